This design comes from an exercise in tuning for small area, a short achievable clock period and few clock cycles on the open sky130 flow, not from production work. In this exercise RTL edits were held to simulation tests only and were not proved equivalent to the original. Runs are listed by start time; runs that overlapped did not see each other's results, and the first one shown may already differ from the original design. Some runs may be left out. An edit can pass the tests and still lose a function that they never use.

<file path="design.v">
module Registrador(
    input  wire        Clk,
    input  wire        Reset,
    input  wire        Load,
    input  wire [31:0] Entrada,
    output reg  [31:0] Saida
);
    always @(posedge Clk or posedge Reset) begin
        if (Reset)
            Saida <= 32'd0;
        else if (Load)
            Saida <= Entrada;
    end
endmodule
module Instr_Reg(
    input  wire        Clk,
    input  wire        Reset,
    input  wire        Load_ir,
    input  wire [31:0] Entrada,
    output reg  [5:0]  Instr31_26,
    output reg  [4:0]  Instr25_21,
    output reg  [4:0]  Instr20_16,
    output reg  [15:0] Instr15_0
);
    always @(posedge Clk or posedge Reset) begin
        if (Reset) begin
            Instr31_26 <= 6'd0;
            Instr25_21 <= 5'd0;
            Instr20_16 <= 5'd0;
            Instr15_0  <= 16'd0;
        end else if (Load_ir) begin
            Instr31_26 <= Entrada[31:26];
            Instr25_21 <= Entrada[25:21];
            Instr20_16 <= Entrada[20:16];
            Instr15_0  <= Entrada[15:0];
        end
    end
endmodule
module Banco_reg(
    input  wire        Clk,
    input  wire        Reset,
    input  wire        RegWrite,
    input  wire [4:0]  ReadReg1,
    input  wire [4:0]  ReadReg2,
    input  wire [4:0]  WriteReg,
    input  wire [31:0] WriteData,
    output wire [31:0] ReadData1,
    output wire [31:0] ReadData2
);
    reg [31:0] Reg [0:31];
    integer k;
    assign ReadData1 = Reg[ReadReg1];
    assign ReadData2 = Reg[ReadReg2];
    always @(posedge Clk or posedge Reset) begin
        if (Reset) begin
            for (k = 0; k < 32; k = k + 1)
                Reg[k] <= (k == 2 || k == 3) ? 32'd1 : 32'd0;
        end else if (RegWrite) begin
            Reg[WriteReg] <= WriteData;
        end
    end
endmodule
module RegDesloc(
    input  wire        Clk,
    input  wire        Reset,
    input  wire [2:0]  Shift,
    input  wire [4:0]  N,
    input  wire [31:0] Entrada,
    output wire [31:0] Saida
);
    reg [31:0] temp;
    wire [63:0] rr = {temp, temp} >> N;
    wire [63:0] rl = {temp, temp} << N;
    always @(posedge Clk or posedge Reset) begin
        if (Reset)
            temp <= 32'd0;
        else begin
            case (Shift)
                3'b001: temp <= Entrada;
                3'b010: temp <= temp << N;
                3'b011: temp <= temp >> N;
                3'b100: temp <= $signed(temp) >>> N;
                3'b101: temp <= rr[31:0];
                3'b110: temp <= rl[63:32];
                default: temp <= temp;
            endcase
        end
    end
    assign Saida = temp;
endmodule
module Ula32(
    input  wire [31:0] A,
    input  wire [31:0] B,
    input  wire [2:0]  Seletor,
    output wire [31:0] S,
    output wire        Overflow,
    output wire        Negativo,
    output wire        z,
    output wire        Igual,
    output wire        Maior,
    output wire        Menor
);
    reg  [31:0] s_temp;
    reg  [31:0] novo_B;
    wire [31:0] soma_temp;
    wire [31:0] carry_temp;
    always @* begin
        case (Seletor)
            3'b001:  novo_B = B;
            3'b100:  novo_B = 32'd1;
            default: novo_B = ~B;
        endcase
    end
    assign soma_temp[0]  = A[0] ^ novo_B[0] ^ Seletor[1];
    assign carry_temp[0] = (Seletor[1] & (A[0] | novo_B[0])) | (A[0] & novo_B[0]);
    genvar g;
    generate
        for (g = 1; g < 32; g = g + 1) begin : rc
            assign soma_temp[g]  = A[g] ^ novo_B[g] ^ carry_temp[g-1];
            assign carry_temp[g] = (carry_temp[g-1] & (A[g] | novo_B[g])) | (A[g] & novo_B[g]);
        end
    endgenerate
    always @* begin
        case (Seletor)
            3'b000:  s_temp = A;
            3'b001:  s_temp = soma_temp;
            3'b010:  s_temp = soma_temp;
            3'b011:  s_temp = A & B;
            3'b110:  s_temp = A ^ B;
            3'b101:  s_temp = ~A;
            3'b100:  s_temp = soma_temp;
            default: s_temp = 32'd0;
        endcase
    end
    wire overflow_temp = carry_temp[31] ^ carry_temp[30];
    wire igual_temp    = (soma_temp == 32'd0) ? ~overflow_temp : 1'b0;
    assign S        = s_temp;
    assign Negativo = s_temp[31];
    assign z        = (s_temp == 32'd0);
    assign Overflow = overflow_temp;
    assign Igual    = igual_temp;
    assign Maior    = ((~soma_temp[31] & ~overflow_temp) | (overflow_temp & ~A[31])) & ~igual_temp;
    assign Menor    = (soma_temp[31] & ~overflow_temp) | (overflow_temp & A[31]);
endmodule
module Controle(input wire [5:0] Opcode,
input wire [5:0] func,
input wire [0:0] clk,
input wire reset,
output reg [0:0] PCWrite,
output reg [0:0] PCWriteCond,
output reg [1:0] PCWriteCondMux,
output reg [2:0] MuxBranch,
output reg [2:0] MuxMemoriaEnd,
output reg [0:0] IRWrite,
output reg [0:0] RegWrite,
output reg [1:0] RegDst,
output reg [2:0] MuxULA1,
output reg [2:0] ALUControl,
output reg [0:0] ALUOutControl,
output reg [0:0] DivControl,
output reg [2:0] MuxULA2,
output reg [1:0] MuxMemoriaDado,
output reg [0:0] AControl,
output reg [0:0] BControl,
output reg [0:0] EPCCont,
output reg [0:0] MultControl,
output reg [2:0] RDControl,
output reg [0:0] MuxRD,
output reg [0:0] MuxSaidaLO,
output reg [0:0] MuxSaidaHI,
output reg [1:0] ContShifts,
output reg [3:0] MuxWriteData,
output reg [0:0] MuxHILO,
output reg [0:0] LuiControl,
output reg [0:0] MuxMDR,
output reg [2:0] ControleBits,
output reg [0:0] CHi,
output reg [0:0] CLo,
output reg [0:0] MemRead,
output reg [0:0] MDRControl);
parameter TipoR = 6'd0;
parameter Addi = 6'd8;
parameter Beq = 6'd4;
parameter Bne = 6'd5;
parameter Bgt = 6'd7;
parameter Ble = 6'd6;
parameter Lui = 6'd15;
parameter Lw = 6'd35;
parameter Sw = 6'd43;
parameter J = 6'd2;
parameter Jal = 6'd3;
parameter Add = 6'd32;
parameter Sub = 6'd34;
parameter Srl = 6'd0;
parameter Sra = 6'd3;
parameter Sll = 6'd2;
parameter Slt = 6'd42;
parameter And = 6'd36;
parameter Jr = 6'd8;
parameter Sllv = 6'd4;
parameter Srav = 6'd7;
parameter S_RESET  = 5'd0;
parameter S_INIT   = 5'd1;
parameter S_FETCH  = 5'd2;
parameter S_FWAIT  = 5'd3;
parameter S_IR     = 5'd4;
parameter S_DEC    = 5'd5;
parameter S_ALU    = 5'd6;
parameter S_ALUWB  = 5'd7;
parameter S_SLT    = 5'd8;
parameter S_ADDI   = 5'd9;
parameter S_ADDIWB = 5'd10;
parameter S_SHLD   = 5'd11;
parameter S_SH     = 5'd12;
parameter S_SHWB   = 5'd13;
parameter S_LUI    = 5'd14;
parameter S_MADDR  = 5'd15;
parameter S_LWA    = 5'd16;
parameter S_LWWAIT = 5'd17;
parameter S_LWMDR  = 5'd18;
parameter S_LWWB   = 5'd19;
parameter S_SW     = 5'd20;
parameter S_BR     = 5'd21;
parameter S_J      = 5'd22;
parameter S_JAL    = 5'd23;
parameter S_JR     = 5'd24;
reg [4:0] state;
reg [4:0] next;
wire rtype    = (Opcode == TipoR);
wire shamt_op = rtype && (func == Sll || func == Srl || func == Sra);
wire var_op   = rtype && (func == Sllv || func == Srav);
always @(*) begin
	case (state)
		S_RESET:  next = S_INIT;
		S_INIT:   next = S_FETCH;
		S_FETCH:  next = S_FWAIT;
		S_FWAIT:  next = S_IR;
		S_IR:     next = S_DEC;
		S_DEC:
			case (Opcode)
				TipoR:
					case (func)
						Add, Sub, And:  next = S_ALU;
						Slt:            next = S_SLT;
						Sll, Srl, Sra,
						Sllv, Srav:     next = S_SHLD;
						Jr:             next = S_JR;
						default:        next = S_FETCH;
					endcase
				Addi:               next = S_ADDI;
				Beq, Bne, Bgt, Ble: next = S_BR;
				Lui:                next = S_LUI;
				Lw, Sw:             next = S_MADDR;
				J:                  next = S_J;
				Jal:                next = S_JAL;
				default:            next = S_FETCH;
			endcase
		S_ALU:    next = S_ALUWB;
		S_ADDI:   next = S_ADDIWB;
		S_SHLD:   next = S_SH;
		S_SH:     next = S_SHWB;
		S_MADDR:  next = (Opcode == Sw) ? S_SW : S_LWA;
		S_LWA:    next = S_LWWAIT;
		S_LWWAIT: next = S_LWMDR;
		S_LWMDR:  next = S_LWWB;
		default:  next = S_FETCH;
	endcase
end
always @(posedge clk) begin
	if (reset)
		state <= S_RESET;
	else
		state <= next;
end
always @(*) begin
	PCWrite = 1'd0;
	PCWriteCond = 1'd0;
	PCWriteCondMux = 2'd0;
	MuxBranch = 3'd0;
	MuxMemoriaEnd = 3'd0;
	IRWrite = 1'd0;
	RegWrite = 1'd0;
	RegDst = 2'd0;
	MuxULA1 = 3'd0;
	ALUControl = 3'd0;
	ALUOutControl = 1'd0;
	DivControl = 1'd0;
	MuxULA2 = 3'd0;
	MuxMemoriaDado = 2'd0;
	AControl = 1'd0;
	BControl = 1'd0;
	EPCCont = 1'd0;
	MultControl = 1'd0;
	RDControl = 3'd0;
	MuxRD = 1'd0;
	MuxSaidaLO = 1'd0;
	MuxSaidaHI = 1'd0;
	ContShifts = 2'd0;
	MuxWriteData = 4'd0;
	MuxHILO = 1'd0;
	LuiControl = 1'd0;
	MuxMDR = 1'd0;
	ControleBits = 3'd0;
	CHi = 1'd0;
	CLo = 1'd0;
	MemRead = 1'd0;
	MDRControl = 1'd0;
	case (state)
		S_INIT: begin
			RegWrite = 1'd1;
			RegDst = 2'd3;
			MuxWriteData = 4'b1000;
		end
		S_FETCH: begin
			MuxMemoriaEnd = 3'd0;
			MuxULA1 = 3'd0;
			MuxULA2 = 3'd1;
			ALUControl = 3'd1;
			PCWrite = 1'd1;
			MuxBranch = 3'd0;
		end
		S_IR: begin
			IRWrite = 1'd1;
		end
		S_DEC: begin
			AControl = 1'd1;
			BControl = 1'd1;
			MuxULA1 = 3'd0;
			MuxULA2 = 3'd4;
			ALUControl = 3'd1;
			ALUOutControl = 1'd1;
		end
		S_ALU: begin
			MuxULA1 = 3'b100;
			MuxULA2 = 3'b000;
			ALUControl = (func == Sub) ? 3'b010 : (func == And) ? 3'b011 : 3'b001;
			ALUOutControl = 1'd1;
		end
		S_ALUWB: begin
			RegWrite = 1'd1;
			RegDst = 2'd1;
			MuxWriteData = 4'd0;
		end
		S_SLT: begin
			MuxULA1 = 3'b100;
			MuxULA2 = 3'b000;
			ALUControl = 3'b010;
			RegWrite = 1'd1;
			RegDst = 2'd1;
			MuxWriteData = 4'd3;
		end
		S_ADDI: begin
			MuxULA1 = 3'b100;
			MuxULA2 = 3'b010;
			ALUControl = 3'b001;
			ALUOutControl = 1'd1;
		end
		S_ADDIWB: begin
			RegWrite = 1'd1;
			RegDst = 2'd0;
			MuxWriteData = 4'd0;
		end
		S_SHLD: begin
			MuxULA1 = 3'b100;
			MuxULA2 = 3'b000;
			MuxRD = shamt_op;
			RDControl = 3'b001;
		end
		S_SH: begin
			ContShifts = var_op ? 2'b01 : 2'b10;
			RDControl = (func == Sll || func == Sllv) ? 3'b010 :
			            (func == Srl) ? 3'b011 : 3'b100;
		end
		S_SHWB: begin
			RegWrite = 1'd1;
			RegDst = 2'd1;
			MuxWriteData = 4'd4;
		end
		S_LUI: begin
			LuiControl = 1'd1;
			RegWrite = 1'd1;
			RegDst = 2'd0;
			MuxWriteData = 4'd7;
		end
		S_MADDR: begin
			MuxULA1 = 3'b100;
			MuxULA2 = 3'b010;
			ALUControl = 3'b001;
			ALUOutControl = 1'd1;
		end
		S_LWA: begin
			MuxMemoriaEnd = 3'd1;
		end
		S_LWMDR: begin
			MuxMDR = 1'd0;
			ControleBits = 3'd0;
			MDRControl = 1'd1;
		end
		S_LWWB: begin
			RegWrite = 1'd1;
			RegDst = 2'd0;
			MuxWriteData = 4'd2;
		end
		S_SW: begin
			MuxMemoriaEnd = 3'd1;
			MuxMemoriaDado = 2'd0;
			MemRead = 1'd1;
		end
		S_BR: begin
			MuxULA1 = 3'b100;
			MuxULA2 = 3'b000;
			ALUControl = 3'b010;
			PCWriteCond = 1'd1;
			MuxBranch = 3'd2;
			PCWriteCondMux = (Opcode == Beq) ? 2'b01 : (Opcode == Bne) ? 2'b00 :
			                 (Opcode == Bgt) ? 2'b10 : 2'b11;
		end
		S_J: begin
			PCWrite = 1'd1;
			MuxBranch = 3'd3;
		end
		S_JAL: begin
			PCWrite = 1'd1;
			MuxBranch = 3'd3;
			RegWrite = 1'd1;
			RegDst = 2'd2;
			MuxWriteData = 4'd5;
		end
		S_JR: begin
			MuxULA1 = 3'b100;
			ALUControl = 3'b000;
			PCWrite = 1'd1;
			MuxBranch = 3'd0;
		end
		default: ;
	endcase
end
endmodule
module CaixaLui(input wire [0:0] LuiControl, input wire [0:0] clk, input wire [15:0] OffsetFio, output wire [31:0] LuiFio);
assign LuiFio = {OffsetFio,16'd0};
endmodule 
module ExtensorBits1(input wire [0:0] MenorFio, output wire [31:0] Ext1bitFio);
assign Ext1bitFio = {31'd0, MenorFio[0:0]};
endmodule
module ExtensorSinal16(input wire [15:0] OffsetFio, output wire [31:0] Ext16Fio);
assign Ext16Fio = {{16{OffsetFio[15]}}, OffsetFio[15:0]};
endmodule
module ExtensorSinal26(input wire [25:0] JFio, output wire [31:0] Ext26Fio);
assign Ext26Fio = {6'd0, JFio[25:0]};
endmodule
module J20B( input wire [15:0] OffsetFio, input wire [4:0] Fio2016, output wire [20:0] J20F);
assign J20F = {Fio2016,OffsetFio};
endmodule 
module J26B( input wire [20:0] J20F, input wire [4:0] RSFio, output wire [25:0] JFio);
assign JFio = {RSFio,J20F};
endmodule 
module J5B( input wire [15:0] J20F, output wire [5:0] JFio);
assign JFio = J20F[5:0];
endmodule 
module Juncao( input wire [31:0] PCULAFio, input wire [27:0] ShiftLCimaFio, output wire [31:0] JumpFio);
assign JumpFio = {PCULAFio[31:28],ShiftLCimaFio};
endmodule 
module MUXWriteData (input wire [3:0] MuxWriteData, input wire [31:0] AluOutFio , input wire [31:0] EPCFio , input wire [31:0] MDRFio,
						input wire [31:0] Menor , input wire [31:0] RegDeslFio , input wire [31:0] SaidaPCFio, 
		    				input wire [31:0] MuxHiLoFio, input wire [31:0] LuiFio,
						output reg [31:0] WriteDataFio);	
	always @* begin
		case(MuxWriteData)
			4'b0000:
			begin
			WriteDataFio <= AluOutFio;
			end
			4'b0001:
			begin
			WriteDataFio <= EPCFio;
			end
			4'b0010:
			begin
			WriteDataFio <= MDRFio;
			end
			4'b0011:
			begin
			WriteDataFio <= Menor;
			end
			4'b0100:
			begin
			WriteDataFio <= RegDeslFio;
			end
			4'b0101:
			begin
			WriteDataFio <= SaidaPCFio;
			end
			4'b0110:
			begin
			WriteDataFio <= MuxHiLoFio;
			end
			4'b0111:
			begin
			WriteDataFio <= LuiFio;
			end
			4'b1000:
			begin
			WriteDataFio <= {24'b0,8'b11100011};
			end
			default: WriteDataFio <= 0;
		endcase
	end				
endmodule
module MuxHi( input wire [31:0] MultHiFio, input wire [31:0] DivHiFio, input wire [0:0] MuxHi, output reg [31:0] MuxHiFio);
always @* begin
		case(MuxHi)
			1'b0: 
			begin
			MuxHiFio <= MultHiFio;
			end
			1'b1:
			begin
			MuxHiFio <= DivHiFio;
			end
			default: MuxHiFio <= 0;
		endcase
	end
endmodule
module MuxMDR (input wire[0:0] MuxMDR, input wire [31:0] ExtBitsFio, input wire [31:0] QtdBitsDadoFio,
			 output reg [31:0] MuxMDRFio); 	
	always @* begin
		case(MuxMDR)
			1'b0: 
			begin
			MuxMDRFio <= QtdBitsDadoFio;
			end
			1'b1:
			begin
			MuxMDRFio <= ExtBitsFio;
			end
			default: MuxMDRFio <= 0;
		endcase
	end
endmodule
module MuxMemoriaEndereco( input wire [2:0] MuxMemoriaEnd, input wire [31:0] SaidaPCFio, input wire [31:0] ALUOutFio, input wire[31:0] RDFio, output reg [31:0] MuxMemFio);
	always @* begin 
		case(MuxMemoriaEnd)
			3'b000:
			begin
				MuxMemFio <= SaidaPCFio;
			end
			3'b001:
			begin
				MuxMemFio <= ALUOutFio;
			end
			3'b010:
			begin
				MuxMemFio <= {24'd0,8'b11111111};
			end
			3'b011:
			begin
				MuxMemFio <= {24'd0,8'b11111110};
			end
			3'b100:
			begin
				MuxMemFio <= {24'd0,8'b11111101};
			end
			3'b101:
			begin
				MuxMemFio <= RDFio;
			end
			default: MuxMemFio <= 0;
		endcase
	end
endmodule 
module MuxPC( input wire [2:0] RegDst, input wire [31:0] SaidaAritDadoFio , input wire [31:0] EPCFio, input wire [31:0] ALUOutFio, input wire [31:0] JumpFio, input wire [31:0] MDRFio, output reg [31:0] PCFio);
	always @* begin 
		case(RegDst)
			3'b000:
			begin
				PCFio <= SaidaAritDadoFio;
			end	
			3'b001:
			begin
				PCFio <= EPCFio;
			end
			3'b010:
			begin
				PCFio <= ALUOutFio;
			end
			3'b011:
			begin
				PCFio <= JumpFio;
			end
			3'b100:
			begin
				PCFio <= MDRFio;
			end
			default: PCFio <= 0;
		endcase
	end
endmodule 
module MuxPCWriteCond( input wire [1:0]PCWriteCondMux, input wire [0:0] ZeroFio, input wire [0:0] MaiorFio,input wire [0:0] MenorFio, input wire [0:0] IgualFio, output reg [0:0] MuxPCWriteCondFio);
	wire [0:0] NotZero;
	wire [0:0] OuFio;
	assign NotZero = ~ ZeroFio;
	always @* begin 
		case(PCWriteCondMux)
			2'b00:
			begin
				MuxPCWriteCondFio <= NotZero;
			end	
			2'b01:
			begin
				MuxPCWriteCondFio <= ZeroFio;
			end
			2'b10:
			begin
				MuxPCWriteCondFio <= MaiorFio;
			end
			2'b11:
			begin
				MuxPCWriteCondFio <= MenorFio | IgualFio;
			end
			default: MuxPCWriteCondFio <= 0;
		endcase
	end
endmodule 
module MuxRegDesl( input wire [1:0] ContShifts, input wire [4:0] Shamt, input wire [31:0] BFio, output reg [4:0] RegWriteFio);
	always @* begin 
		case(ContShifts)
			2'b00:
			begin
				RegWriteFio <= 5'b10000;
			end	
			2'b01:
			begin
				RegWriteFio <= BFio[4:0];
			end
			2'b10:
			begin
				RegWriteFio <= Shamt;
			end
			default: RegWriteFio <= 0;
		endcase
	end
endmodule 
module MuxULA1( input wire [31:0] Ext26Fio, input wire [31:0] PCULAFio, input wire [31:0] AFio, input wire [31:0] MemoriaFio,
input wire [2:0] MuxULA1, output reg [31:0] MuxULA1Fio);
always @* begin
		case(MuxULA1)
			3'b000: 
			begin
			MuxULA1Fio <= PCULAFio;
			end
			3'b010:
			begin
			MuxULA1Fio <= Ext26Fio;
			end
			3'b011: 
			begin
			MuxULA1Fio <= 32'd0;
			end
			3'b100:
			begin
			MuxULA1Fio <= AFio;
			end
			3'b101:
			begin
			MuxULA1Fio <= MemoriaFio;
			end
			default: MuxULA1Fio <= 0;
		endcase
	end
endmodule
module MuxULA2 (input wire [2:0]CRTMuxULA2 ,input wire [31:0] BFio, 
				input wire [31:0] Ext16Fio,  input wire [31:0] ShiftLFio,
				 output reg [31:0] MuxULA2Fio);
	always @* begin
		case(CRTMuxULA2)
			3'b000:
			begin
				MuxULA2Fio <= BFio;
			end
			3'b001:
			begin
				MuxULA2Fio <= {29'd0, 3'd100};
			end
			3'b010:
			begin
				MuxULA2Fio <= Ext16Fio;
			end
			3'b011:
			begin
				MuxULA2Fio <= {31'd0, 1'd1};
			end
			3'b100:
			begin
				MuxULA2Fio <= ShiftLFio;
			end
			3'b101:
			begin
				MuxULA2Fio <= {32'd0};
			end
			default: MuxULA2Fio <= 0;
		endcase
	end
endmodule
module MuxWriteR( input wire [1:0] RegDst, input wire [4:0] FioVinte, input wire [15:0] FioQuinze, output reg [4:0] RegWriteFio);
	always @* begin 
		case(RegDst)
			2'b00:
			begin
				RegWriteFio <= FioVinte;
			end	
			2'b01:
			begin
				RegWriteFio <= FioQuinze[15:11];
			end
			2'b10:
			begin
				RegWriteFio <= 5'b11111;
			end
			2'b11:
			begin
				RegWriteFio <= 5'b11101;
			end
			default: RegWriteFio <= 0;
		endcase
	end
endmodule 
module MuxxMemoriaDado (input wire[1:0] MuxMemoriaDado, input wire [31:0] BFio, input wire [31:0] SaidaAritDadoFio,
						 input wire [31:0] QtdBitsDadoFio , output reg [31:0] MuxDadoFio); 	
	always @* begin
		case(MuxMemoriaDado)
			2'b00: 
			begin
			MuxDadoFio <= BFio;
			end
			2'b01:
			begin
			MuxDadoFio <= SaidaAritDadoFio;
			end
			2'b10:
			begin
			MuxDadoFio <= QtdBitsDadoFio;
			end
			default: MuxDadoFio <= 0;
		endcase
	end
endmodule
module PCCond(input wire [0:0] PCWriteCond, input wire [0:0] PCWrite, input wire [0:0] MuxPCWriteCondFio, output wire [0:0] PCWriteFio);
wire [0:0] PCWriteCondAND;
assign PCWriteCondAND = PCWriteCond[0:0] & MuxPCWriteCondFio[0:0];
assign PCWriteFio = PCWriteCondAND[0:0] | PCWrite[0:0];
endmodule
module QuantidadeDeBits(input wire [31:0] BFio, input wire [31:0] MemFio, input wire [2:0] ControleBits,
 output reg[31:0] QtdBitsDadoFio);
	always @* begin
		case(ControleBits)
			3'b000:  
			begin
			QtdBitsDadoFio <= MemFio;
			end
			3'b001:  
			begin
			QtdBitsDadoFio <= {MemFio[7:0], 24'd0};
			end
			3'b010:  
			begin
			QtdBitsDadoFio <= {MemFio[15:0], 15'd0};
			end
			3'b011:  
			begin
			QtdBitsDadoFio <= {MemFio[31:16], BFio[15:0]};
			end
			3'b100:  
			begin
			QtdBitsDadoFio <= {MemFio[31:8], BFio[7:0]};
			end
			default: QtdBitsDadoFio <= 0;
		endcase
	end	
 endmodule
module ShiftLeft28(input wire [25:0] JFio, output wire [27:0] ShiftCimaFio);
assign ShiftCimaFio = JFio[25:0] << 2'b10;
endmodule
module ShiftLeft32(input wire [31:0] Ext16Fio, output wire [31:0] ShiftLFio);
assign ShiftLFio = Ext16Fio[31:0] << 2'b10;
endmodule
module CPU(
    input  wire        clk,
    input  wire        reset,
    output wire [31:0] mem_addr,
    output wire [31:0] mem_wdata,
    output wire        mem_wr,
    input  wire [31:0] mem_rdata
);
    wire [31:0] inst10_MuxULA1Fio;
    wire [31:0] inst11_MuxULA2Fio;
    wire inst12_Igual;
    wire inst12_Maior;
    wire inst12_Menor;
    wire inst12_Negativo;
    wire inst12_Overflow;
    wire [31:0] inst12_S;
    wire inst12_z;
    wire [31:0] inst13_Saida;
    wire inst14_AControl;
    wire [2:0] inst14_ALUControl;
    wire inst14_ALUOutControl;
    wire inst14_BControl;
    wire inst14_CHi;
    wire inst14_CLo;
    wire [1:0] inst14_ContShifts;
    wire [2:0] inst14_ControleBits;
    wire inst14_DivControl;
    wire inst14_EPCCont;
    wire inst14_IRWrite;
    wire inst14_LuiControl;
    wire inst14_MDRControl;
    wire inst14_MultControl;
    wire [2:0] inst14_MuxBranch;
    wire inst14_MuxHILO;
    wire inst14_MuxMDR;
    wire [1:0] inst14_MuxMemoriaDado;
    wire [2:0] inst14_MuxMemoriaEnd;
    wire inst14_MuxRD;
    wire inst14_MuxSaidaHI;
    wire inst14_MuxSaidaLO;
    wire [2:0] inst14_MuxULA1;
    wire [2:0] inst14_MuxULA2;
    wire [3:0] inst14_MuxWriteData;
    wire inst14_PCWrite;
    wire inst14_PCWriteCond;
    wire [1:0] inst14_PCWriteCondMux;
    wire [2:0] inst14_RDControl;
    wire [1:0] inst14_RegDst;
    wire inst14_RegWrite;
    wire [4:0] inst16_RegWriteFio;
    wire [31:0] inst18_MuxHiLoFio;
    wire inst22_PCWriteFio;
    wire [31:0] inst24_QtdBitsDadoFio;
    wire [31:0] inst26_Saida;
    wire [31:0] inst27_MuxMDRFio;
    wire [31:0] inst28_Saida;
    wire [4:0] inst29_RegWriteFio;
    wire [31:0] inst30_MuxHiFio;
    wire [5:0] inst31_JFio;
    wire [31:0] inst32_WriteDataFio;
    wire [31:0] inst34_Ext1bitFio;
    wire [31:0] inst35_EPCFio;
    wire [31:0] inst36_Ext16Fio;
    wire inst37_MuxPCWriteCondFio;
    wire [31:0] inst38_ShiftLFio;
    wire [20:0] inst39_J20F;
    wire [15:0] inst3_Instr15_0;
    wire [4:0] inst3_Instr20_16;
    wire [4:0] inst3_Instr25_21;
    wire [5:0] inst3_Instr31_26;
    wire [25:0] inst40_JFio;
    wire [27:0] inst42_ShiftCimaFio;
    wire [31:0] inst43_JumpFio;
    wire [31:0] inst44_Ext26Fio;
    wire [31:0] inst4_PCFio;
    wire [31:0] inst6_LuiFio;
    wire [31:0] inst7_ReadData1;
    wire [31:0] inst7_ReadData2;
    wire [31:0] inst8_Saida;
    wire [31:0] inst9_Saida;
    wire [31:0] inst_Saida;
    assign inst35_EPCFio = 32'd0;
    assign inst18_MuxHiLoFio = 32'd0;
    Instr_Reg u_inst3 (.Clk(clk), .Reset(reset), .Load_ir(inst14_IRWrite), .Entrada(mem_rdata), .Instr31_26(inst3_Instr31_26), .Instr25_21(inst3_Instr25_21), .Instr20_16(inst3_Instr20_16), .Instr15_0(inst3_Instr15_0));
    Registrador u_inst8 (.Clk(clk), .Reset(reset), .Load(inst14_BControl), .Entrada(inst7_ReadData2), .Saida(inst8_Saida));
    Registrador u_inst9 (.Clk(clk), .Reset(reset), .Load(inst14_AControl), .Entrada(inst7_ReadData1), .Saida(inst9_Saida));
    Ula32 u_inst12 (.A(inst10_MuxULA1Fio), .B(inst11_MuxULA2Fio), .Seletor(inst14_ALUControl), .S(inst12_S), .Overflow(inst12_Overflow), .Negativo(inst12_Negativo), .z(inst12_z), .Igual(inst12_Igual), .Maior(inst12_Maior), .Menor(inst12_Menor));
    MuxPC u_inst4 (.RegDst(inst14_MuxBranch), .SaidaAritDadoFio(inst12_S), .EPCFio(inst35_EPCFio), .ALUOutFio(inst13_Saida), .JumpFio(inst43_JumpFio), .MDRFio(inst26_Saida), .PCFio(inst4_PCFio));
    MuxULA2 u_inst11 (.CRTMuxULA2(inst14_MuxULA2), .BFio(inst8_Saida), .Ext16Fio(inst36_Ext16Fio), .ShiftLFio(inst38_ShiftLFio), .MuxULA2Fio(inst11_MuxULA2Fio));
    PCCond u_inst22 (.PCWriteCond(inst14_PCWriteCond), .PCWrite(inst14_PCWrite), .MuxPCWriteCondFio(inst37_MuxPCWriteCondFio), .PCWriteFio(inst22_PCWriteFio));
    QuantidadeDeBits u_inst24 (.BFio(inst8_Saida), .MemFio(mem_rdata), .ControleBits(inst14_ControleBits), .QtdBitsDadoFio(inst24_QtdBitsDadoFio));
    MuxxMemoriaDado u_inst25 (.MuxMemoriaDado(inst14_MuxMemoriaDado), .BFio(inst8_Saida), .SaidaAritDadoFio(inst12_S), .QtdBitsDadoFio(inst24_QtdBitsDadoFio), .MuxDadoFio(mem_wdata));
    Registrador u_inst26 (.Clk(clk), .Reset(reset), .Load(inst14_MDRControl), .Entrada(inst27_MuxMDRFio), .Saida(inst26_Saida));
    MuxMDR u_inst27 (.MuxMDR(inst14_MuxMDR), .ExtBitsFio(inst36_Ext16Fio), .QtdBitsDadoFio(inst24_QtdBitsDadoFio), .MuxMDRFio(inst27_MuxMDRFio));
    RegDesloc u_inst28 (.Clk(clk), .Reset(reset), .Shift(inst14_RDControl), .N(inst29_RegWriteFio), .Entrada(inst30_MuxHiFio), .Saida(inst28_Saida));
    MuxHi u_inst30 (.MultHiFio(inst10_MuxULA1Fio), .DivHiFio(inst11_MuxULA2Fio), .MuxHi(inst14_MuxRD), .MuxHiFio(inst30_MuxHiFio));
    MUXWriteData u_inst32 (.MuxWriteData(inst14_MuxWriteData), .AluOutFio(inst13_Saida), .EPCFio(inst35_EPCFio), .MDRFio(inst26_Saida), .Menor(inst34_Ext1bitFio), .RegDeslFio(inst28_Saida), .SaidaPCFio(inst_Saida), .MuxHiLoFio(inst18_MuxHiLoFio), .LuiFio(inst6_LuiFio), .WriteDataFio(inst32_WriteDataFio));
    ExtensorBits1 u_inst34 (.MenorFio(inst12_Menor), .Ext1bitFio(inst34_Ext1bitFio));
    ExtensorSinal16 u_inst36 (.OffsetFio(inst3_Instr15_0), .Ext16Fio(inst36_Ext16Fio));
    ShiftLeft32 u_inst38 (.Ext16Fio(inst36_Ext16Fio), .ShiftLFio(inst38_ShiftLFio));
    J20B u_inst39 (.OffsetFio(inst3_Instr15_0), .Fio2016(inst3_Instr20_16), .J20F(inst39_J20F));
    J26B u_inst40 (.J20F(inst39_J20F), .RSFio(inst3_Instr25_21), .JFio(inst40_JFio));
    ShiftLeft28 u_inst42 (.JFio(inst40_JFio), .ShiftCimaFio(inst42_ShiftCimaFio));
    Juncao u_inst43 (.PCULAFio(inst_Saida), .ShiftLCimaFio(inst42_ShiftCimaFio), .JumpFio(inst43_JumpFio));
    ExtensorSinal26 u_inst44 (.JFio(inst40_JFio), .Ext26Fio(inst44_Ext26Fio));
    Registrador u_inst13 (.Clk(clk), .Reset(reset), .Load(inst14_ALUOutControl), .Entrada(inst12_S), .Saida(inst13_Saida));
    Registrador u_inst (.Clk(clk), .Load(inst22_PCWriteFio), .Entrada(inst4_PCFio), .Saida(inst_Saida), .Reset(reset));
    MuxRegDesl u_inst29 (.ContShifts(inst14_ContShifts), .Shamt(inst3_Instr15_0[10:6]), .BFio(inst8_Saida), .RegWriteFio(inst29_RegWriteFio));
    MuxPCWriteCond u_inst37 (.PCWriteCondMux(inst14_PCWriteCondMux), .ZeroFio(inst12_z), .MaiorFio(inst12_Maior), .MenorFio(inst12_Menor), .IgualFio(inst12_Igual), .MuxPCWriteCondFio(inst37_MuxPCWriteCondFio));
    MuxMemoriaEndereco u_inst1 (.MuxMemoriaEnd(inst14_MuxMemoriaEnd), .SaidaPCFio(inst_Saida), .ALUOutFio(inst13_Saida), .RDFio(inst28_Saida), .MuxMemFio(mem_addr));
    CaixaLui u_inst6 (.LuiControl(inst14_LuiControl), .clk(clk), .OffsetFio(inst3_Instr15_0), .LuiFio(inst6_LuiFio));
    MuxULA1 u_inst10 (.Ext26Fio(inst44_Ext26Fio), .PCULAFio(inst_Saida), .AFio(inst9_Saida), .MemoriaFio(mem_rdata), .MuxULA1(inst14_MuxULA1), .MuxULA1Fio(inst10_MuxULA1Fio));
    MuxWriteR u_inst16 (.RegDst(inst14_RegDst), .FioVinte(inst3_Instr20_16), .FioQuinze(inst3_Instr15_0), .RegWriteFio(inst16_RegWriteFio));
    J5B u_inst31 (.J20F(inst3_Instr15_0), .JFio(inst31_JFio));
    Banco_reg u_inst7 (.Clk(clk), .Reset(reset), .RegWrite(inst14_RegWrite), .ReadReg1(inst3_Instr25_21), .ReadReg2(inst3_Instr20_16), .WriteReg(inst16_RegWriteFio), .WriteData(inst32_WriteDataFio), .ReadData1(inst7_ReadData1), .ReadData2(inst7_ReadData2));
    Controle u_inst14 (.Opcode(inst3_Instr31_26), .func(inst31_JFio), .clk(clk), .PCWrite(inst14_PCWrite), .PCWriteCond(inst14_PCWriteCond), .PCWriteCondMux(inst14_PCWriteCondMux), .MuxBranch(inst14_MuxBranch), .MuxMemoriaEnd(inst14_MuxMemoriaEnd), .IRWrite(inst14_IRWrite), .RegWrite(inst14_RegWrite), .RegDst(inst14_RegDst), .MuxULA1(inst14_MuxULA1), .ALUControl(inst14_ALUControl), .ALUOutControl(inst14_ALUOutControl), .DivControl(inst14_DivControl), .MuxULA2(inst14_MuxULA2), .MuxMemoriaDado(inst14_MuxMemoriaDado), .AControl(inst14_AControl), .BControl(inst14_BControl), .EPCCont(inst14_EPCCont), .MultControl(inst14_MultControl), .RDControl(inst14_RDControl), .MuxRD(inst14_MuxRD), .MuxSaidaLO(inst14_MuxSaidaLO), .MuxSaidaHI(inst14_MuxSaidaHI), .ContShifts(inst14_ContShifts), .MuxWriteData(inst14_MuxWriteData), .MuxHILO(inst14_MuxHILO), .LuiControl(inst14_LuiControl), .MuxMDR(inst14_MuxMDR), .ControleBits(inst14_ControleBits), .CHi(inst14_CHi), .CLo(inst14_CLo), .MemRead(mem_wr), .MDRControl(inst14_MDRControl), .reset(reset));
endmodule
</file>
<file path="run.sh">
#!/bin/bash
# synth_recipe.tcl (not shown) runs the flow's synth.tcl, then flattens the netlist and writes it again
# the make line also repeats each setting of config.mk as NAME=value (left out here)
make -C /OpenROAD-flow-scripts/flow DESIGN_CONFIG=/design/flow/config.mk WORK_HOME=/design/flow/orfs CLKGATE_MAP_FILE= SYNTH_SCRIPT=/design/flow/synth_recipe.tcl finish
</file>
<file path="config.mk">
export PLATFORM = sky130hd
export DESIGN_NAME = CPU
export DESIGN_NICKNAME = CPU
export VERILOG_FILES = /design/flow/design.v
export SDC_FILE = /design/flow/constraint.sdc
export NUM_CORES = 4
export LEC_CHECK = 0
export CAP_MARGIN = 20
export CORE_MARGIN = 2
export CORE_UTILIZATION = 30
export PLACE_DENSITY = 0.35
export SLEW_MARGIN = 20
</file>
<file path="constraint.sdc">
create_clock -name core_clock -period 18.0 [get_ports {clk}]
set_input_delay 3.6000 -clock core_clock [delete_from_list [all_inputs] [get_ports {clk}]]
set_output_delay 3.6000 -clock core_clock [all_outputs]
set_load 0.01 [all_outputs]
</file>
==> metrics.md, run 1 <==
| Metric | Value |
|---|---|
| Crit-path leading delay family | adder cells |
| CTS clk-pin slew, worst paths | 0.06 ns |
| Status | finished clean |
| Clock Latency Late Sink | ~0.83 ns |
| Routed length per instance | 44.6 µm |
| EDFF count, synth | 0 |
| Via Count | 64900 |
| Yosys reg bits | 1253 |
| Die H | 471 µm |
| Most frequent cells in the layout | 1246 x dfrtp_1, 773 x nand2_1, 720 x o21ai_0 |
| Synth Area in XOR/XNOR | 0.00522 |
| Bufs and invs on worst path | 6 |
| CP dominant cell by count | fa_1 |
| CP endpoint kind | flop |
| Ys flop type | dfrtp_1 |
| Period utilization | 0.965 |
| Setup violators final | 0 |
| Hold WC Path Type | flop to flop |
| Total CTS buffers | approximately 160 |
| Worst-Margin Slew | ~1.3 ns |
| Multiplexer share of the synthesized area | 0.0547 |
| Vias in the first global route | ~62000 |
| Gr ovfl total | 0 |
| First-pass GRT wire length | around 600 mm |
| Max incr delay on CP | ~0.51 ns |
| DR pass1 iterations | 8 |
| Post-Synth Adder-Cell Area | 0.0107 |
| R2R depth | between 50 and 60 |
| Startpoint Class | flop |
| Full die area | between 200000 and 250000 µm² |
| Gates resized, CTS repair | 0 |
| Longest Clk Path Bufs | 3 |
| Most common cell after layout, fill and taps aside | dfrtp_1 |
| Main combinational cell family by area after synthesis | compound AO/OA/AOI/OAI gates |
| Number of core rows | about 170 |
| Initial antenna violation count | 48 |
| Vias per cell | ~6.5 |
| Slowest stage cell on the critical path | fa_1 |
| Crit path max fanout | 8 |
| Mapped Cells | between 7000 and 8000 |
| Seq. cell area | ~31000 µm² |
| Fin util | 0.351 |
| # hold bufs at CTS | 0 |
| Worst relative slew slack | 0.127 |
| Area growth from synthesis to layout | 16.3% |
| Post-synthesis sequential area ratio | 0.479 |
| WP data required | between 15 and 20 ns |
| Placer Congestion | roughly 0.96 |
| H-tree levels | 4 |
| Avg Synthesized Cell Area | approximately 9.2 µm² |
| CTS sink count | 1253 |
| DRT antenna net count | 0 |
| Fillers | 22400 |
| Post-synthesis compound-gate area fraction | 0.280 |
| Worst EP arrival | 18.05 ns |
| Post-CTS setup repair buffer count | 0 |
| Initial Util | 0.302 |
| Count of unique library cells instantiated by Yosys | around 90 |
| Final Hold Fails | 0 |
| Fin nets | between 7000 and 8000 |
| Max-slew violations | 0 |
| Post-Synth Simple-Gate Area | 0.128 |
| Fmax | between 50 and 60 MHz |
| Count of input and output buffers | 98 |
| Levels on crit path | between 50 and 60 |
| WL final | roughly 450 mm |
| Maxcap violations | 0 |
| Die extent in x | 471 µm |
| Cells on Worst Hold Path | 2 |
| Area of the multi-input gates | approximately 32000 µm² |
| Minimum clock period | between 15 and 20 ns |
| YS warnings | 20 |
| Async SR Flop Fraction | 0.996 |
| Core Region | approximately 220000 µm² |
| CTS tree | done |
| RSZ-0062 raised after global routing | false |
| Clock root buffer | clkbuf_16 |
| Largest net degree at the start of global routing | around 160 |
| Detailed-route DRC error count | 0 |
| Drt initial violations | between 9000 and 10000 |
| Critical path class | flop to flop |
| Total Routing Usage GR | 0.392 |
| Post-DP HPWL | about 280 mm |
| Final Skew | ~0.034 ns |
| Layout cells sized above 1 | 0.128 |
| Synth Cell Area | ~65000 µm² |
| # IOs | a little under 100 |
sequential cells by signal, indices dropped and copies added (netlist names), 6 cells and up:
register            cells
u_inst3.Instr31_26      6
u_inst.Saida           32
u_inst9.Saida          32
u_inst3.Instr15_0      16
u_inst7.Reg          1024
u_inst28.temp          32
u_inst8.Saida          32
u_inst13.Saida         32
u_inst26.Saida         32
synth_stat cells, types with 19 or more instances:
library cell | count | area [µm²]
fa_1 | 33 | 661
nand4_1 | 131 | 820
dfrtp_1 | 1246 | 31200
o22ai_1 | 27 | 169
o32ai_1 | 51 | 447
inv_1 | 32 | 120
xor2_1 | 20 | 175
nor2_1 | 737 | 2770
a211oi_1 | 46 | 345
clkbuf_1 | 620 | 2330
nand3_1 | 121 | 606
nor4_1 | 22 | 138
a22o_1 | 344 | 3010
xnor2_1 | 19 | 166
nor3_1 | 61 | 305
a222oi_1 | 37 | 370
a21oi_1 | 694 | 3470
mux2_2 | 156 | 1760
a221oi_1 | 326 | 2860
o21ai_0 | 721 | 3610
a31oi_1 | 23 | 144
buf_1 | 47 | 176
a22oi_1 | 376 | 2820
nand2_1 | 773 | 2900
and2_1 | 27 | 169
mux2i_1 | 162 | 1620
buf_2 | 33 | 165
final timing paths:
| path | from | to | slack [ns] |
|---|---|---|---|
| max in group asynchronous | reset | u_inst7.Reg[14][12]$_DFFE_PP0P_ | 11.06 |
| max reg2reg | u_inst3.Instr15_0[0]$_DFFE_PP0P_ | u_inst.Saida[21]$_DFFE_PP0P_ | 0.63 |
| min | u_inst9.Saida[1]$_DFFE_PP0P_ | u_inst9.Saida[1]$_DFFE_PP0P_ | 0.49 |
| min reg2reg | u_inst9.Saida[1]$_DFFE_PP0P_ | u_inst9.Saida[1]$_DFFE_PP0P_ | 0.49 |
| max | u_inst3.Instr15_0[0]$_DFFE_PP0P_ | u_inst.Saida[21]$_DFFE_PP0P_ | 0.63 |
| min in group asynchronous | reset | u_inst28.temp[20]$_DFFE_PP0P_ | 3.23 |
layout make-up:
type / instances / area share
diodes: 13 / 0.000427
clock buffers: 234 / 0.0604
clock inverters: 41 / 0.00707
inverters: 33 / 0.00168
multi-input cells: 5139 / 0.427
flip-flops and latches: 1253 / 0.412
well taps: 2854 / 0.0469
repair buffers: 414 / 0.0452
worst register-to-register path: cells and delay by family (launching register included):
family,cells,cell delay (ns)
AOI/OAI and AO/OA,5,0.94
and+or+nand+nor,6,1.28
DFF,1,0.37
adders and majority gates,33,13.23
muxes,1,0.31
xor gates and xnor gates,2,0.35
buffers and inverters,6,0.79
cell families after synthesis:
| group | count (synthesis) |
|---|---|
| AO/OA/AOI/OAI | 2772 |
| adder cells (fa/ha/maj) | 36 |
| buffers and inverters | 740 |
| XOR/XNOR | 39 |
| flip-flops | 1253 |
| multiplexers | 330 |
| AND/OR/NAND/NOR | 1962 |
metal layers:
layer / GRT usage / vias to the layer above / share of wire
li1: - / 26300 / -
met1: 0.528 / 33900 / 0.43
met2: 0.598 / 3756 / 0.44
met3: 0.0869 / 1023 / 0.082
met4: 0.182 / 30 / 0.053
met5: 0 / - / 0.00045
stage by stage:
stage	cell area (µm²)	cells	TNS, ns	hold WS [ns]	setup WS (ns)
after global placement	70900	9692	0	0.469	0.500
after global routing	76100	9969	0	0.501	0.0806
final	76100	9981	0	0.487	0.631
after floorplan	65500	7132	-3579.49	0.446	-5.71
after CTS	76000	9967	0	0.489	0.509
after detailed placement	70900	9692	0	0.477	0.616
Testbench counts, summed over its fixed seeds: cycles 89,820.
Power of run 1 is not shown: the default activity estimate is doubtful for this run.
==> run 2, diff against run 1 <==
==> design.v (replaced) <==
module CPU(
    input  wire        clk,
    input  wire        reset,
    output wire [31:0] mem_addr,
    output wire [31:0] mem_wdata,
    output wire        mem_wr,
    input  wire [31:0] mem_rdata
);
    reg  [31:0] rf [0:31];
    reg  [31:0] rf_v;
    reg         e_v;         
    reg         e_we;        
    reg  [4:0]  e_wd;        
    reg  [31:0] e_a, e_b;    
    reg  [15:0] e_imm;       
    reg         e_pc4hi;     
    reg  [15:0] e_tgt;       
    reg         e_sub, e_useimm;
    reg  [2:0]  e_rsel;      
    reg         e_shl, e_sra, e_shvar;
    reg         e_ld, e_st;
    reg         e_br;
    reg  [1:0]  e_bty;       
    reg         e_jmp;       
    reg         e_jr;        
    reg  [31:0] ldr;         
    reg  [15:0] fpc;
    reg         s1_f, s2_f, s1_ld, s2_ld;
    reg  [15:0] s1_pc, s2_pc;
    reg  [4:0]  s1_rt, s2_rt;
    wire [31:0] simm  = {{16{e_imm[15]}}, e_imm};
    wire [31:0] opb   = e_sub ? ~e_b : (e_useimm ? simm : e_b);
    wire [31:0] sum   = e_a + opb + {31'd0, e_sub};
    wire        lt    = (e_a[31] ^ e_b[31]) ? e_a[31] : sum[31];
    wire        eq    = (e_a == e_b);
    wire [31:0] sh_in  = e_shvar ? e_a : e_b;
    wire [4:0]  sh_amt = e_shvar ? e_b[4:0] : e_imm[10:6];
    reg  [31:0] sh_rev;
    integer i;
    always @* for (i = 0; i < 32; i = i + 1) sh_rev[i] = sh_in[31 - i];
    wire [31:0] sh_src = e_shl ? sh_rev : sh_in;
    wire [31:0] sh_r   = $signed({e_sra & sh_in[31], sh_src}) >>> sh_amt;
    reg  [31:0] sh_out;
    always @* for (i = 0; i < 32; i = i + 1) sh_out[i] = e_shl ? sh_r[31 - i] : sh_r[i];
    reg [31:0] e_res;
    always @* begin
        case (e_rsel)
            3'd0: e_res = sum;
            3'd1: e_res = e_a & e_b;
            3'd2: e_res = {31'd0, lt};
            3'd3: e_res = sh_out;
            3'd4: e_res = {e_imm, 16'd0};
            3'd5: e_res = {15'd0, e_pc4hi, e_imm};
            default: e_res = ldr;
        endcase
    end
    reg cond;
    always @* begin
        case (e_bty)
            2'd0: cond = eq;
            2'd1: cond = ~eq;
            2'd2: cond = ~lt & ~eq;
            default: cond = lt | eq;
        endcase
    end
    wire redirect = e_v & (e_jmp | e_jr | (e_br & cond));
    wire dmem     = e_v & (e_ld | e_st);
    wire [15:0] rtgt = e_jr ? e_a[15:0] : e_tgt;
    wire [15:0] addr = redirect ? rtgt : (dmem ? sum[15:0] : fpc);
    wire        fetch = ~dmem;
    assign mem_addr  = {16'd0, addr};
    assign mem_wdata = e_b;
    assign mem_wr    = e_v & e_st;
    wire        wen = e_v & e_we;
    always @(posedge clk) begin
        if (wen) rf[e_wd] <= e_res;
    end
    always @(posedge clk or posedge reset) begin
        if (reset) rf_v <= 32'd0;
        else if (wen) rf_v[e_wd] <= 1'b1;
    end
    always @(posedge clk or posedge reset) begin
        if (reset) begin
            fpc  <= 16'd0;
            s1_f <= 1'b0;
            s2_f <= 1'b0;
            s1_ld <= 1'b0;
            s2_ld <= 1'b0;
        end else begin
            if (fetch) fpc <= addr + 16'd4;
            s1_f  <= fetch;
            s2_f  <= s1_f & ~redirect;
            s1_ld <= e_v & e_ld;
            s2_ld <= s1_ld;
        end
    end
    always @(posedge clk) begin
        s1_pc <= addr;
        s2_pc <= s1_pc;
        s1_rt <= e_wd;
        s2_rt <= s1_rt;
        ldr   <= mem_rdata;
    end
    wire [31:0] ins = mem_rdata;
    wire [5:0]  op  = ins[31:26];
    wire [4:0]  rs  = ins[25:21];
    wire [4:0]  rt  = ins[20:16];
    wire [4:0]  rd  = ins[15:11];
    wire [5:0]  fn  = ins[5:0];
    wire rtype = (op == 6'd0);
    wire f_add = rtype & (fn == 6'd32);
    wire f_sub = rtype & (fn == 6'd34);
    wire f_and = rtype & (fn == 6'd36);
    wire f_slt = rtype & (fn == 6'd42);
    wire f_srl = rtype & (fn == 6'd0);
    wire f_sll = rtype & (fn == 6'd2);
    wire f_sra = rtype & (fn == 6'd3);
    wire f_sllv = rtype & (fn == 6'd4);
    wire f_srav = rtype & (fn == 6'd7);
    wire f_jr  = rtype & (fn == 6'd8);
    wire o_addi = (op == 6'd8);
    wire o_lui  = (op == 6'd15);
    wire o_beq  = (op == 6'd4);
    wire o_bne  = (op == 6'd5);
    wire o_bgt  = (op == 6'd7);
    wire o_ble  = (op == 6'd6);
    wire o_lw   = (op == 6'd35);
    wire o_sw   = (op == 6'd43);
    wire o_j    = (op == 6'd2);
    wire o_jal  = (op == 6'd3);
    wire o_br   = o_beq | o_bne | o_bgt | o_ble;
    wire r_alu  = f_add | f_sub | f_and | f_slt;
    wire r_sh   = f_srl | f_sll | f_sra | f_sllv | f_srav;
    wire use_rs = r_alu | f_sllv | f_srav | f_jr | o_addi | o_br | o_lw | o_sw;
    wire use_rt = r_alu | r_sh | o_br | o_sw;
    wire we_d   = r_alu | r_sh | o_addi | o_lui | o_jal;    
    wire [4:0] wd_d = (r_alu | r_sh) ? rd : (o_jal ? 5'd31 : rt);
    wire has_dst = we_d | o_lw;
    wire p1 = e_v & e_ld;
    wire hz1 = p1 & ((use_rs & (rs == e_wd)) | (use_rt & (rt == e_wd)) | (has_dst & (wd_d == e_wd)));
    wire hz2 = s1_ld & ((use_rs & (rs == s1_rt)) | (use_rt & (rt == s1_rt)) | (has_dst & (wd_d == s1_rt)));
    wire hz  = hz1 | hz2;
    wire d_ins  = s2_f & ~redirect;
    wire d_ldwb = s2_ld;
    function [31:0] rinit(input [4:0] r);
        rinit = (r == 5'd2 || r == 5'd3) ? 32'd1 : (r == 5'd29) ? 32'd227 : 32'd0;
    endfunction
    wire [31:0] rf_a = rf_v[rs] ? rf[rs] : rinit(rs);
    wire [31:0] rf_b = rf_v[rt] ? rf[rt] : rinit(rt);
    wire byp_a = wen & (e_wd == rs);
    wire byp_b = wen & (e_wd == rt);
    wire [31:0] a_d = byp_a ? e_res : rf_a;
    wire [31:0] b_d = byp_b ? e_res : rf_b;
    wire [15:0] pc4  = s2_pc + 16'd4;
    wire        pc4hi = (s2_pc[15:2] == 14'h3fff);
    wire [15:0] btgt = pc4 + {ins[13:0], 2'b00};
    wire [15:0] jtgt = {ins[13:0], 2'b00};
    always @(posedge clk or posedge reset) begin
        if (reset) e_v <= 1'b0;
        else e_v <= d_ins | d_ldwb;
    end
    always @(posedge clk) begin
        e_a <= a_d;
        e_b <= b_d;
        e_imm <= o_jal ? pc4 : ins[15:0];
        e_pc4hi <= pc4hi;
        e_tgt <= hz ? s2_pc : ((o_j | o_jal) ? jtgt : btgt);
        if (d_ldwb) begin
            e_we <= 1'b1;
            e_wd <= s2_rt;
            e_rsel <= 3'd6;
            e_ld <= 1'b0; e_st <= 1'b0; e_br <= 1'b0; e_jmp <= 1'b0; e_jr <= 1'b0;
        end else begin
            e_we  <= we_d & ~hz;
            e_wd  <= wd_d;
            e_rsel <= (f_and) ? 3'd1 : f_slt ? 3'd2 : r_sh ? 3'd3 : o_lui ? 3'd4 : o_jal ? 3'd5 : 3'd0;
            e_ld  <= o_lw & ~hz;
            e_st  <= o_sw & ~hz;
            e_br  <= o_br & ~hz;
            e_jmp <= hz | o_j | o_jal;
            e_jr  <= f_jr & ~hz;
        end
        e_sub   <= f_sub | f_slt | o_br;
        e_useimm <= o_addi | o_lw | o_sw;
        e_shl   <= f_sll | f_sllv;
        e_sra   <= f_sra | f_srav;
        e_shvar <= f_sllv | f_srav;
        e_bty   <= o_beq ? 2'd0 : o_bne ? 2'd1 : o_bgt ? 2'd2 : 2'd3;
    end
endmodule
==> metrics.md, run 2 <==
| Metric | Value |
|---|---|
| Status | finished clean |
| Startpoint Class | flop |
| Crit path max fanout | 47 (+39) |
| Maxcap violations | 0 (unchanged) |
| Initial antenna violation count | 14 (-71%) |
| # IOs | 99 (unchanged) |
| Post-DP HPWL | 164 mm (-42%) |
| DR pass1 iterations | 6 (-2) |
| Die extent in x | 467 µm (-0.79%) |
| Minimum clock period | 9.88 ns (-7.49 ns) |
| Count of input and output buffers | 82 (-16%) |
| Detailed-route DRC error count | 0 (unchanged) |
| Max reg flops | 1024 (unchanged) |
| Crit-path leading delay family | compound AO/OA/AOI/OAI gates |
| RSZ-0062 raised after global routing | false |
| Max incr delay on CP | 0.64 ns (+0.13 ns) |
| Worst EP arrival | 6.28 ns (-11.77 ns) |
| Number of core rows | 170 (-0.58%) |
| Bufs and invs on worst path | 3 (-3) |
| Die H | 467 µm (-0.79%) |
| Critical path class | flop to output pin |
| Via Count | 40100 (-38%) |
| Final Hold Fails | 0 (unchanged) |
| Async SR Flop Fraction | 0.0418 (-0.954) |
| Ys flop type | edfxtp_1 |
| Post-synthesis sequential area ratio | 0.558 (+0.0789) |
| Layout cells sized above 1 | 0.265 (+0.136) |
| Period utilization | 0.549 (-0.416) |
| Initial Util | 0.301 (-0.000676) |
| Vias in the first global route | 41100 (-34%) |
| H-tree levels | 4 (unchanged) |
| CP endpoint kind | output pin |
| Gr ovfl total | 0 (unchanged) |
| WL final | 259 mm (-42%) |
| EDFF count, synth | 1024 (+1024) |
| Core Region | 214000 µm² (-1.4%) |
| Post-synth top cells | 1024 x edfxtp_1, 655 x mux4_2, 222 x nand2_1, 207 x mux2i_1, 199 x nor2_1 |
| Drt initial violations | 3560 (-61%) |
| Most frequent cells in the layout | 1024 x edfxtp_1, 655 x mux4_2, 222 x nand2_1 |
| Fillers | 20600 (-8.0%) |
| Post-CTS setup repair buffer count | 0 (unchanged) |
| CTS clk-pin slew, worst paths | 0.06 ns (about the same) |
| Fin nets | 4301 (-39%) |
| Clock root buffer | clkbuf_16 |
| Mapped Cells | 4107 (-42%) |
| WP data required | 14.40 ns (-4.28 ns) |
| Most common cell after layout, fill and taps aside | edfxtp_1 |
| Fmax | 101 MHz (+76%) |
| Setup violators final | 0 (unchanged) |
| Total CTS buffers | 158 (+1.3%) |
| Synth Cell Area | 64400 µm² (-1.6%) |
| Top cells by area, synth | edfxtp_1 48%, mux4_2 23%, dfxtp_1 6.0% |
| Area leader, netlist | edfxtp_1 |
| # hold bufs at CTS | 0 (unchanged) |
| Count leader, synth | edfxtp_1 |
| Count of unique library cells instantiated by Yosys | 87 (-2.2%) |
| Longest Clk Path Bufs | 3 (unchanged) |
| Routed length per instance | 36.1 µm (-19%) |
| Clock Latency Late Sink | 0.83 ns (about the same) |
| Gates resized, CTS repair | 0 (unchanged) |
| YS warnings | 1 (-95%) |
| Full die area | 218000 µm² (-1.6%) |
| CTS tree | done |
| Largest net degree at the start of global routing | 93 (-41%) |
| Total Routing Usage GR | 0.235 (-0.157) |
| Area growth from synthesis to layout | 14.7% |
| Post-synth top area share | 0.477 (+0.00101) |
| Hold WC Path Type | flop to flop |
| Vias per cell | 5.61 (-14%) |
| Slowest stage cell on the critical path | xor2_1 |
| Largest Register | rf |
| Max-slew violations | 0 (unchanged) |
| CTS sink count | 1269 (+1.3%) |
| DRT antenna net count | 0 (unchanged) |
| Placer Congestion | 0.889 (-7.0%) |
| Worst path cell trace | buf_4, mux2_2, o21ai_0, fa_1, inv_1, fa_1, a211o_1, a211o_1, a211oi_1, o21ai_1, xor2_1, nand2_1, and2_1, mux2i_1, clkdlybuf4s50_1 |
| Avg Synthesized Cell Area | 15.7 µm² (+71%) |
| Setup TNS | 0 ns (unchanged) |
| Worst-Margin Slew | 1.30 ns (-0.0136 ns) |
| Worst relative slew slack | 0.133 (+0.00575) |
| Final Skew | 0.0431 ns (+0.00861 ns) |
| Yosys reg bits | 1269 (+1.3%) |
| First-pass GRT wire length | 354 mm (-41%) |
## run 2: cell count changes after synthesis, sizes merged, moves of 119 or more
cell,delta
dfxtp,+187
nand4,-119
nand2,-551
a221oi,-317
nor2,-539
mux4,+652
edfxtp,+1024
clkbuf,-447
a22oi,-364
dfrtp,-1193
o21ai,-553
a22o,-336
a21oi,-551
## run 2: kinds of logic after synthesis
| group | share of synthesized area |
|---|---|
| muxes | 0.270 |
| DFF | 0.558 |
| other | 0.0000582 |
| and+or+nand+nor | 0.0510 |
| AOI/OAI and AO/OA | 0.0663 |
| adders and majority gates | 0.0167 |
| buffers and inverters | 0.0252 |
| xor gates and xnor gates | 0.0131 |
## run 2: layout make-up
class / instances / area (µm²) / area share
sequential: 1269 / 35900 / 0.486
multi-input combinational: 2473 / 27300 / 0.370
clock buffer: 207 / 4320 / 0.0585
tap: 2838 / 3550 / 0.0480
timing repair buffer: 217 / 1940 / 0.0263
clock inverter: 81 / 612 / 0.00828
inverter: 64 / 240 / 0.00325
antenna: 4 / 10.0 / 0.000135
## run 2: routing by layer
metal	vias to the layer above	track usage	wire length (µm)
li1	16900	-	-
met1	21800	0.319	114000
met2	1178	0.395	127000
met3	287	0.0313	11200
met4	2	0.0651	7040
met5	-	0	7
## run 2: final timing paths
check | start | to | slack (ns) | depth (start not counted)
max in group asynchronous | reset | rf_v[25]$_DFFE_PP0P_ | 14.10 | 3
min | s1_pc[12]$_DFF_P_ | s2_pc[12]$_DFF_P_ | 0.32 | 0
max | e_useimm$_DFF_P_ | mem_addr[14] | 8.12 | 15
max reg2reg | e_useimm$_DFF_P_ | rf[12][28]$_DFFE_PP_ | 10.95 | 17
min in group asynchronous | reset | s1_f$_DFF_PP0_ | 3.33 | 3
min reg2reg | s1_pc[12]$_DFF_P_ | s2_pc[12]$_DFF_P_ | 0.32 | 0
## run 2: worst register-to-register path: cells and delay by family, from the launching register on
family          cells  cell delay [ns]
compound gates     10             3.75
buf+inv             3             1.29
xor+xnor            1             0.14
fa+ha+maj           2             0.68
flops               1             0.31
mux                 1             0.40
## run 2: per-stage QoR
step	utilization	hold WS (ns)	cell area, µm²	std cells	setup WS (ns)
after detailed placement	0.322	0.312	69000	6861	9.04
after global routing	0.345	0.331	73900	7150	7.87
after CTS	0.345	0.325	73900	7149	8.10
final	0.345	0.324	73900	7153	8.12
after global placement	0.322	0.310	68900	6858	9.05
after floorplan	-	0.310	64500	4122	10.22
Testbench counts for the RTL of run 2, summed over its fixed seeds: cycles 24,196.
Power of run 2 is not shown: the default activity estimate is doubtful for this run.
==> run 3, diff against run 2 <==
==> design.v (replaced) <==
module CPU(
    input  wire        clk,
    input  wire        reset,
    output wire [31:0] mem_addr,
    output wire [31:0] mem_wdata,
    output wire        mem_wr,
    input  wire [31:0] mem_rdata
);
    reg  [31:0] rf [0:31];
    reg  [31:0] rf_v;
    reg  [15:0] mar;         
    reg  [15:0] fpc;         
    reg         mwr;
    reg  [31:0] wdata;
    assign mem_addr  = {16'd0, mar};
    assign mem_wdata = wdata;
    assign mem_wr    = mwr;
    reg         s0_f, s1_f, s2_f;      
    reg         s0_ld, s1_ld, s2_ld;   
    reg  [4:0]  s0_rt, s1_rt, s2_rt;   
    reg  [15:0] s1_pc, s2_pc;
    reg  [31:0] ir;          
    reg         e_v;
    reg         e_we;
    reg  [4:0]  e_wd;
    reg  [2:0]  e_rsel;      
    reg         e_sub, e_useimm;
    reg         e_shl, e_sra, e_shvar;
    reg         e_ld, e_st;
    reg         e_br;
    reg  [1:0]  e_bty;       
    reg         e_jmp;       
    reg         e_jr;
    reg  [15:0] e_tgt;
    reg  [16:0] e_pc4;
    function [31:0] rinit(input [4:0] r);
        rinit = (r == 5'd2 || r == 5'd3) ? 32'd1 : (r == 5'd29) ? 32'd227 : 32'd0;
    endfunction
    wire [4:0]  ers = ir[25:21];
    wire [4:0]  ert = ir[20:16];
    wire [31:0] va  = rf_v[ers] ? rf[ers] : rinit(ers);
    wire [31:0] vb  = rf_v[ert] ? rf[ert] : rinit(ert);
    wire [31:0] simm  = {{16{ir[15]}}, ir[15:0]};
    wire [31:0] opb   = e_sub ? ~vb : (e_useimm ? simm : vb);
    wire [31:0] sum   = va + opb + {31'd0, e_sub};
    wire        lt    = $signed(va) < $signed(vb);
    wire        eq    = (va == vb);
    wire [15:0] daddr = va[15:0] + ir[15:0];
    wire [31:0] sh_in  = e_shvar ? va : vb;
    wire [4:0]  sh_amt = e_shvar ? vb[4:0] : ir[10:6];
    reg  [31:0] sh_rev;
    integer i;
    always @* for (i = 0; i < 32; i = i + 1) sh_rev[i] = sh_in[31 - i];
    wire [31:0] sh_src = e_shl ? sh_rev : sh_in;
    wire [31:0] sh_r   = $signed({e_sra & sh_in[31], sh_src}) >>> sh_amt;
    reg  [31:0] sh_out;
    always @* for (i = 0; i < 32; i = i + 1) sh_out[i] = e_shl ? sh_r[31 - i] : sh_r[i];
    reg [31:0] e_res;
    always @* begin
        case (e_rsel)
            3'd0: e_res = sum;
            3'd1: e_res = va & vb;
            3'd2: e_res = {31'd0, lt};
            3'd3: e_res = sh_out;
            3'd4: e_res = {ir[15:0], 16'd0};
            3'd5: e_res = {15'd0, e_pc4};
            default: e_res = ir;
        endcase
    end
    reg cond;
    always @* begin
        case (e_bty)
            2'd0: cond = eq;
            2'd1: cond = ~eq;
            2'd2: cond = ~lt & ~eq;
            default: cond = lt | eq;
        endcase
    end
    wire e_redir = e_v & (e_jmp | e_jr | (e_br & cond));
    wire e_dm    = e_v & (e_ld | e_st);
    wire [15:0] e_rtgt = e_jr ? va[15:0] : e_tgt;
    wire wen = e_v & e_we;
    always @(posedge clk) begin
        if (wen) rf[e_wd] <= e_res;
    end
    always @(posedge clk or posedge reset) begin
        if (reset) rf_v <= 32'd0;
        else if (wen) rf_v[e_wd] <= 1'b1;
    end
    wire [31:0] ins = mem_rdata;
    wire [5:0]  op  = ins[31:26];
    wire [4:0]  rs  = ins[25:21];
    wire [4:0]  rt  = ins[20:16];
    wire [4:0]  rd  = ins[15:11];
    wire [5:0]  fn  = ins[5:0];
    wire rtype = (op == 6'd0);
    wire f_add = rtype & (fn == 6'd32);
    wire f_sub = rtype & (fn == 6'd34);
    wire f_and = rtype & (fn == 6'd36);
    wire f_slt = rtype & (fn == 6'd42);
    wire f_srl = rtype & (fn == 6'd0);
    wire f_sll = rtype & (fn == 6'd2);
    wire f_sra = rtype & (fn == 6'd3);
    wire f_sllv = rtype & (fn == 6'd4);
    wire f_srav = rtype & (fn == 6'd7);
    wire f_jr  = rtype & (fn == 6'd8);
    wire o_addi = (op == 6'd8);
    wire o_lui  = (op == 6'd15);
    wire o_beq  = (op == 6'd4);
    wire o_bne  = (op == 6'd5);
    wire o_bgt  = (op == 6'd7);
    wire o_ble  = (op == 6'd6);
    wire o_lw   = (op == 6'd35);
    wire o_sw   = (op == 6'd43);
    wire o_j    = (op == 6'd2);
    wire o_jal  = (op == 6'd3);
    wire o_br   = o_beq | o_bne | o_bgt | o_ble;
    wire r_alu  = f_add | f_sub | f_and | f_slt;
    wire r_sh   = f_srl | f_sll | f_sra | f_sllv | f_srav;
    wire use_rs = r_alu | f_sllv | f_srav | f_jr | o_addi | o_br | o_lw | o_sw;
    wire use_rt = r_alu | r_sh | o_br | o_sw;
    wire we_d   = r_alu | r_sh | o_addi | o_lui | o_jal;    
    wire [4:0] wd_d = (r_alu | r_sh) ? rd : (o_jal ? 5'd31 : rt);
    wire has_dst = we_d | o_lw;
    function conflict(input [4:0] r);
        conflict = (use_rs & (rs == r)) | (use_rt & (rt == r)) | (has_dst & (wd_d == r));
    endfunction
    wire hz = (e_v & e_ld & conflict(e_wd)) | (s0_ld & conflict(s0_rt)) | (s1_ld & conflict(s1_rt));
    wire d_ins  = s2_f & ~e_redir;
    wire d_ldwb = s2_ld;
    wire d_jump = o_j | o_jal;
    wire d_redir = d_ins & (d_jump | hz) & ~e_dm;
    wire [16:0] pc4  = {1'b0, s2_pc} + 17'd4;
    wire [15:0] btgt = pc4[15:0] + {ins[13:0], 2'b00};
    wire [15:0] jtgt = {ins[13:0], 2'b00};
    wire [15:0] d_rtgt = hz ? s2_pc : jtgt;
    reg  [15:0] mar_n;
    reg         fetch_n;
    always @* begin
        if (e_redir)      begin mar_n = e_rtgt; fetch_n = 1'b1; end
        else if (e_dm)    begin mar_n = daddr;  fetch_n = 1'b0; end
        else if (d_redir) begin mar_n = d_rtgt; fetch_n = 1'b1; end
        else              begin mar_n = fpc;    fetch_n = 1'b1; end
    end
    wire squash = e_redir | d_redir;
    always @(posedge clk or posedge reset) begin
        if (reset) begin
            mar  <= 16'd0;
            fpc  <= 16'd4;
            mwr  <= 1'b0;
            s0_f <= 1'b1;
            s1_f <= 1'b0;
            s2_f <= 1'b0;
            s0_ld <= 1'b0;
            s1_ld <= 1'b0;
            s2_ld <= 1'b0;
            e_v  <= 1'b0;
        end else begin
            mar  <= mar_n;
            if (fetch_n) fpc <= mar_n + 16'd4;
            mwr  <= e_v & e_st;
            s0_f <= fetch_n;
            s1_f <= s0_f & ~squash;
            s2_f <= s1_f & ~squash;
            s0_ld <= e_v & e_ld;
            s1_ld <= s0_ld;
            s2_ld <= s1_ld;
            e_v  <= d_ldwb | (d_ins & ~(hz & ~e_dm));
        end
    end
    always @(posedge clk) begin
        wdata <= vb;
        s0_rt <= e_wd;
        s1_rt <= s0_rt;
        s2_rt <= s1_rt;
        s1_pc <= mar;
        s2_pc <= s1_pc;
        ir    <= mem_rdata;
        e_pc4 <= pc4;
        e_tgt <= hz ? s2_pc : (d_jump ? jtgt : btgt);
        if (d_ldwb) begin
            e_we <= 1'b1;
            e_wd <= s2_rt;
            e_rsel <= 3'd6;
            e_ld <= 1'b0; e_st <= 1'b0; e_br <= 1'b0; e_jmp <= 1'b0; e_jr <= 1'b0;
        end else begin
            e_we  <= we_d & ~hz;
            e_wd  <= wd_d;
            e_rsel <= f_and ? 3'd1 : f_slt ? 3'd2 : r_sh ? 3'd3 : o_lui ? 3'd4 : o_jal ? 3'd5 : 3'd0;
            e_ld  <= o_lw & ~hz;
            e_st  <= o_sw & ~hz;
            e_br  <= o_br & ~hz;
            e_jmp <= (hz | d_jump) & e_dm;
            e_jr  <= f_jr & ~hz;
        end
        e_sub   <= f_sub | f_slt;
        e_useimm <= o_addi | o_lw | o_sw;
        e_shl   <= f_sll | f_sllv;
        e_sra   <= f_sra | f_srav;
        e_shvar <= f_sllv | f_srav;
        e_bty   <= o_beq ? 2'd0 : o_bne ? 2'd1 : o_bgt ? 2'd2 : 2'd3;
    end
endmodule
==> metrics.md, run 3 <==
| Metric | Value |
|---|---|
| Gr ovfl total | 0 (unchanged) |
| Clock Latency Late Sink | 0.86 ns (+0.03 ns) |
| Post-synthesis sequential area ratio | 0.535 (-0.0225) |
| CTS clk-pin slew, worst paths | 0.06 ns (about the same) |
| # hold bufs at CTS | 0 (unchanged) |
| Avg Synthesized Cell Area | 13.7 µm² (-13%) |
| Clock root buffer | clkbuf_16 |
| Most common cell after layout, fill and taps aside | edfxtp_1 |
| Drt initial violations | 5240 (+47%) |
| Count leader, synth | edfxtp_1 |
| Gates resized, CTS repair | 0 (unchanged) |
| Placer Congestion | 0.934 (+5.0%) |
| WP data required | 18.77 ns (+4.37 ns) |
| EDFF count, synth | 1024 (unchanged) |
| Place WS | 8.15 ns (-0.897 ns) |
| Die extent in x | 477 µm (+2.0%) |
| WL final | 321 mm (+24%) |
| Initial antenna violation count | 16 (+2) |
| RSZ-0062 raised after global routing | false |
| Minimum clock period | 9.85 ns (-0.0368 ns) |
| Top cells by area, synth | edfxtp_1 46%, mux4_2 11%, mux2i_1 7.0% |
| Maxcap violations | 0 (unchanged) |
| Hold slack final | 0.324 ns (+0.000225 ns) |
| CTS sink count | 1261 (-0.63%) |
| Fillers | 21600 (+5.1%) |
| Count of unique library cells instantiated by Yosys | 122 (+40%) |
| Ys flop type | edfxtp_1 |
| Setup ws final | 8.15 ns (+0.0368 ns) |
| Area of the multi-input gates | 29300 µm² (+7.2%) |
| Setup violators final | 0 (unchanged) |
| Hold WC Path Type | flop to flop |
| Yosys reg bits | 1261 (-0.63%) |
| Cells on Worst Hold Path | 0 (unchanged) |
| Final Hold Fails | 0 (unchanged) |
| Count of input and output buffers | 82 (unchanged) |
| Area growth from synthesis to layout | 15.2% |
| Mapped Cells | 4907 (+19%) |
| Full die area | 227000 µm² (+4.0%) |
| Worst-Margin Slew | 1.17 ns (-0.130 ns) |
| Synth Cell Area | 67000 µm² (+4.0%) |
| First-pass GRT wire length | 433 mm (+22%) |
| Fin nets | 5206 (+21%) |
| CTS tree | done |
| CP endpoint kind | flop |
| Layout cells sized above 1 | 0.193 (-0.0721) |
| Largest Register | rf |
| Reg2reg setup slack | 8.15 ns (-2.80 ns) |
| Number of core rows | 173 (+1.8%) |
| Max reg flops | 1024 (unchanged) |
| Total CTS buffers | 156 (-1.3%) |
| Post-DP HPWL | 216 mm (+32%) |
| DRT antenna net count | 0 (unchanged) |
| Async SR Flop Fraction | 0.0571 (+0.0153) |
| Vias per cell | 5.90 (+5.2%) |
| Setup TNS | 0 ns (unchanged) |
| # IOs | 99 (unchanged) |
| Final Skew | 0.0522 ns (+0.00909 ns) |
| Max-slew violations | 0 (unchanged) |
| Largest net degree at the start of global routing | 101 (+8.6%) |
| Vias in the first global route | 48100 (+17%) |
| Period utilization | 0.547 (-0.00204) |
| DR pass1 iterations | 8 (+2) |
| Total Routing Usage GR | 0.277 (+0.0416) |
| H-tree levels | 4 (unchanged) |
| Worst EP arrival | 10.62 ns (+4.34 ns) |
| Via Count | 48100 (+20%) |
| Status | finished clean |
| Worst relative slew slack | 0.221 (+0.0884) |
| Critical path class | flop to flop |
| Seq. cell area | 35900 µm² (about the same) |
| Post-CTS setup repair buffer count | 0 (unchanged) |
| Fmax | 102 MHz (+0.37%) |
| Routed length per instance | 39.4 µm (+9.0%) |
| Post-synth top area share | 0.459 (-0.0185) |
| Most frequent cells in the layout | 1024 x edfxtp_1, 469 x mux2i_1, 318 x mux4_2 |
| Die H | 477 µm (+2.0%) |
| Core Region | 222000 µm² (+3.8%) |
| Longest Clk Path Bufs | 3 (unchanged) |
| Detailed-route DRC error count | 0 (unchanged) |
| YS warnings | 1 (unchanged) |
| Area leader, netlist | edfxtp_1 |
| Post-synth top cells | 1024 x edfxtp_1, 472 x mux2i_1, 318 x mux4_2, 239 x nor2_1, 230 x nand2_1 |
| Startpoint Class | flop |
| Initial Util | 0.302 (+0.000702) |
| Crit path max fanout | 62 (+32%) |
| R2R depth | 24 (+7) |
| Fin util | 0.348 (+0.00206) |
run 3: through the flow:
| stage | cell area (µm²) | cells |
|---|---|---|
| 2_1_floorplan | 67100 | 4922 |
| 3_3_place_gp | 71900 | 7851 |
| 3_5_place_dp | 72000 | 7856 |
| 4_1_cts | 77200 | 8142 |
| 5_1_grt | 77200 | 8144 |
| 6_report | 77200 | 8148 |
run 3: path summary, 6_finish.rpt:
| kind | startpoint | endpoint |
|---|---|---|
| max in group asynchronous | reset | rf_v[0]$_DFFE_PP0P_ |
| min reg2reg | s1_pc[6]$_DFF_P_ | s2_pc[6]$_DFF_P_ |
| min | s1_pc[6]$_DFF_P_ | s2_pc[6]$_DFF_P_ |
| min in group asynchronous | reset | fpc[9]$_DFFE_PP0P_ |
| max reg2reg | ir[21]$_DFF_P_ | fpc[14]$_DFFE_PP0P_ |
| max | ir[21]$_DFF_P_ | fpc[14]$_DFFE_PP0P_ |
run 3: logic make-up after synthesis:
group                    share of synthesized area
flip-flops                                   0.535
multiplexers                                 0.200
AND/OR/NAND/NOR                             0.0702
buffers and inverters                       0.0370
AO/OA/AOI/OAI                                0.118
adder cells (fa/ha/maj)                     0.0251
XOR/XNOR                                    0.0145
other                                    0.0000560
run 3: worst max-delay path: stages (launching register included):
cell and delay (ns):
dfxtp_4 0.68, buf_4 0.65, buf_12 0.43, buf_4 0.66, mux4_2 0.59, a22oi_1 0.22
a22oi_1 0.12, nor2_1 0.63, inv_1 0.29, ha_1 0.36, nand4_1 0.15, nor4_1 1.00
o21ai_0 0.24, nor4_1 0.58, nand2_1 0.10, a2111o_1 0.41, o211a_1 0.32, a31oi_1 0.25
or2_2 0.16, ha_1 0.14, inv_1 0.07, nor4_1 0.79, nand4_1 0.22, xor2_1 0.18
o21ai_0 0.15
run 3: per-layer routing:
layer  part of all wire  routed length (µm)  up-vias  GRT usage
li1                   -                   -    20000          -
met1               0.44              141000    25800      0.379
met2               0.47              151000     1837      0.449
met3              0.051               16300      401     0.0353
met4              0.039               12500        8      0.100
met5            0.00015                  49        -          0
run 3: cell type report:
type / count / area share
sequential: 1261 / 0.465
inverter: 100 / 0.00488
tap: 2975 / 0.0482
clock buffer: 203 / 0.0554
timing repair buffer: 314 / 0.0353
clock inverter: 83 / 0.0117
antenna: 5 / 0.000162
multi-input combinational: 3207 / 0.379
Testbench counts for the RTL of run 3, summed over its fixed seeds: cycles 25,609.
Power of run 3 is not shown: the default activity estimate is doubtful for this run.
==> run 4, diff against run 3 <==
--- a/config.mk
+++ b/config.mk
@@ -6,4 +6,5 @@
 export NUM_CORES = 4
 export LEC_CHECK = 0
+export ABC_CLOCK_PERIOD_IN_PS = 4000
 export CAP_MARGIN = 20
 export CORE_MARGIN = 2
==> metrics.md, run 4 <==
| Metric | Value |
|---|---|
| Area leader, netlist | edfxtp_1 |
| Count of unique library cells instantiated by Yosys | 122 (unchanged) |
| Final Skew | 0.0522 ns (unchanged) |
| Max-slew violations | 0 (unchanged) |
| Count of input and output buffers | 82 (unchanged) |
| Startpoint Class | flop |
| Gates resized, CTS repair | 0 (unchanged) |
| Post-CTS setup repair buffer count | 0 (unchanged) |
| Largest net degree at the start of global routing | 101 (unchanged) |
| Core Region | 222000 µm² (unchanged) |
| Post-DP HPWL | 216 mm (unchanged) |
| Count leader, synth | edfxtp_1 |
| Largest Register | rf |
| Hold WC Path Type | flop to flop |
| EDFF count, synth | 1024 (unchanged) |
| CP endpoint kind | flop |
| Initial Util | 0.302 (unchanged) |
| Via Count | 48100 (unchanged) |
| Avg Synthesized Cell Area | 13.7 µm² (unchanged) |
| DR pass1 iterations | 8 (unchanged) |
| Layout cells sized above 1 | 0.193 (unchanged) |
| First-pass GRT wire length | 433 mm (unchanged) |
| Final Hold Fails | 0 (unchanged) |
| Synth Cell Area | 67000 µm² (unchanged) |
| Ys flop type | edfxtp_1 |
| Period utilization | 0.547 (unchanged) |
| R2R depth | 24 (unchanged) |
| Longest Clk Path Bufs | 3 (unchanged) |
| Fillers | 21600 (unchanged) |
| Vias per cell | 5.90 (unchanged) |
| Post-synth top cells | 1024 x edfxtp_1, 472 x mux2i_1, 318 x mux4_2, 239 x nor2_1, 230 x nand2_1 |
| Setup TNS | 0 ns (unchanged) |
| Critical path class | flop to flop |
| # hold bufs at CTS | 0 (unchanged) |
| Mapped Cells | 4907 (unchanged) |
| Clock Latency Late Sink | 0.86 ns (about the same) |
| Die H | 477 µm (unchanged) |
| CTS sink count | 1261 (unchanged) |
| WL final | 321 mm (unchanged) |
| Full die area | 227000 µm² (unchanged) |
| Fmax | 102 MHz (unchanged) |
| Fin nets | 5206 (unchanged) |
| Worst EP arrival | 10.62 ns (about the same) |
| DRT antenna net count | 0 (unchanged) |
| Worst-Margin Slew | 1.17 ns (unchanged) |
| Status | finished clean |
| H-tree levels | 4 (unchanged) |
| Worst relative slew slack | 0.221 (unchanged) |
| Max reg flops | 1024 (unchanged) |
| WP data required | 18.77 ns (about the same) |
| CTS clk-pin slew, worst paths | 0.06 ns (about the same) |
| Post-synthesis sequential area ratio | 0.535 (unchanged) |
| Total CTS buffers | 156 (unchanged) |
| Total Routing Usage GR | 0.277 (unchanged) |
| Post-synth top area share | 0.459 (unchanged) |
| Die extent in x | 477 µm (unchanged) |
| Async SR Flop Fraction | 0.0571 (unchanged) |
| Vias in the first global route | 48100 (unchanged) |
| # IOs | 99 (unchanged) |
| Maxcap violations | 0 (unchanged) |
| Number of core rows | 173 (unchanged) |
| Drt initial violations | 5240 (unchanged) |
| Minimum clock period | 9.85 ns (unchanged) |
| Area growth from synthesis to layout | 15.2% (unchanged) |
| RSZ-0062 raised after global routing | false |
| Placer Congestion | 0.934 (unchanged) |
| Gr ovfl total | 0 (unchanged) |
| CTS tree | done |
| Clock root buffer | clkbuf_16 |
| Yosys reg bits | 1261 (unchanged) |
| Detailed-route DRC error count | 0 (unchanged) |
| Cells on Worst Hold Path | 0 (unchanged) |
| Most common cell after layout, fill and taps aside | edfxtp_1 |
| Top cells by area, synth | edfxtp_1 46%, mux4_2 11%, mux2i_1 7.0% |
| YS warnings | 1 (unchanged) |
| Most frequent cells in the layout | 1024 x edfxtp_1, 469 x mux2i_1, 318 x mux4_2 |
| Routed length per instance | 39.4 µm (unchanged) |
| Crit path max fanout | 62 (unchanged) |
| Setup violators final | 0 (unchanged) |
| Initial antenna violation count | 16 (unchanged) |
[run 4: cells by family (layout without fill, tap and decap cells)]
| group | Yosys count | count (layout) | synth area share |
|---|---|---|---|
| adder cells (fa/ha/maj) | 132 | 132 | 0.0251 |
| buffers and inverters | 454 | 700 | 0.0370 |
| AO/OA/AOI/OAI | 1127 | 1127 | 0.118 |
| flip-flops | 1261 | 1261 | 0.535 |
| XOR/XNOR | 111 | 111 | 0.0145 |
| other | 1 | 21 | 0.0000560 |
| multiplexers | 872 | 872 | 0.200 |
| AND/OR/NAND/NOR | 949 | 949 | 0.0702 |
[run 4: routing by layer]
layer  vias up  track usage  routed length, µm
li1      20000            -                  -
met1     25800        0.379             141000
met2      1837        0.449             151000
met3       401       0.0353              16300
met4         8        0.100              12500
met5         -            0                 49
[run 4: cell type report]
cell class / instances / area (µm²) / area share
antenna: 5 / 12.5 / 0.000162
clock buffer: 203 / 4280 / 0.0554
clock inverter: 83 / 900 / 0.0117
inverter: 100 / 377 / 0.00488
multi-input combinational: 3207 / 29300 / 0.379
sequential: 1261 / 35900 / 0.465
tap: 2975 / 3720 / 0.0482
timing repair buffer: 314 / 2730 / 0.0353
[run 4: worst paths after layout]
check / from / endpoint / slack [ns]
max: ir[21]$_DFF_P_ / fpc[14]$_DFFE_PP0P_ / 8.15
min: s1_pc[6]$_DFF_P_ / s2_pc[6]$_DFF_P_ / 0.32
max reg2reg: ir[21]$_DFF_P_ / fpc[14]$_DFFE_PP0P_ / 8.15
min reg2reg: s1_pc[6]$_DFF_P_ / s2_pc[6]$_DFF_P_ / 0.32
max in group asynchronous: reset / rf_v[0]$_DFFE_PP0P_ / 13.85
min in group asynchronous: reset / fpc[9]$_DFFE_PP0P_ / 3.05
[run 4: stage by stage]
stage / instances / setup WS, ns / util / hold slack (ns) / cell area, µm²
global placement: 7851 / 7.66 / 0.324 / 0.312 / 71900
detailed placement: 7856 / 8.15 / 0.324 / 0.313 / 72000
CTS: 8142 / 8.16 / 0.347 / 0.327 / 77200
global route: 8144 / 7.53 / 0.347 / 0.331 / 77200
floorplan: 4922 / 10.81 / - / 0.310 / 67100
finish: 8148 / 8.15 / 0.348 / 0.324 / 77200
[run 4: worst max-delay path, stage by stage, from the launching register on]
cell and delay, ns:
dfxtp_4 0.68, buf_4 0.65, buf_12 0.43, buf_4 0.66, mux4_2 0.59, a22oi_1 0.22
a22oi_1 0.12, nor2_1 0.63, inv_1 0.29, ha_1 0.36, nand4_1 0.15, nor4_1 1.00
o21ai_0 0.24, nor4_1 0.58, nand2_1 0.10, a2111o_1 0.41, o211a_1 0.32, a31oi_1 0.25
or2_2 0.16, ha_1 0.14, inv_1 0.07, nor4_1 0.79, nand4_1 0.22, xor2_1 0.18
o21ai_0 0.15
Power of run 4 is not shown: the default activity estimate is doubtful for this run.
==> run 5, diff against run 4 <==
==> flow/run.sh (new file) <==
#!/bin/bash
# Standard synthesis unchanged, then the standard ORFS layout with repair_timing
# aiming for a setup margin of 11 ns against the design's clock.
set -e
bash standard.sh synth > synth.log 2>&1
bash standard.sh SETUP_SLACK_MARGIN=11 finish > layout.log 2>&1
==> standard.sh (new file) <==
#!/bin/bash
# synth_recipe.tcl (not shown) runs the flow's synth.tcl, then flattens the netlist and writes it again
# the make line also repeats each setting of config.mk as NAME=value (left out here)
make -C /OpenROAD-flow-scripts/flow DESIGN_CONFIG=/design/flow/config.mk WORK_HOME=/design/flow/orfs CLKGATE_MAP_FILE= SYNTH_SCRIPT=/design/flow/synth_recipe.tcl "${@:-finish}"
--- a/config.mk
+++ b/config.mk
@@ -6,5 +6,4 @@
 export NUM_CORES = 4
 export LEC_CHECK = 0
-export ABC_CLOCK_PERIOD_IN_PS = 4000
 export CAP_MARGIN = 20
 export CORE_MARGIN = 2
removed: run.sh
==> metrics.md, run 5 <==
| Metric | Value |
|---|---|
| Status | finished clean |
| Most common cell after layout, fill and taps aside | edfxtp_1 |
| Largest Register | rf |
| Area leader, netlist | edfxtp_1 |
| Max-slew violations | 0 (unchanged) |
| Largest net degree at the start of global routing | 58 (-43%) |
| Total Routing Usage GR | 0.288 (+0.0111) |
| Longest Clk Path Bufs | 3 (unchanged) |
| DRT antenna net count | 0 (unchanged) |
| Period utilization | 0.386 (-0.161) |
| Fin nets | 5363 (+3.0%) |
| Hold WC Path Type | flop to flop |
| Full die area | 227000 µm² (unchanged) |
| Mapped Cells | 4907 (unchanged) |
| Async SR Flop Fraction | 0.0571 (unchanged) |
| First-pass GRT wire length | 447 mm (+3.2%) |
| Vias in the first global route | 48600 (+0.92%) |
| Avg Synthesized Cell Area | 13.7 µm² (unchanged) |
| Slowest stage cell on the critical path | nor2_1 |
| Placer Congestion | 0.933 (about the same) |
| Detailed-route DRC error count | 0 (unchanged) |
| Worst relative slew slack | 0.194 (-0.0271) |
| Via Count | 49900 (+3.7%) |
| Max reg flops | 1024 (unchanged) |
| Clock root buffer | clkbuf_16 |
| Initial antenna violation count | 23 (+7) |
| Die H | 477 µm (unchanged) |
| EDFF count, synth | 1024 (unchanged) |
| Setup violators final | 0 (unchanged) |
| Count of input and output buffers | 82 (unchanged) |
| Worst Hold End | s2_pc[4]$_DFF_P_ |
| Ys flop type | edfxtp_1 |
| CTS tree | done |
| Initial Util | 0.302 (unchanged) |
| YS warnings | 1 (unchanged) |
| H-tree levels | 4 (unchanged) |
| Worst-Margin Slew | 1.21 ns (+0.0400 ns) |
| Count leader, synth | edfxtp_1 |
| # IOs | 99 (unchanged) |
| Post-synth top area share | 0.459 (unchanged) |
| Max incr delay on CP | 0.82 ns (-0.18 ns) |
| Layout cells sized above 1 | 0.236 (+0.0437) |
| Crit path max fanout | 30 (-52%) |
| Area growth from synthesis to layout | 19.9% |
| Fmax | 144 MHz (+42%) |
| WL final | 339 mm (+5.7%) |
| Gr ovfl total | 0 (unchanged) |
| Hold Startpoint | s1_pc[4]$_DFF_P_ |
| Most frequent cells in the layout | 1024 x edfxtp_1, 467 x mux2i_1, 321 x mux4_2 |
| WP data required | 18.57 ns (-0.20 ns) |
| Maxcap violations | 0 (unchanged) |
| Critical path class | flop to flop |
| RR Startpoint | ir[20]$_DFF_P_ |
| Final Skew | 0.0599 ns (+0.00769 ns) |
| Startpoint Class | flop |
| DR pass1 iterations | 6 (-2) |
| Drt initial violations | 5791 (+11%) |
| Top cells by area, synth | edfxtp_1 46%, mux4_2 11%, mux2i_1 7.0% |
| Reg2reg setup slack | 11.06 ns (+2.91 ns) |
| # hold bufs at CTS | 0 (unchanged) |
| RSZ-0062 raised after global routing | true |
| Post-synthesis sequential area ratio | 0.535 (unchanged) |
| Die extent in x | 477 µm (unchanged) |
| Count of unique library cells instantiated by Yosys | 122 (unchanged) |
| Minimum clock period | 6.94 ns (-2.91 ns) |
| R2R depth | 28 (+17%) |
| Clock Latency Late Sink | 0.84 ns (-0.02 ns) |
| Vias per cell | 6.00 (+1.7%) |
| Cells on Worst Hold Path | 0 (unchanged) |
| CTS sink count | 1261 (unchanged) |
| CP endpoint kind | flop |
| Post-DP HPWL | 213 mm (-1.5%) |
| Setup TNS | 0 ns (unchanged) |
| Routed length per instance | 40.8 µm (+3.6%) |
| Yosys reg bits | 1261 (unchanged) |
| Number of core rows | 173 (unchanged) |
| Worst EP arrival | 7.51 ns (-3.11 ns) |
| Final Hold Fails | 0 (unchanged) |
| CTS clk-pin slew, worst paths | 0.06 ns (about the same) |
| Post-synth top cells | 1024 x edfxtp_1, 472 x mux2i_1, 318 x mux4_2, 239 x nor2_1, 230 x nand2_1 |
| Synth Cell Area | 67000 µm² (unchanged) |
| Core Region | 222000 µm² (unchanged) |
| Total CTS buffers | 157 (+0.64%) |
| RR Endpoint | rf[19][30]$_DFFE_PP_ |
run 5: cell counts after synthesis:
No cell type changed its count.
run 5: cells by family after synthesis:
family / synth area share
DFF: 0.535
AOI/OAI and AO/OA: 0.118
and+or+nand+nor: 0.0702
muxes: 0.200
buffers and inverters: 0.0370
adders and majority gates: 0.0251
xor gates and xnor gates: 0.0145
other: 0.0000560
run 5: final cells by class:
type                    instances  area [µm²]
diodes                          9        22.5
well taps                    2975        3720
flip-flops and latches       1261       35900
inverters                     100         379
repair buffers                464        5140
clock buffers                 202        4260
multi-input cells            3213       30100
fillers                     21500      142000
clock inverters                86         823
run 5: timing repair:
item                       in CTS  in global routing
cloned                         14                 12
setup buffers                  81                 54
pin swaps                      26                 44
hold endpoints to repair        0                  0
resized for setup             201                110
setup endpoints to repair    1063                299
run 5: through the flow:
| step | setup WS (ns) | hold WS (ns) | cell area, µm² | cells | utilization |
|---|---|---|---|---|---|
| global placement | 8.37 | 0.310 | 71900 | 7848 | 0.324 |
| global route | 10.96 | 0.332 | 80400 | 8303 | 0.362 |
| CTS | 10.86 | 0.328 | 79200 | 8233 | 0.357 |
| detailed placement | 8.40 | 0.312 | 72000 | 7850 | 0.324 |
| floorplan | 11.01 | 0.310 | 67200 | 4922 | - |
| finish | 11.06 | 0.325 | 80400 | 8310 | 0.362 |
run 5: worst max-delay path by stage:
stage	start	end	slack (ns)	cells after the start
CTS	mem_rdata[2]	fpc[15]$_DFFE_PP0P_	10.86	15
finish	ir[20]$_DFF_P_	rf[19][30]$_DFFE_PP_	11.06	28
global route	mem_rdata[2]	fpc[15]$_DFFE_PP0P_	10.96	18
floorplan	mem_rdata[31]	fpc[15]$_DFFE_PP0P_	11.01	14
global placement	ir[22]$_DFF_P_	fpc[12]$_DFFE_PP0P_	8.37	24
detailed placement	ir[21]$_DFF_P_	fpc[15]$_DFFE_PP0P_	8.40	22
run 5: routing by layer:
layer | GRT usage | share of wire | vias to the layer above
met1 | 0.392 | 0.43 | 26800
met2 | 0.470 | 0.47 | 2193
met3 | 0.0446 | 0.062 | 500
met5 | 0 | 0.00010 | -
met4 | 0.0913 | 0.038 | 6
li1 | - | - | 20400
run 5: critical path: cells and delay by family (launching register included):
family | cells | cell delay [ns]
and+or+nand+nor | 8 | 2.28
AOI/OAI and AO/OA | 11 | 2.00
buffers and inverters | 7 | 1.48
DFF | 1 | 0.32
adders and majority gates | 1 | 0.27
muxes | 1 | 0.18
Power of run 5 is not shown: the default activity estimate is doubtful for this run.
==> run 6, diff against run 5 <==
==> design.v (replaced) <==
module CPU(
    input  wire        clk,
    input  wire        reset,
    output wire [31:0] mem_addr,
    output wire [31:0] mem_wdata,
    output wire        mem_wr,
    input  wire [31:0] mem_rdata
);
    reg  [31:0] rf [0:31];
    reg         rst_q;
    reg  [15:0] mar;         
    reg  [15:0] lf;          
    reg         mwr;
    reg  [31:0] wdata;
    assign mem_addr  = {16'd0, mar};
    assign mem_wdata = wdata;
    assign mem_wr    = mwr;
    reg         s0_f, s1_f, s2_f;      
    reg         s0_ld, s1_ld, s2_ld;   
    reg  [4:0]  s0_rt, s1_rt, s2_rt;   
    reg  [15:0] s1_pc, s2_pc;
    reg  [31:0] ir;          
    reg  [31:0] sel_a, sel_b;    
    reg         e_v;
    reg         e_hz;        
    reg         e_we;
    reg  [4:0]  e_wd;
    reg  [15:0] e_pc;
    reg  [1:0]  e_imm;       
    reg         e_link;      
    reg  [1:0]  e_rsel;      
    reg         e_add;       
    reg         e_sub;
    reg         e_shl, e_sra, e_shvar;
    reg         e_ld, e_st;
    reg         e_br;
    reg  [1:0]  e_bty;       
    reg         e_jmp;       
    reg         e_jr;
    function [31:0] rinit(input [4:0] r);
        rinit = (r == 5'd2 || r == 5'd3) ? 32'd1 : (r == 5'd29) ? 32'd227 : 32'd0;
    endfunction
    integer i;
    reg  [31:0] ra, rb;
    always @* begin
        ra = 32'd0;
        rb = 32'd0;
        for (i = 0; i < 32; i = i + 1) begin
            ra = ra | (rf[i] & {32{sel_a[i]}});
            rb = rb | (rf[i] & {32{sel_b[i]}});
        end
    end
    wire [16:0] pc4 = {1'b0, e_pc} + 17'd4;
    reg  [31:0] immv;
    always @* begin
        case (e_imm)
            2'd1: immv = {{16{ir[15]}}, ir[15:0]};
            2'd2: immv = {ir[15:0], 16'd0};
            2'd3: immv = ir;
            default: immv = e_link ? {15'd0, pc4} : 32'd0;
        endcase
    end
    wire [31:0] va = ra;
    wire [31:0] vb = rb | immv;
    wire [31:0] opb = e_sub ? ~vb : vb;
    wire [31:0] sum = va + opb + {31'd0, e_sub};
    wire        lt  = (va[31] ^ vb[31]) ? va[31] : sum[31];
    wire        eq  = (va == vb);
    wire [31:0] sh_in  = e_shvar ? va : vb;
    wire [4:0]  sh_amt = e_shvar ? vb[4:0] : ir[10:6];
    reg  [31:0] sh_rev;
    always @* for (i = 0; i < 32; i = i + 1) sh_rev[i] = sh_in[31 - i];
    wire [31:0] sh_src = e_shl ? sh_rev : sh_in;
    wire [31:0] sh_r   = $signed({e_sra & sh_in[31], sh_src}) >>> sh_amt;
    reg  [31:0] sh_out;
    always @* for (i = 0; i < 32; i = i + 1) sh_out[i] = e_shl ? sh_r[31 - i] : sh_r[i];
    reg [31:0] e_oth;
    always @* begin
        case (e_rsel)
            2'd1: e_oth = va & vb;
            2'd2: e_oth = {31'd0, lt};
            2'd3: e_oth = sh_out;
            default: e_oth = 32'd0;
        endcase
    end
    wire [31:0] e_res = e_add ? sum : e_oth;
    reg cond;
    always @* begin
        case (e_bty)
            2'd0: cond = eq;
            2'd1: cond = ~eq;
            2'd2: cond = ~lt & ~eq;
            default: cond = lt | eq;
        endcase
    end
    wire e_ok    = e_v & ~e_hz;
    wire e_redir = e_v & (e_hz | e_jmp | e_jr | (e_br & cond));
    wire e_dm    = e_ok & (e_ld | e_st);
    wire [15:0] btgt   = pc4[15:0] + {ir[13:0], 2'b00};
    wire [15:0] e_rtgt = e_hz ? e_pc : e_jr ? va[15:0] : e_br ? btgt : {ir[13:0], 2'b00};
    wire [15:0] daddr  = va[15:0] + ir[15:0];
    wire        wen    = e_ok & e_we;
    always @(posedge clk) rst_q <= reset;
    genvar g;
    generate
        for (g = 0; g < 32; g = g + 1) begin : rfw
            always @(posedge clk)
                if (rst_q | (wen & (e_wd == g))) rf[g] <= e_res | (rst_q ? rinit(g) : 32'd0);
        end
    endgenerate
    wire [31:0] ins = mem_rdata;
    wire [5:0]  op  = ins[31:26];
    wire [4:0]  rs  = ins[25:21];
    wire [4:0]  rt  = ins[20:16];
    wire [4:0]  rd  = ins[15:11];
    wire [5:0]  fn  = ins[5:0];
    wire rtype = (op == 6'd0);
    wire f_add = rtype & (fn == 6'd32);
    wire f_sub = rtype & (fn == 6'd34);
    wire f_and = rtype & (fn == 6'd36);
    wire f_slt = rtype & (fn == 6'd42);
    wire f_srl = rtype & (fn == 6'd0);
    wire f_sll = rtype & (fn == 6'd2);
    wire f_sra = rtype & (fn == 6'd3);
    wire f_sllv = rtype & (fn == 6'd4);
    wire f_srav = rtype & (fn == 6'd7);
    wire f_jr  = rtype & (fn == 6'd8);
    wire o_addi = (op == 6'd8);
    wire o_lui  = (op == 6'd15);
    wire o_beq  = (op == 6'd4);
    wire o_bne  = (op == 6'd5);
    wire o_bgt  = (op == 6'd7);
    wire o_ble  = (op == 6'd6);
    wire o_lw   = (op == 6'd35);
    wire o_sw   = (op == 6'd43);
    wire o_j    = (op == 6'd2);
    wire o_jal  = (op == 6'd3);
    wire o_br   = o_beq | o_bne | o_bgt | o_ble;
    wire r_alu  = f_add | f_sub | f_and | f_slt;
    wire r_sh   = f_srl | f_sll | f_sra | f_sllv | f_srav;
    wire use_rs = r_alu | f_sllv | f_srav | f_jr | o_addi | o_br | o_lw | o_sw;
    wire use_rt = r_alu | r_sh | o_br | o_sw;
    wire we_d   = r_alu | r_sh | o_addi | o_lui | o_jal;    
    wire [4:0] wd_d = (r_alu | r_sh) ? rd : (o_jal ? 5'd31 : rt);
    wire has_dst = we_d | o_lw;
    function conflict(input [4:0] r);
        conflict = (use_rs & (rs == r)) | (use_rt & (rt == r)) | (has_dst & (wd_d == r));
    endfunction
    wire hz = (e_ok & e_ld & conflict(e_wd)) | (s0_ld & conflict(s0_rt)) | (s1_ld & conflict(s1_rt));
    wire d_ins  = s2_f & ~e_redir;
    wire d_ldwb = s2_ld;
    wire d_jump = o_j | o_jal;
    wire p31 = (e_ok & e_ld & (e_wd == 5'd31)) | (s0_ld & (s0_rt == 5'd31)) | (s1_ld & (s1_rt == 5'd31));
    wire d_redir = d_ins & d_jump & ~e_dm & ~(o_jal & p31);
    wire [15:0] d_rtgt = {ins[13:0], 2'b00};
    reg  [15:0] mar_n;
    reg         fetch_n;
    always @* begin
        if (e_redir)      begin mar_n = e_rtgt; fetch_n = 1'b1; end
        else if (e_dm)    begin mar_n = daddr;  fetch_n = 1'b0; end
        else if (d_redir) begin mar_n = d_rtgt; fetch_n = 1'b1; end
        else              begin mar_n = lf + 16'd4; fetch_n = 1'b1; end
    end
    wire squash = e_redir | d_redir;
    always @(posedge clk or posedge reset) begin
        if (reset) begin
            mar  <= 16'd0;
            lf   <= 16'd0;
            mwr  <= 1'b0;
            s0_f <= 1'b1;
            s1_f <= 1'b0;
            s2_f <= 1'b0;
            s0_ld <= 1'b0;
            s1_ld <= 1'b0;
            s2_ld <= 1'b0;
            e_v  <= 1'b0;
            e_add  <= 1'b0;
            e_rsel <= 2'd0;
        end else begin
            mar  <= mar_n;
            if (fetch_n) lf <= mar_n;
            mwr  <= e_ok & e_st;
            s0_f <= fetch_n;
            s1_f <= s0_f & ~squash;
            s2_f <= s1_f & ~squash;
            s0_ld <= e_ok & e_ld;
            s1_ld <= s0_ld;
            s2_ld <= s1_ld;
            e_v  <= d_ldwb | d_ins;
            e_add  <= d_ldwb | ~(f_and | f_slt | r_sh);
            e_rsel <= d_ldwb ? 2'd0 : f_and ? 2'd1 : f_slt ? 2'd2 : r_sh ? 2'd3 : 2'd0;
        end
    end
    always @(posedge clk) begin
        wdata <= vb;
        s0_rt <= e_wd;
        s1_rt <= s0_rt;
        s2_rt <= s1_rt;
        s1_pc <= mar;
        s2_pc <= s1_pc;
        ir    <= mem_rdata;
        e_pc  <= s2_pc;
        e_hz  <= hz & ~d_ldwb;
        for (i = 0; i < 32; i = i + 1) begin
            sel_a[i] <= (rs == i) & ~d_ldwb & ~o_lui & ~o_jal;
            sel_b[i] <= (rt == i) & ~d_ldwb & ~o_addi & ~o_lui & ~o_jal & ~o_lw;
        end
        if (d_ldwb) begin
            e_we <= 1'b1;
            e_wd <= s2_rt;
            e_imm <= 2'd3;
            e_link <= 1'b0;
            e_ld <= 1'b0; e_st <= 1'b0; e_br <= 1'b0; e_jmp <= 1'b0; e_jr <= 1'b0;
            e_sub <= 1'b0;
        end else begin
            e_we  <= we_d;
            e_wd  <= wd_d;
            e_imm <= o_addi ? 2'd1 : o_lui ? 2'd2 : 2'd0;
            e_link <= o_jal;
            e_ld  <= o_lw;
            e_st  <= o_sw;
            e_br  <= o_br;
            e_jmp <= d_jump & (e_dm | (o_jal & p31));
            e_jr  <= f_jr;
            e_sub <= f_sub | f_slt | o_br;
        end
        e_shl   <= f_sll | f_sllv;
        e_sra   <= f_sra | f_srav;
        e_shvar <= f_sllv | f_srav;
        e_bty   <= o_beq ? 2'd0 : o_bne ? 2'd1 : o_bgt ? 2'd2 : 2'd3;
    end
endmodule
==> flow/run.sh (replaced) <==
#!/bin/bash
# Standard synthesis unchanged, then the standard ORFS layout with repair_timing
# aiming for a setup margin against the design's clock (MARGIN ns).
set -e
MARGIN=12.5
bash standard.sh synth > synth.log 2>&1
bash standard.sh SETUP_SLACK_MARGIN=$MARGIN finish > layout.log 2>&1
--- a/config.mk
+++ b/config.mk
@@ -6,7 +6,10 @@
 export NUM_CORES = 4
 export LEC_CHECK = 0
-export CAP_MARGIN = 20
+export CAP_MARGIN = 35
 export CORE_MARGIN = 2
-export CORE_UTILIZATION = 30
-export PLACE_DENSITY = 0.35
-export SLEW_MARGIN = 20
+export CORE_UTILIZATION = 45
+export CTS_BUF_LIST = sky130_fd_sc_hd__clkbuf_8
+export CTS_CLUSTER_DIAMETER = 50
+export CTS_CLUSTER_SIZE = 12
+export PLACE_DENSITY = 0.55
+export SLEW_MARGIN = 35
==> metrics.md, run 6 <==
| Metric | Value |
|---|---|
| Worst Hold End | e_pc[14]$_DFF_P_ |
| DR pass1 iterations | 17 (+11) |
| Vias in the first global route | 47900 (-1.4%) |
| Reg2reg setup slack | 12.36 ns (+1.30 ns) |
| Clock Latency Late Sink | 0.95 ns (+0.11 ns) |
| Most frequent cells in the layout | 1024 x edfxtp_1, 789 x a22oi_1, 275 x buf_4 |
| Max reg flops | 1024 (unchanged) |
| Max incr delay on CP | 0.87 ns (+0.05 ns) |
| Detailed-route DRC error count | 0 (unchanged) |
| Yosys reg bits | 1280 (+1.5%) |
| WL final | 319 mm (-6.0%) |
| Synth Cell Area | 58600 µm² (-13%) |
| Cells on Worst Hold Path | 0 (unchanged) |
| DRT antenna net count | 0 (unchanged) |
| Async SR Flop Fraction | 0.0336 (-0.0235) |
| Via Count | 52400 (+5.0%) |
| Post-synth top cells | 1024 x edfxtp_1, 806 x a22oi_1, 213 x dfxtp_1, 213 x nand4_1 |
| # hold bufs at CTS | 0 (unchanged) |
| Hold WC Path Type | flop to flop |
| YS warnings | 2 (+1) |
| Post-synth top area share | 0.524 (+0.0657) |
| H-tree levels | 4 (unchanged) |
| Fmax | 177 MHz (+23%) |
| Minimum clock period | 5.64 ns (-1.30 ns) |
| # IOs | 99 (unchanged) |
| Worst relative slew slack | 0.250 (+0.0562) |
| CTS sink count | 1280 (+1.5%) |
| Die extent in x | 365 µm (-23%) |
| Number of core rows | 132 (-24%) |
| Setup violators final | 0 (unchanged) |
| EDFF count, synth | 1024 (unchanged) |
| Longest Clk Path Bufs | 3 (unchanged) |
| Clock root buffer | clkbuf_8 |
| Mapped Cells | 4518 (-7.9%) |
| Slowest stage cell on the critical path | nor4_1 |
| Largest Register | rf |
| First-pass GRT wire length | 419 mm (-6.3%) |
| CP endpoint kind | flop |
| Max-slew violations | 0 (unchanged) |
| Drt initial violations | 12600 (+120%) |
| Layout cells sized above 1 | 0.211 (-0.0255) |
| Total CTS buffers | 150 (-4.5%) |
| Worst path cell trace | buf_6, buf_16, buf_4, a22oi_1, nand4_1, nor4_1, buf_4, inv_1, ha_1, nor4_1, nand4_1, or2_2, nand2_1, o31a_1, nor3_2, a221oi_4, buf_12, bufbuf_16, mux2i_1, o21bai_1 |
| Total Routing Usage GR | 0.467 (+0.179) |
| Final Skew | 0.0770 ns (+0.0171 ns) |
| Final Hold Fails | 0 (unchanged) |
| R2R depth | 20 (-29%) |
| Full die area | 133000 µm² (-41%) |
| Area growth from synthesis to layout | 18.0% |
| Fin nets | 4988 (-7.0%) |
| Count of unique library cells instantiated by Yosys | 94 (-23%) |
| Ys flop type | edfxtp_1 |
| Routed length per instance | 47.5 µm (+16%) |
| Maxcap violations | 0 (unchanged) |
| Top cells by area, synth | edfxtp_1 52%, a22oi_1 10%, dfxtp_1 7.3% |
| Placer Congestion | 1.05 (+12%) |
| Post-synthesis sequential area ratio | 0.616 (+0.0806) |
| Post-DP HPWL | 193 mm (-9.2%) |
| Status | finished clean |
| CTS tree | done |
| WP data required | 18.81 ns (+0.24 ns) |
| Critical path class | flop to flop |
| Worst-Margin Slew | 1.12 ns (-0.0809 ns) |
| Gr ovfl total | 0 (unchanged) |
| Largest net degree at the start of global routing | 44 (-24%) |
| Most common cell after layout, fill and taps aside | edfxtp_1 |
| Avg Synthesized Cell Area | 13.0 µm² (-5.0%) |
| Count of input and output buffers | 82 (unchanged) |
| RR Startpoint | sel_a[14]$_DFF_P_ |
| Vias per cell | 7.80 (+30%) |
| Area leader, netlist | edfxtp_1 |
| CTS clk-pin slew, worst paths | 0.08 ns (+0.02 ns) |
| Worst EP arrival | 6.45 ns (-1.06 ns) |
| Core Region | 129000 µm² (-42%) |
| RSZ-0062 raised after global routing | true |
| Die H | 365 µm (-23%) |
| Setup TNS | 0 ns (unchanged) |
| Crit path max fanout | 21 (-30%) |
| RR Endpoint | lf[14]$_DFFE_PP0P_ |
| Hold Startpoint | s2_pc[14]$_DFF_P_ |
| Initial antenna violation count | 23 (unchanged) |
| Count leader, synth | edfxtp_1 |
| Period utilization | 0.313 (-0.0723) |
| Startpoint Class | flop |
| Initial Util | 0.453 (+0.151) |
run 6: how the worst max path moves through the flow:
stage                      start                    to  slack (ns)  depth (start not counted)
5_1_grt         sel_b[1]$_DFF_P_  rf[25][28]$_DFFE_PP_       12.37                         25
3_3_place_gp   sel_a[21]$_DFF_P_   rf[0][28]$_DFFE_PP_       10.09                         18
6_report       sel_a[14]$_DFF_P_    lf[14]$_DFFE_PP0P_       12.36                         20
3_5_place_dp     e_pc[2]$_DFF_P_  rf[19][25]$_DFFE_PP_       10.84                         19
4_1_cts         sel_a[9]$_DFF_P_  rf[25][28]$_DFFE_PP_       12.49                         21
2_1_floorplan      mem_rdata[31]     mar[10]$_DFF_PP0_       12.51                         10
run 6: final cells by class:
cell class	instances	area [µm²]
antenna	20	50.0
clock buffer	160	2200
clock inverter	89	708
fill	11000	60300
inverter	78	299
multi-input combinational	2857	22300
sequential	1280	36300
tap	1742	2180
timing repair buffer	491	5230
timing repair inverter	1	5.00
run 6: kinds of logic (layout without fill, tap and decap cells):
group / count (synthesis) / in the layout / share of synthesized area
adders and majority gates: 95 / 95 / 0.0207
xor gates and xnor gates: 158 / 158 / 0.0236
DFF: 1280 / 1280 / 0.616
buffers and inverters: 400 / 819 / 0.0358
muxes: 117 / 117 / 0.0217
AOI/OAI and AO/OA: 1564 / 1568 / 0.204
and+or+nand+nor: 903 / 903 / 0.0787
other: 1 / 36 / 0.0000640
run 6: what timing repair did:
item,4_1_cts,5_1_grt
resized for setup,289,183
cloned,5,7
hold endpoints to repair,0,0
endpoints found under the setup margin,977,673
setup buffers,58,122
pin swaps,48,71
run 6: through the flow:
stage               hold WS (ns)  setup slack [ns]  cells  instance area [µm²]   util
finish                     0.315             12.36   6718                69200  0.535
global route               0.322             12.37   6703                69200  0.534
CTS                        0.316             12.49   6565                67000  0.518
detailed placement         0.312             10.84   6253                62300  0.481
global placement           0.312             10.09   6250                62100  0.480
floorplan                  0.310             12.51   4533                58700      -
run 6: worst max-delay path: cells and delay by family, from the launching register on:
| family | cells | cell delay, ns |
|---|---|---|
| AO/OA/AOI/OAI | 4 | 0.78 |
| adder cells (fa/ha/maj) | 1 | 0.29 |
| buffers and inverters | 7 | 1.49 |
| flip-flops | 1 | 0.33 |
| multiplexers | 1 | 0.30 |
| AND/OR/NAND/NOR | 7 | 2.25 |
run 6: metal layers:
metal	vias to the layer above	GRT usage	wire length, µm
met5	-	0.0439	1150
met4	40	0.322	31300
met3	1934	0.256	54800
met2	5957	0.639	125000
met1	25300	0.553	107000
li1	19100	-	-
Testbench counts for the RTL of run 6, summed over its fixed seeds: cycles 25,639.
Power of run 6 is not shown: the default activity estimate is doubtful for this run.
==> run 7, diff against run 6 <==
--- a/config.mk
+++ b/config.mk
@@ -6,10 +6,10 @@
 export NUM_CORES = 4
 export LEC_CHECK = 0
-export CAP_MARGIN = 35
+export CAP_MARGIN = 20
 export CORE_MARGIN = 2
-export CORE_UTILIZATION = 45
+export CORE_UTILIZATION = 30
 export CTS_BUF_LIST = sky130_fd_sc_hd__clkbuf_8
 export CTS_CLUSTER_DIAMETER = 50
 export CTS_CLUSTER_SIZE = 12
-export PLACE_DENSITY = 0.55
-export SLEW_MARGIN = 35
+export PLACE_DENSITY = 0.35
+export SLEW_MARGIN = 20
==> metrics.md, run 7 <==
| Metric | Value |
|---|---|
| Status | finished clean |
| Hold slack final | 0.318 ns (+0.00393 ns) |
| Vias in the first global route | 48400 (+1.1%) |
| Longest Clk Path Bufs | 3 (unchanged) |
| CP endpoint kind | flop |
| Worst EP arrival | 6.33 ns (-0.12 ns) |
| Initial antenna violation count | 27 (+17%) |
| Count leader, synth | edfxtp_1 |
| CTS clk-pin slew, worst paths | 0.08 ns (about the same) |
| Setup TNS | 0 ns (unchanged) |
| Most common cell after layout, fill and taps aside | edfxtp_1 |
| Fillers | 18900 (+71%) |
| WL final | 384 mm (+20%) |
| Multiplexer share of the synthesized area | 0.0217 (unchanged) |
| Layout cells sized above 1 | 0.216 (+0.00556) |
| Crit-path leading delay family | compound AO/OA/AOI/OAI gates |
| Mapped Cells | 4518 (unchanged) |
| RSZ-0062 raised after global routing | true |
| Maxcap violations | 0 (unchanged) |
| Fin util | 0.366 (-0.169) |
| Post-synthesis sequential area ratio | 0.616 (unchanged) |
| Full die area | 199000 µm² (+49%) |
| Post-synth top area share | 0.524 (unchanged) |
| Clock Latency Late Sink | 1.06 ns (+0.11 ns) |
| Max incr delay on CP | 0.97 ns (+0.10 ns) |
| Yosys reg bits | 1280 (unchanged) |
| Hold WC Path Type | flop to flop |
| Critical path class | flop to flop |
| Post-synthesis compound-gate area fraction | 0.204 (unchanged) |
| Minimum clock period | 5.70 ns (+0.0605 ns) |
| Post-synth top cells | 1024 x edfxtp_1, 806 x a22oi_1, 213 x dfxtp_1, 213 x nand4_1 |
| Gr ovfl total | 0 (unchanged) |
| Detailed-route DRC error count | 0 (unchanged) |
| Core Region | 195000 µm² (+50%) |
| Async SR Flop Fraction | 0.0336 (unchanged) |
| DRT antenna net count | 0 (unchanged) |
| Crit path max fanout | 32 (+52%) |
| Bufs and invs on worst path | 3 (-4) |
| Worst-Margin Slew | 1.46 ns (+0.339 ns) |
| Most frequent cells in the layout | 1024 x edfxtp_1, 790 x a22oi_1, 222 x buf_4 |
| WP data required | 18.63 ns (-0.18 ns) |
| RR Startpoint | sel_a[11]$_DFF_P_ |
| Post-Synth Simple-Gate Area | 0.0787 (unchanged) |
| Total Routing Usage GR | 0.373 (-0.0943) |
| Slowest stage cell on the critical path | o21ai_4 |
| Cells on Worst Hold Path | 0 (unchanged) |
| Largest net degree at the start of global routing | 44 (unchanged) |
| Synth Area in XOR/XNOR | 0.0236 (unchanged) |
| Via Count | 51600 (-1.6%) |
| CTS tree | done |
| Post-Synth Adder-Cell Area | 0.0207 (unchanged) |
| EDFF count, synth | 1024 (unchanged) |
| R2R depth | 15 (-25%) |
| RR Endpoint | rf[15][17]$_DFFE_PP_ |
| # IOs | 99 (unchanged) |
| YS warnings | 2 (unchanged) |
| Synth Cell Area | 58600 µm² (unchanged) |
| Ys flop type | edfxtp_1 |
| Die H | 446 µm (+22%) |
| Seq. cell area | 36300 µm² (about the same) |
| Vias per cell | 6.85 (-12%) |
| Max reg flops | 1024 (unchanged) |
| First-pass GRT wire length | 488 mm (+17%) |
| Main combinational cell family by area after synthesis | compound AO/OA/AOI/OAI gates |
| Worst path cell trace | buf_6, a22oi_1, nand4_1, nor4_4, buf_4, buf_4, o22ai_1, a221oi_2, mux2i_1, mux2i_1, a22oi_1, o21ai_0, nand2_1, o21ai_0, o21ai_4 |
| Fin nets | 4970 (-0.36%) |
| Die extent in x | 446 µm (+22%) |
| DR pass1 iterations | 8 (-9) |
| Area of the multi-input gates | 22500 µm² (+1.2%) |
| H-tree levels | 4 (unchanged) |
| Fmax | 175 MHz (-1.1%) |
| Final Hold Fails | 0 (unchanged) |
| Post-DP HPWL | 233 mm (+20%) |
| Total CTS buffers | 173 (+15%) |
| Final Skew | 0.0845 ns (+0.00754 ns) |
| Startpoint Class | flop |
| Avg Synthesized Cell Area | 13.0 µm² (unchanged) |
| Clock root buffer | clkbuf_8 |
| Worst Hold End | s2_pc[4]$_DFF_P_ |
| Area leader, netlist | edfxtp_1 |
| Setup violators final | 0 (unchanged) |
| Period utilization | 0.317 (+0.00336) |
| Hold Startpoint | s1_pc[4]$_DFF_P_ |
| Count of unique library cells instantiated by Yosys | 94 (unchanged) |
| Max-slew violations | 0 (unchanged) |
| Placer Congestion | 0.947 (-9.5%) |
| Drt initial violations | 9070 (-28%) |
| Initial Util | 0.301 (-0.151) |
| Worst relative slew slack | 0.0242 (-0.226) |
| Routed length per instance | 50.9 µm (+7.3%) |
| Count of input and output buffers | 82 (unchanged) |
| Area growth from synthesis to layout | 21.4% |
| CTS sink count | 1280 (unchanged) |
| Largest Register | rf |
| Number of core rows | 162 (+23%) |
| Reg2reg setup slack | 12.30 ns (-0.06 ns) |
| Top cells by area, synth | edfxtp_1 52%, a22oi_1 10%, dfxtp_1 7.3% |
-- run 7: cell count changes in the layout (fill, tap and decap cells not counted), sizes merged, moves of 3 or more --
cell,before,now
bufinv,5,18
clkinvlp,7,13
buf,401,354
o21ai,113,117
inv,131,137
dlygate4sd2,11,45
bufbuf,2,5
diode,20,16
clkdlybuf4s50,66,23
dlymetal6s2s,5,13
clkinv,25,37
clkbuf,166,184
-- run 7: how the worst max path moves through the flow --
stage	cells after the start	endpoint	startpoint	slack [ns]
2_1_floorplan	10	mar[10]$_DFF_PP0_	mem_rdata[31]	12.51
3_5_place_dp	19	rf[23][28]$_DFFE_PP_	e_imm[0]$_SDFF_PP1_	9.98
5_1_grt	6	rf[13][4]$_DFFE_PP_	e_add$_DFF_PP0_	12.43
3_3_place_gp	19	rf[0][28]$_DFFE_PP_	e_imm[0]$_SDFF_PP1_	10.02
6_report	15	rf[15][17]$_DFFE_PP_	sel_a[11]$_DFF_P_	12.30
4_1_cts	21	rf[9][28]$_DFFE_PP_	sel_b[27]$_DFF_P_	12.46
-- run 7: kinds of logic after synthesis --
family,Yosys count
muxes,117
xor gates and xnor gates,158
buffers and inverters,400
adders and majority gates,95
DFF,1280
other,1
and+or+nand+nor,903
AOI/OAI and AO/OA,1564
-- run 7: layout make-up --
type	instances	share of cell area
repair buffers	445	0.0701
well taps	2542	0.0447
flip-flops and latches	1280	0.509
diodes	16	0.000563
multi-input cells	2863	0.317
clock inverters	127	0.0196
inverters	78	0.00418
clock buffers	179	0.0346
-- run 7: routing by layer --
| metal | up-vias | GRT usage | routed length (µm) |
|---|---|---|---|
| met2 | 4604 | 0.560 | 163000 |
| met5 | - | 0 | 102 |
| met4 | 14 | 0.227 | 29000 |
| met3 | 1361 | 0.124 | 46700 |
| met1 | 26400 | 0.462 | 144000 |
| li1 | 19200 | - | - |
-- run 7: stage by stage --
step | cells | worst slack, ns | cell area [µm²]
global placement | 7047 | 10.02 | 63300
finish | 7530 | 12.30 | 71200
floorplan | 4533 | 12.51 | 58700
CTS | 7446 | 12.46 | 69900
detailed placement | 7048 | 9.98 | 63300
global route | 7519 | 12.43 | 71100
-- run 7: repair_timing --
action                                  in CTS  in global routing
endpoints found under the setup margin    1123                556
setup buffers                               77                 60
hold buffers                                 0                  0
gates resized for setup                    423                142
endpoints found under the hold margin        0                  0
pin swaps                                   64                 56
gates cloned                                15                  6
Power of run 7 is not shown: the default activity estimate is doubtful for this run.
==> run 8, diff against run 7 <==
--- a/config.mk
+++ b/config.mk
@@ -6,5 +6,5 @@
 export NUM_CORES = 4
 export LEC_CHECK = 0
-export CAP_MARGIN = 20
+export CAP_MARGIN = 35
 export CORE_MARGIN = 2
 export CORE_UTILIZATION = 30
@@ -13,3 +13,3 @@
 export CTS_CLUSTER_SIZE = 12
 export PLACE_DENSITY = 0.35
-export SLEW_MARGIN = 20
+export SLEW_MARGIN = 35
==> metrics.md, run 8 <==
| Metric | Value |
|---|---|
| Status | finished clean |
| Die H | 446 µm (unchanged) |
| First-pass GRT wire length | 483 mm (-1.1%) |
| Levels on crit path | 21 (+6) |
| Fmax | 181 MHz (+3.5%) |
| WP data required | 18.85 ns (+0.22 ns) |
| CTS clk-pin slew, worst paths | 0.08 ns (about the same) |
| Placer Congestion | 0.947 (unchanged) |
| Reg2reg setup slack | 12.49 ns (+0.19 ns) |
| Clock Latency Late Sink | 1.02 ns (-0.04 ns) |
| Worst path cell trace | buf_6, a22oi_1, nand4_1, nor4_4, buf_6, inv_1, ha_1, a21o_1, a21o_1, a21o_1, a221o_1, a41oi_2, nand3_2, xnor2_2, o31a_1, nor3_2, a221oi_4, buf_12, buf_16, mux2i_4, o21ai_0 |
| Max incr delay on CP | 0.49 ns (-0.48 ns) |
| Area growth from synthesis to layout | 20.8% |
| Core Region | 195000 µm² (unchanged) |
| Total Routing Usage GR | 0.368 (-0.00461) |
| Bufs and invs on worst path | 5 (+2) |
| Async SR Flop Fraction | 0.0336 (unchanged) |
| R2R depth | 21 (+6) |
| Grt met3 use | 0.115 (-0.00940) |
| Most Crowded Layer GR | met2 |
| Initial Util | 0.301 (unchanged) |
| YS warnings | 2 (unchanged) |
| Slowest stage cell on the critical path | dfxtp_2 |
| Met1 GRT Util | 0.459 (-0.00353) |
| EDFF count, synth | 1024 (unchanged) |
| Post-DP HPWL | 234 mm (+0.59%) |
| Vias per cell | 6.81 (-0.51%) |
| Hold WC Path Type | flop to flop |
| Drt initial violations | 9030 (-0.44%) |
| Fin cells | 7520 (-0.13%) |
| Longest Clk Path Bufs | 3 (unchanged) |
| Mapped Cells | 4518 (unchanged) |
| Worst-Margin Slew | 1.01 ns (-0.450 ns) |
| Yosys reg bits | 1280 (unchanged) |
| Full die area | 199000 µm² (unchanged) |
| RSZ-0062 raised after global routing | true |
| Most common cell after layout, fill and taps aside | edfxtp_1 |
| Crit-path leading delay family | compound AO/OA/AOI/OAI gates |
| Cells on Worst Hold Path | 0 (unchanged) |
| Area leader, netlist | edfxtp_1 |
| Via Count | 51200 (-0.65%) |
| Fin util | 0.364 (-0.00168) |
| CP dominant cell by count | a21o_1 |
| Detailed-route DRC error count | 0 (unchanged) |
| Synth Cell Area | 58600 µm² (unchanged) |
| Minimum clock period | 5.51 ns (-0.191 ns) |
| Layout cells sized above 1 | 0.214 (-0.00249) |
| Total CTS buffers | 174 (+0.58%) |
| Avg Synthesized Cell Area | 13.0 µm² (unchanged) |
| Max reg flops | 1024 (unchanged) |
| # IOs | 99 (unchanged) |
| Final Hold Fails | 0 (unchanged) |
| Period utilization | 0.306 (-0.0106) |
| Largest net degree at the start of global routing | 44 (unchanged) |
| CP endpoint kind | flop |
| Placed insts | 7059 (+0.16%) |
| Post-synthesis sequential area ratio | 0.616 (unchanged) |
| Top cells by area, synth | edfxtp_1 52%, a22oi_1 10%, dfxtp_1 7.3% |
| Clock root buffer | clkbuf_8 |
| Worst relative slew slack | 0.324 (+0.300) |
| Fin nets | 4962 (-0.16%) |
| Number of core rows | 162 (unchanged) |
| Most frequent cells in the layout | 1024 x edfxtp_1, 799 x a22oi_1, 213 x nand4_1 |
| Largest Register | rf |
| H-tree levels | 4 (unchanged) |
| CP Launch Point | sel_a[10]$_DFF_P_ |
| RR Endpoint | mar[11]$_DFF_PP0_ |
| Count of input and output buffers | 82 (unchanged) |
| Ys flop type | edfxtp_1 |
| Post-synth top area share | 0.524 (unchanged) |
| CTS sink count | 1280 (unchanged) |
| DR pass1 iterations | 14 (+6) |
| Critical path class | flop to flop |
| Gr ovfl total | 0 (unchanged) |
| Startpoint Class | flop |
| Crit path max fanout | 25 (-22%) |
| Die extent in x | 446 µm (unchanged) |
| Routed length per instance | 50.1 µm (-1.6%) |
| CTS tree | done |
| Worst EP arrival | 6.36 ns (+0.03 ns) |
| Vias in the first global route | 48200 (-0.42%) |
| Setup violators final | 0 (unchanged) |
| DRT antenna net count | 0 (unchanged) |
| Max-slew violations | 0 (unchanged) |
| Initial antenna violation count | 28 (+3.7%) |
| Post-synth top cells | 1024 x edfxtp_1, 806 x a22oi_1, 213 x dfxtp_1, 213 x nand4_1 |
| RR Startpoint | sel_a[10]$_DFF_P_ |
| Fillers | 18900 (-0.016%) |
| Count of unique library cells instantiated by Yosys | 94 (unchanged) |
| Capture point of the worst path | mar[11]$_DFF_PP0_ |
| Final Skew | 0.0646 ns (-0.0198 ns) |
| WL final | 377 mm (-1.8%) |
| Setup TNS | 0 ns (unchanged) |
| Met2 Use GR | 0.557 (-0.00350) |
| Maxcap violations | 0 (unchanged) |
| Count leader, synth | edfxtp_1 |
run 8: through the flow:
step | instance area, µm² | hold slack, ns | setup WS [ns]
finish | 70800 | 0.326 | 12.49
global route | 70800 | 0.326 | 12.41
CTS | 69500 | 0.326 | 12.48
detailed placement | 63600 | 0.312 | 9.98
global placement | 63300 | 0.310 | 10.02
floorplan | 58700 | 0.310 | 12.51
run 8: layer usage:
| layer | routed length [µm] | vias up |
|---|---|---|
| met5 | 92 | - |
| met4 | 29400 | 14 |
| met3 | 42700 | 1349 |
| met2 | 162000 | 4355 |
| met1 | 142000 | 26400 |
| li1 | - | 19200 |
run 8: cell type report:
type                            instances  area, µm²  area share
Antenna cell                            9       22.5    0.000318
Timing Repair Buffer                  443       4930      0.0696
Multi-Input combinational cell       2856      22500       0.317
Tap cell                             2542       3180      0.0449
Inverter                               78        298     0.00420
Clock inverter                        134       1230      0.0173
Clock buffer                          178       2450      0.0346
Sequential cell                      1280      36300       0.512
run 8: worst min path at each step:
| stage | startpoint | endpoint | slack, ns |
|---|---|---|---|
| floorplan | s2_pc[0]$_DFF_P_ | e_pc[0]$_DFF_P_ | 0.31 |
| global placement | s1_pc[0]$_DFF_P_ | s2_pc[0]$_DFF_P_ | 0.31 |
| detailed placement | s2_pc[10]$_DFF_P_ | e_pc[10]$_DFF_P_ | 0.31 |
| CTS | s1_pc[12]$_DFF_P_ | s2_pc[12]$_DFF_P_ | 0.33 |
| global route | s1_pc[12]$_DFF_P_ | s2_pc[12]$_DFF_P_ | 0.33 |
| finish | s1_pc[12]$_DFF_P_ | s2_pc[12]$_DFF_P_ | 0.33 |
run 8: cell families after synthesis:
logic type               Yosys count  share of synthesized area
AO/OA/AOI/OAI                   1564                      0.204
XOR/XNOR                         158                     0.0236
AND/OR/NAND/NOR                  903                     0.0787
multiplexers                     117                     0.0217
flip-flops                      1280                      0.616
adder cells (fa/ha/maj)           95                     0.0207
other                              1                  0.0000640
buffers and inverters            400                     0.0358
run 8: what timing repair did:
item                        CTS  global route
hold buffers                  0             0
setup endpoints to repair  1123           632
gates resized for setup     382           162
cloned                        9             4
pin swaps                    54            69
setup buffers                73            54
Power of run 8 is not shown: the default activity estimate is doubtful for this run.
==> run 9, diff against run 8 <==
==> flow/run.sh (replaced) <==
#!/bin/bash
# Standard synthesis unchanged, then the standard ORFS layout with repair_timing
# aiming for a setup margin against the design's clock (MARGIN ns), and CTS
# without dummy clock loads (same clustering and buffer as config.mk).
set -e
MARGIN=12.5
CTS="-sink_clustering_enable -repair_clock_nets -sink_clustering_size 12 -sink_clustering_max_diameter 50 -buf_list sky130_fd_sc_hd__clkbuf_8 -dont_use_dummy_load"
bash standard.sh synth > synth.log 2>&1
bash standard.sh SETUP_SLACK_MARGIN=$MARGIN "CTS_ARGS=$CTS" finish > layout.log 2>&1
==> metrics.md, run 9 <==
| Metric | Value |
|---|---|
| Total Routing Usage GR | 0.369 (+0.000826) |
| Most common cell after layout, fill and taps aside | edfxtp_1 |
| Max-slew violations | 0 (unchanged) |
| Max reg flops | 1024 (unchanged) |
| Die H | 446 µm (unchanged) |
| Worst path cell trace | buf_8, buf_16, buf_8, a222oi_1, nand4_1, a211o_4, buf_4, a221oi_1, mux2i_1, a211oi_1, and3_1, a2111oi_0, a21o_1, mux2i_1, o21ai_2, buf_4 |
| Final Skew | 0.101 ns (+0.0360 ns) |
| WP data required | 18.62 ns (-0.23 ns) |
| Final Hold Fails | 0 (unchanged) |
| Via Count | 50600 (-1.2%) |
| Crit path max fanout | 32 (+28%) |
| Largest Register | rf |
| Max incr delay on CP | 0.73 ns (+0.24 ns) |
| Worst relative slew slack | 0.304 (-0.0198) |
| Vias per cell | 6.85 (+0.62%) |
| YS warnings | 2 (unchanged) |
| RSZ-0062 raised after global routing | true |
| Number of core rows | 162 (unchanged) |
| Clock root buffer | clkbuf_8 |
| Status | finished clean |
| Setup violators final | 0 (unchanged) |
| Routed length per instance | 51.1 µm (+1.9%) |
| Mapped Cells | 4518 (unchanged) |
| Worst Hold End | s2_pc[12]$_DFF_P_ |
| Initial antenna violation count | 27 (-3.6%) |
| Ys flop type | edfxtp_1 |
| Layout cells sized above 1 | 0.197 (-0.0168) |
| Worst-Margin Slew | 1.04 ns (+0.0296 ns) |
| Seq. cell area | 36300 µm² (about the same) |
| # IOs | 99 (unchanged) |
| Post-synthesis sequential area ratio | 0.616 (unchanged) |
| Count of input and output buffers | 82 (unchanged) |
| Hold Startpoint | s1_pc[12]$_DFF_P_ |
| Post-synth top cells | 1024 x edfxtp_1, 806 x a22oi_1, 213 x dfxtp_1, 213 x nand4_1 |
| R2R depth | 16 (-24%) |
| Reg2reg setup slack | 12.46 ns (-0.03 ns) |
| DRT antenna net count | 0 (unchanged) |
| Post-synth top area share | 0.524 (unchanged) |
| CTS sink count | 1280 (unchanged) |
| Core Region | 195000 µm² (unchanged) |
| H-tree levels | 4 (unchanged) |
| RR Endpoint | rf[2][2]$_DFFE_PP_ |
| Maxcap violations | 0 (unchanged) |
| Full die area | 199000 µm² (unchanged) |
| Startpoint Class | flop |
| Top cells by area, synth | edfxtp_1 52%, a22oi_1 10%, dfxtp_1 7.3% |
| Count of unique library cells instantiated by Yosys | 94 (unchanged) |
| Detailed-route DRC error count | 0 (unchanged) |
| Setup TNS | 0 ns (unchanged) |
| Area leader, netlist | edfxtp_1 |
| CP endpoint kind | flop |
| Minimum clock period | 5.54 ns (+0.0348 ns) |
| RR Startpoint | sel_b[5]$_DFF_P_ |
| Largest net degree at the start of global routing | 44 (unchanged) |
| Die extent in x | 446 µm (unchanged) |
| Synth Cell Area | 58600 µm² (unchanged) |
| EDFF count, synth | 1024 (unchanged) |
| Gr ovfl total | 0 (unchanged) |
| Initial Util | 0.301 (unchanged) |
| Avg Synthesized Cell Area | 13.0 µm² (unchanged) |
| Post-DP HPWL | 234 mm (unchanged) |
| Vias in the first global route | 48100 (-0.32%) |
| Area of the multi-input gates | 22300 µm² (-0.60%) |
| Yosys reg bits | 1280 (unchanged) |
| Async SR Flop Fraction | 0.0336 (unchanged) |
| Slowest stage cell on the critical path | a221oi_1 |
| Clock Latency Late Sink | 1.01 ns (about the same) |
| WL final | 377 mm (about the same) |
| Fillers | 18900 (+0.17%) |
| Drt initial violations | 8181 (-9.4%) |
| Total CTS buffers | 174 (unchanged) |
| Hold WC Path Type | flop to flop |
| Period utilization | 0.308 (+0.00193) |
| Worst EP arrival | 6.16 ns (-0.20 ns) |
| CTS clk-pin slew, worst paths | 0.07 ns (about the same) |
| CTS tree | done |
| Most frequent cells in the layout | 1024 x edfxtp_1, 799 x a22oi_1, 216 x buf_4 |
| Critical path class | flop to flop |
| Longest Clk Path Bufs | 3 (unchanged) |
| # hold bufs at CTS | 0 (unchanged) |
| DR pass1 iterations | 10 (-4) |
| Fin nets | 4966 (+0.081%) |
| Placer Congestion | 0.947 (unchanged) |
| Cells on Worst Hold Path | 0 (unchanged) |
| Area growth from synthesis to layout | 18.5% |
| Fmax | 180 MHz (-0.63%) |
| Count leader, synth | edfxtp_1 |
| First-pass GRT wire length | 483 mm (about the same) |
-- run 9: cell counts after synthesis --
No cell type changed its count.
-- run 9: worst max path at each step --
stage / from / endpoint / slack [ns] / cells after the start
final: sel_b[5]$_DFF_P_ / rf[2][2]$_DFFE_PP_ / 12.46 / 16
after CTS: sel_b[23]$_DFF_P_ / rf[27][28]$_DFFE_PP_ / 12.43 / 21
after detailed placement: e_imm[0]$_SDFF_PP1_ / rf[6][28]$_DFFE_PP_ / 9.98 / 19
after global placement: e_imm[0]$_SDFF_PP1_ / rf[0][28]$_DFFE_PP_ / 10.02 / 19
after floorplan: mem_rdata[31] / mar[10]$_DFF_PP0_ / 12.51 / 10
after global routing: sel_b[20]$_DFF_P_ / lf[14]$_DFFE_PP0P_ / 12.48 / 22
-- run 9: metal layers --
metal  part of all wire  global-route usage
met1               0.38               0.456
met3               0.12               0.122
met5            0.00034                   0
met4              0.080               0.224
met2               0.43               0.558
-- run 9: logic make-up after synthesis --
family,Yosys count,synth area share
AOI/OAI and AO/OA,1564,0.204
xor gates and xnor gates,158,0.0236
adders and majority gates,95,0.0207
buffers and inverters,400,0.0358
DFF,1280,0.616
muxes,117,0.0217
other,1,0.0000640
and+or+nand+nor,903,0.0787
-- run 9: final cells by class --
| class | count | area share |
|---|---|---|
| repair buffers | 448 | 0.0722 |
| diodes | 7 | 0.000252 |
| multi-input cells | 2855 | 0.321 |
| well taps | 2542 | 0.0458 |
| inverters | 78 | 0.00428 |
| flip-flops and latches | 1280 | 0.522 |
| clock buffers | 174 | 0.0345 |
-- run 9: critical path, delay by kind of cell, from the launching register on --
kind                   cells  cell delay (ns)
AOI/OAI and AO/OA          7             2.41
buffers and inverters      5             1.05
muxes                      2             0.86
and+or+nand+nor            2             0.45
DFF                        1             0.32
-- run 9: timing repair --
action	CTS	global route
gates cloned	10	3
endpoints found under the setup margin	1110	544
setup buffers	77	54
resized for setup	387	134
pin swaps	52	62
-- run 9: per-stage QoR --
step	setup slack (ns)	cells	cell area [µm²]	hold WS, ns	util
floorplan	12.51	4533	58700	0.310	-
global placement	10.02	7047	63300	0.310	0.325
detailed placement	9.98	7059	63600	0.312	0.327
CTS	12.43	7320	68400	0.313	0.352
global route	12.48	7380	69500	0.312	0.357
finish	12.46	7384	69500	0.312	0.357
Power of run 9 is not shown: the default activity estimate is doubtful for this run.
==> run 10, diff against run 9 <==
--- a/config.mk
+++ b/config.mk
@@ -14,2 +14,3 @@
 export PLACE_DENSITY = 0.35
 export SLEW_MARGIN = 35
+export TNS_END_PERCENT = 0
==> metrics.md, run 10 <==
| Metric | Value |
|---|---|
| Total CTS buffers | 176 (+1.1%) |
| Final Hold Fails | 0 (unchanged) |
| Die H | 446 µm (unchanged) |
| Count of unique library cells instantiated by Yosys | 94 (unchanged) |
| Gr ovfl total | 0 (unchanged) |
| Initial antenna violation count | 21 (-22%) |
| RSZ-0062 raised after global routing | true |
| Setup violators final | 0 (unchanged) |
| # IOs | 99 (unchanged) |
| Startpoint Class | flop |
| Post-Synth Adder-Cell Area | 0.0207 (unchanged) |
| Fin nets | 4931 (-0.70%) |
| Multiplexer share of the synthesized area | 0.0217 (unchanged) |
| Area growth from synthesis to layout | 17.2% |
| Routed length per instance | 50.4 µm (-1.3%) |
| CP dominant cell by count | mux2i_1 |
| CP endpoint kind | flop |
| Minimum clock period | 5.79 ns (+0.242 ns) |
| CTS clk-pin slew, worst paths | 0.08 ns (about the same) |
| Max reg flops | 1024 (unchanged) |
| R2R depth | 13 (-3) |
| Avg Synthesized Cell Area | 13.0 µm² (unchanged) |
| Full die area | 199000 µm² (unchanged) |
| WP data required | 18.63 ns (about the same) |
| Placer Congestion | 0.941 (-0.60%) |
| CTS sink count | 1280 (unchanged) |
| Worst EP arrival | 6.42 ns (+0.26 ns) |
| WL final | 371 mm (-1.7%) |
| Drt initial violations | 8685 (+6.2%) |
| Status | finished clean |
| Core Region | 195000 µm² (unchanged) |
| Total Routing Usage GR | 0.362 (-0.00666) |
| H-tree levels | 4 (unchanged) |
| Fin util | 0.353 (-0.00406) |
| Setup ws final | 12.21 ns (-0.242 ns) |
| Hold Startpoint | s2_pc[0]$_DFF_P_ |
| Post-Synth Simple-Gate Area | 0.0787 (unchanged) |
| Reg2reg setup slack | 12.21 ns (-0.24 ns) |
| Top cells by area, synth | edfxtp_1 52%, a22oi_1 10%, dfxtp_1 7.3% |
| CTS tree | done |
| Clock root buffer | clkbuf_8 |
| Ys flop type | edfxtp_1 |
| Hold WC Path Type | flop to flop |
| First-pass GRT wire length | 476 mm (-1.6%) |
| Fmax | 173 MHz (-4.2%) |
| Count of input and output buffers | 82 (unchanged) |
| Die extent in x | 446 µm (unchanged) |
| Period utilization | 0.321 (+0.0134) |
| Critical path class | flop to flop |
| YS warnings | 2 (unchanged) |
| Longest Clk Path Bufs | 3 (unchanged) |
| Area leader, netlist | edfxtp_1 |
| Post-synth top cells | 1024 x edfxtp_1, 806 x a22oi_1, 213 x dfxtp_1, 213 x nand4_1 |
| Number of core rows | 162 (unchanged) |
| DRT antenna net count | 0 (unchanged) |
| Synth Cell Area | 58600 µm² (unchanged) |
| Largest Register | rf |
| Async SR Flop Fraction | 0.0336 (unchanged) |
| EDFF count, synth | 1024 (unchanged) |
| Post-synthesis compound-gate area fraction | 0.204 (unchanged) |
| Worst-Margin Slew | 1.03 ns (-0.0140 ns) |
| Most frequent cells in the layout | 1024 x edfxtp_1, 804 x a22oi_1, 213 x nand4_1 |
| Layout cells sized above 1 | 0.185 (-0.0123) |
| Most common cell after layout, fill and taps aside | edfxtp_1 |
| Post-synth top area share | 0.524 (unchanged) |
| Main combinational cell family by area after synthesis | compound AO/OA/AOI/OAI gates |
| Cells on Worst Hold Path | 0 (unchanged) |
| Post-synthesis sequential area ratio | 0.616 (unchanged) |
| Vias per cell | 6.83 (-0.28%) |
| Setup TNS | 0 ns (unchanged) |
| Detailed-route DRC error count | 0 (unchanged) |
| Crit path max fanout | 32 (unchanged) |
| Max incr delay on CP | 0.81 ns (+0.08 ns) |
| Initial Util | 0.301 (unchanged) |
| Clock Latency Late Sink | 1.01 ns (about the same) |
| Synth Area in XOR/XNOR | 0.0236 (unchanged) |
| Worst Hold End | e_pc[0]$_DFF_P_ |
| Final Skew | 0.0998 ns (-0.000863 ns) |
| Yosys reg bits | 1280 (unchanged) |
| Place WS | 10.35 ns (+0.376 ns) |
| DR pass1 iterations | 10 (unchanged) |
| Worst path cell trace | buf_12, a222oi_1, o21ai_1, nor2_2, nand2_2, o21bai_4, buf_4, mux2i_1, mux2i_1, a21oi_1, a221oi_2, a31oi_1, a221o_2 |
| Max-slew violations | 0 (unchanged) |
| Slowest stage cell on the critical path | a221o_2 |
| Largest net degree at the start of global routing | 44 (unchanged) |
| RR Endpoint | rf[6][31]$_DFFE_PP_ |
| RR Startpoint | sel_b[8]$_DFF_P_ |
| Count leader, synth | edfxtp_1 |
| Post-DP HPWL | 233 mm (-0.42%) |
| Vias in the first global route | 47500 (-1.0%) |
| Via Count | 50300 (-0.70%) |
| # hold bufs at CTS | 0 (unchanged) |
| Worst relative slew slack | 0.314 (+0.00931) |
| Maxcap violations | 0 (unchanged) |
| Mapped Cells | 4518 (unchanged) |
-- run 10: stage by stage --
| step | hold WS, ns | area [µm²] | std cells |
|---|---|---|---|
| after floorplan | 0.310 | 58700 | 4533 |
| after global placement | 0.310 | 63300 | 7054 |
| after detailed placement | 0.312 | 63800 | 7071 |
| after CTS | 0.276 | 67700 | 7299 |
| after global routing | 0.283 | 68700 | 7345 |
| final | 0.288 | 68700 | 7353 |
-- run 10: what timing repair did --
action,CTS,global route
pin swaps,37,54
endpoints found under the setup margin,1097,722
gates resized for setup,253,128
gates cloned,4,3
buffers inserted,48,40
-- run 10: worst max path at each step --
| stage | start | end | slack (ns) | depth (start not counted) |
|---|---|---|---|---|
| final | sel_b[8]$_DFF_P_ | rf[6][31]$_DFFE_PP_ | 12.21 | 13 |
| after CTS | sel_b[21]$_DFF_P_ | rf[31][28]$_DFFE_PP_ | 12.33 | 20 |
| after floorplan | mem_rdata[2] | e_hz$_DFF_P_ | 12.25 | 13 |
| after detailed placement | e_imm[0]$_SDFF_PP1_ | rf[0][30]$_DFFE_PP_ | 10.35 | 19 |
| after global placement | sel_a[24]$_DFF_P_ | rf[30][30]$_DFFE_PP_ | 9.90 | 18 |
| after global routing | sel_b[26]$_DFF_P_ | rf[22][31]$_DFFE_PP_ | 12.34 | 15 |
-- run 10: layer usage --
layer  routed length (µm)  share of wire  GRT usage  up-vias
met3                39500           0.11      0.100     1264
li1                     -              -          -    18900
met4                27800          0.075      0.219       12
met1               143000           0.38      0.457    26000
met5                   62        0.00017          0        -
met2               161000           0.43      0.552     4059
-- run 10: critical path, delay by kind of cell, from the launching register on --
| kind | cells | cell delay (ns) |
|---|---|---|
| buffers and inverters | 2 | 0.64 |
| multiplexers | 2 | 0.93 |
| flip-flops | 1 | 0.38 |
| AO/OA/AOI/OAI | 7 | 2.92 |
| AND/OR/NAND/NOR | 2 | 0.44 |
-- run 10: kinds of logic after synthesis --
logic type,count (synthesis)
other,1
adders and majority gates,95
xor gates and xnor gates,158
and+or+nand+nor,903
DFF,1280
AOI/OAI and AO/OA,1564
muxes,117
buffers and inverters,400
-- run 10: final cells by class --
cell class / count / area, µm²
fill: 18900 / 126000
sequential: 1280 / 36200
multi-input combinational: 2854 / 22100
timing repair buffer: 412 / 4420
tap: 2542 / 3180
clock buffer: 176 / 2420
inverter: 78 / 302
antenna: 11 / 27.5
Power of run 10 is not shown: the default activity estimate is doubtful for this run.
==> run 11, diff against run 10 <==
--- a/flow/run.sh
+++ b/flow/run.sh
@@ -5,5 +5,5 @@
 set -e
 MARGIN=12.5
-CTS="-sink_clustering_enable -repair_clock_nets -sink_clustering_size 12 -sink_clustering_max_diameter 50 -buf_list sky130_fd_sc_hd__clkbuf_8 -dont_use_dummy_load"
+CTS="-sink_clustering_enable -repair_clock_nets -sink_clustering_size 16 -sink_clustering_max_diameter 60 -buf_list sky130_fd_sc_hd__clkbuf_8 -dont_use_dummy_load"
 bash standard.sh synth > synth.log 2>&1
 bash standard.sh SETUP_SLACK_MARGIN=$MARGIN "CTS_ARGS=$CTS" finish > layout.log 2>&1
--- a/config.mk
+++ b/config.mk
@@ -10,7 +10,6 @@
 export CORE_UTILIZATION = 30
 export CTS_BUF_LIST = sky130_fd_sc_hd__clkbuf_8
-export CTS_CLUSTER_DIAMETER = 50
-export CTS_CLUSTER_SIZE = 12
+export CTS_CLUSTER_DIAMETER = 60
+export CTS_CLUSTER_SIZE = 16
 export PLACE_DENSITY = 0.35
 export SLEW_MARGIN = 35
-export TNS_END_PERCENT = 0
==> metrics.md, run 11 <==
| Metric | Value |
|---|---|
| Status | finished clean |
| Core Region | 195000 µm² (unchanged) |
| Setup ws final | 12.43 ns (+0.213 ns) |
| Seq. cell area | 36300 µm² (about the same) |
| Async SR Flop Fraction | 0.0336 (unchanged) |
| Crit-path leading delay family | compound AO/OA/AOI/OAI gates |
| Place WS | 9.98 ns (-0.376 ns) |
| # IOs | 99 (unchanged) |
| Post-synthesis compound-gate area fraction | 0.204 (unchanged) |
| Longest Clk Path Bufs | 3 (unchanged) |
| Die extent in x | 446 µm (unchanged) |
| Count of input and output buffers | 82 (unchanged) |
| DR pass1 iterations | 10 (unchanged) |
| Area of the multi-input gates | 22400 µm² (+1.3%) |
| CTS sink count | 1280 (unchanged) |
| Hold Startpoint | s1_pc[15]$_DFF_P_ |
| Critical path class | flop to flop |
| Die H | 446 µm (unchanged) |
| Crit path max fanout | 32 (unchanged) |
| Clock Latency Late Sink | 1.00 ns (about the same) |
| R2R depth | 18 (+5) |
| Total Routing Usage GR | 0.366 (+0.00407) |
| Post-synth top cells | 1024 x edfxtp_1, 806 x a22oi_1, 213 x dfxtp_1, 213 x nand4_1 |
| Full die area | 199000 µm² (unchanged) |
| CTS tree | done |
| CP endpoint kind | flop |
| Area leader, netlist | edfxtp_1 |
| Post-DP HPWL | 234 mm (+0.42%) |
| Final Hold Fails | 0 (unchanged) |
| Top cells by area, synth | edfxtp_1 52%, a22oi_1 10%, dfxtp_1 7.3% |
| # hold bufs at CTS | 0 (unchanged) |
| Final Skew | 0.136 ns (+0.0359 ns) |
| Max-slew violations | 0 (unchanged) |
| DRT antenna net count | 0 (unchanged) |
| Largest Register | rf |
| Fin cells | 7388 (+0.48%) |
| Startpoint Class | flop |
| Worst relative slew slack | 0.296 (-0.0175) |
| Yosys reg bits | 1280 (unchanged) |
| Number of core rows | 162 (unchanged) |
| Initial antenna violation count | 22 (+4.8%) |
| Setup violators final | 0 (unchanged) |
| Detailed-route DRC error count | 0 (unchanged) |
| Count of unique library cells instantiated by Yosys | 94 (unchanged) |
| Layout cells sized above 1 | 0.199 (+0.0147) |
| CTS clk-pin slew, worst paths | 0.10 ns (+0.02 ns) |
| Most frequent cells in the layout | 1024 x edfxtp_1, 798 x a22oi_1, 237 x buf_4 |
| Fillers | 18900 (+0.12%) |
| Synth Cell Area | 58600 µm² (unchanged) |
| WL final | 377 mm (+1.9%) |
| Ys flop type | edfxtp_1 |
| Synth Area in XOR/XNOR | 0.0236 (unchanged) |
| WP data required | 18.57 ns (-0.06 ns) |
| Hold WC Path Type | flop to flop |
| Bufs and invs on worst path | 3 (+1) |
| Max reg flops | 1024 (unchanged) |
| EDFF count, synth | 1024 (unchanged) |
| Max incr delay on CP | 0.55 ns (-0.26 ns) |
| Post-synth top area share | 0.524 (unchanged) |
| Maxcap violations | 0 (unchanged) |
| Placer Congestion | 0.947 (+0.61%) |
| Post-Synth Simple-Gate Area | 0.0787 (unchanged) |
| Area growth from synthesis to layout | 18.7% |
| Fmax | 179 MHz (+3.8%) |
| Most common cell after layout, fill and taps aside | edfxtp_1 |
| Worst-Margin Slew | 1.06 ns (+0.0262 ns) |
| Post-Synth Adder-Cell Area | 0.0207 (unchanged) |
| Main combinational cell family by area after synthesis | compound AO/OA/AOI/OAI gates |
| Total CTS buffers | 140 (-20%) |
| Placed insts | 7059 (-0.17%) |
| Worst path cell trace | buf_12, a22oi_2, nand4_1, nor4_2, buf_4, clkinvlp_4, fa_2, a21oi_4, nor2_1, a2111oi_4, o21ai_4, a21oi_2, o21ai_2, o21ai_0, nand2b_1, a31oi_4, xnor2_1, a221o_4 |
| Reg2reg setup slack | 12.43 ns (+0.21 ns) |
| Post-synthesis sequential area ratio | 0.616 (unchanged) |
| Post-DP Area | 63600 µm² (-0.27%) |
| Routed length per instance | 51.1 µm (+1.4%) |
| Worst EP arrival | 6.14 ns (-0.28 ns) |
| Setup TNS | 0 ns (unchanged) |
| Slowest stage cell on the critical path | a221o_4 |
| Via Count | 50900 (+1.2%) |
| Count leader, synth | edfxtp_1 |
| Minimum clock period | 5.57 ns (-0.213 ns) |
| YS warnings | 2 (unchanged) |
| H-tree levels | 4 (unchanged) |
| Period utilization | 0.310 (-0.0118) |
| Vias in the first global route | 47400 (-0.34%) |
| Fin nets | 4963 (+0.65%) |
| Post-route cell area | 69600 µm² (+1.3%) |
| Initial Util | 0.301 (unchanged) |
| Drt initial violations | 8721 (+0.41%) |
| Multiplexer share of the synthesized area | 0.0217 (unchanged) |
| RR Startpoint | sel_a[29]$_DFF_P_ |
| RSZ-0062 raised after global routing | true |
| Cells on Worst Hold Path | 0 (unchanged) |
| Vias per cell | 6.89 (+0.75%) |
| Clock root buffer | clkbuf_8 |
| Worst Hold End | s2_pc[15]$_DFF_P_ |
| Mapped Cells | 4518 (unchanged) |
| Largest net degree at the start of global routing | 44 (unchanged) |
| RR Endpoint | rf[11][26]$_DFFE_PP_ |
| Avg Synthesized Cell Area | 13.0 µm² (unchanged) |
| Gr ovfl total | 0 (unchanged) |
| First-pass GRT wire length | 481 mm (+1.1%) |
-- run 11: cell counts after synthesis --
Identical to the previous run, type by type.
-- run 11: layout make-up --
cell class / instances / share of cell area
sequential: 1280 / 0.521
multi-input combinational: 2854 / 0.322
timing repair buffer: 480 / 0.0788
tap: 2542 / 0.0457
clock buffer: 140 / 0.0277
inverter: 78 / 0.00428
antenna: 14 / 0.000503
-- run 11: metal layers --
metal  vias up  part of all wire  track usage
met5         -           0.00024            0
met4        16             0.077        0.202
met3      1412              0.12        0.118
met2      4461              0.43        0.560
met1     26000              0.37        0.457
li1      19000                 -            -
-- run 11: cells by family (layout without fill, tap and decap cells) --
kind of cell,count (synthesis),after routing
flops,1280,1280
compound gates,1564,1565
other cells,1,30
fa+ha+maj,95,95
simple gates,903,903
mux,117,117
buf+inv,400,698
xor+xnor,158,158
-- run 11: per-stage QoR --
stage | hold slack [ns] | utilization
6_report | 0.303 | 0.358
3_3_place_gp | 0.310 | 0.325
4_1_cts | 0.306 | 0.347
5_1_grt | 0.308 | 0.357
3_5_place_dp | 0.312 | 0.327
2_1_floorplan | 0.310 | -
-- run 11: timing repair --
item	CTS	global route
gates resized for setup	330	205
setup buffers	60	95
pin swaps	46	65
endpoints found under the setup margin	1100	675
cloned	6	14
-- run 11: worst max path at each step --
| stage | slack [ns] | cells past startpoint | startpoint | to |
|---|---|---|---|---|
| finish | 12.43 | 18 | sel_a[29]$_DFF_P_ | rf[11][26]$_DFFE_PP_ |
| global route | 12.46 | 23 | sel_b[20]$_DFF_P_ | mar[5]$_DFF_PP0_ |
| floorplan | 12.51 | 10 | mem_rdata[31] | mar[10]$_DFF_PP0_ |
| CTS | 12.48 | 22 | e_pc[3]$_DFF_P_ | mar[11]$_DFF_PP0_ |
| detailed placement | 9.98 | 19 | e_imm[0]$_SDFF_PP1_ | rf[6][28]$_DFFE_PP_ |
| global placement | 10.02 | 19 | e_imm[0]$_SDFF_PP1_ | rf[0][28]$_DFFE_PP_ |
-- run 11: worst register-to-register path, cell delays in order (launching register included) --
cell	delay, ns
dfxtp_2	0.50
buf_12	0.30
a22oi_2	0.35
nand4_1	0.17
nor4_2	0.40
buf_4	0.28
clkinvlp_4	0.21
fa_2	0.41
a21oi_4	0.20
nor2_1	0.10
a2111oi_4	0.45
o21ai_4	0.17
a21oi_2	0.20
o21ai_2	0.10
o21ai_0	0.16
nand2b_1	0.14
a31oi_4	0.27
xnor2_1	0.13
a221o_4	0.55
Power of run 11 is not shown: the default activity estimate is doubtful for this run.
==> run 12, diff against run 11 <==
==> flow/run.sh (replaced) <==
#!/bin/bash
# Standard synthesis unchanged, then the standard ORFS layout with repair_timing
# aiming for a setup margin against the design's clock (MARGIN ns), and CTS
# without dummy clock loads (same clustering and buffer as config.mk).
set -e
MARGIN=12.75
CTS="-sink_clustering_enable -repair_clock_nets -sink_clustering_size 12 -sink_clustering_max_diameter 50 -buf_list sky130_fd_sc_hd__clkbuf_8 -dont_use_dummy_load"
bash standard.sh synth > synth.log 2>&1
bash standard.sh SETUP_SLACK_MARGIN=$MARGIN "CTS_ARGS=$CTS" finish > layout.log 2>&1
--- a/config.mk
+++ b/config.mk
@@ -10,6 +10,6 @@
 export CORE_UTILIZATION = 30
 export CTS_BUF_LIST = sky130_fd_sc_hd__clkbuf_8
-export CTS_CLUSTER_DIAMETER = 60
-export CTS_CLUSTER_SIZE = 16
+export CTS_CLUSTER_DIAMETER = 50
+export CTS_CLUSTER_SIZE = 12
 export PLACE_DENSITY = 0.35
 export SLEW_MARGIN = 35
==> metrics.md, run 12 <==
| Metric | Value |
|---|---|
| Reg2reg setup slack | 12.53 ns (+0.10 ns) |
| Seq. cell area | 36300 µm² (about the same) |
| Maxcap violations | 0 (unchanged) |
| CTS sink count | 1280 (unchanged) |
| DR pass1 iterations | 11 (+1) |
| Bufs and invs on worst path | 6 (+3) |
| Period utilization | 0.304 (-0.00551) |
| Count leader, synth | edfxtp_1 |
| Placer Congestion | 0.934 (-1.4%) |
| Grt met3 use | 0.119 (+0.00120) |
| Final Hold Fails | 0 (unchanged) |
| Initial Util | 0.301 (unchanged) |
| Critical path class | flop to flop |
| Area leader, netlist | edfxtp_1 |
| Count of unique library cells instantiated by Yosys | 94 (unchanged) |
| Synth Cell Area | 58600 µm² (unchanged) |
| CTS tree | done |
| Final Skew | 0.124 ns (-0.0114 ns) |
| Startpoint Class | flop |
| Core Region | 195000 µm² (unchanged) |
| Minimum clock period | 5.47 ns (-0.0991 ns) |
| Vias in the first global route | 49100 (+3.6%) |
| Slowest stage cell on the critical path | or4_4 |
| Levels on crit path | 22 (+4) |
| Met2 Use GR | 0.567 (+0.00762) |
| Detailed-route DRC error count | 0 (unchanged) |
| Die extent in x | 446 µm (unchanged) |
| Worst path cell trace | buf_12, buf_16, buf_4, a22oi_1, nand4_1, or4_4, a211o_4, xor2_1, ha_1, a21o_1, a21oi_2, o21ai_4, a311oi_4, or2_4, o311ai_4, a31o_2, a31oi_4, xor2_2, o221ai_4, buf_12, buf_12, buf_16 |
| H-tree levels | 4 (unchanged) |
| R2R depth | 22 (+4) |
| Clock Latency Late Sink | 1.02 ns (+0.02 ns) |
| # hold bufs at CTS | 0 (unchanged) |
| WL final | 393 mm (+4.2%) |
| Yosys reg bits | 1280 (unchanged) |
| Count of input and output buffers | 82 (unchanged) |
| Drt initial violations | 9250 (+6.1%) |
| Area of the multi-input gates | 23100 µm² (+3.1%) |
| Routed length per instance | 51.7 µm (+1.2%) |
| Gr ovfl total | 0 (unchanged) |
| Most frequent cells in the layout | 1024 x edfxtp_1, 780 x a22oi_1, 359 x buf_4 |
| DRT antenna net count | 0 (unchanged) |
| Largest Register | rf |
| Post-route cell area | 73400 µm² (+5.5%) |
| Worst-Margin Slew | 1.08 ns (+0.0219 ns) |
| Initial antenna violation count | 34 (+55%) |
| Avg Synthesized Cell Area | 13.0 µm² (unchanged) |
| Layout cells sized above 1 | 0.255 (+0.0557) |
| CP endpoint kind | flop |
| Fillers | 18600 (-1.4%) |
| Die H | 446 µm (unchanged) |
| Post-DP HPWL | 237 mm (+1.5%) |
| Max incr delay on CP | 0.50 ns (-0.05 ns) |
| Worst EP arrival | 6.16 ns (+0.02 ns) |
| Largest net degree at the start of global routing | 44 (unchanged) |
| Post-synthesis sequential area ratio | 0.616 (unchanged) |
| Setup violators final | 0 (unchanged) |
| Via Count | 52400 (+3.0%) |
| CP dominant cell by count | buf_12 |
| Top cells by area, synth | edfxtp_1 52%, a22oi_1 10%, dfxtp_1 7.3% |
| Vias per cell | 6.88 (about the same) |
| Total Routing Usage GR | 0.385 (+0.0182) |
| Clock root buffer | clkbuf_8 |
| # IOs | 99 (unchanged) |
| Longest Clk Path Bufs | 3 (unchanged) |
| YS warnings | 2 (unchanged) |
| Async SR Flop Fraction | 0.0336 (unchanged) |
| Post-DP Area | 63900 µm² (+0.47%) |
| Hold WC Path Type | flop to flop |
| Fmax | 183 MHz (+1.8%) |
| Ys flop type | edfxtp_1 |
| Cells on Worst Hold Path | 0 (unchanged) |
| First-pass GRT wire length | 502 mm (+4.5%) |
| Met1 GRT Util | 0.484 (+0.0264) |
| Area growth from synthesis to layout | 25.2% |
| RSZ-0062 raised after global routing | true |
| Crit-path leading delay family | compound AO/OA/AOI/OAI gates |
| EDFF count, synth | 1024 (unchanged) |
| Post-synth top area share | 0.524 (unchanged) |
| Number of core rows | 162 (unchanged) |
| Setup TNS | 0 ns (unchanged) |
| CTS clk-pin slew, worst paths | 0.08 ns (-0.02 ns) |
| Worst relative slew slack | 0.277 (-0.0197) |
| Full die area | 199000 µm² (unchanged) |
| Status | finished clean |
| Post-synth top cells | 1024 x edfxtp_1, 806 x a22oi_1, 213 x dfxtp_1, 213 x nand4_1 |
| Crit path max fanout | 8 (-75%) |
| Most common cell after layout, fill and taps aside | edfxtp_1 |
| Total CTS buffers | 172 (+23%) |
| Most Crowded Layer GR | met2 |
| Fin nets | 5190 (+4.6%) |
| Mapped Cells | 4518 (unchanged) |
| Max-slew violations | 0 (unchanged) |
| Max reg flops | 1024 (unchanged) |
| WP data required | 18.69 ns (+0.12 ns) |
[run 12: cell counts after synthesis]
Identical to the previous run, type by type.
[run 12: layer usage]
metal	vias up	part of all wire
li1	19500	-
met3	1436	0.11
met2	4600	0.42
met4	26	0.087
met1	26800	0.38
met5	-	0.00041
[run 12: kinds of logic after synthesis]
group	Yosys count	share of synthesized area
AO/OA/AOI/OAI	1564	0.204
multiplexers	117	0.0217
AND/OR/NAND/NOR	903	0.0787
buffers and inverters	400	0.0358
flip-flops	1280	0.616
other	1	0.0000640
adder cells (fa/ha/maj)	95	0.0207
XOR/XNOR	158	0.0236
[run 12: cell type report]
cell class / instances / area share
flip-flops and latches: 1280 / 0.494
multi-input cells: 2854 / 0.315
repair buffers: 675 / 0.111
well taps: 2542 / 0.0433
clock buffers: 172 / 0.0323
inverters: 78 / 0.00416
diodes: 11 / 0.000375
[run 12: worst paths after layout]
kind | from | to
min in group asynchronous | reset | mar[10]$_DFF_PP0_
max in group asynchronous | reset | lf[1]$_DFFE_PP0P_
min reg2reg | s1_pc[1]$_DFF_P_ | s2_pc[1]$_DFF_P_
max reg2reg | sel_b[27]$_DFF_P_ | rf[1][29]$_DFFE_PP_
min | s1_pc[1]$_DFF_P_ | s2_pc[1]$_DFF_P_
max | sel_b[27]$_DFF_P_ | rf[1][29]$_DFFE_PP_
[run 12: stage by stage]
stage / utilization / std cells / setup slack [ns] / hold slack, ns
finish: 0.377 / 7612 / 12.53 / 0.300
global route: 0.377 / 7603 / 12.53 / 0.300
CTS: 0.368 / 7505 / 12.61 / 0.301
detailed placement: 0.328 / 7068 / 10.37 / 0.312
global placement: 0.326 / 7050 / 10.33 / 0.311
floorplan: - / 4533 / 12.69 / 0.310
[run 12: repair_timing]
item / in CTS / in global routing
gates cloned: 31 / 9
setup endpoints to repair: 1128 / 837
pin swaps: 110 / 112
buffers inserted: 234 / 85
gates resized for setup: 648 / 185
Power of run 12 is not shown: the default activity estimate is doubtful for this run.

-- re-timing with driven ports --
Ports are ideal in the flow. The routed layouts listed here were re-timed in OpenROAD. Step 1 sets driving cells, clkbuf_16 on the clock port and buf_2 on the other inputs (assumed; they add their load-dependent delay and slew). Step 2 times the ports against the registers' clock, not the clock port: input delays grow and output delays shrink by t, the midpoint of the rising clock arrivals with the driver on. a / b / c = no drivers / after step 1 / after step 2; a / b = the first two.
run | t (ns) | slack for setup (ns) | worst register clock-pin slew, ns | cell pins on the clock port's net
run 1 | 0.901 | 0.631 / 0.631 / 0.631 | 0.07 / 0.07 | 1
run 2 | 0.895 | 8.117 / 8.035 / 8.929 | 0.06 / 0.06 | 1
run 3 | 0.914 | 8.154 / 8.154 / 8.154 | 0.07 / 0.07 | 1
run 4 | 0.914 | 8.154 / 8.154 / 8.154 | 0.07 / 0.07 | 1
run 5 | 0.901 | 11.059 / 11.059 / 10.240 | 0.07 / 0.07 | 1
run 6 | 0.992 | 12.360 / 12.360 / 11.583 | 0.09 / 0.09 | 1
run 7 | 1.106 | 12.299 / 12.299 / 11.705 | 0.09 / 0.09 | 1
run 8 | 1.077 | 12.490 / 12.490 / 11.596 | 0.09 / 0.09 | 1
run 9 | 1.055 | 12.455 / 12.455 / 11.537 | 0.09 / 0.09 | 1
run 10 | 1.040 | 12.214 / 12.214 / 11.529 | 0.09 / 0.09 | 1
run 11 | 1.030 | 12.427 / 12.427 / 11.722 | 0.11 / 0.11 | 1
run 12 | 1.041 | 12.526 / 12.526 / 11.878 | 0.09 / 0.09 | 1
After both steps every run listed still meets setup and hold. The setup slack of run 9, which loses most, moves by 0.000 ns with the drivers and by -0.918 ns with both steps.
